Background: an optimization exercise with open tools, aiming at small area, a short achievable clock period and few clock cycles. Do not read the settings as production practice. Where RTL was checked, it was by simulation tests only, not by an equivalence proof against the original. The runs stand in the order in which they began. Some may have run side by side, so a run need not build on the results above it, and the first need not be the original design. Not every run is shown, and edits may drop behaviour that the tests do not exercise. Only the layout flow was run in runs 2 to 4, 7, 8, 14 and 15; the RTL was not checked for function there. No activity file was given, so power comes from the tool's default toggle rates.

--- flow/run.sh ---
#!/bin/bash
# synth_recipe.tcl (not shown) runs the flow's synth.tcl, then flattens the netlist and writes it again
# the make line also repeats each setting of config.mk as NAME=value (left out here)
make -C /OpenROAD-flow-scripts/flow DESIGN_CONFIG=/design/flow/config.mk WORK_HOME=/design/flow/orfs CLKGATE_MAP_FILE= SYNTH_SCRIPT=/design/flow/synth_recipe.tcl finish
--- flow/config.mk ---
export PLATFORM = sky130hd
export DESIGN_NAME = kombajn
export DESIGN_NICKNAME = kombajn
export VERILOG_FILES = /design/flow/design.v
export SDC_FILE = /design/flow/constraint.sdc
export NUM_CORES = 4
export LEC_CHECK = 0
export CAP_MARGIN = 20
export CORE_MARGIN = 2
export CORE_UTILIZATION = 40
export SLEW_MARGIN = 20
--- flow/constraint.sdc ---
create_clock -name core_clock -period 8.0 [get_ports {clk}]
set_input_delay 1.6000 -clock core_clock [delete_from_list [all_inputs] [get_ports {clk}]]
set_output_delay 1.6000 -clock core_clock [all_outputs]
set_load 0.01 [all_outputs]
--- flow/design.v ---
module dekoder64
#(
	parameter N = 64,
	parameter K = 128
)
(
	input              rst,
	input              clk,
	input              ena,
	input              start,
	input      [N-1:0] data,
	input      [K-1:0] key,
	output reg [N-1:0] res,
	output reg         rdy
);
	localparam SIZE = 4;
	localparam [SIZE-1:0] idle     = 4'd0,
	                      init     = 4'd1,  
	                      divide   = 4'd2,
	                      state_r2 = 4'd3,
	                      state_l1 = 4'd4,
	                      state_l2 = 4'd5,
	                      state_r1 = 4'd6,
	                      swap     = 4'd7,
	                      store    = 4'd8;
	localparam [31:0] delta    = 32'h9e3779b9;
	localparam [31:0] sum_init = 32'hc6ef3720;
	reg [SIZE-1:0] state_reg, state_next;
	reg            rdy_next;
	reg  [4:0]   iteration, iteration_next;
	reg  [31:0]  sum_par, sum_par_next;
	reg  [N-1:0] data_reg, data_reg_next;
	reg  [K-1:0] key_reg, key_reg_next;
	wire [31:0]  key0 = key_reg[127:96];
	wire [31:0]  key1 = key_reg[95:64];
	wire [31:0]  key2 = key_reg[63:32];
	wire [31:0]  key3 = key_reg[31:0];
	reg  [31:0]  temp0, temp1, temp2, temp3;
	reg  [31:0]  temp0_next, temp1_next, temp2_next, temp3_next;
	reg  [31:0]  L_reg, L_next;
	reg  [31:0]  R_reg, R_next;
	reg  [N-1:0] res_next;
	always @(posedge clk or posedge rst) begin
		if (rst) begin
			state_reg <= idle;
			rdy       <= 1'b0;
		end
		else if (ena) begin
			state_reg <= state_next;
			rdy       <= rdy_next;
		end
	end
	always @(posedge clk or posedge rst) begin
		if (rst) begin
			L_reg     <= 32'd0;
			R_reg     <= 32'd0;
			temp0     <= 32'd0;
			temp1     <= 32'd0;
			temp2     <= 32'd0;
			temp3     <= 32'd0;
			res       <= {(N){1'b0}};
			iteration <= 5'd0;
			sum_par   <= sum_init;
			data_reg  <= {(N){1'b0}};
			key_reg   <= {(K){1'b0}};
		end
		else if (ena) begin
			L_reg     <= L_next;
			R_reg     <= R_next;
			temp0     <= temp0_next;
			temp1     <= temp1_next;
			temp2     <= temp2_next;
			temp3     <= temp3_next;
			res       <= res_next;
			iteration <= iteration_next;
			sum_par   <= sum_par_next;
			data_reg  <= data_reg_next;
			key_reg   <= key_reg_next;
		end
	end
	always @(*)
		case (state_reg)
			idle     : if (start) state_next = init;
			           else       state_next = idle;
			init     : state_next = divide;
			divide   : state_next = state_l2;
			state_r2 : state_next = state_l1;
			state_l1 : state_next = swap;
			state_l2 : state_next = state_r1;
			state_r1 : state_next = state_r2;
			swap     : if (iteration == 5'd31) state_next = store;
			           else                    state_next = state_l2;
			store    : state_next = idle;
			default  : state_next = idle;
		endcase
	always @(*) begin
		L_next         = L_reg;
		R_next         = R_reg;
		temp0_next     = temp0;
		temp1_next     = temp1;
		temp2_next     = temp2;
		temp3_next     = temp3;
		res_next       = res;
		rdy_next       = 1'b0;
		iteration_next = iteration;
		sum_par_next   = sum_par;
		data_reg_next  = data_reg;
		key_reg_next   = key_reg;
		case (state_reg)
			init     : begin
			           data_reg_next  = data;
			           key_reg_next   = key;
			           res_next       = {(N){1'b0}};
			           iteration_next = 5'd0;
			           sum_par_next   = sum_init;
			           end
			divide   : begin
			           L_next = data_reg[63:32];
			           R_next = data_reg[31:0];
			           end
			state_r2 : begin
			           temp0_next = ((R_reg << 4) + key0);
			           temp1_next =  R_reg + sum_par;
			           temp2_next = ((R_reg >> 5) + key1);
			           end
			state_l1 : begin
			           temp3_next = (temp0 ^ temp1 ^ temp2);
			           L_next = L_reg - temp3_next;
			           end
			state_l2 : begin
			           temp0_next = ((L_reg << 4) + key2);
			           temp1_next =  L_reg + sum_par;
			           temp2_next = ((L_reg >> 5) + key3);
			           end
			state_r1 : begin
			           temp3_next = temp0 ^ temp1 ^ temp2;
			           R_next = R_reg - temp3_next;
			           end
			swap     : begin
			           iteration_next = iteration + 5'd1;
			           sum_par_next   = sum_par - delta;
			           end
			store    : begin
			           res_next[63:32] = L_reg;
			           res_next[31:0]  = R_reg;
			           rdy_next        = 1'b1;
			           end
			default  : ;
		endcase
	end
endmodule
module keygen
(
input         rst,        
input         clk,        
input         load,       
input  [47:0] start_key,  
input         ena,        
output        done,       
output [127:0] key        
);
reg [7:0] cnt1_reg, cnt2_reg, cnt3_reg, cnt4_reg, cnt5_reg, cnt6_reg;
reg [7:0] cnt1_next, cnt2_next, cnt3_next, cnt4_next, cnt5_next, cnt6_next;
function [7:0] step;
	input [7:0] c;
	begin
		if (c == 8'd122)     step = 8'd32;
		else if (c == 8'd32) step = 8'd65;
		else                 step = c + 8'd1;
	end
endfunction
always @(posedge clk or posedge rst) begin
	if (rst) begin
		cnt1_reg <= 65;
		cnt2_reg <= 65;
		cnt3_reg <= 65;
		cnt4_reg <= 65;
		cnt5_reg <= 65;
		cnt6_reg <= 65;
	end
	else if (load) begin
		cnt1_reg <= start_key[47:40];
		cnt2_reg <= start_key[39:32];
		cnt3_reg <= start_key[31:24];
		cnt4_reg <= start_key[23:16];
		cnt5_reg <= start_key[15:8];
		cnt6_reg <= start_key[7:0];
	end
	else if (ena) begin
		cnt1_reg <= cnt1_next;
		cnt2_reg <= cnt2_next;
		cnt3_reg <= cnt3_next;
		cnt4_reg <= cnt4_next;
		cnt5_reg <= cnt5_next;
		cnt6_reg <= cnt6_next;
	end
end
always @(*) begin
	cnt1_next = step(cnt1_reg);
	cnt2_next = (cnt1_reg == 8'd32) ? step(cnt2_reg) : cnt2_reg;
	cnt3_next = (cnt1_reg == 8'd32 && cnt2_reg == 8'd32) ? step(cnt3_reg) : cnt3_reg;
	cnt4_next = (cnt1_reg == 8'd32 && cnt2_reg == 8'd32 && cnt3_reg == 8'd32) ? step(cnt4_reg) : cnt4_reg;
	cnt5_next = (cnt1_reg == 8'd32 && cnt2_reg == 8'd32 && cnt3_reg == 8'd32 &&
	             cnt4_reg == 8'd32) ? step(cnt5_reg) : cnt5_reg;
	cnt6_next = (cnt1_reg == 8'd32 && cnt2_reg == 8'd32 && cnt3_reg == 8'd32 &&
	             cnt4_reg == 8'd32 && cnt5_reg == 8'd32) ? step(cnt6_reg) : cnt6_reg;
end
assign key[127:48] = 80'h68756c6b206973207468;  
assign key[47:40]  = cnt1_reg;
assign key[39:32]  = cnt2_reg;
assign key[31:24]  = cnt3_reg;
assign key[23:16]  = cnt4_reg;
assign key[15:8]   = cnt5_reg;
assign key[7:0]    = cnt6_reg;
assign done = (cnt1_reg == 8'd32 && cnt2_reg == 8'd32 && cnt3_reg == 8'd32 &&
               cnt4_reg == 8'd32 && cnt5_reg == 8'd32 && cnt6_reg == 8'd32);
endmodule
module kombajn
(
	input              rst,
	input              clk,
	input              start,
	input      [63:0]  data,
	input      [47:0]  start_key,
	output reg         busy,
	output reg         found,
	output reg [127:0] keyout
);
wire [127:0] key;
wire         next;
wire         done;
wire [63:0]  result;
reg  [63:0]  data_reg;
wire accept = start & ~busy;
wire match  = (result[63:32] == 32'h25706466);
wire finish = busy & next & (match | done);
dekoder64
	b1
	(
	.rst   (rst),
	.clk   (clk),
	.start (busy & ~finish),
	.ena   (1'b1),
	.data  (data_reg),
	.res   (result),
	.rdy   (next),
	.key   (key)
	);
keygen
	b2
	(
	.rst       (rst),
	.clk       (clk),
	.load      (accept),
	.start_key (start_key),
	.ena       (busy & next & ~finish),
	.done      (done),
	.key       (key)
	);
always @(posedge clk or posedge rst) begin
	if (rst) begin
		busy     <= 1'b0;
		found    <= 1'b0;
		keyout   <= 128'd0;
		data_reg <= 64'd0;
	end
	else if (accept) begin
		busy     <= 1'b1;
		found    <= 1'b0;
		data_reg <= data;
	end
	else if (finish) begin
		busy  <= 1'b0;
		found <= match;
		if (match) keyout <= key;
	end
end
endmodule
==> impl_metrics.ini, run 1 <==
[global_route]
use_met1 = 0.3085
antenna_found_initial = 0
grt_first_pass_wirelength_um = 143900
grt_pass1_vias = 24845
grt_use_total = 0.2298
grt_use_met3 = 0.03502
grt_max_degree = 142
busiest_layer = met2
use_met2 = 0.3751
overflow = 0

[synth]
synth_seq_area_share = 0.4125
synth_area_mm2 = 0.03103
ys_seq_elements = 510
synth_ff_type = dfrtp_1
avgSynthCellArea_um2 = 8.755
async_reset_ff_frac = 1.000
synth_edf_count = 0
syn-instance-count = 3544
ys_types = 88
ys_warn_count = 3

[die]
rows = 102
die_h_um = 282.5
die-area_mm2 = 0.07981
coreArea_mm2 = 0.07708
num_io_pins = 245
die_w_um = 282.5
start_util = 0.4025

[cells_and_area]
syn_to_final_growth_pct = 14.93
instances_no_fill = 4719
layout_commonest_cell = nand2_1
antennaDiodeCount = 0
layout_common_cells = nand2_1 (834), dfrtp_1 (481), nor2_1 (204)
multiInputGateArea_mm2 = 0.01691
nNetsFinal = 3900
nFillCells = 7494
finish.instance_area_mm2 = 0.03566
ff_latch_area_mm2 = 0.01280
postLayoutCoreUtil = 0.4626
final_layout_size_suffix_gt1_frac = 0.07556

[worst_setup_path]
cp-start-kind = flip-flop
cp_slowest_cell = o41ai_1
end_kind = flip-flop
cp.depth = 19
cp_cell_sequence = inv_1 > nor2_1 > nand2_2 > nand2_1 > nand2_1 > ha_1 > a21o_1 > a21oi_1 > o211a_1 > o31ai_1 > a21oi_1 > o41ai_1 > a311o_1 > a211oi_1 > o21ai_1 > and3_1 > a41oi_1 > xnor2_1 > o21ai_1
cp_data_required_time_ns = 8.50
critical_path_arrival_ns = 6.01
reg2regPathDepth = 19
path_max_fanout = 52
crit_type = flip-flop to flip-flop
cp.buffers_inverters = 1
crit_family = compound AO/OA/AOI/OAI gates
crit_path_max_incr_delay_ns = 0.71

[min_path]
holdPathStages = 2
min_path_type = flip-flop to flip-flop

[timing]
slew_headroom = 0.3077
finalSetupTns_ns = 0
worstMarginPinSlew_ns = 1.035
timing.hold.ws_ns = 0.4612
setup_viol = 0
hold_viol = 0
drv_slew = 0
finalClockSkew_ns = 0.02078
fin_crit_sh = 0.6887
fmax_mhz = 181.5
setup_ws_ns = 2.490
finalCriticalPeriod_ns = 5.510
rsz0062_at_grt = false

[route]
drt-vias-per-instance = 5.397
routed_wirelength_um = 91670
initialDrtViolationCount = 1736
firstDrtPassIters = 5
avgRoutedWirePerCell_um = 19.43
antenna_left = 0
drc_errors = 0
dr_total_vias = 25469

[pwr]
total_power_mw = 15.61
leakagePower_nw = 16.34
peakVddDrop_mv = 0.2790
cellPowerDensity_mw_per_mm2 = 437.8

[clock_network]
postCtsHoldBufs = 0
clockBufferDepth = 3
clkSlewWorstSetupHoldPaths_ns = 0.06
worst_skew_pair.late_latency_ns = 0.64
cts_setup_buffers = 0
clock_sinks = 510
cts_resized = 0
cts_buffers = 58
ctsRootBufferMaster = clkbuf_16
h-tree-depth = 2
cts_tree = yes

[placement]
place_inst = 4609
gp_congestion = 0.9140
placement.cell_area_mm2 = 0.03362
portBuffers = 199
dp_slack_ns = 2.641
dp_hpwl_um = 66420

[run]
cap_violations = 0

[status]
status = timing/DRC/antenna clean
[cell families (layout without fill, tap and decap cells)]
logic type      Yosys count  in the layout  share of synthesized area
simple gates           1360           1360                     0.1890
compound gates          852            852                     0.1797
flops                   510            510                     0.4125
buf+inv                 335            426                    0.05037
xor+xnor                243            243                    0.07400
fa+ha+maj               175            175                    0.07033
mux                      68             68                    0.02391
other cells               1             45                  0.0001209
[tightest hold or removal path: stages, from the launching register on]
cell and delay [ns]:
dfrtp_1 0.34, nand2_1 0.05, nand2_1 0.05
[cells in the mapped netlist (all sizes together), types with 13 or more instances]
cell      n  area share
o21ai   219       0.035
a41oi    14      0.0042
nand4    22      0.0044
clkbuf  151       0.018
mux2i    19      0.0061
a221oi   13      0.0039
mux2     49       0.018
nand3    64       0.010
dfrtp   481        0.39
nor3b    18      0.0044
nand2b   24      0.0048
o21a     15      0.0036
nor3     50      0.0081
o21bai   27      0.0065
and3     35      0.0071
dfstp    29       0.025
maj3     19      0.0065
inv      81      0.0098
a21o     57       0.014
o22ai    13      0.0026
a211oi   26      0.0068
buf     103       0.022
ha      152       0.061
nor2    208       0.025
a31o     15      0.0042
o31ai    21      0.0051
a31oi    53       0.011
xor2    101       0.029
xnor2   130       0.037
and2     16      0.0032
a21oi   201       0.032
nor4b    13      0.0037
o211ai   24      0.0058
nor2b    19      0.0038
nand2   837        0.10
a22o     36       0.010
a221o    27      0.0087
a22oi    38      0.0092
[final timing paths]
| path | slack (ns) | startpoint | end |
|---|---|---|---|
| min in group asynchronous | 1.30 | rst | b1.data_reg[7] |
| min | 0.46 | data_reg[33] | b1.data_reg[33] |
| max | 2.49 | b1.state_reg[2] | b1.temp1[31] |
| max in group asynchronous | 5.49 | rst | b1.key_reg[25] |
| max reg2reg | 2.49 | b1.state_reg[2] | b1.temp1[31] |
| min reg2reg | 0.46 | data_reg[33] | b1.data_reg[33] |
[routing by layer]
layer | share of wire | routed length (µm)
met5 | 0 | 0
met4 | 0.037 | 3418
met3 | 0.050 | 4603
met2 | 0.47 | 42790
met1 | 0.45 | 40860
[layout make-up]
type,instances,share of cell area
multi-input cells,2743,0.4742
flip-flops and latches,510,0.3589
repair buffers,235,0.06449
clock buffers,82,0.04804
well taps,1040,0.03649
clock inverters,28,0.009263
inverters,81,0.008632
[where the power goes]
| part | internal (mW) | switching (mW) |
|---|---|---|
| combinational | 3.78 | 5.04 |
| clock | 1.69 | 1.17 |
| sequential | 3.09 | 0.842 |
| total | 8.56 | 7.05 |
Testbench counts, summed over its fixed seeds: cycles 1,713,072.
==> inputs of run 2 (changes only) <==
==> flow/design.v (replaced) <==
module dekoder64
(
	input             clk,
	input             load,    
	input      [31:0] d,
	input      [31:0] s,       
	input      [31:0] kx,
	input      [31:0] ky,
	output reg [31:0] b
);
	reg  [31:0] a;
	wire [31:0] f   = ((b << 4) + kx) ^ (b + s) ^ ((b >> 5) + ky);
	wire [31:0] nxt = a - f;
	always @(posedge clk) begin
		a <= b;
		b <= load ? d : nxt;
	end
endmodule
module keygen
(
	input  [39:0] hi,     
	output [39:0] next,
	output        last    
);
	function [7:0] step;
		input [7:0] c;
		begin
			if (c == 8'd122)     step = 8'd32;
			else if (c == 8'd32) step = 8'd65;
			else                 step = c + 8'd1;
		end
	endfunction
	wire [4:0] sp;
	genvar i;
	generate for (i = 0; i < 5; i = i + 1) begin : g
		assign sp[i] = (hi[39-8*i -: 8] == 8'd32);
		if (i == 0) begin : g0
			assign next[39 -: 8] = step(hi[39 -: 8]);
		end else begin : gn
			assign next[39-8*i -: 8] = &sp[i-1:0] ? step(hi[39-8*i -: 8]) : hi[39-8*i -: 8];
		end
	end endgenerate
	assign last = &sp;
endmodule
module kombajn
(
	input              rst,
	input              clk,
	input              start,
	input      [63:0]  data,
	input      [47:0]  start_key,
	output reg         busy,
	output reg         found,
	output     [127:0] keyout
);
localparam P  = 12;
localparam NB = (59 + P - 1) / P;      
localparam [31:0] MAGIC = 32'h25706466;
localparam [31:0] DELTA = 32'h9e3779b9;
localparam [31:0] SUM0  = 32'hc6ef3720;
localparam [31:0] K0    = 32'h68756c6b;
localparam [31:0] K1    = 32'h20697320;
reg  [63:0] data_reg;
reg  [7:0]  c1_raw;        
reg  [39:0] hi;            
reg  [5:0]  bp;            
reg  [5:0]  so;            
reg         first;         
reg  [6:0]  cnt;
reg  [31:0] sum;
reg  [47:0] kout;
wire [39:0] hi_next;
wire        hi_last;
keygen kg (.hi(hi), .next(hi_next), .last(hi_last));
assign keyout = {80'h68756c6b206973207468, kout};
wire [5:0] pos0 = (c1_raw == 8'd32) ? 6'd58 : c1_raw[5:0] - 6'd1;    
wire [5:0] bp0  = (pos0 / P) * P;
wire accept = start & ~busy;
wire load   = (cnt == 7'd0) | (cnt == 7'd1);
wire phase  = cnt[0];      
wire [31:0] d = cnt[0] ? data_reg[63:32] : data_reg[31:0];
wire [31:0] ky = phase ? K1 : hi[31:0];
wire [P-1:0] match;
wire [P-1:0] valid;
wire [7:0]   c1 [0:P-1];
genvar i;
generate for (i = 0; i < P; i = i + 1) begin : lane
	wire [5:0]  pos = bp + i;
	assign c1[i] = (pos == 6'd58) ? 8'd32 : {2'b01, pos} + 8'd1;
	wire [31:0] kx = phase ? K0 : {16'h7468, c1[i], hi[39:32]};
	wire [31:0] b;
	dekoder64 u (.clk(clk), .load(load), .d(d), .s(sum), .kx(kx), .ky(ky), .b(b));
	assign match[i] = (b == MAGIC);
	assign valid[i] = (i >= so) && (pos <= 6'd58);
end endgenerate
wire [P-1:0] hit = match & valid;
reg [7:0] hit_c1;
integer j;
always @(*) begin
	hit_c1 = c1[0];
	for (j = P - 1; j >= 0; j = j - 1)
		if (hit[j]) hit_c1 = c1[j];
end
wire eval     = busy & ~first & (cnt == 7'd0);
wire any_hit  = |hit;
wire last_blk = (bp == (NB - 1) * P);
wire finish   = eval & (any_hit | (hi_last & last_blk));
always @(posedge clk or posedge rst) begin
	if (rst) begin
		busy  <= 1'b0;
		found <= 1'b0;
	end else if (accept) begin
		busy  <= 1'b1;
		found <= 1'b0;
	end else if (finish) begin
		busy  <= 1'b0;
		found <= any_hit;
	end
end
always @(posedge clk) begin
	if (~busy) begin
		data_reg <= data;
		c1_raw   <= start_key[47:40];
		hi       <= start_key[39:0];
		first    <= 1'b1;
		cnt      <= 7'd0;
	end else begin
		cnt <= (cnt == 7'd65) ? 7'd0 : cnt + 7'd1;
		if (cnt == 7'd0) begin
			if (first) begin
				bp    <= bp0;
				so    <= pos0 - bp0;
				first <= 1'b0;
			end else begin
				so <= 6'd0;
				if (last_blk) begin
					bp <= 6'd0;
					hi <= hi_next;
				end else
					bp <= bp + P;
			end
		end
	end
	if (cnt == 7'd1)
		sum <= SUM0;
	else if (phase)
		sum <= sum - DELTA;
	if (finish & any_hit)
		kout <= {hit_c1, hi};
end
endmodule
==> run 2 against run 1 <==
Compared with the run above: largest cell class unchanged; still clean; setup slack got worse by 1.8 ns; critical path type unchanged; wire length rose to 4.6 times the previous value; synthesized area rose to 3.1 times the previous value; sequential cell count rose by 470; critical path depth rose by 5; utilization fell by 1.5 points; non-clock buffer count rose by 134; critical endpoint is now lane[11].u.b[31]; first-iteration DRC count rose to 6.6 times the previous value; die area rose to 3.0 times the previous value.
==> impl_metrics.ini, run 2 <==
[status]
status = timing/DRC/antenna clean

[worst_setup_path]
cp-start-kind = flip-flop
path_max_fanout = 9
critical_path_arrival_ns = 8.05
end_kind = flip-flop
cp_data_required_time_ns = 8.73
reg2reg_from = bp[3]
crit_path_start = bp[3]
crit_type = flip-flop to flip-flop

[cells_and_area]
layout_commonest_cell = xnor2_1
final_layout_size_suffix_gt1_frac = 0.05401
nNetsFinal = 12864
postLayoutCoreUtil = 0.4477
syn_to_final_growth_pct = 11.53
layout_common_cells = xnor2_1 (1758), ha_1 (1303), a21oi_1 (1008)

[synth]
synth_top_family_by_area = compound AO/OA/AOI/OAI gates
ys_types = 86
synth-adder-area-share = 0.1818
synth.top_cell.area_share = 0.1712
avgSynthCellArea_um2 = 8.607
yosysMostFrequentCell = xnor2_1
synthMuxAreaShare = 0.004626
synth_area_mm2 = 0.09520
ys_warn_count = 3
yosys.area_share.simple = 0.1301
synth_top_cell_by_area = ha_1
syn-instance-count = 11061
synth_ff_type = dfxtp_1
synthTopCellsByArea = ha_1 (17%), dfxtp_1 (17%), xnor2_1 (16%)
ys_seq_elements = 980
synth-compound-area-share = 0.2320
synth_edf_count = 170
async_reset_ff_frac = 0.002041
synth_seq_area_share = 0.2241
synthXorXnorAreaFrac = 0.2024
ys_top_cells_by_count = xnor2_1 (1759), ha_1 (1303), a21oi_1 (1008), o21ai_0 (817), dfxtp_1 (808)

[die]
die-area_mm2 = 0.2419
num_io_pins = 245
coreArea_mm2 = 0.2372
die_h_um = 491.9
die_w_um = 491.9
start_util = 0.4014
rows = 179

[placement]
dp_hpwl_um = 319300
gp_congestion = 1.059
portBuffers = 164

[route]
firstDrtPassIters = 6
drt-vias-per-instance = 6.208
routed_wirelength_um = 426200
initialDrtViolationCount = 11420
antenna_left = 0
avgRoutedWirePerCell_um = 28.81
dr_total_vias = 91822
drc_errors = 0

[timing]
fin_crit_sh = 0.9151
drv_slew = 0
slew_headroom = 0.1510
finalCriticalPeriod_ns = 7.321
finalSetupTns_ns = 0
worstMarginPinSlew_ns = 1.274
hold_viol = 0
setup_viol = 0
fmax_mhz = 136.6
rsz0062_at_grt = false
finalClockSkew_ns = 0.04956

[global_route]
overflow = 0
grt_first_pass_wirelength_um = 599900
grt_use_total = 0.3382
grt_pass1_vias = 86276
antenna_found_initial = 70
grt_max_degree = 159

[min_path]
worstHoldStart = lane[10].u.b[0]
min_path_type = flip-flop to flip-flop

[clock_network]
clkSlewWorstSetupHoldPaths_ns = 0.07
cts_tree = yes
cts_resized = 0
worst_skew_pair.late_latency_ns = 0.84
postCtsHoldBufs = 0
cts_setup_buffers = 0
h-tree-depth = 3
ctsRootBufferMaster = clkbuf_16
clockBufferDepth = 3
clock_sinks = 980
cts_buffers = 120

[run]
cap_violations = 0
## run 2: cell count changes in the layout (fill, tap and decap cells not counted), sizes merged, moves of 162 or more
cell,previous run,this run
xnor2,130,1759
ha,152,1303
a21oi,201,1009
dfxtp,0,808
a21o,57,690
o21ai,219,827
dfrtp,481,2
nor2,208,533
xor2,101,403
inv,82,327
nand2,837,661
edfxtp,0,170
buf,36,205
nand3,64,226
## run 2: layout make-up
class	instances	area (µm²)
antenna	127	317.8
clock buffer	156	3322
clock inverter	68	668.1
fill	23162	131000
inverter	318	1199
multi-input combinational	9607	72050
sequential	980	21340
tap	3167	3963
timing repair buffer	369	3321
## run 2: critical path, cell delays in order (launching register included)
cell and delay [ns]:
edfxtp_1 0.56, inv_1 0.30, ha_1 0.50, nand3b_1 0.81, nand2b_1 0.42, ha_1 0.36
a21boi_0 0.14, o21ai_0 0.25, nand2b_1 0.15, a2111oi_0 0.50, nor3_1 0.16, xnor2_1 0.22
xnor2_1 0.17, xnor2_1 0.15, ha_1 0.31, a21oi_1 0.18, nor2b_1 0.09, nand2_1 0.07
or3b_2 0.45, nand2_1 0.11, a31oi_1 0.13, and4_1 0.23, a2111oi_0 0.54, xnor3_1 0.30
o21ai_0 0.14
## run 2: cells by family after synthesis
family	count (synthesis)
other	2
and+or+nand+nor	2462
buffers and inverters	552
xor gates and xnor gates	2177
muxes	40
AOI/OAI and AO/OA	3495
DFF	980
adders and majority gates	1353
## run 2: stage by stage
stage,area (µm²),cells,hold slack (ns),setup slack [ns]
2_1_floorplan,95510,11139,0.3671,0.1141
3_3_place_gp,101800,14439,0.3921,0.9744
3_5_place_dp,101800,14439,0.3994,0.8976
4_1_cts,105800,14663,0.3980,0.8667
5_1_grt,105900,14685,0.4114,0.3993
6_report,106200,14792,0.3868,0.6791
## run 2: routing by layer
layer  up-vias  wire, µm  track usage
met2      5756    177800       0.4968
met1     43952    169300       0.4426
met4        26     26620       0.2062
met5         -       175            0
li1      40992         -            -
met3      1096     52250      0.08545
## run 2: worst paths after layout
check                                   end  slack [ns]  depth (start not counted)
setup / recovery           lane[11].u.b[31]        0.68                         24
hold / removal              lane[10].u.a[0]        0.39                          0
setup reg to reg           lane[11].u.b[31]        0.68                         24
hold reg to reg             lane[10].u.a[0]        0.39                          0
max in group asynchronous              busy        6.93                          2
min in group asynchronous             found        0.95                          2
Power of run 2 is left out: the tool's default activity adds up to more than one toggle a clock period on the data nets, which glitch-free logic cannot reach.
==> inputs of run 3 (changes only) <==
==> flow/design.v (replaced) <==
module dekoder64
(
	input             clk,
	input             load,    
	input             phase,   
	input      [31:0] d,
	input      [31:0] s,       
	input      [7:0]  c1,      
	input      [7:0]  c2,
	input      [31:0] ky,
	output reg [31:0] x,
	output reg [31:0] d1
);
	function [31:0] addf;
		input [31:0] x, y;
		input        ci;
		reg   [31:0] g, p, p0;
		integer i, d;
		begin
			p0 = x ^ y;
			g  = x & y;
			p  = p0;
			g[0] = g[0] | (p[0] & ci);
			for (d = 1; d < 32; d = d * 2)
				for (i = 2*d - 1; i < 32; i = i + 2*d) begin
					g[i] = g[i] | (p[i] & g[i-d]);
					p[i] = p[i] & p[i-d];
				end
			for (d = 8; d >= 1; d = d / 2)
				for (i = 3*d - 1; i < 32; i = i + 2*d) begin
					g[i] = g[i] | (p[i] & g[i-d]);
					p[i] = p[i] & p[i-d];
				end
			addf = p0 ^ {g[30:0], ci};
		end
	endfunction
	reg [31:0] d2, d3, t;
	reg        ld, ph;
	reg  [7:0]  c1r;
	wire [31:0] kx = ph ? 32'h68756c6b : {16'h7468, c1r, c2};
	wire [31:0] f = addf(x << 4, kx, 1'b0) ^ addf(x, s, 1'b0) ^ addf(x >> 5, ky, 1'b0);
	always @(posedge clk) begin
		ld  <= load;
		ph  <= phase;
		c1r <= c1;
		t  <= f;
		d1 <= x;
		d2 <= d1;
		d3 <= d2;
		x  <= ld ? d : addf(d3, ~t, 1'b1);
	end
endmodule
module keygen
(
	input  [39:0] hi,     
	output [39:0] next,
	output        last    
);
	function [7:0] step;
		input [7:0] c;
		begin
			if (c == 8'd122)     step = 8'd32;
			else if (c == 8'd32) step = 8'd65;
			else                 step = c + 8'd1;
		end
	endfunction
	wire [4:0] sp;
	genvar i;
	generate for (i = 0; i < 5; i = i + 1) begin : g
		assign sp[i] = (hi[39-8*i -: 8] == 8'd32);
		if (i == 0) begin : g0
			assign next[39 -: 8] = step(hi[39 -: 8]);
		end else begin : gn
			assign next[39-8*i -: 8] = &sp[i-1:0] ? step(hi[39-8*i -: 8]) : hi[39-8*i -: 8];
		end
	end endgenerate
	assign last = &sp;
endmodule
module kombajn
(
	input              rst,
	input              clk,
	input              start,
	input      [63:0]  data,
	input      [47:0]  start_key,
	output reg         busy,
	output reg         found,
	output     [127:0] keyout
);
localparam P = 8;
localparam B = 2 * P;                  
localparam [31:0] MAGIC = 32'h25706466;
localparam [31:0] DELTA = 32'h9e3779b9;
localparam [31:0] SUM0  = 32'hc6ef3720;
localparam [31:0] K1    = 32'h20697320;
reg  [63:0] data_reg;
reg  [7:0]  c1_raw;        
reg  [39:0] hi;            
reg  [1:0]  blk;           
reg  [3:0]  so;            
reg         first;         
reg  [7:0]  cnt;
reg  [31:0] sum;
reg  [31:0] ky;            
reg  [31:0] d;             
reg  [47:0] kout;
wire [39:0] hi_next;
wire        hi_last;
keygen kg (.hi(hi), .next(hi_next), .last(hi_last));
assign keyout = {80'h68756c6b206973207468, kout};
wire [5:0] pos0 = (c1_raw == 8'd32) ? 6'd58 : c1_raw[5:0] - 6'd1;    
function [7:0] chr;
	input [5:0] pos;
	chr = (pos == 6'd58) ? 8'd32 : {2'b01, pos} + 8'd1;
endfunction
wire accept   = start & ~busy;
wire [7:0] cn = ~busy ? 8'd129 : (cnt == 8'd131) ? 8'd0 : cnt + 8'd1;    
wire load_n   = (cn == 8'd129) | (cn == 8'd130) | (cn == 8'd131) | (cn == 8'd0);
wire [B-1:0] match;
wire [B-1:0] valid;
wire [7:0]   c1 [0:B-1];
genvar i;
generate for (i = 0; i < P; i = i + 1) begin : lane
	wire [5:0] pa = {blk, i[2:0], 1'b0};
	assign c1[2*i]   = chr(pa);
	assign c1[2*i+1] = chr(pa | 6'd1);
	wire [31:0] x, d1;
	dekoder64 u (.clk(clk), .load(load_n), .phase(cn[1]), .d(d), .s(sum),
	             .c1(cn[0] ? c1[2*i+1] : c1[2*i]), .c2(hi[39:32]), .ky(ky),
	             .x(x), .d1(d1));
	assign match[2*i]   = (d1 == MAGIC);
	assign match[2*i+1] = (x == MAGIC);
	assign valid[2*i]   = (2*i >= so) && (pa <= 6'd58);
	assign valid[2*i+1] = (2*i+1 >= so) && (pa <= 6'd57);
end endgenerate
wire [B-1:0] hit = match & valid;
reg [7:0] hit_c1;
integer j;
always @(*) begin
	hit_c1 = c1[0];
	for (j = B - 1; j >= 0; j = j - 1)
		if (hit[j]) hit_c1 = c1[j];
end
wire eval     = busy & ~first & (cnt == 8'd129);
wire any_hit  = |hit;
wire last_blk = (blk == 2'd3);
wire finish   = eval & (any_hit | (hi_last & last_blk));
always @(posedge clk or posedge rst) begin
	if (rst) begin
		busy  <= 1'b0;
		found <= 1'b0;
	end else if (accept) begin
		busy  <= 1'b1;
		found <= 1'b0;
	end else if (finish) begin
		busy  <= 1'b0;
		found <= any_hit;
	end
end
always @(posedge clk) begin
	cnt <= cn;
	if (~busy) begin
		data_reg <= data;
		c1_raw   <= start_key[47:40];
		hi       <= start_key[39:0];
		first    <= 1'b1;
	end else if (cnt == 8'd129) begin
		if (first) begin
			blk   <= pos0[5:4];
			so    <= pos0[3:0];
			first <= 1'b0;
		end else begin
			so  <= 4'd0;
			blk <= blk + 2'd1;
			if (last_blk)
				hi <= hi_next;
		end
	end
	if (~busy)
		d <= data[31:0];
	else
		d <= (cn == 8'd129 || cn == 8'd130) ? data_reg[31:0] : data_reg[63:32];
	ky <= cn[1] ? K1 : hi[31:0];
	if (cnt == 8'd131)
		sum <= SUM0;
	else if (cnt[1:0] == 2'd3)
		sum <= sum - DELTA;
	if (finish & any_hit)
		kout <= {hit_c1, hi};
end
endmodule
--- a/flow/config.mk
+++ b/flow/config.mk
@@ -9,3 +9,4 @@
 export CORE_MARGIN = 2
-export CORE_UTILIZATION = 40
+export CORE_UTILIZATION = 60
+export SETUP_SLACK_MARGIN = 4.5
 export SLEW_MARGIN = 20
==> run 3 against run 2 <==
Compared with the run above: synthesized area down 15%; still clean; via count down 36%; highest routed layer is now met4; global-route usage up 2.7 points; utilization up 29 points; fmax up 83%.
==> impl_metrics.ini, run 3 <==
[worst_setup_path]
cp-endpoint = lane[7].u.t[26]
path_max_fanout = 7
reg2reg_from = cnt[1]
reg2regPathDepth = 15
crit_family = compound AO/OA/AOI/OAI gates
cp.buffers_inverters = 2
rr_endpoint = lane[7].u.t[26]
end_kind = flip-flop
r2r_slack_ns = 3.99
crit_path_start = cnt[1]
crit_type = flip-flop to flip-flop
cp.depth = 15
cp_cell_sequence = buf_6 > or2_4 > ha_4 > nor2b_4 > o31a_1 > o41ai_4 > a211oi_2 > a21o_1 > a211oi_2 > a21o_1 > inv_2 > and3_4 > fa_2 > xnor2_1 > xnor2_1
cp-start-kind = flip-flop
critical_path_arrival_ns = 4.71
cp_slowest_cell = fa_2
cp_data_required_time_ns = 8.70
crit_path_max_incr_delay_ns = 0.57

[min_path]
min_path_type = flip-flop to flip-flop

[timing]
finalClockSkew_ns = 0.02774
rsz0062_at_grt = true
slew_headroom = 0.1978
drv_slew = 0
setup_ws_ns = 3.991
finalSetupTns_ns = 0
fmax_mhz = 249.4
finalCriticalPeriod_ns = 4.009
worstMarginPinSlew_ns = 1.199
setup_viol = 0
fin_crit_sh = 0.5012
hold_viol = 0

[synth]
yosysMostFrequentCell = dfxtp_1
synth_area_mm2 = 0.08121
syn-instance-count = 7427
synthTopCellsByArea = dfxtp_1 (34%), ha_1 (13%), fa_1 (11%)
ys_top_cells_by_count = dfxtp_1 (1399), ha_1 (870), xnor2_1 (806), inv_1 (663), fa_1 (448)
synth_top_cell_by_area = dfxtp_1
synth_seq_area_share = 0.4069
synth_ff_type = dfxtp_1
avgSynthCellArea_um2 = 10.93
async_reset_ff_frac = 0.001276
ys_types = 80
ys_seq_elements = 1567
synth.top_cell.area_share = 0.3449
synth_edf_count = 166
ys_warn_count = 3

[pwr]
pwr-share-clk = 0.189
total_power_mw = 41.79
leakagePower_nw = 42.49
power.internal_mw = 25.58
seq_power_share = 0.294
p_comb_frac = 0.517
peakVddDrop_mv = 0.1951
swShare = 0.3879
cellPowerDensity_mw_per_mm2 = 425.1
p_sw_mw = 16.21

[run]
cap_violations = 0

[global_route]
grt_max_degree = 127
grt_use_total = 0.3650
antenna_found_initial = 10
grt_pass1_vias = 59767
grt_first_pass_wirelength_um = 368500
overflow = 0

[clock_network]
h-tree-depth = 4
postCtsHoldBufs = 0
ctsRootBufferMaster = clkbuf_16
clkSlewWorstSetupHoldPaths_ns = 0.06
clockBufferDepth = 3
cts_buffers = 162
worst_skew_pair.late_latency_ns = 0.81
cts_tree = yes
clock_sinks = 1567

[cells_and_area]
syn_to_final_growth_pct = 21.05
ff_latch_area_mm2 = 0.03323
final_layout_size_suffix_gt1_frac = 0.1738
nNetsFinal = 9499
instances_no_fill = 9976
layout_common_cells = dfxtp_1 (1295), ha_1 (804), xnor2_1 (684)
multiInputGateArea_mm2 = 0.04963
finish.instance_area_mm2 = 0.09831
nFillCells = 9342
layout_commonest_cell = dfxtp_1

[die]
start_util = 0.6062
rows = 134
coreArea_mm2 = 0.1340
die-area_mm2 = 0.1383
die_w_um = 371.9
die_h_um = 371.9
num_io_pins = 245

[route]
firstDrtPassIters = 6
drt-vias-per-instance = 5.880
drc_errors = 0
dr_total_vias = 58661
initialDrtViolationCount = 4510
routed_wirelength_um = 255900
antenna_left = 0
avgRoutedWirePerCell_um = 25.65

[placement]
dp_hpwl_um = 191800
portBuffers = 164
place_inst = 9361
placement.cell_area_mm2 = 0.08531
gp_congestion = 0.9894
dp_slack_ns = 3.024

[status]
status = timing/DRC/antenna clean
[run 3: final cells by class]
class | count | area share
antenna | 5 | 0.0001273
timing repair buffer | 546 | 0.05190
clock buffer | 220 | 0.04691
sequential | 1567 | 0.3380
tap | 1768 | 0.02250
multi-input combinational | 5124 | 0.5048
inverter | 665 | 0.02565
clock inverter | 81 | 0.01009
[run 3: metrics by stage]
step	util	hold WS, ns
final	0.7339	0.3143
after global routing	0.7338	0.3263
after detailed placement	0.6368	0.3121
after floorplan	-	0.3096
after global placement	0.6368	0.3096
after CTS	0.7136	0.3171
[run 3: timing repair]
| item | 4_1_cts | 5_1_grt |
|---|---|---|
| gates resized for setup | 693 | 336 |
| pin swaps | 401 | 424 |
| setup buffers | 191 | 112 |
| cloned | 3 | 3 |
| setup endpoints to repair | 345 | 281 |
[run 3: kinds of logic after synthesis]
kind of cell,Yosys count,share of synthesized area
other,2,0.00009248
adder cells (fa/ha/maj),1318,0.2445
AO/OA/AOI/OAI,1448,0.1141
flip-flops,1567,0.4069
XOR/XNOR,1026,0.1107
AND/OR/NAND/NOR,1214,0.07787
multiplexers,34,0.004206
buffers and inverters,818,0.04171
[run 3: power groups by stage]
| stage | Combinational, mW | Clock (mW) | Sequential [mW] |
|---|---|---|---|
| after CTS | 19.8 | 7.97 | 12.2 |
| after floorplan | 14.3 | 0 | 10.9 |
| after detailed placement | 17.9 | 0 | 12.2 |
| final | 21.6 | 7.90 | 12.3 |
| after global routing | 23.4 | 8.29 | 12.3 |
| after global placement | 17.5 | 0 | 12.2 |
[run 3: worst min path at each step]
stage,startpoint,cells after the start,slack (ns),to
finish,lane[1].u.d2[30],0,0.31,lane[1].u.d3[30]
global route,lane[6].u.d2[31],0,0.33,lane[6].u.d3[31]
CTS,lane[1].u.d2[30],0,0.32,lane[1].u.d3[30]
detailed placement,lane[3].u.d2[4],0,0.31,lane[3].u.d3[4]
global placement,lane[4].u.d2[4],0,0.31,lane[4].u.d3[4]
floorplan,lane[0].u.d2[0],0,0.31,lane[0].u.d3[0]
[run 3: routing by layer]
layer	track usage	share of wire	vias up
met4	0.2266	0.074	0
met2	0.5993	0.47	2290
met3	0.05936	0.067	691
li1	-	-	26625
met1	0.4499	0.39	29055
met5	0	0	-
==> inputs of run 4 (changes only) <==
--- a/flow/config.mk
+++ b/flow/config.mk
@@ -9,3 +9,3 @@
 export CORE_MARGIN = 2
-export CORE_UTILIZATION = 60
+export CORE_UTILIZATION = 40
 export SETUP_SLACK_MARGIN = 4.5
==> run 4 against run 3 <==
Compared with the run above: wire length up 5.8%; clock-buffer cell count is 5 higher; global-route usage fell by 11 points; critical path type unchanged; highest routed layer is now met5.
==> impl_metrics.ini, run 4 <==
[clock_network]
ctsRootBufferMaster = clkbuf_16
cts_buffers = 167
cts_tree = yes
h-tree-depth = 4
clockBufferDepth = 3
clock_sinks = 1567
clkSlewWorstSetupHoldPaths_ns = 0.06
postCtsHoldBufs = 0
worst_skew_pair.late_latency_ns = 0.85

[global_route]
grt_first_pass_wirelength_um = 390300
grt_pass1_vias = 60440
grt_max_degree = 110
antenna_found_initial = 20
grt_use_total = 0.2583
overflow = 0

[cells_and_area]
nNetsFinal = 9533
syn_to_final_growth_pct = 24.25
ff_latch_area_mm2 = 0.03323
final_layout_size_suffix_gt1_frac = 0.1903
instances_no_fill = 10912
finish.instance_area_mm2 = 0.1009
layout_commonest_cell = dfxtp_1
layout_common_cells = dfxtp_1 (1305), ha_1 (796), xnor2_1 (640)
multiInputGateArea_mm2 = 0.05035
nFillCells = 17828

[synth]
synth_edf_count = 166
ys_types = 80
ys_seq_elements = 1567
yosysMostFrequentCell = dfxtp_1
synth_area_mm2 = 0.08121
synth_ff_type = dfxtp_1
synth_seq_area_share = 0.4069
ys_warn_count = 3
synth.top_cell.area_share = 0.3449
avgSynthCellArea_um2 = 10.93
ys_top_cells_by_count = dfxtp_1 (1399), ha_1 (870), xnor2_1 (806), inv_1 (663), fa_1 (448)
synthTopCellsByArea = dfxtp_1 (34%), ha_1 (13%), fa_1 (11%)
synth_top_cell_by_area = dfxtp_1
syn-instance-count = 7427
async_reset_ff_frac = 0.001276

[placement]
place_inst = 10268
placement.cell_area_mm2 = 0.08646
gp_congestion = 0.9465
portBuffers = 164
dp_hpwl_um = 205600

[route]
dr_total_vias = 58360
drc_errors = 0
avgRoutedWirePerCell_um = 24.81
routed_wirelength_um = 270800
initialDrtViolationCount = 3928
drt-vias-per-instance = 5.348
firstDrtPassIters = 5
antenna_left = 0

[timing]
rsz0062_at_grt = true
finalClockSkew_ns = 0.04629
drv_slew = 0
finalCriticalPeriod_ns = 3.991
timing.hold.ws_ns = 0.3018
setup_viol = 0
fmax_mhz = 250.5
fin_crit_sh = 0.4989
finalSetupTns_ns = 0
worstMarginPinSlew_ns = 1.215
hold_viol = 0
slew_headroom = 0.1869

[status]
status = timing/DRC/antenna clean

[die]
coreArea_mm2 = 0.2019
die-area_mm2 = 0.2066
num_io_pins = 245
die_w_um = 454.6
die_h_um = 454.6
rows = 165
start_util = 0.4022

[worst_setup_path]
end_kind = flip-flop
path_max_fanout = 6
cp-start-kind = flip-flop
cp_data_required_time_ns = 8.78
crit_type = flip-flop to flip-flop
critical_path_arrival_ns = 4.77

[pwr]
total_power_mw = 43.67
leakagePower_nw = 43.14
peakVddDrop_mv = 0.2167
cellPowerDensity_mw_per_mm2 = 432.8

[run]
cap_violations = 0

[min_path]
min_path_type = flip-flop to flip-flop
run 4: worst paths after layout:
kind,startpoint,to,slack [ns],cells after the start
min reg2reg,lane[1].u.d2[7],lane[1].u.d3[7],0.30,0
max reg2reg,hi[36],lane[6].u.t[31],4.01,20
min in group asynchronous,rst,busy,0.89,2
max in group asynchronous,rst,busy,6.98,2
max,hi[36],lane[6].u.t[31],4.01,20
min,lane[1].u.d2[7],lane[1].u.d3[7],0.30,0
run 4: timing repair:
action / 4_1_cts / 5_1_grt
resized for setup: 770 / 404
pin swaps: 437 / 477
cloned: 6 / 0
buffers inserted: 220 / 109
setup endpoints to repair: 347 / 269
run 4: metrics by stage:
stage | utilization | setup WS [ns]
2_1_floorplan | - | 3.248
3_3_place_gp | 0.4282 | 2.676
3_5_place_dp | 0.4282 | 2.713
4_1_cts | 0.4853 | 4.001
5_1_grt | 0.4997 | 3.905
6_report | 0.4998 | 4.009
run 4: power by group:
| group | switching, mW | internal (mW) | total (mW) |
|---|---|---|---|
| logic | 11.2 | 11.8 | 23.0 |
| clock network | 3.43 | 4.93 | 8.36 |
| registers | 2.49 | 9.81 | 12.3 |
run 4: kinds of logic (layout without fill, tap and decap cells):
kind of cell | Yosys count | after routing | share of synthesized area
xor+xnor | 1026 | 1026 | 0.1107
fa+ha+maj | 1318 | 1318 | 0.2445
buf+inv | 818 | 1545 | 0.04171
mux | 34 | 34 | 0.004206
other cells | 2 | 85 | 0.00009248
flops | 1567 | 1567 | 0.4069
simple gates | 1214 | 1214 | 0.07787
compound gates | 1448 | 1451 | 0.1141
run 4: layer usage:
layer	up-vias	GRT usage	wire [µm]
met3	642	0.04024	16450
met2	2027	0.4250	125700
met1	29009	0.3265	112900
li1	26678	-	-
met5	-	0	27
met4	4	0.1356	15610
run 4: critical path: stages, from the launching register on:
cell and delay [ns]:
edfxtp_1 0.45, nor2b_4 0.17, buf_12 0.15, buf_12 0.13, ha_4 0.15, inv_2 0.05, fa_2 0.24, nor2b_4 0.06
o21ai_4 0.15, a21boi_2 0.09, o211ai_1 0.34, a211oi_2 0.17, a21oi_2 0.27, o21ai_2 0.12, a311o_1 0.39, buf_4 0.16
a211oi_2 0.21, ha_2 0.22, xnor2_2 0.12, xnor2_1 0.15, xnor2_1 0.14
run 4: final cells by class:
type	count	area share
repair buffers	575	0.05403
diodes	4	0.00009920
inverters	665	0.02491
flip-flops and latches	1567	0.3293
multi-input cells	5124	0.4990
clock inverters	80	0.01218
well taps	2672	0.03313
clock buffers	225	0.04737
==> inputs of run 5 (changes only) <==
--- a/flow/design.v
+++ b/flow/design.v
@@ -105,3 +105,3 @@
 reg  [31:0] d;             
-reg  [47:0] kout;
+reg  [7:0]  kc1;           
 wire [39:0] hi_next;
@@ -109,3 +109,3 @@
 keygen kg (.hi(hi), .next(hi_next), .last(hi_last));
-assign keyout = {80'h68756c6b206973207468, kout};
+assign keyout = {80'h68756c6b206973207468, kc1, hi};
 wire [5:0] pos0 = (c1_raw == 8'd32) ? 6'd58 : c1_raw[5:0] - 6'd1;    
@@ -136,8 +136,8 @@
 wire [B-1:0] hit = match & valid;
-reg [7:0] hit_c1;
+reg [3:0] hit_q;
 integer j;
 always @(*) begin
-	hit_c1 = c1[0];
+	hit_q = 4'd0;
 	for (j = B - 1; j >= 0; j = j - 1)
-		if (hit[j]) hit_c1 = c1[j];
+		if (hit[j]) hit_q = j;
 end
@@ -161,2 +161,4 @@
 	cnt <= cn;
+	if (accept)
+		hi <= start_key[39:0];
 	if (~busy) begin
@@ -164,3 +166,2 @@
 		c1_raw   <= start_key[47:40];
-		hi       <= start_key[39:0];
 		first    <= 1'b1;
@@ -171,3 +172,3 @@
 			first <= 1'b0;
-		end else begin
+		end else if (~any_hit) begin
 			so  <= 4'd0;
@@ -188,3 +189,3 @@
 	if (finish & any_hit)
-		kout <= {hit_c1, hi};
+		kc1 <= chr({blk, hit_q});
 end
--- a/flow/config.mk
+++ b/flow/config.mk
@@ -9,3 +9,3 @@
 export CORE_MARGIN = 2
-export CORE_UTILIZATION = 40
+export CORE_UTILIZATION = 60
 export SETUP_SLACK_MARGIN = 4.5
==> run 5 against run 4 <==
Compared with the run above: non-clock buffer count decreased by 19; sequential share of layout area shrank 0.13 points; fmax down 5.3%; register-to-register slack worse by 0.22 ns; synthesized area is 0.98% lower; wire length decreased by 4.3%; sequential cell count is 39 lower; first-iteration DRC count rose by 15%; cell area down 3.6%; still clean; highest routed layer unchanged.
==> impl_metrics.ini, run 5 <==
[status]
status = timing/DRC/antenna clean

[cells_and_area]
multiInputGateArea_mm2 = 0.05032
nNetsFinal = 9543
instances_no_fill = 10016
ff_latch_area_mm2 = 0.03189
finish.instance_area_mm2 = 0.09724
syn_to_final_growth_pct = 20.93
nFillCells = 9519
layout_commonest_cell = dfxtp_1
final_layout_size_suffix_gt1_frac = 0.1783
layout_common_cells = dfxtp_1 (1344), ha_1 (811), xnor2_1 (667)

[timing]
finalSetupTns_ns = 0
fin_crit_sh = 0.5268
drv_slew = 0
worstMarginPinSlew_ns = 1.157
finalClockSkew_ns = 0.02777
slew_headroom = 0.2255
finalCriticalPeriod_ns = 4.214
rsz0062_at_grt = true
setup_ws_ns = 3.786
hold_viol = 0
setup_viol = 0
fmax_mhz = 237.3

[global_route]
antenna_found_initial = 14
overflow = 0
grt_pass1_vias = 60497
grt_use_total = 0.3730
grt_first_pass_wirelength_um = 374300
grt_max_degree = 147

[clock_network]
ctsRootBufferMaster = clkbuf_16
clock_sinks = 1528
clkSlewWorstSetupHoldPaths_ns = 0.07
h-tree-depth = 4
cts_buffers = 160
cts_tree = yes
clockBufferDepth = 3
worst_skew_pair.late_latency_ns = 0.83

[synth]
avgSynthCellArea_um2 = 10.75
synth_edf_count = 118
ys_seq_elements = 1528
ys_warn_count = 3
synth_seq_area_share = 0.3952
async_reset_ff_frac = 0.001309
syn-instance-count = 7480
synth-compound-area-share = 0.1169
yosysMostFrequentCell = dfxtp_1
ys_top_cells_by_count = dfxtp_1 (1408), ha_1 (871), xnor2_1 (770), inv_1 (624), fa_1 (448)
synthMuxAreaShare = 0.005104
synth.top_cell.area_share = 0.3505
synth-adder-area-share = 0.2471
synth_top_family_by_area = adder cells
synth_ff_type = dfxtp_1
synth_area_mm2 = 0.08041
synth_top_cell_by_area = dfxtp_1
ys_types = 91
synthTopCellsByArea = dfxtp_1 (35%), ha_1 (14%), fa_1 (11%)
yosys.area_share.simple = 0.08486
synthXorXnorAreaFrac = 0.1098

[placement]
placement.cell_area_mm2 = 0.08452
gp_congestion = 1.003
dp_hpwl_um = 196800
place_inst = 9395
dp_slack_ns = 2.404
portBuffers = 164

[min_path]
worstHoldStart = lane[2].u.d2[28]
min_path_type = flip-flop to flip-flop

[run]
cap_violations = 0

[worst_setup_path]
cp-start-kind = flip-flop
crit_path_start = cnt[1]
cp_data_required_time_ns = 8.75
end_kind = flip-flop
crit_type = flip-flop to flip-flop
path_max_fanout = 7
critical_path_arrival_ns = 4.96
reg2reg_from = cnt[1]

[die]
rows = 134
die_h_um = 370.1
die-area_mm2 = 0.1370
num_io_pins = 245
start_util = 0.6033
coreArea_mm2 = 0.1333
die_w_um = 370.1

[route]
initialDrtViolationCount = 4519
avgRoutedWirePerCell_um = 25.86
drt-vias-per-instance = 5.921
routed_wirelength_um = 259000
firstDrtPassIters = 6
drc_errors = 0
antenna_left = 0
dr_total_vias = 59300
[run 5: final timing paths]
check	to	cells after the start	slack (ns)
max	lane[2].u.t[31]	17	3.79
min	lane[2].u.d3[28]	0	0.32
max reg2reg	lane[2].u.t[31]	17	3.79
min reg2reg	lane[2].u.d3[28]	0	0.32
max in group asynchronous	busy	2	6.91
min in group asynchronous	found	2	0.96
[run 5: logic make-up (layout without fill, tap and decap cells)]
family                   Yosys count  after routing
buffers and inverters            794           1477
adder cells (fa/ha/maj)         1319           1319
XOR/XNOR                        1008           1008
AND/OR/NAND/NOR                 1281           1281
other                              2             87
AO/OA/AOI/OAI                   1507           1507
multiplexers                      41             41
flip-flops                      1528           1528
[run 5: worst max-delay path: stages, from the launching register on]
cell and delay, ns:
dfxtp_4 0.44, nor2b_4 0.13, ha_4 0.18, fa_2 0.37, a21o_1 0.18, a21o_1 0.19, a2111oi_4 0.40, o211ai_1 0.19
a31o_1 0.25, a21o_1 0.21, a211oi_4 0.28, a21oi_2 0.12, a41o_1 0.30, o41ai_2 0.22, ha_2 0.23, xnor2_1 0.13
xnor2_1 0.16, xnor2_1 0.14
[run 5: layer usage]
| metal | global-route usage | wire length (µm) |
|---|---|---|
| met2 | 0.6129 | 120300 |
| met3 | 0.05836 | 18060 |
| met4 | 0.2296 | 19060 |
| met1 | 0.4618 | 101600 |
| met5 | 0 | 8 |
[run 5: cell type report]
| cell class | count | area share |
|---|---|---|
| Multi-Input combinational cell | 5236 | 0.5175 |
| Sequential cell | 1528 | 0.3280 |
| Timing Repair Buffer | 556 | 0.05193 |
| Clock buffer | 231 | 0.04788 |
| Inverter | 627 | 0.02424 |
| Tap cell | 1768 | 0.02275 |
| Clock inverter | 63 | 0.007514 |
| Antenna cell | 7 | 0.0001801 |
[run 5: what timing repair did]
| action | CTS | global route |
|---|---|---|
| resized for setup | 721 | 314 |
| gates cloned | 1 | 2 |
| setup endpoints to repair | 456 | 289 |
| hold buffers | 0 | 0 |
| setup buffers | 202 | 115 |
| pin swaps | 459 | 429 |
[run 5: per-stage QoR]
stage	utilization	hold slack, ns
2_1_floorplan	-	0.3096
3_3_place_gp	0.6340	0.3095
3_5_place_dp	0.6341	0.3121
4_1_cts	0.7109	0.3181
5_1_grt	0.7294	0.3224
6_report	0.7296	0.3157
Testbench counts for the RTL of run 5, summed over its fixed seeds: cycles 109,024.
Power of run 5 is not shown: the default activity estimate is doubtful for this run.
==> inputs of run 6 (changes only) <==
--- a/flow/config.mk
+++ b/flow/config.mk
@@ -10,2 +10,3 @@
 export CORE_UTILIZATION = 60
+export CTS_BUF_LIST = sky130_fd_sc_hd__clkbuf_4
 export SETUP_SLACK_MARGIN = 4.5
==> run 6 against run 5 <==
Compared with the run above: first-iteration DRC count increased by 1.1%; synthesized cell count unchanged; still clean; critical path depth unchanged.
==> impl_metrics.ini, run 6 <==
[worst_setup_path]
cp-start-kind = flip-flop
cp_data_required_time_ns = 9.28
crit_type = flip-flop to flip-flop
end_kind = flip-flop
r2r_slack_ns = 3.71
reg2regPathDepth = 17
critical_path_arrival_ns = 5.57
path_max_fanout = 6
reg2reg_from = hi[36]
rr_endpoint = lane[0].u.t[26]

[clock_network]
cts_tree = yes
postCtsHoldBufs = 0
ctsRootBufferMaster = clkbuf_4
worst_skew_pair.late_latency_ns = 1.39
clock_sinks = 1528
clkSlewWorstSetupHoldPaths_ns = 0.07
h-tree-depth = 5
cts_buffers = 396
clockBufferDepth = 4

[synth]
synth_top_cell_by_area = dfxtp_1
syn-instance-count = 7480
yosysMostFrequentCell = dfxtp_1
ys_top_cells_by_count = dfxtp_1 (1408), ha_1 (871), xnor2_1 (770), inv_1 (624), fa_1 (448)
ys_seq_elements = 1528
synth_edf_count = 118
synth.top_cell.area_share = 0.3505
synthTopCellsByArea = dfxtp_1 (35%), ha_1 (14%), fa_1 (11%)
async_reset_ff_frac = 0.001309
synth_area_mm2 = 0.08041
avgSynthCellArea_um2 = 10.75
ys_types = 91
ys_warn_count = 3
synth_ff_type = dfxtp_1
synth_seq_area_share = 0.3952

[cells_and_area]
layout_common_cells = dfxtp_1 (1343), ha_1 (818), xnor2_1 (659)
final_layout_size_suffix_gt1_frac = 0.2141
syn_to_final_growth_pct = 20.03
nNetsFinal = 9802
layout_commonest_cell = dfxtp_1
nFillCells = 9878

[min_path]
worstHoldStart = lane[2].u.d2[21]
min_to = lane[2].u.d3[21]
holdPathStages = 0
min_path_type = flip-flop to flip-flop

[timing]
finalSetupTns_ns = 0
fmax_mhz = 233.2
setup_viol = 0
drv_slew = 0
finalCriticalPeriod_ns = 4.288
slew_headroom = 0.1928
worstMarginPinSlew_ns = 1.206
fin_crit_sh = 0.5360
finalClockSkew_ns = 0.1134
hold_viol = 0
rsz0062_at_grt = true

[route]
dr_total_vias = 61081
drc_errors = 0
drt-vias-per-instance = 5.866
avgRoutedWirePerCell_um = 25.02
firstDrtPassIters = 6
initialDrtViolationCount = 4570
routed_wirelength_um = 260500
antenna_left = 0

[global_route]
grt_max_degree = 147
grt_pass1_vias = 62850
overflow = 0
grt_first_pass_wirelength_um = 378800
grt_use_total = 0.3761
antenna_found_initial = 10

[die]
rows = 134
coreArea_mm2 = 0.1333
die_h_um = 370.1
start_util = 0.6033
die_w_um = 370.1
num_io_pins = 245
die-area_mm2 = 0.1370

[placement]
portBuffers = 164
gp_congestion = 1.003
dp_hpwl_um = 196800

[run]
cap_violations = 0

[status]
status = timing/DRC/antenna clean
-- run 6: cell types whose count changed in the layout (fill, tap and decap cells not counted), sizes merged --
cell / previous run / this run
clkinv: 39 / 107
dlygate4sd2: 10 / 0
buf: 389 / 462
diode: 7 / 18
inv: 634 / 631
dlymetal6s2s: 2 / 0
clkinvlp: 6 / 1
clkdlybuf4s50: 152 / 114
clkbuf: 233 / 539
bufinv: 11 / 5
bufbuf: 1 / 3
-- run 6: worst max-delay path by stage --
stage | slack, ns | to | cells after the start | startpoint
2_1_floorplan | 3.17 | lane[0].u.t[26] | 18 | cnt[1]
3_3_place_gp | 2.40 | hi[7] | 12 | blk[0]
3_5_place_dp | 2.40 | hi[7] | 12 | blk[0]
4_1_cts | 3.74 | lane[0].u.t[26] | 16 | hi[36]
5_1_grt | 3.63 | lane[0].u.t[26] | 17 | hi[36]
6_report | 3.71 | lane[0].u.t[26] | 17 | hi[36]
-- run 6: cells by family after synthesis --
group	after synthesis	share of synthesized area
flops	1528	0.3952
compound gates	1507	0.1169
fa+ha+maj	1319	0.2471
simple gates	1281	0.08486
xor+xnor	1008	0.1098
buf+inv	794	0.04103
mux	41	0.005104
other cells	2	0.00009339
-- run 6: per-stage QoR --
stage | cell area, µm² | hold WS (ns) | util | std cells | setup slack (ns)
6_report | 96520 | 0.2693 | 0.7241 | 10412 | 3.712
5_1_grt | 96500 | 0.2763 | 0.7240 | 10405 | 3.629
4_1_cts | 94180 | 0.2735 | 0.7066 | 10286 | 3.735
3_5_place_dp | 84520 | 0.3121 | 0.6341 | 9395 | 2.404
3_3_place_gp | 84500 | 0.3095 | 0.6340 | 9395 | 2.397
2_1_floorplan | 80980 | 0.3096 | - | 7558 | 3.172
-- run 6: cell type report --
class / instances / area [µm²] / area share
Antenna cell: 18 / 45.04 / 0.0004667
Clock buffer: 539 / 4046 / 0.04192
Clock inverter: 117 / 596.8 / 0.006183
Inverter: 627 / 2357 / 0.02442
Multi-Input combinational cell: 5236 / 50260 / 0.5208
Sequential cell: 1528 / 31920 / 0.3307
Tap cell: 1768 / 2212 / 0.02292
Timing Repair Buffer: 579 / 5081 / 0.05264
-- run 6: what timing repair did --
| item | 4_1_cts | 5_1_grt |
|---|---|---|
| pin swaps | 458 | 428 |
| cloned | 3 | 0 |
| endpoints found under the setup margin | 467 | 310 |
| resized for setup | 936 | 295 |
| buffers inserted | 232 | 108 |
-- run 6: critical path, stage by stage, from the launching register on --
cell,delay [ns]
dfxtp_4,0.37
nor2b_4,0.19
buf_6,0.14
ha_4,0.15
fa_2,0.35
a21o_1,0.16
a21o_1,0.20
a2111oi_4,0.38
o31ai_2,0.13
o311a_1,0.43
a31o_1,0.23
a211o_1,0.31
nor2_4,0.16
nor2_2,0.06
and3_4,0.19
fa_2,0.55
xnor2_2,0.11
xnor2_1,0.12
-- run 6: per-layer routing --
| layer | track usage | wire, µm | vias up |
|---|---|---|---|
| met5 | 0 | 0 | - |
| met2 | 0.6134 | 121100 | 2627 |
| met3 | 0.06518 | 18590 | 786 |
| met1 | 0.4597 | 101400 | 30021 |
| met4 | 0.2462 | 19410 | 0 |
| li1 | - | - | 27647 |
Power of run 6 is not shown: the default activity estimate is doubtful for this run.
==> inputs of run 7 (changes only) <==
--- a/flow/design.v
+++ b/flow/design.v
@@ -4,3 +4,3 @@
 	input             load,    
-	input             phase,   
+	input             sync,    
 	input      [31:0] d,
@@ -16,24 +16,8 @@
 		input        ci;
-		reg   [31:0] g, p, p0;
-		integer i, d;
-		begin
-			p0 = x ^ y;
-			g  = x & y;
-			p  = p0;
-			g[0] = g[0] | (p[0] & ci);
-			for (d = 1; d < 32; d = d * 2)
-				for (i = 2*d - 1; i < 32; i = i + 2*d) begin
-					g[i] = g[i] | (p[i] & g[i-d]);
-					p[i] = p[i] & p[i-d];
-				end
-			for (d = 8; d >= 1; d = d / 2)
-				for (i = 3*d - 1; i < 32; i = i + 2*d) begin
-					g[i] = g[i] | (p[i] & g[i-d]);
-					p[i] = p[i] & p[i-d];
-				end
-			addf = p0 ^ {g[30:0], ci};
-		end
+		addf = x + y + ci;
 	endfunction
 	reg [31:0] d2, d3, t;
-	reg        ld, ph;
+	reg        ld;
+	reg [1:0]  lc;      
+	wire       ph = lc[1];    
 	reg  [7:0]  c1r;
@@ -43,3 +27,3 @@
 		ld  <= load;
-		ph  <= phase;
+		lc  <= sync ? 2'd1 : lc + 2'd1;
 		c1r <= c1;
@@ -105,2 +89,4 @@
 reg  [31:0] d;             
+reg         hitr;          
+reg  [3:0]  hq;            
 reg  [7:0]  kc1;           
@@ -127,3 +113,3 @@
 	wire [31:0] x, d1;
-	dekoder64 u (.clk(clk), .load(load_n), .phase(cn[1]), .d(d), .s(sum),
+	dekoder64 u (.clk(clk), .load(load_n), .sync(~busy), .d(d), .s(sum),
 	             .c1(cn[0] ? c1[2*i+1] : c1[2*i]), .c2(hi[39:32]), .ky(ky),
@@ -143,6 +129,5 @@
 end
-wire eval     = busy & ~first & (cnt == 8'd129);
-wire any_hit  = |hit;
+wire eval     = busy & ~first & (cnt == 8'd130);
 wire last_blk = (blk == 2'd3);
-wire finish   = eval & (any_hit | (hi_last & last_blk));
+wire finish   = eval & (hitr | (hi_last & last_blk));
 always @(posedge clk or posedge rst) begin
@@ -156,3 +141,3 @@
 		busy  <= 1'b0;
-		found <= any_hit;
+		found <= hitr;
 	end
@@ -168,2 +153,4 @@
 	end else if (cnt == 8'd129) begin
+		hitr <= |hit;
+		hq   <= hit_q;
 		if (first) begin
@@ -171,4 +158,7 @@
 			so    <= pos0[3:0];
+		end
+	end else if (cnt == 8'd130) begin
+		if (first)
 			first <= 1'b0;
-		end else if (~any_hit) begin
+		else if (~hitr) begin
 			so  <= 4'd0;
@@ -188,4 +178,4 @@
 		sum <= sum - DELTA;
-	if (finish & any_hit)
-		kc1 <= chr({blk, hit_q});
+	if (finish & hitr)
+		kc1 <= chr({blk, hq});
 end
--- a/flow/config.mk
+++ b/flow/config.mk
@@ -10,4 +10,3 @@
 export CORE_UTILIZATION = 60
-export CTS_BUF_LIST = sky130_fd_sc_hd__clkbuf_4
-export SETUP_SLACK_MARGIN = 4.5
+export SETUP_SLACK_MARGIN = 5
 export SLEW_MARGIN = 20
==> run 7 against run 6 <==
Compared with the run above: final cell count up 16%; via count up 29%; sequential cell count up 21; synthesized area up 7.3%; non-clock buffer count up 241; clock skew down 0.063 ns; sequential share of layout area down 3.0 points; hold slack better by 0.022 ns.
==> impl_metrics.ini, run 7 <==
[global_route]
use_met1 = 0.5669
grt_first_pass_wirelength_um = 485300
grt_use_total = 0.4536
use_met2 = 0.6272
antenna_found_initial = 68
grt_max_degree = 92
busiest_layer = met2
overflow = 0
grt_pass1_vias = 72860
grt_use_met3 = 0.1532

[die]
die_w_um = 383.3
die_h_um = 383.3
start_util = 0.6030
coreArea_mm2 = 0.1431
rows = 139
die-area_mm2 = 0.1469
num_io_pins = 245

[route]
antenna_left = 0
drt-vias-per-instance = 6.481
drc_errors = 0
avgRoutedWirePerCell_um = 29.06
firstDrtPassIters = 7
initialDrtViolationCount = 9726
dr_total_vias = 78610
routed_wirelength_um = 352400

[clock_network]
ctsRootBufferMaster = clkbuf_16
clockBufferDepth = 3
h-tree-depth = 4
postCtsHoldBufs = 0
clock_sinks = 1549
cts_buffers = 159
clkSlewWorstSetupHoldPaths_ns = 0.06
worst_skew_pair.late_latency_ns = 0.84
cts_tree = yes

[synth]
ys_types = 103
synthTopCellsByArea = dfxtp_1 (33%), ha_1 (13%), xnor2_1 (12%)
synth_top_cell_by_area = dfxtp_1
synth_ff_type = dfxtp_1
yosysMostFrequentCell = dfxtp_1
synth_edf_count = 123
synth.top_cell.area_share = 0.3303
avgSynthCellArea_um2 = 9.449
async_reset_ff_frac = 0.001291
synth_seq_area_share = 0.3736
synth_area_mm2 = 0.08632
syn-instance-count = 9135
ys_top_cells_by_count = dfxtp_1 (1424), xnor2_1 (1148), ha_1 (872), a21oi_1 (696), o21ai_0 (587)
ys_warn_count = 3
ys_seq_elements = 1549

[timing]
finalClockSkew_ns = 0.05056
fmax_mhz = 277.6
drv_slew = 0
fin_crit_sh = 0.4502
worstMarginPinSlew_ns = 1.235
timing.hold.ws_ns = 0.2917
finalCriticalPeriod_ns = 3.602
rsz0062_at_grt = true
setup_viol = 0
slew_headroom = 0.1739
hold_viol = 0
finalSetupTns_ns = 0

[cells_and_area]
layout_commonest_cell = dfxtp_1
nNetsFinal = 11020
layout_common_cells = dfxtp_1 (1295), xnor2_1 (1069), ha_1 (720)
syn_to_final_growth_pct = 25.58
nFillCells = 9884
finish.instance_area_mm2 = 0.1084
final_layout_size_suffix_gt1_frac = 0.2092

[worst_setup_path]
cp-start-kind = flip-flop
end_kind = flip-flop
cp_cell_sequence = buf_12 > or2_4 > fa_2 > a21oi_4 > o22ai_4 > o41ai_4 > o21ai_2 > a21o_1 > a31oi_2 > o211ai_1 > buf_4 > nand4_1 > xnor2_1 > xnor2_1 > xnor2_1
r2r_slack_ns = 4.40
reg2reg_from = hi[37]
cp.buffers_inverters = 2
critical_path_arrival_ns = 4.33
crit_family = compound AO/OA/AOI/OAI gates
cp_data_required_time_ns = 8.73
cp_slowest_cell = dfxtp_4
path_max_fanout = 5
reg2regPathDepth = 15
crit_type = flip-flop to flip-flop
rr_endpoint = lane[5].u.t[26]
crit_path_max_incr_delay_ns = 0.41
cp_common_cell = xnor2_1

[status]
status = timing/DRC/antenna clean

[placement]
dp_hpwl_um = 228600
portBuffers = 164
placement.cell_area_mm2 = 0.09103
gp_congestion = 1.042

[min_path]
worstHoldStart = lane[0].u.d2[10]
holdPathStages = 0
min_to = lane[0].u.d3[10]
min_path_type = flip-flop to flip-flop

[run]
cap_violations = 0
## run 7: timing repair
item                        CTS  global route
resized for setup          1043           648
setup endpoints to repair   397           295
pin swaps                   462           532
buffers inserted            382           188
gates cloned                  4             3
## run 7: cell type report
class                      instances  area (µm²)  share of cell area
sequential                      1549       32550              0.3003
tap                             1903        2381             0.02197
clock inverter                    81       991.0            0.009142
inverter                         437        1647             0.01519
clock buffer                     213        4632             0.04273
timing repair buffer             820        7671             0.07077
antenna                           92       230.2            0.002124
multi-input combinational       7034       58290              0.5378
## run 7: worst max-delay path by stage
stage,startpoint,to,cells after the start
final,hi[37],lane[5].u.t[26],15
after global routing,hi[37],lane[4].u.t[31],14
after CTS,hi[37],lane[4].u.t[31],14
after detailed placement,sum[2],lane[4].u.t[27],12
after global placement,sum[2],lane[4].u.t[25],12
after floorplan,lane[4].u.lc[1],lane[4].u.t[31],14
## run 7: routing by layer
| metal | vias to the layer above | wire length [µm] | part of all wire |
|---|---|---|---|
| li1 | 34463 | - | - |
| met1 | 37401 | 130200 | 0.37 |
| met2 | 5302 | 142700 | 0.40 |
| met3 | 1412 | 47570 | 0.13 |
| met4 | 32 | 31730 | 0.090 |
| met5 | - | 213 | 0.00060 |
## run 7: logic make-up after synthesis
| logic type | Yosys count | synth area share |
|---|---|---|
| AO/OA/AOI/OAI | 2515 | 0.1865 |
| flip-flops | 1549 | 0.3736 |
| buffers and inverters | 633 | 0.03119 |
| multiplexers | 45 | 0.005262 |
| adder cells (fa/ha/maj) | 904 | 0.1338 |
| other | 2 | 0.00008701 |
| XOR/XNOR | 1427 | 0.1456 |
| AND/OR/NAND/NOR | 2060 | 0.1239 |
## run 7: stage by stage
stage | utilization | setup WS (ns) | std cells
after floorplan | - | 4.729 | 9213
after global placement | 0.6357 | 3.579 | 11163
after detailed placement | 0.6360 | 3.695 | 11165
after CTS | 0.7227 | 4.500 | 11845
after global routing | 0.7562 | 4.326 | 12065
final | 0.7573 | 4.398 | 12129
Power of run 7 is not shown: the default activity estimate is doubtful for this run.
==> inputs of run 8 (changes only) <==
==> flow/design.v (replaced) <==
module dekoder64
(
	input             clk,
	input             load,    
	input             sync,    
	input      [31:0] d,
	input      [15:0] s_lo,    
	input      [15:0] s_hi,    
	input      [23:0] c1,      
	input      [7:0]  c2,
	input      [15:0] ky_lo,   
	input      [15:0] ky_hi,   
	output            ph_n,    
	output reg [31:0] x,
	output reg [31:0] d1,
	output reg [31:0] d2
);
	function [16:0] add16;
		input [15:0] a, b;
		input        ci;
		reg   [15:0] g, p, p0;
		integer i, w;
		begin
			p0 = a ^ b;
			g  = a & b;
			p  = p0;
			g[0] = g[0] | (p[0] & ci);
			for (w = 1; w < 16; w = w * 2)
				for (i = 2*w - 1; i < 16; i = i + 2*w) begin
					g[i] = g[i] | (p[i] & g[i-w]);
					p[i] = p[i] & p[i-w];
				end
			for (w = 4; w >= 1; w = w / 2)
				for (i = 3*w - 1; i < 16; i = i + 2*w) begin
					g[i] = g[i] | (p[i] & g[i-w]);
					p[i] = p[i] & p[i-w];
				end
			add16 = {g[15], p0 ^ {g[14:0], ci}};
		end
	endfunction
	reg  [31:0] d3, d4;
	reg  [15:0] d5;
	reg         ld;
	reg  [2:0]  lc;        
	reg         ph1;       
	reg         ph2;       
	reg  [7:0]  c1r;
	reg  [15:0] tlo;
	reg  [2:0]  cy;
	reg  [19:0] xh;        
	reg  [15:0] thi;
	reg  [15:0] slo;
	reg         sc;
	wire [2:0] lc_n = sync ? 3'd2 : (lc == 3'd5) ? 3'd0 : lc + 3'd1;
	assign ph_n = (lc_n >= 3'd3);
	wire [1:0] j_n = (lc == 3'd2 || lc == 3'd5) ? 2'd0 : (lc == 3'd0 || lc == 3'd3) ? 2'd1 : 2'd2;
	wire [15:0] kx_lo = ph1 ? 16'h6c6b : {c1r, c2};
	wire [16:0] a1 = add16({x[11:0], 4'b0}, kx_lo, 1'b0);
	wire [16:0] a2 = add16(x[15:0], s_lo, 1'b0);
	wire [16:0] a3 = add16(x[20:5], ky_lo, 1'b0);
	wire [15:0] kx_hi = ph2 ? 16'h6875 : 16'h7468;
	wire [16:0] b1 = add16(xh[15:0], kx_hi, cy[0]);
	wire [16:0] b2 = add16(xh[19:4], s_hi, cy[1]);
	wire [16:0] b3 = add16({5'b0, xh[19:9]}, ky_hi, cy[2]);
	wire [16:0] sl = add16(d4[15:0], ~tlo, 1'b1);
	wire [16:0] sh = add16(d5, ~thi, sc);
	always @(posedge clk) begin
		ld  <= load;
		lc  <= lc_n;
		ph1 <= ph_n;
		ph2 <= ph1;
		c1r <= c1[8*j_n +: 8];
		tlo <= a1[15:0] ^ a2[15:0] ^ a3[15:0];
		cy  <= {a3[16], a2[16], a1[16]};
		xh  <= x[31:12];
		thi <= b1[15:0] ^ b2[15:0] ^ b3[15:0];
		slo <= sl[15:0];
		sc  <= sl[16];
		d1  <= x;
		d2  <= d1;
		d3  <= d2;
		d4  <= d3;
		d5  <= d4[31:16];
		x   <= ld ? d : {sh[15:0], slo};
	end
endmodule
module keygen
(
	input  [39:0] hi,     
	output [39:0] next,
	output        last    
);
	function [7:0] step;
		input [7:0] c;
		begin
			if (c == 8'd122)     step = 8'd32;
			else if (c == 8'd32) step = 8'd65;
			else                 step = c + 8'd1;
		end
	endfunction
	wire [4:0] sp;
	genvar i;
	generate for (i = 0; i < 5; i = i + 1) begin : g
		assign sp[i] = (hi[39-8*i -: 8] == 8'd32);
		if (i == 0) begin : g0
			assign next[39 -: 8] = step(hi[39 -: 8]);
		end else begin : gn
			assign next[39-8*i -: 8] = &sp[i-1:0] ? step(hi[39-8*i -: 8]) : hi[39-8*i -: 8];
		end
	end endgenerate
	assign last = &sp;
endmodule
module kombajn
(
	input              rst,
	input              clk,
	input              start,
	input      [63:0]  data,
	input      [47:0]  start_key,
	output reg         busy,
	output reg         found,
	output     [127:0] keyout
);
localparam P = 5;
localparam B = 3 * P;                  
localparam [31:0] MAGIC = 32'h25706466;
localparam [31:0] DELTA = 32'h9e3779b9;
localparam [31:0] SUM0  = 32'hc6ef3720;
localparam [31:0] K1    = 32'h20697320;
reg  [63:0] data_reg;
reg  [7:0]  c1_raw;        
reg  [39:0] hi;            
reg  [6:0]  p;             
reg         first;         
reg  [7:0]  cnt;
reg  [31:0] sum;           
reg  [15:0] sum2;          
reg  [31:0] ky;            
reg  [15:0] ky2;           
reg  [31:0] d;             
reg         hitr;          
reg  [4:0]  hq;            
reg  [7:0]  kc1;           
wire [39:0] hi_next;
wire        hi_last;
keygen kg (.hi(hi), .next(hi_next), .last(hi_last));
assign keyout = {80'h68756c6b206973207468, kc1, hi};
wire [6:0] pos0 = (c1_raw == 8'd32) ? 7'd123 : c1_raw[6:0];
function [7:0] chr;
	input [6:0] p;
	input [6:0] q;
	reg   [6:0] s;
	begin
		s   = p + q;
		chr = (s == 7'd123) ? 8'd32 : {1'b0, s};
	end
endfunction
wire accept   = start & ~busy;
wire [7:0] cn = ~busy ? 8'd194 : (cnt == 8'd197) ? 8'd0 : cnt + 8'd1;    
wire load_n   = (cn >= 8'd194) | (cn <= 8'd1);
wire zload_n  = (cn >= 8'd194) & (cn <= 8'd196);
wire [B-1:0] match;
wire [B-1:0] valid;
wire         ph_n;
genvar i;
generate for (i = 0; i < P; i = i + 1) begin : lane
	wire [31:0] x, d1, d2;
	wire        phl;
	dekoder64 u (.clk(clk), .load(load_n), .sync(~busy), .d(d),
	             .s_lo(sum[15:0]), .s_hi(sum2),
	             .c1({chr(p, 3*i + 2), chr(p, 3*i + 1), chr(p, 3*i)}), .c2(hi[39:32]),
	             .ky_lo(ky[15:0]), .ky_hi(ky2),
	             .ph_n(phl), .x(x), .d1(d1), .d2(d2));
	if (i == 0) begin : ph0
		assign ph_n = phl;
	end
	assign match[3*i]   = (d2 == MAGIC);
	assign match[3*i+1] = (d1 == MAGIC);
	assign match[3*i+2] = (x == MAGIC);
	assign valid[3*i]   = (p <= 123 - 3*i);
	assign valid[3*i+1] = (p <= 122 - 3*i);
	assign valid[3*i+2] = (p <= 121 - 3*i);
end endgenerate
wire [B-1:0] hit = match & valid;
reg [4:0] hit_q;
integer j;
always @(*) begin
	hit_q = 5'd0;
	for (j = B - 1; j >= 0; j = j - 1)
		if (hit[j]) hit_q = j;
end
wire eval     = busy & ~first & (cnt == 8'd195);
wire last_blk = (p >= 124 - B);        
wire finish   = eval & (hitr | (hi_last & last_blk));
always @(posedge clk or posedge rst) begin
	if (rst) begin
		busy  <= 1'b0;
		found <= 1'b0;
	end else if (accept) begin
		busy  <= 1'b1;
		found <= 1'b0;
	end else if (finish) begin
		busy  <= 1'b0;
		found <= hitr;
	end
end
always @(posedge clk) begin
	cnt <= cn;
	if (accept)
		hi <= start_key[39:0];
	if (~busy) begin
		data_reg <= data;
		c1_raw   <= start_key[47:40];
		first    <= 1'b1;
	end else if (cnt == 8'd194) begin
		hitr <= |hit;
		hq   <= hit_q;
		if (first)
			p <= pos0;
	end else if (cnt == 8'd195) begin
		if (first)
			first <= 1'b0;
		else if (~hitr) begin
			if (last_blk) begin
				p  <= 7'd65;
				hi <= hi_next;
			end else
				p <= p + B;
		end
	end
	if (~busy)
		d <= data[31:0];
	else
		d <= zload_n ? data_reg[31:0] : data_reg[63:32];
	ky   <= ph_n ? K1 : hi[31:0];
	ky2  <= ky[31:16];
	sum2 <= sum[31:16];
	if (cnt == 8'd197)
		sum <= SUM0;
	else if (cnt == 8'd5 || cnt == 8'd11 || cnt == 8'd17 || cnt == 8'd23 || cnt == 8'd29 || cnt == 8'd35 ||
	         cnt == 8'd41 || cnt == 8'd47 || cnt == 8'd53 || cnt == 8'd59 || cnt == 8'd65 || cnt == 8'd71 ||
	         cnt == 8'd77 || cnt == 8'd83 || cnt == 8'd89 || cnt == 8'd95 || cnt == 8'd101 || cnt == 8'd107 ||
	         cnt == 8'd113 || cnt == 8'd119 || cnt == 8'd125 || cnt == 8'd131 || cnt == 8'd137 || cnt == 8'd143 ||
	         cnt == 8'd149 || cnt == 8'd155 || cnt == 8'd161 || cnt == 8'd167 || cnt == 8'd173 || cnt == 8'd179 ||
	         cnt == 8'd185 || cnt == 8'd191)
		sum <= sum - DELTA;
	if (finish & hitr)
		kc1 <= chr(p, {2'b00, hq});
end
endmodule
==> run 8 against run 7 <==
Compared with the run above: critical path type unchanged; hold slack better by 0.021 ns; global-route usage is 10 points lower; cell area is 28% lower; still clean; register-to-register slack better by 0.19 ns; via count is 41% lower; clock skew is 0.030 ns lower; first-iteration DRC count is 61% lower; synthesized area is 24% lower; synthesized cell count is 34% lower.
==> impl_metrics.ini, run 8 <==
[cells_and_area]
nNetsFinal = 7481
nFillCells = 7827
final_layout_size_suffix_gt1_frac = 0.1725
layout_common_cells = dfxtp_1 (1271), inv_1 (568), ha_1 (511)
finish.instance_area_mm2 = 0.07837
layout_commonest_cell = dfxtp_1
instances_no_fill = 8056
syn_to_final_growth_pct = 19.31

[pwr]
cellPowerDensity_mw_per_mm2 = 482.8
peakVddDrop_mv = 0.2210
leakagePower_nw = 34.53

[timing]
rsz0062_at_grt = true
slew_headroom = 0.2757
fmax_mhz = 293.1
drv_slew = 0
finalClockSkew_ns = 0.02067
finalCriticalPeriod_ns = 3.411
finalSetupTns_ns = 0
hold_viol = 0
fin_crit_sh = 0.4264
worstMarginPinSlew_ns = 1.085
setup_viol = 0

[die]
die_w_um = 334.9
die_h_um = 334.9
die-area_mm2 = 0.1121
num_io_pins = 245
rows = 121
coreArea_mm2 = 0.1087
start_util = 0.6042

[min_path]
min_path_type = flip-flop to flip-flop

[worst_setup_path]
path_max_fanout = 4
rr_endpoint = lane[4].u.thi[14]
reg2reg_from = sum2[0]
cp.depth = 15
cp_cell_sequence = buf_4 > fa_2 > inv_2 > fa_2 > nor2b_2 > o21ai_1 > nand2b_1 > a2111oi_2 > or3_4 > o21ai_4 > o41ai_4 > o21a_1 > fa_2 > xnor2_2 > xnor2_1
cp_data_required_time_ns = 8.64
r2r_slack_ns = 4.59
critical_path_arrival_ns = 4.05
cp-endpoint = lane[4].u.thi[14]
cp_slowest_cell = fa_2
reg2regPathDepth = 15
crit_path_max_incr_delay_ns = 0.47
end_kind = flip-flop
crit_path_start = sum2[0]
cp.buffers_inverters = 2
crit_type = flip-flop to flip-flop
crit_family = compound AO/OA/AOI/OAI gates
cp-start-kind = flip-flop
cp_common_cell = fa_2

[clock_network]
clockBufferDepth = 3
clkSlewWorstSetupHoldPaths_ns = 0.06
cts_tree = yes
clock_sinks = 1471
cts_buffers = 149
ctsRootBufferMaster = clkbuf_16
worst_skew_pair.late_latency_ns = 0.76
h-tree-depth = 4

[placement]
portBuffers = 163
gp_congestion = 0.9651
placement.cell_area_mm2 = 0.06898
place_inst = 7525
dp_hpwl_um = 147800

[synth]
ys_warn_count = 3
yosysMostFrequentCell = dfxtp_1
synth_top_cell_by_area = dfxtp_1
ys_seq_elements = 1471
synth_edf_count = 123
synth.top_cell.area_share = 0.4102
synth_ff_type = dfxtp_1
synth_seq_area_share = 0.4672
ys_types = 84
syn-instance-count = 6019
async_reset_ff_frac = 0.001360
avgSynthCellArea_um2 = 10.91
ys_top_cells_by_count = dfxtp_1 (1346), inv_1 (596), ha_1 (552), xnor2_1 (536), fa_1 (301)
synthTopCellsByArea = dfxtp_1 (41%), ha_1 (11%), fa_1 (9.2%)
synth_area_mm2 = 0.06568

[global_route]
grt_pass1_vias = 45753
antenna_found_initial = 18
grt_max_degree = 124
grt_first_pass_wirelength_um = 287900
grt_use_total = 0.3507
overflow = 0

[route]
drc_errors = 0
routed_wirelength_um = 198700
dr_total_vias = 46203
avgRoutedWirePerCell_um = 24.67
drt-vias-per-instance = 5.735
antenna_left = 0
firstDrtPassIters = 6
initialDrtViolationCount = 3746

[status]
status = timing/DRC/antenna clean

[run]
cap_violations = 0
==> run 8: cell types whose count changed in the layout (fill, tap and decap cells not counted), sizes merged, moves of 305 or more <==
cell,change
a21o,-312
a21oi,-476
ha,-320
o21ai,-305
buf,-372
xnor2,-612
==> run 8: worst min path at each step <==
stage	from	endpoint	cells after the start
global placement	lane[2].u.d3[4]	lane[2].u.d4[4]	0
global route	ky[16]	ky2[0]	0
floorplan	ky[16]	ky2[0]	0
finish	lane[2].u.d3[26]	lane[2].u.d4[26]	0
detailed placement	lane[0].u.d3[10]	lane[0].u.d4[10]	0
CTS	lane[2].u.d3[26]	lane[2].u.d4[26]	0
==> run 8: layout make-up <==
| class | instances | area (µm²) | area share |
|---|---|---|---|
| Clock inverter | 72 | 865.8 | 0.01105 |
| Multi-Input combinational cell | 3843 | 34340 | 0.4382 |
| Clock buffer | 202 | 4330 | 0.05526 |
| Tap cell | 1414 | 1769 | 0.02258 |
| Antenna cell | 6 | 15.01 | 0.0001916 |
| Timing Repair Buffer | 450 | 3895 | 0.04970 |
| Sequential cell | 1471 | 30850 | 0.3937 |
| Inverter | 598 | 2298 | 0.02933 |
==> run 8: where the power goes <==
part           internal (mW)  switching [mW]  leakage, nW
combinational           8.78            8.21         19.5
clock                   4.29            3.03         2.53
sequential              10.9            2.60         12.5
==> run 8: cell families (layout without fill, tap and decap cells) <==
kind of cell,count (synthesis),after routing,share of synthesized area
compound gates,958,958,0.09439
fa+ha+maj,853,853,0.1969
flops,1471,1471,0.4672
simple gates,1262,1263,0.09974
xor+xnor,670,670,0.08934
mux,13,13,0.002000
buf+inv,790,1322,0.05027
other cells,2,92,0.0001143
==> run 8: through the flow <==
step | utilization | total power [mW] | setup WS (ns) | hold slack, ns
floorplan | - | 24.06 | 4.854 | 0.3089
global placement | 0.6340 | 27.74 | 3.145 | 0.3098
detailed placement | 0.6346 | 28.21 | 4.019 | 0.3121
CTS | 0.7040 | 36.80 | 4.635 | 0.3101
global route | 0.7208 | 40.27 | 4.470 | 0.3247
finish | 0.7209 | 37.83 | 4.589 | 0.3129
==> run 8: timing repair <==
action	CTS	global route
buffers inserted	151	97
pin swaps	255	286
cloned	1	2
gates resized for setup	548	242
hold buffers	0	0
endpoints found under the setup margin	302	198
==> run 8: metal layers <==
layer | up-vias | global-route usage | wire length (µm)
met3 | 487 | 0.06581 | 15360
met1 | 22627 | 0.4701 | 83810
met4 | 6 | 0.1852 | 12080
met5 | - | 0 | 46
li1 | 21216 | - | -
met2 | 1867 | 0.5410 | 87410
==> inputs of run 9 (changes only) <==
==> flow/design.v (replaced) <==
module dekoder64
(
	input             clk,
	input             load,    
	input             sync,    
	input      [31:0] d,
	input      [31:0] s,       
	input      [7:0]  c1,      
	input      [7:0]  c2,
	input      [31:0] ky,
	output reg [31:0] x,
	output reg [31:0] d1
);
	function [31:0] addf;
		input [31:0] x, y;
		input        ci;
		addf = x + y + ci;
	endfunction
	reg [31:0] d2, d3, t;
	reg        ld;
	reg [1:0]  lc;      
	wire       ph = lc[1];    
	reg  [7:0]  c1r;
	wire [31:0] kx = ph ? 32'h68756c6b : {16'h7468, c1r, c2};
	wire [31:0] f = addf(x << 4, kx, 1'b0) ^ addf(x, s, 1'b0) ^ addf(x >> 5, ky, 1'b0);
	always @(posedge clk) begin
		ld  <= load;
		lc  <= sync ? 2'd1 : lc + 2'd1;
		c1r <= c1;
		t  <= f;
		d1 <= x;
		d2 <= d1;
		d3 <= d2;
		x  <= ld ? d : addf(d3, ~t, 1'b1);
	end
endmodule
module keygen
(
	input  [39:0] hi,     
	output [39:0] next,
	output        last    
);
	function [7:0] step;
		input [7:0] c;
		begin
			if (c == 8'd122)     step = 8'd32;
			else if (c == 8'd32) step = 8'd65;
			else                 step = c + 8'd1;
		end
	endfunction
	wire [4:0] sp;
	genvar i;
	generate for (i = 0; i < 5; i = i + 1) begin : g
		assign sp[i] = (hi[39-8*i -: 8] == 8'd32);
		if (i == 0) begin : g0
			assign next[39 -: 8] = step(hi[39 -: 8]);
		end else begin : gn
			assign next[39-8*i -: 8] = &sp[i-1:0] ? step(hi[39-8*i -: 8]) : hi[39-8*i -: 8];
		end
	end endgenerate
	assign last = &sp;
endmodule
module kombajn
(
	input              rst,
	input              clk,
	input              start,
	input      [63:0]  data,
	input      [47:0]  start_key,
	output reg         busy,
	output reg         found,
	output     [127:0] keyout
);
localparam P = 8;
localparam B = 2 * P;                  
localparam [31:0] MAGIC = 32'h25706466;
localparam [31:0] DELTA = 32'h9e3779b9;
localparam [31:0] SUM0  = 32'hc6ef3720;
localparam [31:0] K1    = 32'h20697320;
reg  [63:0] data_reg;
reg  [7:0]  c1_raw;        
reg  [39:0] hi;            
reg  [6:0]  p;             
reg         first;         
reg  [7:0]  cnt;
reg  [31:0] sum;
reg  [31:0] ky;            
reg  [31:0] d;             
reg         hitr;          
reg  [3:0]  hq;            
reg  [7:0]  kc1;           
wire [39:0] hi_next;
wire        hi_last;
keygen kg (.hi(hi), .next(hi_next), .last(hi_last));
assign keyout = {80'h68756c6b206973207468, kc1, hi};
wire [6:0] pos0 = (c1_raw == 8'd32) ? 7'd123 : c1_raw[6:0];
function [7:0] chr;
	input [6:0] p;
	input [6:0] q;
	reg   [6:0] s;
	begin
		s   = p + q;
		chr = (s == 7'd123) ? 8'd32 : {1'b0, s};
	end
endfunction
wire accept   = start & ~busy;
wire [7:0] cn = ~busy ? 8'd129 : (cnt == 8'd131) ? 8'd0 : cnt + 8'd1;    
wire load_n   = (cn == 8'd129) | (cn == 8'd130) | (cn == 8'd131) | (cn == 8'd0);
wire [B-1:0] match;
wire [B-1:0] valid;
genvar i;
generate for (i = 0; i < P; i = i + 1) begin : lane
	wire [31:0] x, d1;
	dekoder64 u (.clk(clk), .load(load_n), .sync(~busy), .d(d), .s(sum),
	             .c1(chr(p, 2*i + cn[0])), .c2(hi[39:32]), .ky(ky),
	             .x(x), .d1(d1));
	assign match[2*i]   = (d1 == MAGIC);
	assign match[2*i+1] = (x == MAGIC);
	assign valid[2*i]   = (p <= 123 - 2*i);
	assign valid[2*i+1] = (p <= 122 - 2*i);
end endgenerate
wire [B-1:0] hit = match & valid;
reg [3:0] hit_q;
integer j;
always @(*) begin
	hit_q = 4'd0;
	for (j = B - 1; j >= 0; j = j - 1)
		if (hit[j]) hit_q = j;
end
wire eval     = busy & ~first & (cnt == 8'd130);
wire last_blk = (p >= 124 - B);         
wire finish   = eval & (hitr | (hi_last & last_blk));
always @(posedge clk or posedge rst) begin
	if (rst) begin
		busy  <= 1'b0;
		found <= 1'b0;
	end else if (accept) begin
		busy  <= 1'b1;
		found <= 1'b0;
	end else if (finish) begin
		busy  <= 1'b0;
		found <= hitr;
	end
end
always @(posedge clk) begin
	cnt <= cn;
	if (accept)
		hi <= start_key[39:0];
	if (~busy) begin
		data_reg <= data;
		c1_raw   <= start_key[47:40];
		first    <= 1'b1;
	end else if (cnt == 8'd129) begin
		hitr <= |hit;
		hq   <= hit_q;
		if (first) begin
			p <= pos0;
		end
	end else if (cnt == 8'd130) begin
		if (first)
			first <= 1'b0;
		else if (~hitr) begin
			if (last_blk) begin
				p  <= 7'd65;
				hi <= hi_next;
			end else
				p <= p + B;
		end
	end
	if (~busy)
		d <= data[31:0];
	else
		d <= (cn == 8'd129 || cn == 8'd130) ? data_reg[31:0] : data_reg[63:32];
	ky <= cn[1] ? K1 : hi[31:0];
	if (cnt == 8'd131)
		sum <= SUM0;
	else if (cnt[1:0] == 2'd3)
		sum <= sum - DELTA;
	if (finish & hitr)
		kc1 <= chr(p, {3'b000, hq});
end
endmodule
==> run 9 against run 8 <==
Compared with the run above: utilization is 4.1 points higher; sequential cell count is 120 higher; clock skew is 0.010 ns higher; wire length is 84% higher; global-route usage is 11 points higher; critical path type unchanged; highest routed layer unchanged.
==> impl_metrics.ini, run 9 <==
[die]
coreArea_mm2 = 0.1456
die-area_mm2 = 0.1495
start_util = 0.6035
rows = 140
die_w_um = 386.6
num_io_pins = 245
die_h_um = 386.6

[clock_network]
clockBufferDepth = 3
cts_buffers = 161
clock_sinks = 1591
cts_tree = yes
clkSlewWorstSetupHoldPaths_ns = 0.06
h-tree-depth = 4
ctsRootBufferMaster = clkbuf_16
worst_skew_pair.late_latency_ns = 0.86

[worst_setup_path]
end_kind = flip-flop
crit_path_start = ky[27]
critical_path_arrival_ns = 4.60
rr_endpoint = lane[1].u.t[30]
r2r_slack_ns = 4.17
cp-start-kind = flip-flop
path_max_fanout = 22
reg2regPathDepth = 7
cp_data_required_time_ns = 8.77
reg2reg_from = ky[27]
crit_type = flip-flop to flip-flop

[synth]
ys_top_cells_by_count = dfxtp_1 (1466), xnor2_1 (1180), ha_1 (887), a21oi_1 (692), o21ai_0 (505)
ys_seq_elements = 1591
ys_types = 103
synthTopCellsByArea = dfxtp_1 (33%), ha_1 (13%), xnor2_1 (12%)
synth_edf_count = 123
avgSynthCellArea_um2 = 9.494
syn-instance-count = 9253
async_reset_ff_frac = 0.001257
synth.top_cell.area_share = 0.3341
synth_seq_area_share = 0.3767
synth_ff_type = dfxtp_1
synth_top_cell_by_area = dfxtp_1
synth_area_mm2 = 0.08785
yosysMostFrequentCell = dfxtp_1
ys_warn_count = 3

[route]
avgRoutedWirePerCell_um = 29.75
routed_wirelength_um = 366300
route.met3.wl_um = 47730
initialDrtViolationCount = 9113
drt-vias-per-instance = 6.489
drt-met1-wl_um = 130200
antenna_left = 0
dr_total_vias = 79885
top_layer_used = met5
dr_wl_met2_um = 151500
drc_errors = 0
firstDrtPassIters = 8

[timing]
rsz0062_at_grt = true
worstMarginPinSlew_ns = 1.253
drv_slew = 0
finalSetupTns_ns = 0
finalCriticalPeriod_ns = 3.826
fin_crit_sh = 0.4783
finalClockSkew_ns = 0.03067
setup_viol = 0
fmax_mhz = 261.3
hold_viol = 0
slew_headroom = 0.1627
setup_ws_ns = 4.174

[cells_and_area]
layout_commonest_cell = dfxtp_1
nFillCells = 9834
final_layout_size_suffix_gt1_frac = 0.2134
layout_common_cells = dfxtp_1 (1329), xnor2_1 (1096), ha_1 (736)
syn_to_final_growth_pct = 26.31
nNetsFinal = 11217

[status]
status = timing/DRC/antenna clean

[global_route]
grt_max_degree = 66
grt_use_total = 0.4648
grt_first_pass_wirelength_um = 507300
grt_pass1_vias = 75435
antenna_found_initial = 46
overflow = 0

[min_path]
min_path_type = flip-flop to flip-flop
worstHoldStart = lane[4].u.d2[24]
min_to = lane[4].u.d3[24]
holdPathStages = 0

[placement]
portBuffers = 163
dp_slack_ns = 3.329
gp_congestion = 1.062
dp_hpwl_um = 243000

[run]
cap_violations = 0
[run 9: critical path, cell delays in order (launching register included)]
cell     delay (ns)
dfxtp_1        0.30
buf_4          0.61
and2_1         1.02
nand2_1        0.78
a21oi_1        0.46
a41oi_2        0.09
xnor2_1        0.28
xnor2_1        0.14
[run 9: what timing repair did]
action / CTS / global route
hold buffers: 0 / 0
setup endpoints to repair: 474 / 330
pin swaps: 565 / 525
resized for setup: 1190 / 500
buffers inserted: 427 / 210
gates cloned: 3 / 1
[run 9: layer usage]
layer  vias to the layer above  global-route usage
met4                        10              0.3855
met1                     37804              0.5600
met5                         -                   0
li1                      34891                   -
met3                      1610              0.1404
met2                      5570              0.6818
[run 9: per-stage QoR]
step	hold WS, ns	instances	cell area, µm²	util
6_report	0.3216	12310	111000	0.7623
5_1_grt	0.3260	12239	110800	0.7610
4_1_cts	0.3221	12016	106600	0.7320
3_5_place_dp	0.3121	11293	92750	0.6372
3_3_place_gp	0.3100	11289	92670	0.6366
2_1_floorplan	0.3096	9332	89140	-
[run 9: worst max path at each step]
stage                           end  slack [ns]  cells past startpoint
finish              lane[1].u.t[30]        4.17                      7
CTS                 lane[4].u.t[30]        4.47                     13
floorplan           lane[4].u.t[30]        4.63                     13
detailed placement            hq[1]        3.33                     12
global placement              hq[0]        2.27                     12
global route        lane[4].u.t[30]        4.33                     13
[run 9: kinds of logic after synthesis]
| kind of cell | Yosys count | synth area share |
|---|---|---|
| adders and majority gates | 920 | 0.1339 |
| DFF | 1591 | 0.3767 |
| AOI/OAI and AO/OA | 2561 | 0.1876 |
| other | 2 | 0.00008549 |
| xor gates and xnor gates | 1459 | 0.1462 |
| buffers and inverters | 665 | 0.03200 |
| muxes | 43 | 0.004928 |
| and+or+nand+nor | 2012 | 0.1186 |
[run 9: final cells by class]
type	count	area, µm²	share of cell area
antenna	81	202.7	0.001827
clock buffer	219	4533	0.04085
sequential	1591	33370	0.3008
inverter	452	1717	0.01547
tap	1917	2399	0.02162
multi-input combinational	7076	59310	0.5345
clock inverter	74	1052	0.009483
timing repair buffer	900	8374	0.07547
Testbench counts for the RTL of run 9, summed over its fixed seeds: cycles 104,268.
Power of run 9 is not shown: default switching activity piles up to over one toggle a cycle in this logic, so the estimate is an artifact.
==> inputs of run 10 (changes only) <==
--- a/flow/design.v
+++ b/flow/design.v
@@ -6,30 +6,62 @@
 	input      [31:0] d,
-	input      [31:0] s,       
-	input      [7:0]  c1,      
+	input      [15:0] s_lo,    
+	input      [15:0] s_hi,    
+	input      [23:0] c1,      
 	input      [7:0]  c2,
-	input      [31:0] ky,
+	input      [15:0] ky_lo,   
+	input      [15:0] ky_hi,   
+	output            ph_n,    
 	output reg [31:0] x,
-	output reg [31:0] d1
+	output reg [31:0] d1,
+	output reg [31:0] d2
 );
-	function [31:0] addf;
-		input [31:0] x, y;
+	function [16:0] add16;
+		input [15:0] a, b;
 		input        ci;
-		addf = x + y + ci;
+		add16 = {1'b0, a} + {1'b0, b} + {16'd0, ci};
 	endfunction
-	reg [31:0] d2, d3, t;
-	reg        ld;
-	reg [1:0]  lc;      
-	wire       ph = lc[1];    
+	reg  [31:0] d3, d4;
+	reg  [15:0] d5;
+	reg         ld;
+	reg  [2:0]  lc;        
+	reg         ph1;       
+	reg         ph2;       
 	reg  [7:0]  c1r;
-	wire [31:0] kx = ph ? 32'h68756c6b : {16'h7468, c1r, c2};
-	wire [31:0] f = addf(x << 4, kx, 1'b0) ^ addf(x, s, 1'b0) ^ addf(x >> 5, ky, 1'b0);
+	reg  [15:0] tlo;
+	reg  [2:0]  cy;
+	reg  [19:0] xh;        
+	reg  [15:0] thi;
+	reg  [15:0] slo;
+	reg         sc;
+	wire [2:0] lc_n = sync ? 3'd2 : (lc == 3'd5) ? 3'd0 : lc + 3'd1;
+	assign ph_n = (lc_n >= 3'd3);
+	wire [1:0] j_n = (lc == 3'd2 || lc == 3'd5) ? 2'd0 : (lc == 3'd0 || lc == 3'd3) ? 2'd1 : 2'd2;
+	wire [15:0] kx_lo = ph1 ? 16'h6c6b : {c1r, c2};
+	wire [16:0] a1 = add16({x[11:0], 4'b0}, kx_lo, 1'b0);
+	wire [16:0] a2 = add16(x[15:0], s_lo, 1'b0);
+	wire [16:0] a3 = add16(x[20:5], ky_lo, 1'b0);
+	wire [15:0] kx_hi = ph2 ? 16'h6875 : 16'h7468;
+	wire [16:0] b1 = add16(xh[15:0], kx_hi, cy[0]);
+	wire [16:0] b2 = add16(xh[19:4], s_hi, cy[1]);
+	wire [16:0] b3 = add16({5'b0, xh[19:9]}, ky_hi, cy[2]);
+	wire [16:0] sl = add16(d4[15:0], ~tlo, 1'b1);
+	wire [16:0] sh = add16(d5, ~thi, sc);
 	always @(posedge clk) begin
 		ld  <= load;
-		lc  <= sync ? 2'd1 : lc + 2'd1;
-		c1r <= c1;
-		t  <= f;
-		d1 <= x;
-		d2 <= d1;
-		d3 <= d2;
-		x  <= ld ? d : addf(d3, ~t, 1'b1);
+		lc  <= lc_n;
+		ph1 <= ph_n;
+		ph2 <= ph1;
+		c1r <= c1[8*j_n +: 8];
+		tlo <= a1[15:0] ^ a2[15:0] ^ a3[15:0];
+		cy  <= {a3[16], a2[16], a1[16]};
+		xh  <= x[31:12];
+		thi <= b1[15:0] ^ b2[15:0] ^ b3[15:0];
+		slo <= sl[15:0];
+		sc  <= sl[16];
+		d1  <= x;
+		d2  <= d1;
+		d3  <= d2;
+		d4  <= d3;
+		d5  <= d4[31:16];
+		x   <= ld ? d : {sh[15:0], slo};
 	end
@@ -73,4 +105,4 @@
 );
-localparam P = 8;
-localparam B = 2 * P;                  
+localparam P = 5;
+localparam B = 3 * P;                  
 localparam [31:0] MAGIC = 32'h25706466;
@@ -85,7 +117,9 @@
 reg  [7:0]  cnt;
-reg  [31:0] sum;
+reg  [31:0] sum;           
+reg  [15:0] sum2;          
 reg  [31:0] ky;            
+reg  [15:0] ky2;           
 reg  [31:0] d;             
 reg         hitr;          
-reg  [3:0]  hq;            
+reg  [4:0]  hq;            
 reg  [7:0]  kc1;           
@@ -106,22 +140,32 @@
 wire accept   = start & ~busy;
-wire [7:0] cn = ~busy ? 8'd129 : (cnt == 8'd131) ? 8'd0 : cnt + 8'd1;    
-wire load_n   = (cn == 8'd129) | (cn == 8'd130) | (cn == 8'd131) | (cn == 8'd0);
+wire [7:0] cn = ~busy ? 8'd194 : (cnt == 8'd197) ? 8'd0 : cnt + 8'd1;    
+wire load_n   = (cn >= 8'd194) | (cn <= 8'd1);
+wire zload_n  = (cn >= 8'd194) & (cn <= 8'd196);
 wire [B-1:0] match;
 wire [B-1:0] valid;
+wire         ph_n;
 genvar i;
 generate for (i = 0; i < P; i = i + 1) begin : lane
-	wire [31:0] x, d1;
-	dekoder64 u (.clk(clk), .load(load_n), .sync(~busy), .d(d), .s(sum),
-	             .c1(chr(p, 2*i + cn[0])), .c2(hi[39:32]), .ky(ky),
-	             .x(x), .d1(d1));
-	assign match[2*i]   = (d1 == MAGIC);
-	assign match[2*i+1] = (x == MAGIC);
-	assign valid[2*i]   = (p <= 123 - 2*i);
-	assign valid[2*i+1] = (p <= 122 - 2*i);
+	wire [31:0] x, d1, d2;
+	wire        phl;
+	dekoder64 u (.clk(clk), .load(load_n), .sync(~busy), .d(d),
+	             .s_lo(sum[15:0]), .s_hi(sum2),
+	             .c1({chr(p, 3*i + 2), chr(p, 3*i + 1), chr(p, 3*i)}), .c2(hi[39:32]),
+	             .ky_lo(ky[15:0]), .ky_hi(ky2),
+	             .ph_n(phl), .x(x), .d1(d1), .d2(d2));
+	if (i == 0) begin : ph0
+		assign ph_n = phl;
+	end
+	assign match[3*i]   = (d2 == MAGIC);
+	assign match[3*i+1] = (d1 == MAGIC);
+	assign match[3*i+2] = (x == MAGIC);
+	assign valid[3*i]   = (p <= 123 - 3*i);
+	assign valid[3*i+1] = (p <= 122 - 3*i);
+	assign valid[3*i+2] = (p <= 121 - 3*i);
 end endgenerate
 wire [B-1:0] hit = match & valid;
-reg [3:0] hit_q;
+reg [4:0] hit_q;
 integer j;
 always @(*) begin
-	hit_q = 4'd0;
+	hit_q = 5'd0;
 	for (j = B - 1; j >= 0; j = j - 1)
@@ -129,4 +173,4 @@
 end
-wire eval     = busy & ~first & (cnt == 8'd130);
-wire last_blk = (p >= 124 - B);         
+wire eval     = busy & ~first & (cnt == 8'd195);
+wire last_blk = (p >= 124 - B);        
 wire finish   = eval & (hitr | (hi_last & last_blk));
@@ -152,9 +196,8 @@
 		first    <= 1'b1;
-	end else if (cnt == 8'd129) begin
+	end else if (cnt == 8'd194) begin
 		hitr <= |hit;
 		hq   <= hit_q;
-		if (first) begin
+		if (first)
 			p <= pos0;
-		end
-	end else if (cnt == 8'd130) begin
+	end else if (cnt == 8'd195) begin
 		if (first)
@@ -172,10 +215,17 @@
 	else
-		d <= (cn == 8'd129 || cn == 8'd130) ? data_reg[31:0] : data_reg[63:32];
-	ky <= cn[1] ? K1 : hi[31:0];
-	if (cnt == 8'd131)
+		d <= zload_n ? data_reg[31:0] : data_reg[63:32];
+	ky   <= ph_n ? K1 : hi[31:0];
+	ky2  <= ky[31:16];
+	sum2 <= sum[31:16];
+	if (cnt == 8'd197)
 		sum <= SUM0;
-	else if (cnt[1:0] == 2'd3)
+	else if (cnt == 8'd5 || cnt == 8'd11 || cnt == 8'd17 || cnt == 8'd23 || cnt == 8'd29 || cnt == 8'd35 ||
+	         cnt == 8'd41 || cnt == 8'd47 || cnt == 8'd53 || cnt == 8'd59 || cnt == 8'd65 || cnt == 8'd71 ||
+	         cnt == 8'd77 || cnt == 8'd83 || cnt == 8'd89 || cnt == 8'd95 || cnt == 8'd101 || cnt == 8'd107 ||
+	         cnt == 8'd113 || cnt == 8'd119 || cnt == 8'd125 || cnt == 8'd131 || cnt == 8'd137 || cnt == 8'd143 ||
+	         cnt == 8'd149 || cnt == 8'd155 || cnt == 8'd161 || cnt == 8'd167 || cnt == 8'd173 || cnt == 8'd179 ||
+	         cnt == 8'd185 || cnt == 8'd191)
 		sum <= sum - DELTA;
 	if (finish & hitr)
-		kc1 <= chr(p, {3'b000, hq});
+		kc1 <= chr(p, {2'b00, hq});
 end
==> run 10 against run 9 <==
Compared with the run above: cell area down 29%; critical path type unchanged; critical path depth up 1; sequential share of layout area up 8.9 points; highest routed layer unchanged; global-route usage down 11 points; clock skew up 0.011 ns; critical endpoint is now lane[3].u.tlo[15]; non-clock buffer count down 608.
==> impl_metrics.ini, run 10 <==
[global_route]
grt_max_degree = 147
grt_first_pass_wirelength_um = 314500
grt_pass1_vias = 51046
grt_use_total = 0.3596
antenna_found_initial = 24
overflow = 0

[status]
status = timing/DRC/antenna clean

[timing]
setup_viol = 0
finalClockSkew_ns = 0.04192
worstMarginPinSlew_ns = 1.064
setup_ws_ns = 4.840
fin_crit_sh = 0.3950
slew_headroom = 0.2813
hold_viol = 0
timing.hold.ws_ns = 0.3190
finalCriticalPeriod_ns = 3.160
rsz0062_at_grt = true
finalSetupTns_ns = 0
drv_slew = 0
fmax_mhz = 316.4

[cells_and_area]
layout_commonest_cell = dfxtp_1
syn_to_final_growth_pct = 15.03
nNetsFinal = 7950
layout_common_cells = dfxtp_1 (1284), xnor2_1 (687), ha_1 (549)
ff_latch_area_mm2 = 0.03083
nFillCells = 8666
postLayoutCoreUtil = 0.6943
final_layout_size_suffix_gt1_frac = 0.1035
multiInputGateArea_mm2 = 0.03705

[run]
cap_violations = 0

[clock_network]
clkSlewWorstSetupHoldPaths_ns = 0.07
ctsRootBufferMaster = clkbuf_16
cts_tree = yes
postCtsHoldBufs = 0
cts_buffers = 149
worst_skew_pair.late_latency_ns = 0.78
clockBufferDepth = 3
clock_sinks = 1471
h-tree-depth = 4

[worst_setup_path]
cp-start-kind = flip-flop
cp_data_required_time_ns = 8.68
end_kind = flip-flop
path_max_fanout = 5
r2r_slack_ns = 4.84
critical_path_arrival_ns = 3.84
reg2reg_from = ky[7]
rr_endpoint = lane[3].u.tlo[15]
reg2regPathDepth = 8
crit_type = flip-flop to flip-flop

[min_path]
min_path_type = flip-flop to flip-flop
min_to = lane[1].u.d4[11]
holdPathStages = 0
worstHoldStart = lane[1].u.d3[11]

[route]
dr_total_vias = 53112
firstDrtPassIters = 7
drt-vias-per-instance = 5.999
drc_errors = 0
avgRoutedWirePerCell_um = 24.32
antenna_left = 0
routed_wirelength_um = 215300
initialDrtViolationCount = 4386

[synth]
ys_top_cells_by_count = dfxtp_1 (1346), xnor2_1 (691), ha_1 (572), inv_1 (407), nor2_1 (393)
synthTopCellsByArea = dfxtp_1 (39%), ha_1 (10%), xnor2_1 (8.8%)
yosysMostFrequentCell = dfxtp_1
synth_ff_type = dfxtp_1
ys_warn_count = 3
async_reset_ff_frac = 0.001360
synth_edf_count = 123
synth_area_mm2 = 0.06882
synth_top_cell_by_area = dfxtp_1
synth.top_cell.area_share = 0.3915
synth_seq_area_share = 0.4459
avgSynthCellArea_um2 = 10.00
ys_seq_elements = 1471
ys_types = 94
syn-instance-count = 6882

[die]
die_w_um = 342.7
die_h_um = 342.7
rows = 124
die-area_mm2 = 0.1174
start_util = 0.6035
coreArea_mm2 = 0.1140
num_io_pins = 245

[placement]
dp_slack_ns = 3.888
dp_hpwl_um = 165100
gp_congestion = 0.9861
portBuffers = 163
## run 10: logic make-up after synthesis
kind of cell / count (synthesis) / share of synthesized area
compound gates: 1467 / 0.1387
buf+inv: 611 / 0.03840
flops: 1471 / 0.4459
fa+ha+maj: 628 / 0.1203
mux: 60 / 0.008799
other cells: 2 / 0.0001091
xor+xnor: 883 / 0.1142
simple gates: 1760 / 0.1337
## run 10: worst max-delay path by stage
stage / from / end / slack (ns) / cells past startpoint
floorplan: p[2] / hq[0] / 5.02 / 11
global placement: p[4] / hitr / 3.71 / 8
detailed placement: p[4] / hitr / 3.89 / 8
CTS: p[2] / hq[3] / 4.85 / 9
global route: ky[1] / lane[3].u.tlo[15] / 4.81 / 9
finish: ky[7] / lane[3].u.tlo[15] / 4.84 / 8
## run 10: layout make-up
cell class,instances,share of cell area
Multi-Input combinational cell,4884,0.4680
Sequential cell,1471,0.3894
Clock buffer,204,0.05313
Timing Repair Buffer,292,0.03298
Tap cell,1512,0.02390
Inverter,409,0.01991
Clock inverter,70,0.01231
Antenna cell,12,0.0003793
## run 10: metal layers
metal	global-route usage	up-vias	wire, µm
met5	0	-	25
met4	0.2116	4	14270
met3	0.06571	554	16780
met2	0.5658	2107	95440
met1	0.4635	25544	88820
li1	-	24903	-
## run 10: critical path: stages (launching register included)
cell       delay, ns
dfxtp_1         0.91
ha_1            0.42
and3_1          0.19
o311a_1         0.13
a2111oi_0       0.72
a211o_1         0.22
o21ai_0         0.12
xnor2_1         0.19
xnor2_1         0.17
## run 10: per-stage QoR
stage               std cells  area, µm²
finish                   8854      79170
global route             8847      79150
CTS                      8800      78000
detailed placement       8470      71840
global placement         8469      71820
floorplan                6966      69140
## run 10: what timing repair did
action                                  CTS  global route
setup buffers                            56            39
endpoints found under the hold margin     0             0
pin swaps                                 7            68
gates resized for setup                 356           187
endpoints found under the setup margin  275           155
gates cloned                              0             3
Testbench counts for the RTL of run 10, summed over its fixed seeds: cycles 163,140.
Power of run 10 is not shown: the default activity estimate is doubtful for this run.
==> inputs of run 11 (changes only) <==
--- a/flow/config.mk
+++ b/flow/config.mk
@@ -10,2 +10,4 @@
 export CORE_UTILIZATION = 60
+export CTS_CLUSTER_DIAMETER = 60
+export CTS_CLUSTER_SIZE = 24
 export SETUP_SLACK_MARGIN = 5
==> run 11 against run 10 <==
Compared with the run above: clock skew down 0.011 ns; hold slack improved by 0.0071 ns; clock-buffer cell count shrank 86; global-route usage down 0.49 points; final cell count decreased by 0.99%; critical endpoint is now hq[0]; critical path type unchanged; non-clock buffer count down 12; wire length shrank 1.1%; fmax increased by 3.4%; critical path depth shrank 1; register-to-register slack gained 0.10 ns; setup slack better by 0.10 ns.
==> impl_metrics.ini, run 11 <==
[die]
die_w_um = 342.7
coreArea_mm2 = 0.1140
num_io_pins = 245
die-area_mm2 = 0.1174
start_util = 0.6035
rows = 124
die_h_um = 342.7

[synth]
yosysMostFrequentCell = dfxtp_1
synth-adder-area-share = 0.1203
ys_seq_elements = 1471
synthTopCellsByArea = dfxtp_1 (39%), ha_1 (10%), xnor2_1 (8.8%)
synth_area_mm2 = 0.06882
synth_top_cell_by_area = dfxtp_1
synth_edf_count = 123
synth.top_cell.area_share = 0.3915
synth_seq_area_share = 0.4459
async_reset_ff_frac = 0.001360
synth_ff_type = dfxtp_1
yosys.area_share.simple = 0.1337
synthMuxAreaShare = 0.008799
synth-compound-area-share = 0.1387
synth_top_family_by_area = compound AO/OA/AOI/OAI gates
ys_warn_count = 3
syn-instance-count = 6882
ys_types = 94
avgSynthCellArea_um2 = 10.00
synthXorXnorAreaFrac = 0.1142
ys_top_cells_by_count = dfxtp_1 (1346), xnor2_1 (691), ha_1 (572), inv_1 (407), nor2_1 (393)

[worst_setup_path]
path_max_fanout = 2
critical_path_arrival_ns = 3.49
cp_cell_sequence = nor4bb_1 > nand4_1 > a2111oi_4 > o21bai_1 > a21oi_1 > o41ai_2 > o31ai_1
end_kind = flip-flop
cp-start-kind = flip-flop
crit_path_max_incr_delay_ns = 0.72
crit_type = flip-flop to flip-flop
cp.depth = 7
cp_slowest_cell = nor4bb_1
reg2regPathDepth = 7
cp_data_required_time_ns = 8.44
cp.buffers_inverters = 0
crit_family = simple AND/OR/NAND/NOR gates

[placement]
dp_hpwl_um = 165100
gp_congestion = 0.9861
portBuffers = 163

[timing]
finalSetupTns_ns = 0
finalCriticalPeriod_ns = 3.056
hold_viol = 0
fmax_mhz = 327.2
setup_viol = 0
finalClockSkew_ns = 0.03085
worstMarginPinSlew_ns = 1.112
rsz0062_at_grt = true
drv_slew = 0
fin_crit_sh = 0.3820
slew_headroom = 0.2547

[clock_network]
h-tree-depth = 3
clkSlewWorstSetupHoldPaths_ns = 0.09
worst_skew_pair.late_latency_ns = 0.74
ctsRootBufferMaster = clkbuf_16
clock_sinks = 1471
cts_tree = yes
cts_buffers = 105
postCtsHoldBufs = 0
clockBufferDepth = 3

[cells_and_area]
nFillCells = 8852
ff_latch_area_mm2 = 0.03083
multiInputGateArea_mm2 = 0.03707
layout_commonest_cell = dfxtp_1
final_layout_size_suffix_gt1_frac = 0.09641
layout_common_cells = dfxtp_1 (1282), xnor2_1 (687), ha_1 (546)
syn_to_final_growth_pct = 13.00
nNetsFinal = 7895

[run]
cap_violations = 0

[status]
status = timing/DRC/antenna clean

[route]
drt-vias-per-instance = 5.992
dr_total_vias = 52527
initialDrtViolationCount = 4371
avgRoutedWirePerCell_um = 24.30
firstDrtPassIters = 5
drc_errors = 0
routed_wirelength_um = 213000
antenna_left = 0

[min_path]
holdPathStages = 0
min_path_type = flip-flop to flip-flop

[global_route]
grt_use_total = 0.3547
grt_pass1_vias = 50609
overflow = 0
grt_max_degree = 147
antenna_found_initial = 28
grt_first_pass_wirelength_um = 310900
run 11: per-stage QoR:
| stage | hold WS, ns | util | instance area (µm²) | setup WS [ns] | instances |
|---|---|---|---|---|---|
| detailed placement | 0.3121 | 0.6300 | 71840 | 3.888 | 8470 |
| floorplan | 0.3096 | - | 69140 | 5.018 | 6966 |
| global placement | 0.3096 | 0.6298 | 71820 | 3.715 | 8469 |
| global route | 0.3185 | 0.6819 | 77760 | 4.917 | 8761 |
| finish | 0.3262 | 0.6820 | 77770 | 4.944 | 8766 |
| CTS | 0.3268 | 0.6727 | 76710 | 4.898 | 8720 |
run 11: per-layer routing:
metal,wire length [µm],global-route usage,part of all wire,vias up
met3,16310,0.06078,0.077,491
met2,93830,0.5583,0.44,1986
met1,88900,0.4602,0.42,25280
met5,44,0,0.00021,-
li1,-,-,-,24764
met4,13940,0.2072,0.065,6
run 11: cell families (layout without fill, tap and decap cells):
family | Yosys count | after routing
simple gates | 1760 | 1761
other cells | 2 | 100
compound gates | 1467 | 1467
fa+ha+maj | 628 | 628
flops | 1471 | 1471
xor+xnor | 883 | 883
mux | 60 | 60
buf+inv | 611 | 884
run 11: final cells by class:
type                       count  share of cell area
multi-input combinational   4885              0.4766
sequential                  1471              0.3964
clock buffer                 118             0.03546
timing repair buffer         280             0.03227
tap                         1512             0.02432
inverter                     409             0.02027
clock inverter                77             0.01414
antenna                       14           0.0004505
run 11: worst reg2reg max path: stages (launching register included):
cell	delay [ns]
dfxtp_1	0.37
nor4bb_1	0.72
nand4_1	0.49
a2111oi_4	0.49
o21bai_1	0.19
a21oi_1	0.11
o41ai_2	0.29
o31ai_1	0.11
run 11: worst paths after layout:
| check | from | to | slack (ns) |
|---|---|---|---|
| setup / recovery | lane[3].u.d1[6] | hq[0] | 4.94 |
| hold reg to reg | lane[1].u.d4[31] | lane[1].u.d5[15] | 0.33 |
| min in group asynchronous | rst | busy | 1.04 |
| setup reg to reg | lane[3].u.d1[6] | hq[0] | 4.94 |
| hold / removal | lane[1].u.d4[31] | lane[1].u.d5[15] | 0.33 |
| max in group asynchronous | rst | busy | 6.82 |
run 11: repair_timing:
item	CTS	global route
endpoints found under the setup margin	278	159
cloned	0	3
endpoints found under the hold margin	0	0
pin swaps	10	67
buffers inserted	55	29
resized for setup	354	192
Power of run 11 is not shown: the default activity estimate is doubtful for this run.
==> inputs of run 12 (changes only) <==
--- a/flow/config.mk
+++ b/flow/config.mk
@@ -9,3 +9,3 @@
 export CORE_MARGIN = 2
-export CORE_UTILIZATION = 60
+export CORE_UTILIZATION = 70
 export CTS_CLUSTER_DIAMETER = 60
==> run 12 against run 11 <==
Compared with the run above: non-clock buffer count rose by 20; cell area fell by 0.77%; register-to-register slack got worse by 0.10 ns; sequential share of layout area rose by 0.31 points; clock skew rose by 0.012 ns; critical endpoint unchanged.
==> impl_metrics.ini, run 12 <==
[placement]
gp_congestion = 1.031
portBuffers = 163
dp_hpwl_um = 164400

[min_path]
min_to = lane[4].u.d4[21]
worstHoldStart = lane[4].u.d3[21]
holdPathStages = 0
min_path_type = flip-flop to flip-flop

[synth]
yosysMostFrequentCell = dfxtp_1
syn-instance-count = 6882
ys_seq_elements = 1471
ys_warn_count = 3
synth_area_mm2 = 0.06882
avgSynthCellArea_um2 = 10.00
synth_top_cell_by_area = dfxtp_1
synth.top_cell.area_share = 0.3915
synth_ff_type = dfxtp_1
synth_edf_count = 123
async_reset_ff_frac = 0.001360
ys_types = 94
synthTopCellsByArea = dfxtp_1 (39%), ha_1 (10%), xnor2_1 (8.8%)
ys_top_cells_by_count = dfxtp_1 (1346), xnor2_1 (691), ha_1 (572), inv_1 (407), nor2_1 (393)
synth_seq_area_share = 0.4459

[worst_setup_path]
rr_endpoint = hq[0]
end_kind = flip-flop
path_max_fanout = 5
r2r_slack_ns = 4.84
reg2regPathDepth = 7
critical_path_arrival_ns = 3.61
cp-start-kind = flip-flop
reg2reg_from = lane[3].u.d1[27]
cp_data_required_time_ns = 8.45
crit_path_start = lane[3].u.d1[27]
crit_type = flip-flop to flip-flop

[route]
drc_errors = 0
drt-vias-per-instance = 6.448
firstDrtPassIters = 8
initialDrtViolationCount = 5929
avgRoutedWirePerCell_um = 25.96
dr_total_vias = 55049
routed_wirelength_um = 221600
antenna_left = 0

[die]
die_h_um = 317.6
coreArea_mm2 = 0.09799
start_util = 0.7024
die_w_um = 317.6
rows = 115
num_io_pins = 245
die-area_mm2 = 0.1008

[global_route]
grt_first_pass_wirelength_um = 322900
overflow = 0
grt_pass1_vias = 53239
grt_use_total = 0.4234
grt_max_degree = 78
antenna_found_initial = 32

[clock_network]
cts_buffers = 95
h-tree-depth = 3
clkSlewWorstSetupHoldPaths_ns = 0.09
worst_skew_pair.late_latency_ns = 0.74
ctsRootBufferMaster = clkbuf_16
cts_tree = yes
clockBufferDepth = 3
postCtsHoldBufs = 0
clock_sinks = 1471

[cells_and_area]
final_layout_size_suffix_gt1_frac = 0.09374
layout_commonest_cell = dfxtp_1
layout_common_cells = dfxtp_1 (1283), xnor2_1 (687), ha_1 (548)
syn_to_final_growth_pct = 12.14
nNetsFinal = 7905

[timing]
hold_viol = 0
finalClockSkew_ns = 0.04321
fin_crit_sh = 0.3946
setup_viol = 0
rsz0062_at_grt = true
fmax_mhz = 316.8
slew_headroom = 0.1892
drv_slew = 0
worstMarginPinSlew_ns = 1.214
finalSetupTns_ns = 0
finalCriticalPeriod_ns = 3.157

[status]
status = timing/DRC/antenna clean

[run]
cap_violations = 0
run 12: cell counts after synthesis:
Identical to the previous run, type by type.
run 12: how the worst max path moves through the flow:
stage,endpoint,depth (start not counted)
finish,hq[0],7
global route,lane[1].u.tlo[15],9
CTS,hi[11],13
detailed placement,hi[11],10
global placement,hq[0],9
floorplan,hq[0],11
run 12: area by class of cell:
| class | instances | area, µm² |
|---|---|---|
| antenna | 17 | 42.54 |
| clock buffer | 106 | 2470 |
| clock inverter | 62 | 894.6 |
| fill | 6142 | 20810 |
| inverter | 409 | 1574 |
| multi-input combinational | 4885 | 37080 |
| sequential | 1471 | 30840 |
| tap | 1287 | 1610 |
| timing repair buffer | 300 | 2668 |
run 12: cells by family (layout without fill, tap and decap cells):
group	count (synthesis)	count (layout)	share of synthesized area
and+or+nand+nor	1760	1761	0.1337
DFF	1471	1471	0.4459
AOI/OAI and AO/OA	1467	1467	0.1387
xor gates and xnor gates	883	883	0.1142
adders and majority gates	628	628	0.1203
buffers and inverters	611	877	0.03840
muxes	60	60	0.008799
other	2	103	0.0001091
run 12: layer usage:
layer  wire, µm  global-route usage  vias up
li1           -                   -    24733
met1      82040              0.5237    26341
met2      98200              0.6772     3179
met3      23630             0.08438      788
met4      17710              0.2753        8
met5         61                   0        -
run 12: what timing repair did:
item | 4_1_cts | 5_1_grt
setup buffers | 66 | 46
endpoints found under the setup margin | 290 | 132
gates cloned | 0 | 2
pin swaps | 17 | 79
gates resized for setup | 346 | 174
run 12: worst max-delay path, cell delays in order (launching register included):
cell and delay (ns):
dfxtp_1 0.43, nor4bb_1 0.96, nand2_1 0.36, a2111oi_4 0.42
o21bai_1 0.16, a21oi_1 0.14, o41ai_2 0.30, o31ai_1 0.12
run 12: metrics by stage:
step | instances | setup slack (ns) | util | hold WS [ns] | area [µm²]
6_report | 8537 | 4.843 | 0.7876 | 0.3173 | 77180
5_1_grt | 8524 | 4.884 | 0.7873 | 0.3322 | 77150
4_1_cts | 8472 | 4.967 | 0.7763 | 0.3228 | 76070
3_5_place_dp | 8238 | 3.927 | 0.7297 | 0.3121 | 71500
3_3_place_gp | 8238 | 3.725 | 0.7296 | 0.3095 | 71490
2_1_floorplan | 6966 | 5.018 | - | 0.3096 | 69140
Power of run 12 is not shown: the default activity estimate is doubtful for this run.
==> inputs of run 13 (changes only) <==
--- a/flow/design.v
+++ b/flow/design.v
@@ -13,5 +13,4 @@
 	output            ph_n,    
-	output reg [31:0] x,
-	output reg [31:0] d1,
-	output reg [31:0] d2
+	output            eq,      
+	output reg [1:0]  eqd      
 );
@@ -22,3 +21,3 @@
 	endfunction
-	reg  [31:0] d3, d4;
+	reg  [31:0] x, d1, d2, d3, d4;
 	reg  [15:0] d5;
@@ -60,2 +59,3 @@
 		sc  <= sl[16];
+		eqd <= {eqd[0], eq};
 		d1  <= x;
@@ -67,2 +67,3 @@
 	end
+	assign eq = (x == 32'h25706466);    
 endmodule
@@ -117,2 +118,3 @@
 reg  [7:0]  cnt;
+reg  [2:0]  m6;            
 reg  [31:0] sum;           
@@ -148,3 +150,4 @@
 generate for (i = 0; i < P; i = i + 1) begin : lane
-	wire [31:0] x, d1, d2;
+	wire        eq;
+	wire [1:0]  eqd;
 	wire        phl;
@@ -154,3 +157,3 @@
 	             .ky_lo(ky[15:0]), .ky_hi(ky2),
-	             .ph_n(phl), .x(x), .d1(d1), .d2(d2));
+	             .ph_n(phl), .eq(eq), .eqd(eqd));
 	if (i == 0) begin : ph0
@@ -158,5 +161,5 @@
 	end
-	assign match[3*i]   = (d2 == MAGIC);
-	assign match[3*i+1] = (d1 == MAGIC);
-	assign match[3*i+2] = (x == MAGIC);
+	assign match[3*i]   = eqd[1];
+	assign match[3*i+1] = eqd[0];
+	assign match[3*i+2] = eq;
 	assign valid[3*i]   = (p <= 123 - 3*i);
@@ -190,2 +193,3 @@
 	cnt <= cn;
+	m6  <= ~busy ? 3'd2 : (m6 == 3'd5) ? 3'd0 : m6 + 3'd1;    
 	if (accept)
@@ -221,8 +225,3 @@
 		sum <= SUM0;
-	else if (cnt == 8'd5 || cnt == 8'd11 || cnt == 8'd17 || cnt == 8'd23 || cnt == 8'd29 || cnt == 8'd35 ||
-	         cnt == 8'd41 || cnt == 8'd47 || cnt == 8'd53 || cnt == 8'd59 || cnt == 8'd65 || cnt == 8'd71 ||
-	         cnt == 8'd77 || cnt == 8'd83 || cnt == 8'd89 || cnt == 8'd95 || cnt == 8'd101 || cnt == 8'd107 ||
-	         cnt == 8'd113 || cnt == 8'd119 || cnt == 8'd125 || cnt == 8'd131 || cnt == 8'd137 || cnt == 8'd143 ||
-	         cnt == 8'd149 || cnt == 8'd155 || cnt == 8'd161 || cnt == 8'd167 || cnt == 8'd173 || cnt == 8'd179 ||
-	         cnt == 8'd185 || cnt == 8'd191)
+	else if (m6 == 3'd5)
 		sum <= sum - DELTA;
--- a/flow/config.mk
+++ b/flow/config.mk
@@ -9,3 +9,3 @@
 export CORE_MARGIN = 2
-export CORE_UTILIZATION = 70
+export CORE_UTILIZATION = 60
 export CTS_CLUSTER_DIAMETER = 60
==> run 13 against run 12 <==
Compared with the run above: still clean on timing, DRC and antenna; sequential cell count grew 13; non-clock buffer count down 29; sequential share of layout area is 0.88 points higher; synthesized cell count shrank 2.1%; clock-buffer cell count is 9 higher; hold slack got worse by 0.0032 ns.
==> impl_metrics.ini, run 13 <==
[status]
status = timing/DRC/antenna clean

[synth]
yosysMostFrequentCell = dfxtp_1
ys_warn_count = 3
synth_top_cell_by_area = dfxtp_1
synth.top_cell.area_share = 0.4003
synth_edf_count = 123
ys_seq_elements = 1484
ys_types = 94
synthTopCellsByArea = dfxtp_1 (40%), ha_1 (11%), xnor2_1 (9.3%)
avgSynthCellArea_um2 = 10.09
ys_top_cells_by_count = dfxtp_1 (1359), xnor2_1 (723), ha_1 (571), inv_1 (408), nand2_1 (380)
synth_seq_area_share = 0.4554
synth_area_mm2 = 0.06796
syn-instance-count = 6737
synth_ff_type = dfxtp_1
async_reset_ff_frac = 0.001348

[timing]
hold_viol = 0
finalClockSkew_ns = 0.03481
finalSetupTns_ns = 0
setup_ws_ns = 4.948
drv_slew = 0
slew_headroom = 0.2591
fin_crit_sh = 0.3815
worstMarginPinSlew_ns = 1.107
rsz0062_at_grt = true
setup_viol = 0
fmax_mhz = 327.7
finalCriticalPeriod_ns = 3.052

[global_route]
grt_max_degree = 77
grt_use_total = 0.3120
overflow = 0
grt_pass1_vias = 48676
grt_first_pass_wirelength_um = 278900
antenna_found_initial = 9

[placement]
dp_slack_ns = 4.077
gp_congestion = 0.9669
portBuffers = 163
dp_hpwl_um = 143500

[route]
routed_wirelength_um = 185500
drc_errors = 0
avgRoutedWirePerCell_um = 21.58
dr_wl_met2_um = 83070
drt-vias-per-instance = 5.789
top_layer_used = met4
initialDrtViolationCount = 3775
route.met3.wl_um = 13580
dr_total_vias = 49773
firstDrtPassIters = 6
drt-met1-wl_um = 83950
antenna_left = 0

[cells_and_area]
nNetsFinal = 7748
layout_commonest_cell = dfxtp_1
syn_to_final_growth_pct = 11.89
nFillCells = 8797
layout_common_cells = dfxtp_1 (1312), xnor2_1 (716), ha_1 (555)
final_layout_size_suffix_gt1_frac = 0.08478
ff_latch_area_mm2 = 0.03105
multiInputGateArea_mm2 = 0.03549

[worst_setup_path]
path_max_fanout = 3
end_kind = flip-flop
critical_path_arrival_ns = 3.53
crit_type = flip-flop to flip-flop
cp_data_required_time_ns = 8.48
cp-start-kind = flip-flop

[clock_network]
cts_buffers = 103
postCtsHoldBufs = 0
ctsRootBufferMaster = clkbuf_16
h-tree-depth = 3
worst_skew_pair.late_latency_ns = 0.74
cts_tree = yes
clockBufferDepth = 3
clkSlewWorstSetupHoldPaths_ns = 0.09
clock_sinks = 1484

[die]
num_io_pins = 245
die_w_um = 340.6
die_h_um = 340.6
die-area_mm2 = 0.1160
start_util = 0.6049
rows = 123
coreArea_mm2 = 0.1123

[min_path]
min_path_type = flip-flop to flip-flop

[run]
cap_violations = 0
==> run 13: layout make-up <==
| class | count | share of cell area |
|---|---|---|
| Multi-Input combinational cell | 4735 | 0.4666 |
| Sequential cell | 1484 | 0.4084 |
| Clock buffer | 115 | 0.03570 |
| Timing Repair Buffer | 271 | 0.03032 |
| Tap cell | 1500 | 0.02468 |
| Inverter | 411 | 0.02073 |
| Clock inverter | 73 | 0.01326 |
| Antenna cell | 9 | 0.0002962 |
==> run 13: per-stage QoR <==
step / utilization / hold slack, ns / cell area (µm²) / cells
6_report: 0.6769 / 0.3140 / 76040 / 8598
5_1_grt: 0.6767 / 0.3163 / 76020 / 8590
4_1_cts: 0.6697 / 0.3159 / 75240 / 8561
3_5_place_dp: 0.6312 / 0.3121 / 70910 / 8314
3_3_place_gp: 0.6312 / 0.3095 / 70910 / 8314
2_1_floorplan: - / 0.3096 / 68290 / 6821
==> run 13: worst max-delay path: stages (launching register included) <==
cell and delay, ns:
dfxtp_1 0.34, nor4b_1 0.82, nand4_1 0.39, nor2_1 0.54, o21a_1 0.23, nor2b_1 0.07
a21boi_0 0.14, o21ai_0 0.18, a21oi_1 0.10
==> run 13: cells by family (layout without fill, tap and decap cells) <==
kind of cell    Yosys count  in the layout  synth area share
compound gates         1442           1442            0.1388
buf+inv                 604            870           0.03857
xor+xnor                900            900            0.1172
mux                      37             37          0.005450
fa+ha+maj               627            627            0.1216
simple gates           1641           1643            0.1228
flops                  1484           1484            0.4554
other cells               2             95         0.0001105
==> run 13: what timing repair did <==
action,in CTS,in global routing
gates resized for setup,274,148
setup endpoints to repair,242,135
pin swaps,10,34
setup buffers,59,25
cloned,0,2
==> run 13: final timing paths <==
path	start	to	slack, ns	depth (start not counted)
min	lane[4].u.d2[15]	lane[4].u.d3[15]	0.31	0
max reg2reg	lane[2].u.x[31]	hq[1]	4.95	8
max	lane[2].u.x[31]	hq[1]	4.95	8
min reg2reg	lane[4].u.d2[15]	lane[4].u.d3[15]	0.31	0
min in group asynchronous	rst	busy	1.04	2
max in group asynchronous	rst	busy	6.83	2
==> run 13: metal layers <==
metal  global-route usage  up-vias
li1                     -    23991
met1               0.4409    23844
met2               0.5042     1648
met3              0.04339      290
met4              0.08040        0
met5                    0        -
Testbench counts for the RTL of run 13, summed over its fixed seeds: cycles 163,140.
Power of run 13 is not shown: the default activity estimate is doubtful for this run.
==> inputs of run 14 (changes only) <==
--- a/flow/design.v
+++ b/flow/design.v
@@ -113,3 +113,2 @@
 reg  [63:0] data_reg;
-reg  [7:0]  c1_raw;        
 reg  [39:0] hi;            
@@ -131,3 +130,3 @@
 assign keyout = {80'h68756c6b206973207468, kc1, hi};
-wire [6:0] pos0 = (c1_raw == 8'd32) ? 7'd123 : c1_raw[6:0];
+wire [6:0] pos0 = (start_key[47:40] == 8'd32) ? 7'd123 : start_key[46:40];
 function [7:0] chr;
@@ -194,7 +193,8 @@
 	m6  <= ~busy ? 3'd2 : (m6 == 3'd5) ? 3'd0 : m6 + 3'd1;    
-	if (accept)
+	if (accept) begin
 		hi <= start_key[39:0];
+		p  <= pos0;
+	end
 	if (~busy) begin
 		data_reg <= data;
-		c1_raw   <= start_key[47:40];
 		first    <= 1'b1;
@@ -203,4 +203,2 @@
 		hq   <= hit_q;
-		if (first)
-			p <= pos0;
 	end else if (cnt == 8'd195) begin
==> run 14 against run 13 <==
Compared with the run above: final cell count decreased by 0.93%; fmax about the same; critical path depth decreased by 6; cell area increased by 0.52%; clock skew decreased by 0.0051 ns; synthesized cell count decreased by 1.9%; setup slack about the same; synthesized area decreased by 1.7%; non-clock buffer count increased by 57; clock-buffer cell count decreased by 1; die area decreased by 1.6%; largest cell class unchanged.
==> impl_metrics.ini, run 14 <==
[status]
status = timing/DRC/antenna clean

[synth]
synth_area_mm2 = 0.06683
syn-instance-count = 6608
synth_top_cell_by_area = dfxtp_1
avgSynthCellArea_um2 = 10.11
synth_edf_count = 108
synth.top_cell.area_share = 0.4092
synth_seq_area_share = 0.4585
ys_top_cells_by_count = dfxtp_1 (1366), xnor2_1 (713), ha_1 (573), inv_1 (430), o21ai_0 (383)
ys_warn_count = 3
ys_seq_elements = 1476
synthTopCellsByArea = dfxtp_1 (41%), ha_1 (11%), xnor2_1 (9.3%)
async_reset_ff_frac = 0.001355
yosysMostFrequentCell = dfxtp_1
synth_ff_type = dfxtp_1
ys_types = 91

[die]
coreArea_mm2 = 0.1105
die_h_um = 337.7
die_w_um = 337.7
num_io_pins = 245
die-area_mm2 = 0.1141
start_util = 0.6047
rows = 122

[worst_setup_path]
crit_type = flip-flop to primary output
end_kind = primary output
cp-start-kind = flip-flop
crit_path_max_incr_delay_ns = 0.36
cp_cell_sequence = buf_4 > clkdlybuf4s15_1
cp_slowest_cell = dfxtp_4
crit_family = buffers and inverters
cp.buffers_inverters = 2
critical_path_arrival_ns = 1.45
cp_data_required_time_ns = 6.40
path_max_fanout = 2

[timing]
finalClockSkew_ns = 0.02968
fin_crit_sh = 0.3814
drv_slew = 0
fmax_mhz = 327.7
rsz0062_at_grt = true
hold_viol = 0
finalCriticalPeriod_ns = 3.052
finalSetupTns_ns = 0
setup_viol = 0
worstMarginPinSlew_ns = 1.043
slew_headroom = 0.2990

[cells_and_area]
syn_to_final_growth_pct = 14.38
nNetsFinal = 7680
final_layout_size_suffix_gt1_frac = 0.1121
layout_common_cells = dfxtp_1 (1304), xnor2_1 (701), ha_1 (553)
postLayoutCoreUtil = 0.6916
layout_commonest_cell = dfxtp_1

[route]
dr_wl_met2_um = 79920
initialDrtViolationCount = 3950
antenna_left = 0
avgRoutedWirePerCell_um = 21.13
top_layer_used = met5
dr_total_vias = 48803
routed_wirelength_um = 180000
drc_errors = 0
route.met3.wl_um = 12400
drt-vias-per-instance = 5.729
drt-met1-wl_um = 82230
firstDrtPassIters = 6

[clock_network]
ctsRootBufferMaster = clkbuf_16
h-tree-depth = 3
clockBufferDepth = 3
worst_skew_pair.late_latency_ns = 0.73
cts_tree = yes
clkSlewWorstSetupHoldPaths_ns = 0.08
cts_buffers = 103
clock_sinks = 1476

[min_path]
min_path_type = flip-flop to flip-flop

[global_route]
grt_first_pass_wirelength_um = 267500
antenna_found_initial = 13
overflow = 0
grt_use_total = 0.3085
grt_pass1_vias = 46299
grt_max_degree = 147

[run]
cap_violations = 0

[placement]
portBuffers = 163
dp_hpwl_um = 137100
gp_congestion = 0.9725
## run 14: changes by cell type after synthesis, sizes merged, moves of 12 or more
cell	before	now
a21oi	329	375
nand2	382	341
o211ai	52	14
a211oi	69	38
a21o	141	171
inv	408	431
o21a	68	46
or2	65	45
nand3	136	119
nor3	183	166
edfxtp	123	108
nand4	40	27
o21bai	34	47
xor2	171	183
## run 14: logic make-up after synthesis
group / synth area share
AOI/OAI and AO/OA: 0.1380
xor gates and xnor gates: 0.1195
adders and majority gates: 0.1241
buffers and inverters: 0.03997
DFF: 0.4585
muxes: 0.005243
other: 0.0001124
and+or+nand+nor: 0.1147
## run 14: final timing paths
path	start	endpoint	slack [ns]	cells past startpoint
max reg2reg	sum2[0]	lane[3].u.thi[15]	4.97	12
min in group asynchronous	rst	busy	1.01	2
max in group asynchronous	rst	busy	6.87	2
max	hi[37]	keyout[37]	4.95	2
min reg2reg	lane[0].u.d3[9]	lane[0].u.d4[9]	0.32	0
min	lane[0].u.d3[9]	lane[0].u.d4[9]	0.32	0
## run 14: final cells by class
cell class / instances / area (µm²)
diodes: 11 / 27.53
clock buffers: 114 / 2744
clock inverters: 74 / 1175
fillers: 8647 / 34080
inverters: 433 / 1660
multi-input cells: 4593 / 35310
flip-flops and latches: 1476 / 30790
well taps: 1488 / 1862
repair buffers: 328 / 2870
repair inverters: 1 / 5.005
## run 14: repair_timing
| item | in CTS | in global routing |
|---|---|---|
| gates resized for setup | 408 | 217 |
| hold buffers | 0 | 0 |
| buffers inserted | 97 | 49 |
| cloned | 1 | 0 |
| pin swaps | 66 | 135 |
| endpoints found under the setup margin | 276 | 148 |
## run 14: stage by stage
stage	instance area, µm²	worst slack (ns)	instances	hold slack [ns]
2_1_floorplan	67150	5.067	6692	0.3096
3_3_place_gp	69770	3.777	8172	0.3095
3_5_place_dp	69770	3.716	8172	0.3121
4_1_cts	75130	4.894	8458	0.3164
5_1_grt	76410	4.819	8507	0.3132
6_report	76440	4.948	8518	0.3170
## run 14: layer usage
layer,vias up,GRT usage
li1,23467,-
met1,23372,0.4349
met2,1664,0.4894
met3,296,0.04245
met4,4,0.09976
met5,-,0
Power of run 14 is not shown: the default activity estimate is doubtful for this run.
==> inputs of run 15 (changes only) <==
==> flow/flow/run.sh (new file) <==
#!/bin/bash
set -euo pipefail
export SETUP_SLACK_MARGIN=5.4
bash standard.sh > standard.log 2>&1
==> flow/standard.sh (new file) <==
#!/bin/bash
# synth_recipe.tcl (not shown) runs the flow's synth.tcl, then flattens the netlist and writes it again
# the make line also repeats each setting of config.mk as NAME=value (left out here)
make -C /OpenROAD-flow-scripts/flow DESIGN_CONFIG=/design/flow/config.mk WORK_HOME=/design/flow/orfs CLKGATE_MAP_FILE= SYNTH_SCRIPT=/design/flow/synth_recipe.tcl "${@:-finish}"
--- a/flow/config.mk
+++ b/flow/config.mk
@@ -12,3 +12,2 @@
 export CTS_CLUSTER_SIZE = 24
-export SETUP_SLACK_MARGIN = 5
 export SLEW_MARGIN = 20
removed: flow/run.sh
==> run 15 against run 14 <==
Compared with the run above: critical path type unchanged; still clean; synthesized cell count is the same; hold slack got worse by 0.0056 ns; first-iteration DRC count increased by 2.3%.
==> impl_metrics.ini, run 15 <==
[status]
status = timing/DRC/antenna clean

[cells_and_area]
postLayoutCoreUtil = 0.7307
nFillCells = 8111
nNetsFinal = 7930
syn_to_final_growth_pct = 20.84
layout_common_cells = dfxtp_1 (1256), xnor2_1 (677), ha_1 (514)
layout_commonest_cell = dfxtp_1
final_layout_size_suffix_gt1_frac = 0.1962

[route]
initialDrtViolationCount = 4041
firstDrtPassIters = 6
drt-vias-per-instance = 5.784
antenna_left = 0
avgRoutedWirePerCell_um = 21.96
dr_total_vias = 50680
drc_errors = 0
routed_wirelength_um = 192500

[synth]
synth_area_mm2 = 0.06683
synth-compound-area-share = 0.1380
ys_types = 91
synth.top_cell.area_share = 0.4092
synth_top_family_by_area = compound AO/OA/AOI/OAI gates
synth_edf_count = 108
synth-adder-area-share = 0.1241
synth_ff_type = dfxtp_1
synth_seq_area_share = 0.4585
synth_top_cell_by_area = dfxtp_1
avgSynthCellArea_um2 = 10.11
synthMuxAreaShare = 0.005242
ys_top_cells_by_count = dfxtp_1 (1366), xnor2_1 (713), ha_1 (573), inv_1 (430), o21ai_0 (383)
synthTopCellsByArea = dfxtp_1 (41%), ha_1 (11%), xnor2_1 (9.3%)
yosys.area_share.simple = 0.1147
ys_seq_elements = 1476
yosysMostFrequentCell = dfxtp_1
async_reset_ff_frac = 0.001355
synthXorXnorAreaFrac = 0.1195
syn-instance-count = 6608
ys_warn_count = 3

[timing]
slew_headroom = 0.2561
finalCriticalPeriod_ns = 3.027
finalSetupTns_ns = 0
setup_ws_ns = 4.973
finalClockSkew_ns = 0.03560
drv_slew = 0
fmax_mhz = 330.4
timing.hold.ws_ns = 0.3114
rsz0062_at_grt = true
setup_viol = 0
worstMarginPinSlew_ns = 1.111
fin_crit_sh = 0.3784
hold_viol = 0

[clock_network]
h-tree-depth = 3
worst_skew_pair.late_latency_ns = 0.73
ctsRootBufferMaster = clkbuf_16
clock_sinks = 1476
postCtsHoldBufs = 0
clkSlewWorstSetupHoldPaths_ns = 0.09
cts_tree = yes
cts_buffers = 99
clockBufferDepth = 3

[worst_setup_path]
crit_family = flip-flops
crit_type = flip-flop to primary output
crit_path_max_incr_delay_ns = 0.51
path_max_fanout = 5
cp_slowest_cell = edfxtp_1
cp_data_required_time_ns = 6.40
cp.buffers_inverters = 1
critical_path_arrival_ns = 1.43
cp-start-kind = flip-flop
end_kind = primary output
cp_cell_sequence = buf_2

[placement]
dp_slack_ns = 4.059
portBuffers = 163
dp_hpwl_um = 139100
gp_congestion = 0.9729

[die]
rows = 122
die_h_um = 337.7
start_util = 0.6047
die-area_mm2 = 0.1141
coreArea_mm2 = 0.1105
die_w_um = 337.7
num_io_pins = 245

[global_route]
antenna_found_initial = 10
overflow = 0
grt_pass1_vias = 48539
grt_use_total = 0.3244
grt_first_pass_wirelength_um = 281600
grt_max_degree = 61

[min_path]
min_path_type = flip-flop to flip-flop

[run]
cap_violations = 0
[run 15: cell counts after synthesis]
No cell type changed its count.
[run 15: cells by family (layout without fill, tap and decap cells)]
family                   Yosys count  count (layout)
AO/OA/AOI/OAI                   1432            1433
other                              2              93
adder cells (fa/ha/maj)          629             629
multiplexers                      35              35
flip-flops                      1476            1476
XOR/XNOR                         902             902
buffers and inverters            623            1194
AND/OR/NAND/NOR                 1509            1512
[run 15: layer usage]
layer	up-vias	global-route usage	wire, µm
li1	23982	-	-
met1	24372	0.4498	84380
met2	1924	0.5194	86660
met3	398	0.04434	14380
met4	4	0.1142	7012
met5	-	0	18
[run 15: cell type report]
| class | instances | area (µm²) | area share |
|---|---|---|---|
| diodes | 7 | 17.52 | 0.0002169 |
| clock buffers | 110 | 2634 | 0.03262 |
| clock inverters | 72 | 898.4 | 0.01113 |
| inverters | 433 | 1689 | 0.02092 |
| multi-input cells | 4597 | 37630 | 0.4660 |
| flip-flops and latches | 1476 | 30880 | 0.3825 |
| well taps | 1488 | 1862 | 0.02306 |
| repair buffers | 579 | 5141 | 0.06367 |
[run 15: what timing repair did]
item / CTS / global route
endpoints found under the setup margin: 385 / 280
gates cloned: 4 / 8
pin swaps: 340 / 345
resized for setup: 815 / 362
setup buffers: 237 / 152
[run 15: worst paths after layout]
path | slack (ns) | endpoint | start | cells past startpoint
worst max-delay path | 4.97 | keyout[18] | hi[18] | 1
worst max register to register | 5.05 | lane[1].u.thi[15] | sum2[0] | 11
max in group asynchronous | 6.84 | busy | rst | 2
worst min register to register | 0.31 | lane[4].u.d5[15] | lane[4].u.d4[31] | 0
worst min-delay path | 0.31 | lane[4].u.d5[15] | lane[4].u.d4[31] | 0
min in group asynchronous | 1.03 | busy | rst | 2
[run 15: stage by stage]
step,instances,area [µm²]
after global routing,8755,80730
after CTS,8595,77860
after floorplan,6692,67680
after detailed placement,8172,70160
final,8762,80750
after global placement,8172,70160
Power of run 15 is not shown: the default activity estimate is doubtful for this run.
==> inputs of run 16 (changes only) <==
--- a/flow/design.v
+++ b/flow/design.v
@@ -113,2 +113,3 @@
 reg  [63:0] data_reg;
+reg  [7:0]  c1_raw;        
 reg  [39:0] hi;            
@@ -130,3 +131,3 @@
 assign keyout = {80'h68756c6b206973207468, kc1, hi};
-wire [6:0] pos0 = (start_key[47:40] == 8'd32) ? 7'd123 : start_key[46:40];
+wire [6:0] pos0 = (c1_raw == 8'd32) ? 7'd123 : c1_raw[6:0];
 function [7:0] chr;
@@ -193,8 +194,7 @@
 	m6  <= ~busy ? 3'd2 : (m6 == 3'd5) ? 3'd0 : m6 + 3'd1;    
-	if (accept) begin
+	if (accept)
 		hi <= start_key[39:0];
-		p  <= pos0;
-	end
 	if (~busy) begin
 		data_reg <= data;
+		c1_raw   <= start_key[47:40];
 		first    <= 1'b1;
@@ -203,2 +203,4 @@
 		hq   <= hit_q;
+		if (first)
+			p <= pos0;
 	end else if (cnt == 8'd195) begin
==> flow/run.sh (new file) <==
#!/bin/bash
# synth_recipe.tcl (not shown) runs the flow's synth.tcl, then flattens the netlist and writes it again
# the make line also repeats each setting of config.mk as NAME=value (left out here)
make -C /OpenROAD-flow-scripts/flow DESIGN_CONFIG=/design/flow/config.mk WORK_HOME=/design/flow/orfs CLKGATE_MAP_FILE= SYNTH_SCRIPT=/design/flow/synth_recipe.tcl finish
--- a/flow/config.mk
+++ b/flow/config.mk
@@ -10,4 +10,5 @@
 export CORE_UTILIZATION = 60
-export CTS_CLUSTER_DIAMETER = 60
-export CTS_CLUSTER_SIZE = 24
+export CTS_CLUSTER_DIAMETER = 70
+export CTS_CLUSTER_SIZE = 30
+export SETUP_SLACK_MARGIN = 5
 export SLEW_MARGIN = 20
removed: flow/flow/run.sh
removed: flow/standard.sh
==> run 16 against run 15 <==
Compared with the run above: via count is 1.7% lower; critical path depth stayed put; utilization is 6.0 points lower; sequential share of layout area is 2.9 points higher; still clean; synthesized area is 1.7% higher.
==> impl_metrics.ini, run 16 <==
[synth]
syn-instance-count = 6737
synth_seq_area_share = 0.4554
synth_edf_count = 123
ys_seq_elements = 1484
synthTopCellsByArea = dfxtp_1 (40%), ha_1 (11%), xnor2_1 (9.3%)
avgSynthCellArea_um2 = 10.09
synth_area_mm2 = 0.06796
synth_top_cell_by_area = dfxtp_1
ys_warn_count = 3
async_reset_ff_frac = 0.001348
ys_types = 94
synth.top_cell.area_share = 0.4003
ys_top_cells_by_count = dfxtp_1 (1359), xnor2_1 (723), ha_1 (571), inv_1 (408), nand2_1 (380)
yosysMostFrequentCell = dfxtp_1
synth_ff_type = dfxtp_1

[worst_setup_path]
cp.buffers_inverters = 1
cp_cell_sequence = clkdlybuf4s15_1
reg2reg_from = lane[4].u.ph2
cp_data_required_time_ns = 6.40
path_max_fanout = 2
cp_slowest_cell = edfxtp_1
end_kind = primary output
critical_path_arrival_ns = 1.37
rr_endpoint = lane[4].u.thi[15]
crit_path_start = hi[2]
r2r_slack_ns = 5.04
reg2regPathDepth = 9
crit_path_max_incr_delay_ns = 0.43
crit_type = flip-flop to primary output
crit_family = flip-flops
cp-start-kind = flip-flop

[timing]
setup_viol = 0
rsz0062_at_grt = true
drv_slew = 0
slew_headroom = 0.2720
finalCriticalPeriod_ns = 2.972
finalSetupTns_ns = 0
fmax_mhz = 336.4
worstMarginPinSlew_ns = 1.088
hold_viol = 0
fin_crit_sh = 0.3715
finalClockSkew_ns = 0.04478

[run]
cap_violations = 0

[status]
status = timing/DRC/antenna clean

[route]
drt-vias-per-instance = 5.823
antenna_left = 0
drc_errors = 0
firstDrtPassIters = 6
routed_wirelength_um = 185700
avgRoutedWirePerCell_um = 21.69
dr_total_vias = 49842
initialDrtViolationCount = 3877

[die]
start_util = 0.6049
die_w_um = 340.6
die-area_mm2 = 0.1160
die_h_um = 340.6
coreArea_mm2 = 0.1123
num_io_pins = 245
rows = 123

[min_path]
holdPathStages = 0
worstHoldStart = lane[2].u.d2[4]
min_to = lane[2].u.d3[4]
min_path_type = flip-flop to flip-flop

[cells_and_area]
layout_common_cells = dfxtp_1 (1311), xnor2_1 (716), ha_1 (560)
layout_commonest_cell = dfxtp_1
syn_to_final_growth_pct = 10.95
nNetsFinal = 7735
final_layout_size_suffix_gt1_frac = 0.07994
nFillCells = 8886

[global_route]
grt_pass1_vias = 48455
grt_max_degree = 77
antenna_found_initial = 15
grt_use_total = 0.3120
grt_first_pass_wirelength_um = 278600
overflow = 0

[clock_network]
cts_tree = yes
ctsRootBufferMaster = clkbuf_16
clkSlewWorstSetupHoldPaths_ns = 0.10
h-tree-depth = 3
worst_skew_pair.late_latency_ns = 0.70
cts_buffers = 82
clock_sinks = 1484
clockBufferDepth = 3

[placement]
gp_congestion = 0.9669
portBuffers = 163
dp_hpwl_um = 143500
==> run 16: cell count changes after synthesis, sizes merged, moves of 23 or more <==
| cell | change |
|---|---|
| a211oi | +31 |
| o211ai | +38 |
| a21oi | -46 |
| inv | -23 |
| nand2 | +41 |
| a21o | -30 |
==> run 16: metrics by stage <==
stage / hold WS (ns) / area [µm²] / setup WS (ns) / utilization / instances
floorplan: 0.3096 / 68290 / 5.016 / - / 6821
finish: 0.3074 / 75400 / 5.028 / 0.6712 / 8559
global route: 0.3154 / 75390 / 4.860 / 0.6711 / 8555
CTS: 0.3046 / 74600 / 4.984 / 0.6640 / 8520
global placement: 0.3095 / 70910 / 4.153 / 0.6312 / 8314
detailed placement: 0.3121 / 70910 / 4.077 / 0.6312 / 8314
==> run 16: area by class of cell <==
class | count | area [µm²] | area share
multi-input cells | 4735 | 35460 | 0.4703
flip-flops and latches | 1484 | 31060 | 0.4119
clock buffers | 90 | 2145 | 0.02844
well taps | 1500 | 1877 | 0.02489
inverters | 411 | 1577 | 0.02091
clock inverters | 56 | 849.6 | 0.01127
repair buffers | 279 | 2430 | 0.03222
diodes | 4 | 10.01 | 0.0001327
==> run 16: how the worst max path moves through the flow <==
stage | cells past startpoint | slack [ns] | end
finish | 1 | 5.03 | keyout[2]
global placement | 11 | 4.15 | hi[34]
global route | 9 | 4.86 | lane[4].u.thi[15]
detailed placement | 11 | 4.08 | hi[28]
CTS | 10 | 4.98 | hi[28]
floorplan | 15 | 5.02 | hi[12]
==> run 16: routing by layer <==
metal  routed length (µm)  global-route usage  part of all wire  vias to the layer above
li1                     -                   -                 -                    23943
met1                84330              0.4403              0.45                    24017
met2                83410              0.5028              0.45                     1609
met3                12810             0.04328             0.069                      269
met4                 5124             0.08480             0.028                        4
met5                   19                   0           0.00010                        -
==> run 16: timing repair <==
action	4_1_cts	5_1_grt
gates cloned	0	2
setup endpoints to repair	246	146
hold buffers	0	0
gates resized for setup	251	151
pin swaps	12	31
setup buffers	60	32
endpoints found under the hold margin	0	0
==> run 16: cells by family (layout without fill, tap and decap cells) <==
kind of cell | after synthesis | in the layout | share of synthesized area
other cells | 2 | 90 | 0.0001105
xor+xnor | 900 | 900 | 0.1172
fa+ha+maj | 627 | 627 | 0.1216
simple gates | 1641 | 1643 | 0.1228
compound gates | 1442 | 1442 | 0.1388
mux | 37 | 37 | 0.005450
flops | 1484 | 1484 | 0.4554
buf+inv | 604 | 836 | 0.03857
Testbench counts for the RTL of run 16, summed over its fixed seeds: cycles 163,140.
Power of run 16 is not shown: the default activity estimate is doubtful for this run.
==> inputs of run 17 (changes only) <==
--- a/flow/config.mk
+++ b/flow/config.mk
@@ -7,2 +7,3 @@
 export LEC_CHECK = 0
+export ABC_AREA = 1
 export CAP_MARGIN = 20
==> run 17 against run 16 <==
Compared with the run above: clock-buffer cell count shrank 2; non-clock buffer count decreased by 3; utilization decreased by 0.49 points; cell area rose by 1.0%; hold slack got worse by 0.0057 ns; critical path type unchanged; largest cell class unchanged.
==> impl_metrics.ini, run 17 <==
[status]
status = timing/DRC/antenna clean

[cells_and_area]
final_layout_size_suffix_gt1_frac = 0.05418
nNetsFinal = 9019
layout_common_cells = nand2_1 (1587), dfxtp_1 (1334), inv_1 (964)
syn_to_final_growth_pct = 10.21
layout_commonest_cell = nand2_1

[route]
firstDrtPassIters = 7
drt-vias-per-instance = 5.500
antenna_left = 0
routed_wirelength_um = 196400
initialDrtViolationCount = 4523
dr_total_vias = 54215
drc_errors = 0
avgRoutedWirePerCell_um = 19.92

[synth]
synth_edf_count = 123
ys_top_cells_by_count = nand2_1 (1590), dfxtp_1 (1359), inv_1 (975), ha_1 (571), xor2_1 (526)
synth_top_cell_by_area = dfxtp_1
syn-instance-count = 7995
synth_area_mm2 = 0.06913
avgSynthCellArea_um2 = 8.647
synth_seq_area_share = 0.4477
ys_warn_count = 3
synthTopCellsByArea = dfxtp_1 (39%), ha_1 (10%), nand2_1 (8.6%)
ys_seq_elements = 1484
yosysMostFrequentCell = nand2_1
ys_types = 60
synth.top_cell.area_share = 0.3935
synth_ff_type = dfxtp_1
async_reset_ff_frac = 0.001348

[clock_network]
h-tree-depth = 3
cts_buffers = 82
clockBufferDepth = 3
worst_skew_pair.late_latency_ns = 0.71
clkSlewWorstSetupHoldPaths_ns = 0.10
clock_sinks = 1484
ctsRootBufferMaster = clkbuf_16
cts_tree = yes

[worst_setup_path]
crit_path_max_incr_delay_ns = 0.42
cp_data_required_time_ns = 6.40
cp_common_cell = buf_6
path_max_fanout = 2
crit_type = flip-flop to primary output
critical_path_arrival_ns = 1.47
end_kind = primary output
cp_cell_sequence = buf_6 > buf_12 > buf_6
cp_slowest_cell = dfrtp_2
cp-start-kind = flip-flop

[timing]
worstMarginPinSlew_ns = 1.290
rsz0062_at_grt = true
hold_viol = 0
fin_crit_sh = 0.3834
setup_viol = 0
finalCriticalPeriod_ns = 3.067
fmax_mhz = 326.1
drv_slew = 0
slew_headroom = 0.1310
finalSetupTns_ns = 0
finalClockSkew_ns = 0.03768
setup_ws_ns = 4.933

[global_route]
grt_pass1_vias = 52542
overflow = 0
grt_use_total = 0.3287
grt_max_degree = 76
grt_first_pass_wirelength_um = 294900
antenna_found_initial = 7

[die]
die_h_um = 343.4
start_util = 0.6046
die_w_um = 343.4
rows = 124
coreArea_mm2 = 0.1143
die-area_mm2 = 0.1179
num_io_pins = 245

[placement]
gp_congestion = 0.9786
dp_slack_ns = 3.614
dp_hpwl_um = 154400
portBuffers = 163

[min_path]
min_path_type = flip-flop to flip-flop

[run]
cap_violations = 0
-- run 17: cell count changes after synthesis, sizes merged, moves of 94 or more --
cell	previous run	this run
xnor2	723	228
nand2	382	1591
nand3	136	354
xor2	171	526
a21oi	329	477
a21o	141	38
nor3	183	85
nor2	362	456
inv	408	982
-- run 17: kinds of logic (layout without fill, tap and decap cells) --
logic type / count (synthesis) / after routing / synth area share
buffers and inverters: 1150 / 1412 / 0.06722
muxes: 13 / 13 / 0.002118
AOI/OAI and AO/OA: 1230 / 1230 / 0.09900
adders and majority gates: 627 / 627 / 0.1196
DFF: 1484 / 1484 / 0.4477
other: 2 / 90 / 0.0001086
and+or+nand+nor: 2726 / 2727 / 0.1658
xor gates and xnor gates: 763 / 763 / 0.09851
-- run 17: worst paths after layout --
kind                       slack, ns               to  depth (start not counted)       startpoint
max in group asynchronous       6.74             busy                          2              rst
min in group asynchronous       1.14            found                          2              rst
setup reg to reg                5.02           hi[16]                         15             p[1]
setup / recovery                4.93             busy                          3             busy
hold / removal                  0.30  lane[3].u.d2[2]                          0  lane[3].u.d1[2]
hold reg to reg                 0.30  lane[3].u.d2[2]                          0  lane[3].u.d1[2]
-- run 17: area by class of cell --
class | instances | area, µm²
fill | 9541 | 38160
multi-input combinational | 5446 | 33980
sequential | 1484 | 31000
inverter | 986 | 3755
timing repair buffer | 276 | 2456
clock buffer | 88 | 2126
tap | 1512 | 1892
clock inverter | 61 | 964.7
antenna | 4 | 10.01
timing repair inverter | 1 | 5.005
-- run 17: layer usage --
metal	share of wire	up-vias	global-route usage	routed length [µm]
met5	0.000087	-	0	17
met4	0.036	2	0.1184	7127
met3	0.071	344	0.03691	13910
met2	0.45	1869	0.5351	88100
met1	0.44	25493	0.4532	87210
li1	-	26507	-	-
-- run 17: timing repair --
action                                  4_1_cts  5_1_grt
cloned                                        4        0
endpoints found under the setup margin      224      143
setup buffers                                62       15
pin swaps                                     2        4
gates resized for setup                     207       60
hold buffers                                  0        0
-- run 17: worst max-delay path, delay by kind of cell, from the launching register on --
kind,cells,cell delay [ns]
buffers and inverters,3,0.35
DFF,1,0.42
-- run 17: per-stage QoR --
step / utilization / cell area [µm²] / instances / hold slack, ns
2_1_floorplan: - / 69450 / 8079 / 0.3096
3_3_place_gp: 0.6323 / 72300 / 9624 / 0.3095
3_5_place_dp: 0.6323 / 72300 / 9624 / 0.3121
4_1_cts: 0.6642 / 75950 / 9839 / 0.3051
5_1_grt: 0.6662 / 76180 / 9854 / 0.3002
6_report: 0.6663 / 76190 / 9858 / 0.3017
Power of run 17 is not shown: default switching activity piles up to over one toggle a cycle in this logic, so the estimate is an artifact.
==> inputs of run 18 (changes only) <==
--- a/flow/config.mk
+++ b/flow/config.mk
@@ -11,4 +11,4 @@
 export CORE_UTILIZATION = 60
-export CTS_CLUSTER_DIAMETER = 70
-export CTS_CLUSTER_SIZE = 30
+export CTS_CLUSTER_DIAMETER = 60
+export CTS_CLUSTER_SIZE = 24
 export SETUP_SLACK_MARGIN = 5
==> run 18 against run 17 <==
Compared with the run above: die area did not move; still clean; critical path type unchanged; sequential cell count did not move; fmax rose by 1.6%; via count rose by 0.57%; first-iteration DRC count rose by 0.27%; utilization rose by 0.49 points; register-to-register slack barely moved; largest cell class unchanged.
==> impl_metrics.ini, run 18 <==
[global_route]
grt_max_degree = 76
grt_pass1_vias = 53001
antenna_found_initial = 6
grt_first_pass_wirelength_um = 296800
overflow = 0
grt_use_total = 0.3303

[cells_and_area]
layout_commonest_cell = nand2_1
final_layout_size_suffix_gt1_frac = 0.05792
layout_common_cells = nand2_1 (1587), dfxtp_1 (1334), inv_1 (963)
syn_to_final_growth_pct = 11.02
nNetsFinal = 9037

[synth]
synth_seq_area_share = 0.4477
synth_area_mm2 = 0.06913
synth.top_cell.area_share = 0.3935
synth_top_cell_by_area = dfxtp_1
yosysMostFrequentCell = nand2_1
synth_ff_type = dfxtp_1
async_reset_ff_frac = 0.001348
syn-instance-count = 7995
synth_edf_count = 123
avgSynthCellArea_um2 = 8.647
synthTopCellsByArea = dfxtp_1 (39%), ha_1 (10%), nand2_1 (8.6%)
ys_types = 60
ys_top_cells_by_count = nand2_1 (1590), dfxtp_1 (1359), inv_1 (975), ha_1 (571), xor2_1 (526)
ys_warn_count = 3
ys_seq_elements = 1484

[worst_setup_path]
critical_path_arrival_ns = 1.42
rr_endpoint = lane[1].u.c1r[1]
path_max_fanout = 2
crit_type = flip-flop to primary output
reg2regPathDepth = 9
reg2reg_from = p[0]
end_kind = primary output
cp-start-kind = flip-flop
r2r_slack_ns = 5.02
cp_data_required_time_ns = 6.40

[route]
firstDrtPassIters = 5
dr_total_vias = 54524
drt-vias-per-instance = 5.512
routed_wirelength_um = 197600
avgRoutedWirePerCell_um = 19.98
initialDrtViolationCount = 4535
drc_errors = 0
antenna_left = 0

[clock_network]
cts_buffers = 102
cts_tree = yes
clock_sinks = 1484
ctsRootBufferMaster = clkbuf_16
h-tree-depth = 3
clkSlewWorstSetupHoldPaths_ns = 0.09
clockBufferDepth = 3
worst_skew_pair.late_latency_ns = 0.73

[run]
cap_violations = 0

[timing]
rsz0062_at_grt = true
finalCriticalPeriod_ns = 3.019
slew_headroom = 0.1448
fmax_mhz = 331.2
worstMarginPinSlew_ns = 1.269
setup_viol = 0
finalClockSkew_ns = 0.03384
hold_viol = 0
fin_crit_sh = 0.3774
finalSetupTns_ns = 0
drv_slew = 0

[min_path]
holdPathStages = 0
min_path_type = flip-flop to flip-flop
min_to = lane[4].u.d2[11]
worstHoldStart = lane[4].u.d1[11]

[die]
start_util = 0.6046
die_w_um = 343.4
die-area_mm2 = 0.1179
num_io_pins = 245
rows = 124
coreArea_mm2 = 0.1143
die_h_um = 343.4

[placement]
dp_hpwl_um = 154400
portBuffers = 163
gp_congestion = 0.9786

[status]
status = timing/DRC/antenna clean
## run 18: cell families (layout without fill, tap and decap cells)
| kind of cell | Yosys count | after routing | synth area share |
|---|---|---|---|
| AOI/OAI and AO/OA | 1230 | 1230 | 0.09900 |
| xor gates and xnor gates | 763 | 763 | 0.09851 |
| adders and majority gates | 627 | 627 | 0.1196 |
| buffers and inverters | 1150 | 1444 | 0.06722 |
| DFF | 1484 | 1484 | 0.4477 |
| muxes | 13 | 13 | 0.002118 |
| other | 2 | 91 | 0.0001086 |
| and+or+nand+nor | 2726 | 2727 | 0.1658 |
## run 18: worst max-delay path, stage by stage (launching register included)
cell     delay [ns]
dfrtp_2        0.45
buf_12         0.14
buf_6          0.11
## run 18: cell type report
type	instances	area [µm²]
Inverter	986	3756
Timing Repair Buffer	274	2427
Clock buffer	116	2711
Antenna cell	5	12.51
Multi-Input combinational cell	5446	33990
Sequential cell	1484	31000
Clock inverter	67	954.7
Fill cell	9458	37600
Tap cell	1512	1892
Timing Repair inverter	1	5.005
## run 18: worst max-delay path by stage
stage                     slack [ns]   from     end
after global routing            4.95   busy    busy
after global placement          3.73   p[1]  hi[10]
after detailed placement        3.61   p[1]  hi[10]
after floorplan                 5.01  start  hi[27]
after CTS                       4.95   busy    busy
final                           4.98   busy    busy
## run 18: what timing repair did
| item | 4_1_cts | 5_1_grt |
|---|---|---|
| setup buffers | 63 | 11 |
| setup endpoints to repair | 223 | 147 |
| gates resized for setup | 220 | 59 |
| hold buffers | 0 | 0 |
| hold endpoints to repair | 0 | 0 |
| cloned | 4 | 1 |
| pin swaps | 2 | 1 |
## run 18: per-stage QoR
step	cell area, µm²	cells	hold slack (ns)	utilization	setup WS (ns)
after floorplan	69450	8079	0.3096	-	5.010
after global placement	72300	9624	0.3095	0.6323	3.735
after detailed placement	72300	9624	0.3121	0.6323	3.614
after CTS	76510	9874	0.3163	0.6691	4.950
after global routing	76730	9886	0.3126	0.6711	4.946
final	76750	9891	0.3127	0.6712	4.981
## run 18: routing by layer
| metal | global-route usage | part of all wire | vias up |
|---|---|---|---|
| met5 | 0 | 0 | - |
| met1 | 0.4529 | 0.44 | 25577 |
| met2 | 0.5357 | 0.45 | 1981 |
| li1 | - | - | 26591 |
| met4 | 0.1245 | 0.038 | 0 |
| met3 | 0.04012 | 0.075 | 375 |
Power of run 18 is left out for the same reason.

==> what the ideal ports hide <==
In the flow no input, the clock included, has a driving cell. The finished layouts below were timed again as built, in two steps.
Step 1: set_driving_cell puts a clkbuf_16 on clk and a buf_2 on each other input, an assumption about the parent block.
Step 2 also shifts input and output timing later by t, the mid clock arrival at the registers, as if the neighbouring blocks saw the same clock.
Slacks: ideal ports / drivers / drivers and shift; pairs: ideal ports / drivers.
run	t, ns	setup slack, ns	hold slack, ns	worst setup path after step 2	cell pins on the clock port's net
run 1	0.700	2.490 / 2.490 / 2.490	0.461 / 0.461 / 0.461	register to register	1
run 2	0.905	0.679 / 0.679 / 0.679	0.387 / 0.387 / 0.387	register to register	1
run 3	0.885	3.991 / 3.991 / 3.991	0.314 / 0.314 / 0.314	register to register	1
run 4	0.923	4.009 / 4.009 / 4.009	0.302 / 0.302 / 0.302	register to register	1
run 5	0.899	3.786 / 3.786 / 3.786	0.316 / 0.316 / 0.316	register to register	1
run 6	1.409	3.712 / 3.712 / 3.712	0.269 / 0.269 / 0.269	register to register	1
run 7	0.907	4.398 / 4.398 / 4.307	0.292 / 0.292 / 0.292	input to register	1
run 8	0.833	4.589 / 4.589 / 4.537	0.313 / 0.313 / 0.313	input to register	1
run 9	0.933	4.174 / 4.174 / 4.174	0.322 / 0.322 / 0.322	register to register	1
run 10	0.838	4.840 / 4.840 / 4.352	0.319 / 0.319 / 0.319	input to register	1
run 11	0.804	4.944 / 4.923 / 4.337	0.326 / 0.326 / 0.326	input to register	1
run 12	0.791	4.843 / 4.843 / 4.206	0.317 / 0.317 / 0.317	input to register	1
run 13	0.793	4.948 / 4.948 / 4.469	0.314 / 0.314 / 0.314	input to register	1
run 14	0.795	4.948 / 4.872 / 4.417	0.317 / 0.317 / 0.317	input to register	1
run 15	0.794	4.973 / 4.893 / 4.733	0.311 / 0.311 / 0.311	input to register	1
run 16	0.754	5.028 / 4.953 / 4.488	0.307 / 0.307 / 0.307	input to register	1
run 17	0.768	4.933 / 4.854 / 4.489	0.302 / 0.302 / 0.302	input to register	1
run 18	0.789	4.981 / 4.904 / 4.474	0.313 / 0.313 / 0.313	input to register	1
After both steps every run listed still meets setup and hold. The setup slack of run 12, which loses most, moves by 0.000 ns with the drivers and by -0.637 ns with both steps.
